What follows belongs to an exercise in optimizing a design on an open flow for small area; a production flow would make more cautious choices. Function was checked by simulation only, so behaviour that the tests miss may differ from the original. Runs are listed by start time; runs that overlapped did not see each other's results, and the first one shown may already differ from the original design. Some runs may be left out. An edit can pass the tests and still lose a function that they never use. Power is estimated from default activity; no workload was simulated.

--- flow/design.v ---
module fifo 
#(
	parameter DATA_WIDTH = 32,
	parameter ADDR_WIDTH = 8
)(
clk      ,  
rst      ,  
data_in  ,  
rd_en    ,  
wr_en    ,  
data_out ,  
empty    ,  
full        
);    
parameter RAM_DEPTH = (1 << ADDR_WIDTH);
input clk ;
input rst ;
input rd_en ;
input wr_en ;
input [DATA_WIDTH-1:0] data_in ;
output full ;
output empty ;
output [DATA_WIDTH-1:0] data_out ;
reg [ADDR_WIDTH-1:0] wr_pointer;
reg [ADDR_WIDTH-1:0] rd_pointer;
reg [ADDR_WIDTH :0] status_cnt;
reg [DATA_WIDTH-1:0] data_out ;
reg [DATA_WIDTH-1:0] data_ram [RAM_DEPTH-1:0];
assign full = (status_cnt == (RAM_DEPTH-1));
assign empty = (status_cnt == 0);
wire write_data;
wire read_data;
assign write_data = wr_en && !full;
assign read_data = rd_en && !empty;
always @ (posedge clk or posedge rst)
begin : WRITE
  if (rst) begin
    wr_pointer <= 0;
  end else if (write_data) begin
    wr_pointer <= wr_pointer + 1;
  end
end
always @ (posedge clk)
begin : RAM_WRITE
  if (write_data) begin
    data_ram[wr_pointer] <= data_in;
  end
end
always @ (posedge clk or posedge rst)
begin : READ
  if (rst) begin
    rd_pointer <= 0;
    data_out <= 0;
  end else if (read_data) begin
    rd_pointer <= rd_pointer + 1;
    data_out <= data_ram[rd_pointer];
  end
end
always @ (posedge clk or posedge rst)
begin : STATUS_COUNTER
  if (rst) begin
    status_cnt <= 0;
  end else if (read_data && !write_data) begin
    status_cnt <= status_cnt - 1;
  end else if (write_data && !read_data) begin
    status_cnt <= status_cnt + 1;
  end
end 
endmodule
module comparator(
	input									clk,
	input									reset,	
	output reg [(4-1):0]      	comparator_task_id,
	output reg[1:0]							comparator_logical_core_id,
	input									comparator_nmr,
	input[10-1 : 0]		csr_task_maxcount,
	output 									comparator_status_write,
	output reg	 							comparator_mismatch_detected,
	input 									csr_status_ack,
	input [32 - 1: 0]				fprint_0,
	input [32 - 1: 0]				fprint_1,
	input [32 - 1: 0]				fprint_2,
	input [((1 << (4))-1):0]				fprint_checkin,
	output									fprint_reset_task,
	input									fprint_reset_task_ack,
	output									comparator_checkpoint,
	input									checkpoint_ack
);
wire[4:0]				task_check;
wire 								fprints_match;
wire								fprints_match_0_1;
wire								fprints_match_1_2;
wire								fprints_match_2_0;
reg[10-1 : 0]	task_count[(1 << (4))-1 : 0];
wire								task_count_inc;
wire								task_maxcount_reached;
wire								task_count_reset;
integer	i;
assign task_check = fprint_checkin[0]		?	0	: fprint_checkin[1]		? 1		: 
					fprint_checkin[2]		?	2	: fprint_checkin[3]		? 3		:
					fprint_checkin[4]		?	4	: fprint_checkin[5] 	? 5		:
					fprint_checkin[6]		?	6	: fprint_checkin[7]		? 7		:
					fprint_checkin[8]		?	8	: fprint_checkin[9]		? 9		:
					fprint_checkin[10]		?	10	: fprint_checkin[11]	? 11	:
					fprint_checkin[12]		?	12	: fprint_checkin[13]	? 13	:
					fprint_checkin[14]		?	14	: fprint_checkin[15]	? 15	:
					16;  
assign fprints_match_0_1 = (fprint_0 == fprint_1);
assign fprints_match_1_2 = (fprint_1 == fprint_2);
assign fprints_match_2_0 = (fprint_2 == fprint_0);
assign fprints_match = fprints_match_0_1 & ((fprints_match_1_2 & fprints_match_2_0) | ~comparator_nmr);
assign task_maxcount_reached = (task_count[comparator_task_id] == csr_task_maxcount);
reg[3:0] state;
parameter idle								= 0;
parameter st_set_task 						= 1;
parameter st_load_fprint   					= 2;
parameter st_compare_fprints				= 3;
parameter st_comparator_checkpoint			= 4;
parameter st_task_count_inc					= 5;
parameter st_comparator_mismatch_detected	= 6;
parameter st_fprint_reset_task				= 7;
parameter st_task_count_reset				= 8;
parameter st_comparator_status_write		= 9;
always @ (posedge clk or posedge reset)
begin
	if (reset) begin
		state <= idle;
	end else begin
		case (state)
			idle:
				if(~task_check[4])
					state <= st_set_task;
			st_set_task:
				state <= st_load_fprint;
			st_load_fprint:
				state <= st_compare_fprints;
			st_compare_fprints:
				if(fprints_match)
					state <= st_comparator_checkpoint;
				else 
					state <= st_comparator_mismatch_detected;
			st_comparator_checkpoint:
				if(checkpoint_ack)
					state <= st_task_count_inc;
			st_task_count_inc:
				state <= st_fprint_reset_task;
			st_comparator_mismatch_detected:
				state <= st_fprint_reset_task;
			st_fprint_reset_task:
				if(fprint_reset_task_ack)
					if(task_maxcount_reached | comparator_mismatch_detected)
						state <= st_task_count_reset;
					else
						state <= idle;
			st_task_count_reset:
				state <= st_comparator_status_write;
			st_comparator_status_write:
				if(csr_status_ack)
					state <= idle;
		endcase
	end
end
assign comparator_checkpoint		=	(state == st_comparator_checkpoint);
assign task_count_inc				=	(state == st_task_count_inc);
assign fprint_reset_task			=	(state == st_fprint_reset_task);
assign task_count_reset				=	(state == st_task_count_reset);
assign comparator_status_write		=	(state == st_comparator_status_write);
always @ (posedge clk or posedge reset)
begin
	if(reset)
		comparator_mismatch_detected <= 0;
	else begin
		if(state == st_comparator_mismatch_detected)
			comparator_mismatch_detected <= 1;
		else if(state == idle)
			comparator_mismatch_detected <= 0;
	end
end
always @ (posedge clk) begin
	if(state == st_comparator_mismatch_detected) begin
		comparator_logical_core_id <=	~comparator_nmr ? 3 :
										(~fprints_match_0_1 & ~fprints_match_2_0) ? 0 :
										(~fprints_match_1_2 & ~fprints_match_0_1) ? 1 :
										(~fprints_match_2_0 & ~fprints_match_1_2) ? 2 :
										3;
	end
end
always @ (posedge clk or posedge reset)
begin
	if(reset)
		comparator_task_id <= 4'h0;
	else begin
		if (state == st_set_task)
			comparator_task_id <= task_check[4-1:0];
	end
end
always @ (posedge clk or posedge reset)
begin
	if(reset) begin
		for(i=0 ; i<(1 << (4)) ; i=i+1) begin
			task_count[i] <= 0;
		end
	end else begin
	if(task_count_inc) begin
		task_count[comparator_task_id] <= task_count[comparator_task_id] + 1;
	end
	if(task_count_reset) begin
		task_count[comparator_task_id] <= 0;
	end
	end
end
endmodule
module csr_registers(
	input										clk,
	input										reset,	
	input [(10-1):0]				csr_address,
	input										csr_read,
	output reg [(32-1):0]			csr_readdata,
	input										csr_write,
	input [(32-1):0]				csr_writedata,
	output 										csr_waitrequest,
	input [(4-1):0]				comparator_task_id,
	input [1:0]									comparator_logical_core_id,
	output										comparator_nmr,
	output [10-1 : 0]		csr_task_maxcount,
	input 										comparator_status_write,
	input 		 								comparator_mismatch_detected,
	output 										csr_status_ack,
	input [(4-1):0]				fprint_task_id,
	input [(4-1):0]				fprint_physical_core_id,
	output [1:0]								fprint_logical_core_id,
	output [((1 << (4))-1):0]				fprint_nmr,
	input [1:0]									checkpoint_logical_core_id,
	output [(4-1):0]				checkpoint_physical_core_id,
	output 										irq
);
reg [(16-1):0] 	exception_reg;
reg [((1 << (4))-1):0] 						success_reg;
reg [1:0]				 						fail_reg[((1 << (4))-1):0];
reg [4-1:0]						cat_mem_0[(1 << (4))-1:0];
reg [4-1:0]						cat_mem_1[(1 << (4))-1:0];
reg [4-1:0]						cat_mem_2[(1 << (4))-1:0];
reg [10-1 : 0]				task_maxcount_mem	[((1 << (4))-1):0];
reg [((1 << (4))-1):0]						nmr_mem;
wire											csr_regs_write;
wire											csr_cat_write;
wire											csr_task_maxcount_write;
wire											csr_nmr_write;
wire											comparator_regs_write;
wire [10-1:0]				csr_task_maxcount_data;
wire											csr_nmr_data;
wire [(4-1):0]						csr_task_id;
wire [1:0]										csr_logical_core_id;
wire [(4-1):0]						csr_physical_core_id;
integer i,j;
wire 								exception_reg_sel;
wire 								success_reg_sel;
wire 								fail_reg_sel;
wire								cat_sel;
wire 								task_maxcount_reg_sel;
wire								nmr_sel;
wire [32-1:0]			fail_reg_out;
assign exception_reg_sel  			= (csr_address == 'h00);
assign success_reg_sel    			= (csr_address == 'h02);
assign fail_reg_sel       			= (csr_address == 'h03);
assign task_maxcount_reg_sel		= (csr_address == 'h06);
assign cat_sel			 			= (csr_address[5:0] == 'h04);
assign nmr_sel						= (csr_address == 'h05);
assign csr_task_id					= csr_writedata[19:16];
assign csr_logical_core_id			= csr_writedata[25:24];
assign csr_physical_core_id			= csr_writedata[3:0];
assign csr_task_maxcount_data		= csr_writedata[10-1:0];
assign csr_nmr_data					= csr_writedata[0];
assign irq 							= exception_reg[6];
assign fail_reg_out					=	{	fail_reg[15],
											fail_reg[14],
											fail_reg[13],
											fail_reg[12],
											fail_reg[11],
											fail_reg[10],
											fail_reg[9],
											fail_reg[8],
											fail_reg[7],
											fail_reg[6],
											fail_reg[5],
											fail_reg[4],
											fail_reg[3],
											fail_reg[2],
											fail_reg[1],
											fail_reg[0]
										};
reg[3:0] state;
parameter idle							= 0;
parameter st_csr_regs_write				= 1;
parameter st_csr_cat_write				= 2;
parameter st_csr_task_maxcount_write	= 3;
parameter st_csr_nmr_write				= 4;
parameter st_csr_read					= 5;
parameter st_waitrequest				= 6;
parameter st_comparator_regs_write		= 7;
parameter st_comparator_status_ack		= 8;
always @(posedge clk or posedge reset)
begin
	if(reset)
		state <= idle;
	else begin
		case(state)
			idle:
				if(csr_write) begin
					if(exception_reg_sel) begin
						state <= st_csr_regs_write;
					end else if (cat_sel) begin
						state <= st_csr_cat_write;
					end else if (task_maxcount_reg_sel) begin
						state <= st_csr_task_maxcount_write;
					end else if (nmr_sel) begin
						state <= st_csr_nmr_write;
					end
				end else if(csr_read) begin
					state <= st_csr_read;
				end else if(comparator_status_write & ~irq) begin
					state <= st_comparator_regs_write;
				end
			st_csr_regs_write:
				state <= st_waitrequest;
			st_csr_cat_write:
					state <= st_waitrequest;
			st_csr_task_maxcount_write:
					state <= st_waitrequest;
			st_csr_nmr_write:
				state <= st_waitrequest;
			st_csr_read:
				state <= st_waitrequest;
			st_waitrequest:
				state <= idle;
			st_comparator_regs_write:
				state <= st_comparator_status_ack;
			st_comparator_status_ack:
				state <= idle;
		endcase
	end
end
assign csr_regs_write			=	(state == st_csr_regs_write);
assign csr_cat_write			=	(state == st_csr_cat_write);
assign csr_task_maxcount_write	=	(state == st_csr_task_maxcount_write);
assign csr_nmr_write			=	(state == st_csr_nmr_write);
assign csr_waitrequest			=	~(state == st_waitrequest);
assign csr_status_ack			=	(state == st_comparator_status_ack);
assign comparator_regs_write	=	(state == st_comparator_regs_write);
always @(posedge clk or posedge reset)
begin
	if(reset)begin
		csr_readdata <= 0;
	end else begin
		if(state == st_csr_read)begin
			csr_readdata <= exception_reg_sel ? exception_reg : success_reg_sel ? success_reg :
									fail_reg_sel ? fail_reg_out : 0; 
		end 
	end
end
always @(posedge clk or posedge reset)
begin
	if(reset)begin
		exception_reg <= 0;
		success_reg <= 0;
		for(i=0 ; i<(1 << (4)) ; i=i+1) begin
			fail_reg[i] <= 3;
		end
	end else begin
		if(csr_regs_write)begin
			success_reg <= 0;
			for(i=0 ; i<(1 << (4)) ; i=i+1) begin
				fail_reg[i] <= 3;
			end
			exception_reg <= csr_writedata;
		end else if(comparator_regs_write)begin
			exception_reg[6] <= 1;
			exception_reg[(4)-1:0] <= comparator_task_id;
			exception_reg[5] <= comparator_mismatch_detected;
			success_reg[comparator_task_id] <= ~comparator_mismatch_detected;
			if(comparator_mismatch_detected) begin
				fail_reg[comparator_task_id] <= comparator_logical_core_id;
			end
		end
	end
end
always @ (posedge clk or posedge reset) begin
	if(reset) begin
		for(i=0 ; i<(1 << (4)) ; i=i+1) begin
			cat_mem_0[i] <= 0;
			cat_mem_1[i] <= 0;
			cat_mem_2[i] <= 0;
		end
	end else begin
	if(csr_cat_write & (csr_logical_core_id == 0)) begin
		cat_mem_0[csr_task_id] <= csr_physical_core_id;
	end
	if(csr_cat_write & (csr_logical_core_id == 1)) begin
		cat_mem_1[csr_task_id] <= csr_physical_core_id;
	end
	if(csr_cat_write & (csr_logical_core_id == 2)) begin
		cat_mem_2[csr_task_id] <= csr_physical_core_id;
	end
	end
end
assign fprint_logical_core_id	=	cat_mem_0[fprint_task_id] == fprint_physical_core_id ? 0 :
									cat_mem_1[fprint_task_id] == fprint_physical_core_id ? 1 :
									cat_mem_2[fprint_task_id] == fprint_physical_core_id ? 2 :
									3;
assign checkpoint_physical_core_id	=	checkpoint_logical_core_id == 0 ? cat_mem_0[comparator_task_id] :
										checkpoint_logical_core_id == 1 ? cat_mem_1[comparator_task_id] :
										checkpoint_logical_core_id == 2 ? cat_mem_2[comparator_task_id] :
										0;
always @ (posedge clk or posedge reset)
begin
	if(reset) begin
		for(i=0 ; i<(1 << (4)) ; i=i+1) begin
			task_maxcount_mem[i] <= 0;
		end
	end else if(csr_task_maxcount_write) begin
		task_maxcount_mem[csr_task_id] <= csr_task_maxcount_data;
	end
end
assign csr_task_maxcount = task_maxcount_mem[comparator_task_id];
always @ (posedge clk or posedge reset) begin
	if(reset)
		nmr_mem <= 0;
	else if(csr_nmr_write)
		nmr_mem[csr_task_id] <= csr_nmr_data;
end
assign comparator_nmr	=	nmr_mem[comparator_task_id];
assign fprint_nmr		=	nmr_mem;
endmodule
module fprint_registers(
	input								    	clk,
	input								    	reset,
	input 	[(10-1):0]	fprint_address,
	input										fprint_write,
	input 	[(32-1):0]			fprint_writedata,
	output										fprint_waitrequest,
	output [(4-1):0]				fprint_task_id,
	output [(4-1):0]				fprint_physical_core_id,
	input [1:0]									fprint_logical_core_id,
	input [((1 << (4))-1):0]					fprint_nmr,
	input [(4-1):0] 				comparator_task_id,
	output [32 - 1: 0] 					fprint_0,
	output [32 - 1: 0]             		fprint_1,
	output [32 - 1: 0]             		fprint_2,
	output [((1 << (4))-1):0]  				fprint_checkin,
	input 										fprint_reset_task,
	output 										fprint_reset_task_ack
);
reg  [((1 << (4))-1):0]                  checkout_reg[2:0];
reg  [((1 << (4))-1):0]                  checkin_reg[2:0];
reg  [32/2 - 1: 0] 					fprint_mem_0_0[(1 << (4)) -1 :0];
reg  [32/2 - 1: 0] 					fprint_mem_0_1[(1 << (4)) -1 :0];
reg  [32/2 - 1: 0] 					fprint_mem_1_0[(1 << (4)) -1 :0];
reg  [32/2 - 1: 0] 					fprint_mem_1_1[(1 << (4)) -1 :0];
reg  [32/2 - 1: 0] 					fprint_mem_2_0[(1 << (4)) -1 :0];
reg  [32/2 - 1: 0] 					fprint_mem_2_1[(1 << (4)) -1 :0];
reg [32/2 - 1: 0] 					fprint_0_0;
reg [32/2 - 1: 0] 					fprint_0_1;
reg [32/2 - 1: 0] 					fprint_1_0;
reg [32/2 - 1: 0] 					fprint_1_1;
reg [32/2 - 1: 0] 					fprint_2_0;
reg [32/2 - 1: 0] 					fprint_2_1;
wire [32/2 - 1: 0] 					fprint_mem_data_in;
wire 										fprint_regs_write;
wire										fprint_mem_write;
wire 										fprint_block;
wire										comparator_regs_write;
wire										fifo_rd_en;
wire										fifo_wr_en;
wire 										fifo_full;
wire										fifo_empty;
wire [29:0]									fifo_data_in;
wire [29:0]									fifo_data_out;
integer i,j;
wire checkout_sel;
wire checkin_sel;
wire fprint_sel;
assign fifo_data_in				=	{fprint_writedata[31:16],fprint_address[7:0],fprint_writedata[5:0]};
assign fprint_mem_data_in		=	fifo_data_out[29:14];
assign fprint_physical_core_id	=	fifo_data_out[13:10];
assign fprint_task_id			=	fifo_data_out[3:0];
assign checkout_sel				=	(fifo_data_out[9:6] == 0) & fifo_data_out[4];
assign checkin_sel				=	(fifo_data_out[9:6] == 0) & ~fifo_data_out[4];
assign fprint_sel				=	(fifo_data_out[9:6] == 1);
assign fprint_block				=	(fifo_data_out[5]);
assign fprint_0					=	{fprint_0_1,fprint_0_0};
assign fprint_1					=	{fprint_1_1,fprint_1_0};
assign fprint_2					=	{fprint_2_1,fprint_2_0};
reg[3:0] FIFO_state;
parameter idle 				= 0;
parameter st_fifo_wr_en		= 1;
parameter st_waitrequest    = 2;
always @(posedge clk or posedge reset)
begin
	if(reset)
		FIFO_state <= idle;
	else begin
		case(FIFO_state)
			idle:
				if(fprint_write & ~fifo_full)
					FIFO_state <= st_fifo_wr_en;
			st_fifo_wr_en:
				FIFO_state <= st_waitrequest;
			st_waitrequest:
				FIFO_state <= idle;	
		endcase
	end
end
assign fifo_wr_en           = (FIFO_state == st_fifo_wr_en);
assign fprint_waitrequest   = ~(FIFO_state == st_waitrequest);
fifo #(30, 4)
fifo_block (
clk,
reset,
fifo_data_in,
fifo_rd_en,
fifo_wr_en,
fifo_data_out,
fifo_empty,
fifo_full
);
reg[3:0] state;
parameter st_comparator_regs_write		= 1;
parameter st_fprint_reset_task_ack		= 2;
parameter st_fifo_rd_en					= 3;
parameter st_decode						= 4;
parameter st_fprint_regs_write			= 5;
parameter st_fprint_mem_write			= 6;
always @(posedge clk or posedge reset)
begin
	if(reset)
		state <= idle;
	else begin
		case(state)
			idle:
				if(fprint_reset_task)
					state <= st_comparator_regs_write;
				else if(~fifo_empty)
                    state <= st_fifo_rd_en;
			st_comparator_regs_write:
				state <= st_fprint_reset_task_ack;
			st_fprint_reset_task_ack:
				state <= idle;
			st_fifo_rd_en:
                state <= st_decode;
			st_decode:
                if(fprint_sel) begin
					if((fprint_logical_core_id != 3) && checkout_reg[fprint_logical_core_id][fprint_task_id])
						state <= st_fprint_mem_write;
					else 
						state <= idle;
				end else if(~fprint_sel)
                    state <= st_fprint_regs_write;
			st_fprint_regs_write:
				state <= idle;
			st_fprint_mem_write:
				state <= idle;
		endcase
	end
end
assign comparator_regs_write	= (state == st_comparator_regs_write);
assign fprint_reset_task_ack	= (state == st_fprint_reset_task_ack);
assign fifo_rd_en           	= (state == st_fifo_rd_en);
assign fprint_regs_write  		= (state == st_fprint_regs_write);
assign fprint_mem_write			= (state == st_fprint_mem_write);
always @ (posedge clk or posedge reset)
begin
	if(reset)begin
		for(i=0 ; i<3 ; i=i+1) begin
			checkout_reg[i] <= 0;
			checkin_reg[i] <= 0;
		end
	end else begin			
		if(comparator_regs_write)begin
			for(i=0 ; i<3 ; i=i+1) begin
				checkout_reg[i][comparator_task_id] <= 0;
				checkin_reg[i][comparator_task_id] <= 0;
			end
		end else if(fprint_regs_write)begin
			if(checkout_sel & ~(fprint_logical_core_id == 3))
				checkout_reg[fprint_logical_core_id][fprint_task_id] <= 1;
			if (checkin_sel & ~(fprint_logical_core_id == 3) && checkout_reg[fprint_logical_core_id][fprint_task_id])
				checkin_reg[fprint_logical_core_id][fprint_task_id] <= 1;
		end
	end
end
assign fprint_checkin = checkin_reg[0] & checkin_reg[1] & (checkin_reg[2] | ~fprint_nmr);
always @ (posedge clk)
begin
	fprint_0_0 <= fprint_mem_0_0[comparator_task_id];
	if(fprint_mem_write & (fprint_logical_core_id == 0) & ~fprint_block)begin
		fprint_mem_0_0[fprint_task_id] <= fprint_mem_data_in; 
	end
end
always @ (posedge clk)
begin
	fprint_0_1 <= fprint_mem_0_1[comparator_task_id];
	if(fprint_mem_write & (fprint_logical_core_id == 0) & fprint_block)begin
		fprint_mem_0_1[fprint_task_id] <= fprint_mem_data_in; 
	end
end
always @ (posedge clk)
begin
	fprint_1_0 <= fprint_mem_1_0[comparator_task_id];
	if(fprint_mem_write & (fprint_logical_core_id == 1) & ~fprint_block)begin
		fprint_mem_1_0[fprint_task_id] <= fprint_mem_data_in; 
	end
end
always @ (posedge clk)
begin
	fprint_1_1 <= fprint_mem_1_1[comparator_task_id];
	if(fprint_mem_write & (fprint_logical_core_id == 1) & fprint_block)begin
		fprint_mem_1_1[fprint_task_id] <= fprint_mem_data_in; 
	end
end
always @ (posedge clk)
begin
	fprint_2_0 <= fprint_mem_2_0[comparator_task_id];
	if(fprint_mem_write & (fprint_logical_core_id == 2) & ~fprint_block)begin
		fprint_mem_2_0[fprint_task_id] <= fprint_mem_data_in; 
	end
end
always @ (posedge clk)
begin
	fprint_2_1 <= fprint_mem_2_1[comparator_task_id];
	if(fprint_mem_write & (fprint_logical_core_id == 2) & fprint_block)begin
		fprint_mem_2_1[fprint_task_id] <= fprint_mem_data_in; 
	end
end
endmodule
module checkpoint(
	input											clk,
	input											reset,
	output											checkpoint_write,
	output [32-1 : 0]					checkpoint_writedata,
	output [27-1 : 0]				checkpoint_address,
	input											checkpoint_waitrequest,
	output reg [1:0]								checkpoint_logical_core_id,
	input											checkpoint_nmr,
	input [(4-1):0]					checkpoint_physical_core_id,	
	input[(4-1):0]						comparator_task_id,
	input											comparator_checkpoint,
	output											checkpoint_ack
);
wire											checkpoint_done;
wire											checkpoint_logical_core_count;
wire [4+4-1 : 0]		fifo_data_in;
wire											fifo_rd_en;
wire											fifo_wr_en;
wire [4+4-1 : 0]		fifo_data_out;
wire											fifo_empty;
wire											fifo_full;
reg[3:0] state;
parameter idle					= 0;
parameter st_checkpoint			= 1;
parameter st_checkpoint_ack		= 2;
always @(posedge clk or posedge reset)
begin
	if(reset)
		state <= idle;
	else begin
		case(state)
			idle:
				if(comparator_checkpoint)
					state <= st_checkpoint;
			st_checkpoint:
				if(checkpoint_done)
					state <= st_checkpoint_ack;
			st_checkpoint_ack:
				state <= idle;
		endcase
	end
end
assign checkpoint_logical_core_count	=	(state == st_checkpoint);
assign checkpoint_ack					=	(state == st_checkpoint_ack);
always @ (posedge clk) begin
	if (checkpoint_logical_core_count)
		checkpoint_logical_core_id <= checkpoint_logical_core_id + 1;
	else
		checkpoint_logical_core_id <= 0;
end
assign checkpoint_done = checkpoint_nmr ? checkpoint_logical_core_id == 2 : checkpoint_logical_core_id == 1;
assign fifo_wr_en				=	(state == st_checkpoint);								
assign fifo_data_in				=	{checkpoint_physical_core_id, comparator_task_id};
fifo #(4+4, 4)
overflow_fifo (
clk,
reset,
fifo_data_in,
fifo_rd_en,
fifo_wr_en,
fifo_data_out,
fifo_empty,
fifo_full
);
reg[3:0] fifo_state;
parameter st_fifo_rd_en		= 1;
parameter st_output_ready	= 2;
always @(posedge clk or posedge reset)
begin
	if(reset)
		fifo_state <= idle;
	else begin
		case(fifo_state)
			idle:
				if(~fifo_empty)
					fifo_state <= st_fifo_rd_en;
			st_fifo_rd_en:
				fifo_state <= st_output_ready;
			st_output_ready:
				if(~checkpoint_waitrequest)
					fifo_state <= idle;
		endcase
	end
end
assign fifo_rd_en				=	(fifo_state == st_fifo_rd_en);
assign checkpoint_write			=	(fifo_state == st_output_ready);
assign checkpoint_address		=	27'h6000000+{fifo_data_out[4+4-1 : 4],20'h0};
assign checkpoint_writedata		=	{9'h100}+fifo_data_out;
endmodule
module cfpu(
	input										clk,
	input										reset,
	input [(10-1):0]				csr_address,
	input										csr_read,
	output [(32-1):0]				csr_readdata,
	input										csr_write,
	input [(32-1):0]				csr_writedata,
	output										csr_waitrequest,
	input [(10-1):0]		fprint_address,
	input										fprint_write,
	input [(32-1):0]				fprint_writedata,
	output										fprint_waitrequest,
   	output										checkpoint_write,
	output [32-1 : 0]				checkpoint_writedata,
	output [27-1 : 0]			checkpoint_address,
	input										checkpoint_waitrequest,
	output										irq
);
	wire [(4-1):0]			comparator_task_id;
	wire [1:0]							comparator_logical_core_id;
	wire								comparator_nmr;
	wire[10-1 : 0]	csr_task_maxcount;
	wire 								comparator_status_write;
	wire 		 						comparator_mismatch_detected;
	wire 								csr_status_ack;
	wire [(4-1):0]			fprint_task_id;
	wire [(4-1):0]			fprint_physical_core_id;
	wire [1:0]							fprint_logical_core_id;
	wire [((1 << (4))-1):0]			fprint_nmr;
	wire [1:0]							checkpoint_logical_core_id;
	wire [(4-1):0]			checkpoint_physical_core_id;
	wire [32 - 1: 0]			fprint_0;
	wire [32 - 1: 0]			fprint_1;
	wire [32 - 1: 0]			fprint_2;
	wire [((1 << (4))-1):0]			fprint_checkin;
	wire								fprint_reset_task;
	wire								fprint_reset_task_ack;
	wire								comparator_checkpoint;
	wire								checkpoint_ack;
csr_registers csr_registers(
	clk,
	reset,	
	csr_address,
	csr_read,
	csr_readdata,
	csr_write,
	csr_writedata,
	csr_waitrequest,
	comparator_task_id,
	comparator_logical_core_id,
	comparator_nmr,
	csr_task_maxcount,
	comparator_status_write,
	comparator_mismatch_detected,
	csr_status_ack,
	fprint_task_id,
	fprint_physical_core_id,
	fprint_logical_core_id,
	fprint_nmr,
	checkpoint_logical_core_id,
	checkpoint_physical_core_id,
	irq
);
comparator comparator(
	clk,
	reset,	
	comparator_task_id,
	comparator_logical_core_id,
	comparator_nmr,
	csr_task_maxcount,
	comparator_status_write,
	comparator_mismatch_detected,
	csr_status_ack,
	fprint_0,
	fprint_1,
	fprint_2,
	fprint_checkin,
	fprint_reset_task,
	fprint_reset_task_ack,
	comparator_checkpoint,
	checkpoint_ack
);
fprint_registers fprint_registers(
	clk,
	reset,
	fprint_address,
	fprint_write,
	fprint_writedata,
	fprint_waitrequest,
	fprint_task_id,
	fprint_physical_core_id,
	fprint_logical_core_id,
	fprint_nmr,
	comparator_task_id,
	fprint_0,
	fprint_1,
	fprint_2,
	fprint_checkin,
	fprint_reset_task,
	fprint_reset_task_ack
);
checkpoint checkpoint(
	clk,
	reset,
	checkpoint_write,
	checkpoint_writedata,
	checkpoint_address,
	checkpoint_waitrequest,
	checkpoint_logical_core_id,
	comparator_nmr,
	checkpoint_physical_core_id,	
	comparator_task_id,
	comparator_checkpoint,
	checkpoint_ack
);
endmodule
--- flow/run.sh ---
#!/bin/bash
# synth_recipe.tcl (not shown) runs the flow's synth.tcl, then flattens the netlist and writes it again
# the make line also repeats each setting of config.mk as NAME=value (left out here)
make -C /OpenROAD-flow-scripts/flow DESIGN_CONFIG=/design/flow/config.mk WORK_HOME=/design/flow/orfs CLKGATE_MAP_FILE= SYNTH_SCRIPT=/design/flow/synth_recipe.tcl finish
--- flow/config.mk ---
export PLATFORM = sky130hd
export DESIGN_NAME = cfpu
export DESIGN_NICKNAME = cfpu
export VERILOG_FILES = /design/flow/design.v
export SDC_FILE = /design/flow/constraint.sdc
export NUM_CORES = 4
export LEC_CHECK = 0
export CAP_MARGIN = 20
export CORE_MARGIN = 2
export CORE_UTILIZATION = 40
export SLEW_MARGIN = 20
--- flow/constraint.sdc ---
create_clock -name core_clock -period 10.0 [get_ports {clk}]
set_input_delay 2.0000 -clock core_clock [delete_from_list [all_inputs] [get_ports {clk}]]
set_output_delay 2.0000 -clock core_clock [all_outputs]
set_load 0.01 [all_outputs]
==> results of run 1 <==
==> worst max-delay path: stages (launching register included) <==
cell and delay, ns:
dfrtp_1 0.67, ha_1 0.51, buf_4 0.44, nor3b_1 0.85, a22o_1 0.24, a221oi_1 0.05
a41oi_1 0.36, xnor2_1 0.17, nand4_1 0.29, o21ai_0 0.33, ha_1 0.75, a22oi_1 0.20
a211oi_1 0.34, o31ai_1 0.14, a221o_1 0.32, a21oi_1 0.22, nor3b_2 0.80, buf_4 0.43
a32o_1 0.23
==> power groups by stage <==
stage | clock network, uW | registers, uW | logic [uW]
2_1_floorplan | 0 | 16300 | 2680
5_1_grt | 12600 | 16300 | 5080
3_5_place_dp | 0 | 16700 | 4450
4_1_cts | 12100 | 16500 | 4460
6_report | 11900 | 16200 | 4750
3_3_place_gp | 0 | 16700 | 4330
==> worst paths after layout <==
kind | start | to | slack [ns]
setup / recovery | fprint_registers.fifo_block.data_out[1]$_DFFE_PP0P_ | fprint_registers.checkin_reg[1][4]$_DFFE_PP0P_ | 2.52
hold / removal | checkpoint.checkpoint_logical_core_id[0]$_SDFF_PN0_ | checkpoint.checkpoint_logical_core_id[0]$_SDFF_PN0_ | 0.46
setup reg to reg | fprint_registers.fifo_block.data_out[1]$_DFFE_PP0P_ | fprint_registers.checkin_reg[1][4]$_DFFE_PP0P_ | 2.52
hold reg to reg | checkpoint.checkpoint_logical_core_id[0]$_SDFF_PN0_ | checkpoint.checkpoint_logical_core_id[0]$_SDFF_PN0_ | 0.46
max in group asynchronous | reset | fprint_registers.fifo_block.data_out[17]$_DFFE_PP0P_ | 6.70
min in group asynchronous | reset | comparator.task_count[5][8]$_DFF_PP0_ | 1.68
==> cell families after synthesis <==
| logic type | share of synthesized area (%) |
|---|---|
| DFF | 69.8 |
| and+or+nand+nor | 4.62 |
| muxes | 16.8 |
| AOI/OAI and AO/OA | 5.16 |
| buffers and inverters | 1.94 |
| xor gates and xnor gates | 1.14 |
| adders and majority gates | 0.566 |
| other | 0.00605 |
==> metrics by stage <==
step	total power, uW	setup WS (ns)	std cells	utilization, %	hold WS (ns)
final	32900	2.52	11740	45.7	0.464
after global routing	34000	2.22	11734	45.7	0.477
after detailed placement	21200	2.78	11136	42.2	0.462
after CTS	33100	2.76	11725	45.7	0.468
after floorplan	18900	-3.04	7199	-	0.420
after global placement	21000	2.85	11136	42.2	0.436
==> placed cells by master (no fill, tap or decap), types with 29 or more instances in the layout <==
cell | Yosys | final
ha_1 | 53 | 49
dfstp_2 | 32 | 32
a222oi_1 | 31 | 31
nand2_1 | 370 | 370
a22oi_1 | 120 | 120
clkbuf_8 | 0 | 33
clkbuf_16 | 0 | 334
a22o_1 | 79 | 79
and2_1 | 29 | 29
a21oi_1 | 119 | 118
mux4_2 | 685 | 685
dfrtp_1 | 774 | 748
xor2_1 | 54 | 51
clkdlybuf4s50_1 | 0 | 111
inv_1 | 52 | 50
a31oi_1 | 33 | 32
clkinv_1 | 2 | 40
mux2_2 | 393 | 393
a32o_1 | 45 | 45
nand3_1 | 151 | 151
buf_4 | 68 | 191
a221oi_1 | 53 | 53
xnor2_1 | 100 | 100
nor2_2 | 1 | 55
conb_1 | 2 | 47
nor2b_1 | 31 | 29
a211oi_1 | 105 | 105
edfxtp_1 | 2146 | 2146
dfxtp_1 | 98 | 98
o21ai_0 | 149 | 149
clkbuf_1 | 319 | 79
clkinv_2 | 0 | 42
mux2i_1 | 100 | 100
nor2_1 | 478 | 410
nand4_1 | 48 | 48
==> layout make-up <==
cell class                 count  area share, %
antenna                        7         0.0124
clock buffer                 447           6.45
sequential                  3050           61.4
timing repair buffer         325           2.08
tap                         4120           3.65
multi-input combinational   3594           25.3
inverter                      55          0.154
clock inverter               142           1.00
==> metal layers <==
metal	up-vias	track usage (%)
li1	28657	-
met1	36197	28.9
met2	2665	33.3
met3	558	3.66
met4	6	5.54
met5	-	0
==> run notes, run 1 <==
* Sinks on Clock Net at 3050
* Synth area leader: edfxtp_1
* Dpl cell area at 0.130 mm2
* Met1 WL at 138 mm
* Die area at 0.315 mm2
* Initial core utilization at 40.2%
* Setup TNS Final at 0 ns
* # fillers at 26338
* F_max at 134 MHz
* First-pass GRT wire length at 483 mm
* Reg2Reg Depth at 18
* Synth Cell Area at 0.124 mm2
* Fin. max-slew vios at 0
* Core Region at 0.309 mm2
* Num CTS Buffers at 323
* PD cells at 233 mW/mm2
* Chip height at 561 um
* Count of different cell masters after synthesis at 88
* WL/cell at 28.2 um
* Multi-input logic area at 0.0357 mm2
* Clock slew at reported path FFs at 0.07 ns
* Routability Congestion at 0.882
* Max cap viols at 0
* Fin area at 0.141 mm2
* Post-DRT Antenna Nets at 0
* Vias per Instance at 5.80
* Number of global-route vias before repair at 68577
* Syn Area/Cell at 17.4 um2
* Main flop type after synthesis: edfxtp_1
* CP Capture Type: flop
* Pin count of the biggest net entering global routing at 179
* CP Data Required Time at 10.81 ns
* Min Clock Period, post-route at 7.48 ns
* Largest register FFs at 480
* Dpl hpwl at 200 mm
* Post-CTS Resized at 0
* Cell-internal power at 23800 uW
* Final Cycle Share at 74.8%
* Synth top cells by count: 2146 x edfxtp_1, 774 x dfrtp_1, 685 x mux4_2, 478 x nor2_1, 393 x mux2_2
* Yosys top cell area share at 51.9%
* Row cnt at 204
* Met3 routed wirelength at 24.2 mm
* Initial antenna violation count at 20
* Worst hold stages at 1
* FF+latch area at 0.0867 mm2
* TritonCTS clock tree: built
* GRT Total Usage at 20.7%
* Iteration-0 DRC Markers at 7535
* Max layer used: met5
* Post-CTS setup repair buffer count at 0
* Net switching power at 9050 uW
* First-pass detailed-route iteration total at 7
* Main area contributors after synthesis: edfxtp_1 52%, dfrtp_1 16%, mux4_2 12%, mux2_2 3.6%, dfxtp_1 1.6%
* DRC at 0
* Max VDD drop at 0.188 mV
* Most instantiated library cell after synthesis: edfxtp_1
* Most flop-heavy register: fprint_registers.fifo_block.data_ram
* Clock skew at 0.0659 ns
* Via count at 68083
* #FFs+latches synth at 3050
* Hold Buf Count CTS at 0
* Sequential power share at 49.3%
* # setup viols final at 0
* Clk pwr share at 36.2%
* CP Launch Type: flop
* Crit Path Class: reg2reg
* Routed wire length at 330 mm
* Width of the die at 561 um
* Sequential area share after synthesis at 69.8%
* Sw frac at 27.5%
* Asr flop ratio synth at 26.4%
* Metal2 WL at 159 mm
* Yosys warns at 14
* Root buffer cell: clkbuf_16
* Maximum fanout along the worst path at 27
* Slew Limit Headroom at 21.7%
* CP arrival at 8.29 ns
* Worst Tran Pin Value at 1.17 ns
* Comb pwr share at 14.4%
* Pleak at 0.0482 uW
* Area grow syn2layout at 13.8%
* Number of I/O pins at 185
* Worst min path class: reg2reg
* RSZ-0062 raised after global routing: no
* H-tree depth at 5
* Clock Path Buffers at 4
* Post-synth EDFFs at 2146
* Port Buffers at 115
* Status: timing/DRC/antenna clean
* Fin nets at 7494
* GRT overflow at 0
* Share of cells above drive strength 1 at 25.7%
* Syn Inst Count at 7154
* Hold Vio Cnt, Final at 0
* Clock latency (worst-skew pair) at 0.90 ns
==> inputs of run 2 (changes only) <==
==> flow/design.v (replaced) <==
module cfpu(
	input										clk,
	input										reset,
	input [(10-1):0]				csr_address,
	input										csr_read,
	output [(32-1):0]				csr_readdata,
	input										csr_write,
	input [(32-1):0]				csr_writedata,
	output										csr_waitrequest,
	input [(10-1):0]		fprint_address,
	input										fprint_write,
	input [(32-1):0]				fprint_writedata,
	output										fprint_waitrequest,
	output										checkpoint_write,
	output [32-1 : 0]				checkpoint_writedata,
	output [27-1 : 0]			checkpoint_address,
	input										checkpoint_waitrequest,
	output										irq
);
integer i;
localparam CS_IDLE = 3'd0, CS_ACC = 3'd1, CS_WAIT = 3'd2, CS_CMPW = 3'd3, CS_ACK = 3'd4;
reg [2:0] cs;
wire exception_sel	= (csr_address == 10'd0);
wire success_sel	= (csr_address == 10'd2);
wire fail_sel		= (csr_address == 10'd3);
wire cat_sel		= (csr_address[5:0] == 6'd4);
wire nmr_sel		= (csr_address == 10'd5);
wire maxcount_sel	= (csr_address == 10'd6);
wire wr_known		= exception_sel | cat_sel | nmr_sel | maxcount_sel;
reg [15:0]	exception_reg;
reg [15:0]	success_reg;
reg [31:0]	fail_reg;
assign irq = exception_reg[6];
wire cmp_status_write;
always @(posedge clk or posedge reset) begin
	if (reset)
		cs <= CS_IDLE;
	else case (cs)
		CS_IDLE:
			if (csr_write) begin
				if (wr_known) cs <= CS_ACC;
			end else if (csr_read)
				cs <= CS_ACC;
			else if (cmp_status_write & ~irq)
				cs <= CS_CMPW;
		CS_ACC:  cs <= CS_WAIT;
		CS_CMPW: cs <= CS_ACK;
		default: cs <= CS_IDLE;
	endcase
end
assign csr_waitrequest = ~(cs == CS_WAIT);
wire csr_status_ack  = (cs == CS_ACK);
wire csr_regs_write  = (cs == CS_ACC) & csr_write & exception_sel;
wire csr_cat_write   = (cs == CS_ACC) & csr_write & cat_sel;
wire csr_nmr_write   = (cs == CS_ACC) & csr_write & nmr_sel;
wire csr_max_write   = (cs == CS_ACC) & csr_write & maxcount_sel;
wire cmp_regs_write  = (cs == CS_CMPW);
assign csr_readdata = exception_sel ? {16'd0, exception_reg} :
					  success_sel   ? {16'd0, success_reg} :
					  fail_sel      ? fail_reg : 32'd0;
wire [3:0]	csr_task	= csr_writedata[19:16];
wire [1:0]	csr_lcore	= csr_writedata[25:24];
reg [3:0]	tid;			 
reg			mismatch;
reg [1:0]	lcid;			 
always @(posedge clk or posedge reset) begin
	if (reset) begin
		exception_reg <= 0;
		success_reg <= 0;
		fail_reg <= 32'hffffffff;
	end else if (csr_regs_write) begin
		exception_reg <= csr_writedata[15:0];
		success_reg <= 0;
		fail_reg <= 32'hffffffff;
	end else if (cmp_regs_write) begin
		exception_reg[6] <= 1'b1;
		exception_reg[3:0] <= tid;
		exception_reg[5] <= mismatch;
		for (i = 0; i < 16; i = i + 1)
			if (tid == i) begin
				success_reg[i] <= ~mismatch;
				if (mismatch) fail_reg[2*i +: 2] <= lcid;
			end
	end
end
reg [3:0]	cat0 [0:15];
reg [3:0]	cat1 [0:15];
reg [3:0]	cat2 [0:15];
reg [9:0]	maxc [0:15];
reg [15:0]	nmr;
always @(posedge clk or posedge reset) begin
	if (reset) begin
		for (i = 0; i < 16; i = i + 1) begin
			cat0[i] <= 0; cat1[i] <= 0; cat2[i] <= 0; maxc[i] <= 0;
		end
		nmr <= 0;
	end else begin
		for (i = 0; i < 16; i = i + 1) begin
			if (csr_cat_write && csr_task == i && csr_lcore == 2'd0) cat0[i] <= csr_writedata[3:0];
			if (csr_cat_write && csr_task == i && csr_lcore == 2'd1) cat1[i] <= csr_writedata[3:0];
			if (csr_cat_write && csr_task == i && csr_lcore == 2'd2) cat2[i] <= csr_writedata[3:0];
			if (csr_max_write && csr_task == i) maxc[i] <= csr_writedata[9:0];
			if (csr_nmr_write && csr_task == i) nmr[i] <= csr_writedata[0];
		end
	end
end
wire cmp_nmr = nmr[tid];
localparam FF_IDLE = 2'd0, FF_WR = 2'd1, FF_WQ = 2'd2;
reg [1:0] ff;
reg [4:0]	fi_cnt;
reg [3:0]	fi_wp;
reg [3:0]	fi_q;			 
reg [25:0]	fi_ram [0:15];
wire fi_full  = (fi_cnt == 5'd15);
wire fi_empty = (fi_cnt == 5'd0);
always @(posedge clk or posedge reset) begin
	if (reset)
		ff <= FF_IDLE;
	else case (ff)
		FF_IDLE: if (fprint_write & ~fi_full) ff <= FF_WR;
		FF_WR:   ff <= FF_WQ;
		default: ff <= FF_IDLE;
	endcase
end
assign fprint_waitrequest = ~(ff == FF_WQ);
wire fi_wr = (ff == FF_WR);
wire is_fp_in = (fprint_address[3:0] == 4'd1);
wire [25:0] fi_in = {is_fp_in ? fprint_writedata[5] : fprint_writedata[4], is_fp_in,
					 fprint_address[7:4], fprint_writedata[3:0],
					 fprint_writedata[31:17],
					 is_fp_in ? fprint_writedata[16] : (fprint_address[3:0] == 4'd0)};
always @(posedge clk)
	if (fi_wr) fi_ram[fi_wp] <= fi_in;
localparam FS_IDLE = 3'd0, FS_CRW = 3'd1, FS_ACK = 3'd2, FS_RD = 3'd3,
		   FS_DEC = 3'd4, FS_RW = 3'd5, FS_MW = 3'd6;
reg [2:0] fs;
wire fi_rd = (fs == FS_RD);
always @(posedge clk or posedge reset) begin
	if (reset) begin
		fi_cnt <= 0; fi_wp <= 0; fi_q <= 4'hf;
	end else begin
		if (fi_wr) fi_wp <= fi_wp + 1'b1;
		if (fi_rd) fi_q <= fi_q + 1'b1;
		if (fi_wr & ~fi_rd) fi_cnt <= fi_cnt + 1'b1;
		else if (fi_rd & ~fi_wr) fi_cnt <= fi_cnt - 1'b1;
	end
end
wire [25:0]	fe		= fi_ram[fi_q];
wire [15:0]	fe_data	= fe[15:0];
wire [3:0]	fe_task	= fe[19:16];
wire [3:0]	fe_core	= fe[23:20];
wire		fe_fp	= fe[24];
wire		fe_k	= fe[25];
wire		fe_cs	= ~fe_fp & fe[0];
wire [1:0]	fe_lid	= (cat0[fe_task] == fe_core) ? 2'd0 :
					  (cat1[fe_task] == fe_core) ? 2'd1 :
					  (cat2[fe_task] == fe_core) ? 2'd2 : 2'd3;
reg [15:0]	checkout0, checkout1, checkout2;
reg [15:0]	checkin0, checkin1, checkin2;
wire fe_out = (fe_lid == 2'd0) ? checkout0[fe_task] :
			  (fe_lid == 2'd1) ? checkout1[fe_task] :
			  (fe_lid == 2'd2) ? checkout2[fe_task] : 1'b0;
localparam C_IDLE = 4'd0, C_SET = 4'd1, C_LOAD = 4'd2, C_CMP = 4'd3, C_CKPT = 4'd4,
		   C_INC = 4'd5, C_MM = 4'd6, C_RST = 4'd7, C_TCR = 4'd8, C_STW = 4'd9;
reg [3:0] cst;
assign cmp_status_write = (cst == C_STW);
wire fprint_reset_task = (cst == C_RST);
wire fprint_reset_ack  = (fs == FS_ACK);
always @(posedge clk or posedge reset) begin
	if (reset)
		fs <= FS_IDLE;
	else case (fs)
		FS_IDLE:
			if (fprint_reset_task) fs <= FS_CRW;
			else if (~fi_empty) fs <= FS_RD;
		FS_CRW: fs <= FS_ACK;
		FS_RD:  fs <= FS_DEC;
		FS_DEC:
			if (fe_fp) fs <= fe_out ? FS_MW : FS_IDLE;
			else fs <= FS_RW;
		default: fs <= FS_IDLE;
	endcase
end
always @(posedge clk or posedge reset) begin
	if (reset) begin
		checkout0 <= 0; checkout1 <= 0; checkout2 <= 0;
		checkin0 <= 0; checkin1 <= 0; checkin2 <= 0;
	end else begin
		for (i = 0; i < 16; i = i + 1) begin
			if (fs == FS_CRW) begin
				if (tid == i) begin
					checkout0[i] <= 0; checkout1[i] <= 0; checkout2[i] <= 0;
					checkin0[i] <= 0; checkin1[i] <= 0; checkin2[i] <= 0;
				end
			end else if (fs == FS_RW && fe_cs && fe_task == i) begin
				if (fe_k) begin
					if (fe_lid == 2'd0) checkout0[i] <= 1'b1;
					if (fe_lid == 2'd1) checkout1[i] <= 1'b1;
					if (fe_lid == 2'd2) checkout2[i] <= 1'b1;
				end else if (fe_out) begin
					if (fe_lid == 2'd0) checkin0[i] <= 1'b1;
					if (fe_lid == 2'd1) checkin1[i] <= 1'b1;
					if (fe_lid == 2'd2) checkin2[i] <= 1'b1;
				end
			end
		end
	end
end
wire [15:0] fprint_checkin = checkin0 & checkin1 & (checkin2 | ~nmr);
reg [3:0] task_check;
always @(*) begin
	task_check = 4'd0;
	for (i = 15; i >= 0; i = i - 1)
		if (fprint_checkin[i]) task_check = i;
end
reg [15:0]	fm00 [0:15];
reg [15:0]	fm01 [0:15];
reg [15:0]	fm10 [0:15];
reg [15:0]	fm11 [0:15];
reg [15:0]	fm20 [0:15];
reg [15:0]	fm21 [0:15];
wire mw = (fs == FS_MW);
always @(posedge clk) begin
	if (mw && fe_lid == 2'd0 && !fe_k) fm00[fe_task] <= fe_data;
	if (mw && fe_lid == 2'd0 &&  fe_k) fm01[fe_task] <= fe_data;
	if (mw && fe_lid == 2'd1 && !fe_k) fm10[fe_task] <= fe_data;
	if (mw && fe_lid == 2'd1 &&  fe_k) fm11[fe_task] <= fe_data;
	if (mw && fe_lid == 2'd2 && !fe_k) fm20[fe_task] <= fe_data;
	if (mw && fe_lid == 2'd2 &&  fe_k) fm21[fe_task] <= fe_data;
end
wire [31:0] rf0 = {fm01[tid], fm00[tid]};
wire [31:0] rf1 = {fm11[tid], fm10[tid]};
wire [31:0] rf2 = {fm21[tid], fm20[tid]};
reg m01, m12, m20;
always @(posedge clk) begin
	m01 <= (rf0 == rf1);
	m12 <= (rf1 == rf2);
	m20 <= (rf2 == rf0);
end
wire fmatch = m01 & ((m12 & m20) | ~cmp_nmr);
reg [9:0]	tcount [0:15];
wire		ckpt_ack;
wire		max_reached = (tcount[tid] == maxc[tid]);
always @(posedge clk or posedge reset) begin
	if (reset)
		cst <= C_IDLE;
	else case (cst)
		C_IDLE: if (|fprint_checkin) cst <= C_SET;
		C_SET:  cst <= C_LOAD;
		C_LOAD: cst <= C_CMP;
		C_CMP:  cst <= fmatch ? C_CKPT : C_MM;
		C_CKPT: if (ckpt_ack) cst <= C_INC;
		C_INC:  cst <= C_RST;
		C_MM:   cst <= C_RST;
		C_RST:
			if (fprint_reset_ack)
				cst <= (max_reached | mismatch) ? C_TCR : C_IDLE;
		C_TCR:  cst <= C_STW;
		C_STW:  if (csr_status_ack) cst <= C_IDLE;
		default: cst <= cst;
	endcase
end
always @(posedge clk or posedge reset) begin
	if (reset)
		mismatch <= 0;
	else if (cst == C_MM)
		mismatch <= 1'b1;
	else if (cst == C_IDLE)
		mismatch <= 1'b0;
end
always @(posedge clk)
	if (cst == C_MM)
		lcid <= ~cmp_nmr ? 2'd3 :
				(~m01 & ~m20) ? 2'd0 :
				(~m12 & ~m01) ? 2'd1 :
				(~m20 & ~m12) ? 2'd2 : 2'd3;
always @(posedge clk or posedge reset) begin
	if (reset)
		tid <= 0;
	else if (cst == C_SET)
		tid <= task_check;
end
always @(posedge clk or posedge reset) begin
	if (reset) begin
		for (i = 0; i < 16; i = i + 1) tcount[i] <= 0;
	end else begin
		for (i = 0; i < 16; i = i + 1)
			if (tid == i) begin
				if (cst == C_TCR) tcount[i] <= 0;
				else if (cst == C_INC) tcount[i] <= tcount[i] + 1'b1;
			end
	end
end
localparam P_IDLE = 2'd0, P_CK = 2'd1, P_ACK = 2'd2;
reg [1:0] ps;
reg [1:0] cp_lid;
wire cp_done = cmp_nmr ? (cp_lid == 2'd2) : (cp_lid == 2'd1);
assign ckpt_ack = (ps == P_ACK);
always @(posedge clk or posedge reset) begin
	if (reset)
		ps <= P_IDLE;
	else case (ps)
		P_IDLE: if (cst == C_CKPT) ps <= P_CK;
		P_CK:   if (cp_done) ps <= P_ACK;
		default: ps <= P_IDLE;
	endcase
end
always @(posedge clk)
	cp_lid <= (ps == P_CK) ? cp_lid + 1'b1 : 2'd0;
wire [3:0] cp_phys = (cp_lid == 2'd0) ? cat0[tid] :
					 (cp_lid == 2'd1) ? cat1[tid] :
					 (cp_lid == 2'd2) ? cat2[tid] : 4'd0;
reg [4:0]	co_cnt;
reg [3:0]	co_wp;
reg [3:0]	co_q;
reg [7:0]	co_ram [0:15];
wire co_full  = (co_cnt == 5'd15);
wire co_empty = (co_cnt == 5'd0);
wire co_wr = (ps == P_CK) & ~co_full;
localparam O_IDLE = 2'd0, O_RD = 2'd1, O_OUT = 2'd2;
reg [1:0] os;
wire co_rd = (os == O_RD);
always @(posedge clk)
	if (co_wr) co_ram[co_wp] <= {cp_phys, tid};
always @(posedge clk or posedge reset) begin
	if (reset) begin
		co_cnt <= 0; co_wp <= 0; co_q <= 4'hf;
	end else begin
		if (co_wr) co_wp <= co_wp + 1'b1;
		if (co_rd) co_q <= co_q + 1'b1;
		if (co_wr & ~co_rd) co_cnt <= co_cnt + 1'b1;
		else if (co_rd & ~co_wr) co_cnt <= co_cnt - 1'b1;
	end
end
always @(posedge clk or posedge reset) begin
	if (reset)
		os <= O_IDLE;
	else case (os)
		O_IDLE: if (~co_empty) os <= O_RD;
		O_RD:   os <= O_OUT;
		O_OUT:  if (~checkpoint_waitrequest) os <= O_IDLE;
		default: os <= O_IDLE;
	endcase
end
wire [7:0] co_out = co_ram[co_q];
assign checkpoint_write     = (os == O_OUT);
assign checkpoint_address   = {3'b110, co_out[7:4], 20'h0};
assign checkpoint_writedata = {23'd0, 1'b1, co_out};
endmodule
==> run 2 against run 1 <==
Against the previous run: synthesized cell count down 0.45%; synthesized area down 4.5%; critical endpoint is now fm10[14][15]$_DFFE_PP_; core utilization up 0.17 points; cell count down 2.0%; clock power down 7%; still clean; via count about the same; register-to-register slack worse by 0.31 ns; highest routed layer unchanged; total power down 0.79%; critical path depth down 6.
==> run notes, run 2 <==
* Number of I/O pins at 185 (unchanged)
* Pleak at 0.0460 uW (was 0.0482 uW)
* Maximum fanout along the worst path at 35 (was 27)
* Pin count of the biggest net entering global routing at 181 (was 179)
* Most instantiated library cell after synthesis: edfxtp_1 (unchanged)
* Most flop-heavy register: fi_ram (was fprint_registers.fifo_block.data_ram)
* Synth top cells by count: 2082 x edfxtp_1, 695 x dfrtp_1, 641 x mux4_2, 442 x nand2_1 (was 2146 x edfxtp_1, 774 x dfrtp_1, 685 x mux4_2, 478 x nor2_1, 393 x mux2_2)
* Post-CTS Resized at 0 (unchanged)
* Slew Limit Headroom at 22.9% (was 21.7%)
* Cell-internal power at 22700 uW (was 23800 uW)
* Crit-path cells: mux2i_1 -> a22oi_1 -> nand3_1 -> nand2_1 -> nor2_1 -> a22o_1 -> a31o_1 -> and3_1 -> nor3_2 -> and3_1 -> nand2_1 -> nor2_2 (was ha_1 -> buf_4 -> nor3b_1 -> a22o_1 -> a221oi_1 -> a41oi_1 -> xnor2_1 -> nand4_1 -> o21ai_0 -> ha_1 -> a22oi_1 -> a211oi_1 -> o31ai_1 -> a221o_1 -> a21oi_1 -> nor3b_2 -> buf_4 -> a32o_1)
* CP startpoint: fi_q[2]$_DFFE_PP1N_ (was fprint_registers.fifo_block.data_out[1]$_DFFE_PP0P_)
* Total power at 32600 uW (was 32900 uW)
* Via count at 68124 (was 68083)
* Worst Tran Pin Value at 1.16 ns (was 1.17 ns)
* Sequential area share after synthesis at 68.4% (was 69.8%)
* Synth area leader: edfxtp_1 (unchanged)
* Hold Buf Count CTS at 0 (unchanged)
* Clock Path Buffers at 4 (unchanged)
* Iteration-0 DRC Markers at 8210 (was 7535)
* Post-synth EDFFs at 2082 (was 2146)
* Hold Vio Cnt, Final at 0 (unchanged)
* CP arrival at 8.26 ns (was 8.29 ns)
* Row cnt at 199 (was 204)
* First-pass detailed-route iteration total at 8 (was 7)
* Main area contributors after synthesis: edfxtp_1 53%, dfrtp_1 15%, mux4_2 12%, mux2_2 3.6%, nand2_1 1.4% (was edfxtp_1 52%, dfrtp_1 16%, mux4_2 12%, mux2_2 3.6%, dfxtp_1 1.6%)
* Area grow syn2layout at 14.0% (was 13.8%)
* Port Buffers at 115 (unchanged)
* Place WS at 2.46 ns (was 2.78 ns)
* # fillers at 25061 (was 26338)
* Most common cell after layout, fill and taps aside: edfxtp_1 (unchanged)
* CP Launch Type: flop (unchanged)
* Main flop type after synthesis: edfxtp_1 (unchanged)
* Sequential power share at 45.6% (was 49.3%)
* H-tree depth at 5 (unchanged)
* F_max at 128 MHz (was 134 MHz)
* GRT overflow at 0 (unchanged)
* Yosys top cell area share at 52.8% (was 51.9%)
* Vias per Instance at 5.92 (was 5.80)
* Chip height at 548 um (was 561 um)
* Crit Path Class: reg2reg (unchanged)
* Clock skew at 0.0524 ns (was 0.0659 ns)
* R2R setup slack at 2.21 ns (was 2.52 ns)
* FF-to-FF Start: fi_q[2]$_DFFE_PP1N_ (was fprint_registers.fifo_block.data_out[1]$_DFFE_PP0P_)
* Post-DRT Antenna Nets at 0 (unchanged)
* CP Data Required Time at 10.47 ns (was 10.81 ns)
* Min Clock Period, post-route at 7.79 ns (was 7.48 ns)
* Routed wire length at 320 mm (was 330 mm)
* Width of the die at 548 um (was 561 um)
* Final Cycle Share at 77.9% (was 74.8%)
* RSZ-0062 raised after global routing: no (unchanged)
* Syn Inst Count at 7122 (was 7154)
* Yosys warns at 6 (was 14)
* Syn Area/Cell at 16.6 um2 (was 17.4 um2)
* Worst-path cell with the longest stage delay: dfstp_4 (was nor3b_1)
* GRT Total Usage at 21.0% (was 20.7%)
* Routability Congestion at 0.917 (was 0.882)
* Initial core utilization at 40.3% (was 40.2%)
* Fin. max-slew vios at 0 (unchanged)
* # setup viols final at 0 (unchanged)
* Comb pwr share at 20.4% (was 14.4%)
* Largest register FFs at 416 (was 480)
* Hold Path Origin: ps[1]$_DFFE_PP0P_ (was checkpoint.checkpoint_logical_core_id[0]$_SDFF_PN0_)
* #FFs+latches synth at 2822 (was 3050)
* CP Capture Type: flop (unchanged)
* DRC at 0 (unchanged)
* Clk pwr share at 34.0% (was 36.2%)
* Root buffer cell: clkbuf_16 (unchanged)
* Max stage delay on crit path at 1.02 ns (was 0.85 ns)
* Most frequent cells in the layout: 2082 x edfxtp_1, 691 x dfrtp_1, 625 x mux4_2 (was 2146 x edfxtp_1, 748 x dfrtp_1, 685 x mux4_2)
* Num CTS Buffers at 303 (was 323)
* Share of cells above drive strength 1 at 25.1% (was 25.7%)
* Core Region at 0.294 mm2 (was 0.309 mm2)
* Post-CTS setup repair buffer count at 0 (unchanged)
* Final WS setup at 2.21 ns (was 2.52 ns)
* Clock latency (worst-skew pair) at 0.86 ns (was 0.90 ns)
* PD cells at 241 mW/mm2 (was 233 mW/mm2)
* Max cap viols at 0 (unchanged)
* Fin nets at 7483 (was 7494)
* Worst min path class: reg2reg (unchanged)
* Synth Cell Area at 0.118 mm2 (was 0.124 mm2)
* Sw frac at 30.4% (was 27.5%)
* Count of different cell masters after synthesis at 101 (was 88)
* Number of global-route vias before repair at 67525 (was 68577)
* Sinks on Clock Net at 2822 (was 3050)
* Dpl hpwl at 196 mm (was 200 mm)
* WL/cell at 27.8 um (was 28.2 um)
* Net switching power at 9900 uW (was 9050 uW)
* Clock slew at reported path FFs at 0.06 ns (was 0.07 ns)
* Status: timing/DRC/antenna clean (unchanged)
* Die area at 0.301 mm2 (was 0.315 mm2)
* Max VDD drop at 0.293 mV (was 0.188 mV)
* Initial antenna violation count at 12 (was 20)
* First-pass GRT wire length at 469 mm (was 483 mm)
* TritonCTS clock tree: built (unchanged)
* Asr flop ratio synth at 26.0% (was 26.4%)
## run 2: cell count changes after synthesis, sizes merged, moves of 71 or more
cell    change
nand2      +73
or3        +71
dfrtp      -79
nor2       -97
xor2      +112
dfxtp      -93
a211oi     -98
xnor2      -82
a22oi      +85
o21ai     +150
## run 2: logic make-up after synthesis
family	after synthesis	synth area share (%)
other cells	2	0.00634
buf+inv	516	1.91
compound gates	1029	5.84
flops	2822	68.4
fa+ha+maj	39	0.425
mux	1057	16.1
simple gates	1469	5.87
xor+xnor	188	1.39
## run 2: critical path, delay by kind of cell (launching register included)
kind | cells | cell delay (ns)
AND/OR/NAND/NOR | 8 | 5.05
AO/OA/AOI/OAI | 3 | 1.00
flip-flops | 1 | 1.02
multiplexers | 1 | 0.25
## run 2: final cells by class
cell class	count	area, um2	share of cell area [%]
flip-flops and latches	2822	81100	60.0
multi-input cells	3829	35900	26.6
clock buffers	399	8310	6.15
well taps	3919	4900	3.63
repair buffers	338	3130	2.32
clock inverters	133	1470	1.09
inverters	60	229	0.169
diodes	2	5.00	0.00370
## run 2: power groups by stage
stage          Clock [uW]  Combinational, uW  Sequential (uW)
5_1_grt             11700               7030            14900
6_report            11100               6660            14900
4_1_cts             11300               6340            14900
2_1_floorplan           0               3600            15000
3_5_place_dp            0               6340            15200
3_3_place_gp            0               6080            15200
## run 2: worst paths after layout
| kind | endpoint | depth (start not counted) |
|---|---|---|
| hold reg to reg | ps[0]$_DFFE_PP0P_ | 1 |
| setup reg to reg | fm10[14][15]$_DFFE_PP_ | 12 |
| min in group asynchronous | ff[1]$_DFFE_PP0P_ | 2 |
| hold / removal | ps[0]$_DFFE_PP0P_ | 1 |
| max in group asynchronous | maxc[6][6]$_DFFE_PP0P_ | 4 |
| setup / recovery | fm10[14][15]$_DFFE_PP_ | 12 |
## run 2: per-layer routing
layer	vias up	global-route usage [%]	wire length (um)	part of all wire [%]
met5	-	0	57	0.018
met1	35977	30.3	137000	43
met3	633	3.36	23000	7.2
met4	8	6.25	10200	3.2
met2	2827	32.9	150000	47
li1	28679	-	-	-
## run 2: per-stage QoR
| stage | TNS, ns | hold slack, ns | std cells | util (%) | area, um2 |
|---|---|---|---|---|---|
| after floorplan | -1417.03 | 0.409 | 7167 | - | 119000 |
| after global placement | 0 | 0.423 | 10955 | 42.5 | 125000 |
| after detailed placement | 0 | 0.426 | 10955 | 42.5 | 125000 |
| after CTS | 0 | 0.435 | 11487 | 45.8 | 135000 |
| after global routing | 0 | 0.467 | 11501 | 45.9 | 135000 |
| final | 0 | 0.438 | 11502 | 45.9 | 135000 |
==> inputs of run 3 (changes only) <==
--- a/flow/design.v
+++ b/flow/design.v
@@ -110,7 +110,9 @@
 reg [4:0]	fi_cnt;
 reg [3:0]	fi_wp;
 reg [3:0]	fi_q;			 
-reg [25:0]	fi_ram [0:15];
+reg [25:0]	fr0 [0:7];
+reg [25:0]	fr1 [0:7];
+reg			fph;
 wire fi_full  = (fi_cnt == 5'd15);
 wire fi_empty = (fi_cnt == 5'd0);
 always @(posedge clk or posedge reset) begin
@@ -129,23 +131,29 @@
 					 fprint_address[7:4], fprint_writedata[3:0],
 					 fprint_writedata[31:17],
 					 is_fp_in ? fprint_writedata[16] : (fprint_address[3:0] == 4'd0)};
-always @(posedge clk)
-	if (fi_wr) fi_ram[fi_wp] <= fi_in;
+wire fi_commit = ((ff == FF_WR) | ((ff == FF_IDLE) & fprint_write & ~fi_full)) & (fi_wp[0] ^ fph);
+always @(posedge clk) begin
+	for (i = 0; i < 8; i = i + 1) begin
+		fr1[i] <= fr0[i];
+		fr0[i] <= (fi_commit && fi_wp[3:1] == i) ? fi_in : fr1[i];
+	end
+end
 localparam FS_IDLE = 3'd0, FS_CRW = 3'd1, FS_ACK = 3'd2, FS_RD = 3'd3,
 		   FS_DEC = 3'd4, FS_RW = 3'd5, FS_MW = 3'd6;
 reg [2:0] fs;
 wire fi_rd = (fs == FS_RD);
 always @(posedge clk or posedge reset) begin
 	if (reset) begin
-		fi_cnt <= 0; fi_wp <= 0; fi_q <= 4'hf;
+		fi_cnt <= 0; fi_wp <= 0; fi_q <= 4'hf; fph <= 0;
 	end else begin
+		fph <= ~fph;
 		if (fi_wr) fi_wp <= fi_wp + 1'b1;
 		if (fi_rd) fi_q <= fi_q + 1'b1;
 		if (fi_wr & ~fi_rd) fi_cnt <= fi_cnt + 1'b1;
 		else if (fi_rd & ~fi_wr) fi_cnt <= fi_cnt - 1'b1;
 	end
 end
-wire [25:0]	fe		= fi_ram[fi_q];
+wire [25:0]	fe		= (fi_q[0] ^ fph) ? fr1[fi_q[3:1]] : fr0[fi_q[3:1]];
 wire [15:0]	fe_data	= fe[15:0];
 wire [3:0]	fe_task	= fe[19:16];
 wire [3:0]	fe_core	= fe[23:20];
@@ -213,24 +221,43 @@
 	for (i = 15; i >= 0; i = i - 1)
 		if (fprint_checkin[i]) task_check = i;
 end
-reg [15:0]	fm00 [0:15];
-reg [15:0]	fm01 [0:15];
-reg [15:0]	fm10 [0:15];
-reg [15:0]	fm11 [0:15];
-reg [15:0]	fm20 [0:15];
-reg [15:0]	fm21 [0:15];
+reg [15:0]	fm [0:95];		 
+reg [1:0]	mph;
+reg			pvalid;
+reg [15:0]	pv;
+reg [3:0]	pt;
+reg [2:0]	pch;
 wire mw = (fs == FS_MW);
+wire paligned = ((pt[1:0] + mph) == 2'd3);
+always @(posedge clk) begin
+	mph <= mph + 1'b1;
+	if (mw) begin
+		pvalid <= (fe_lid != 2'd3);
+		pv <= fe_data;
+		pt <= fe_task;
+		pch <= {fe_lid, fe_k};
+	end else if (paligned)
+		pvalid <= 1'b0;
+end
 always @(posedge clk) begin
-	if (mw && fe_lid == 2'd0 && !fe_k) fm00[fe_task] <= fe_data;
-	if (mw && fe_lid == 2'd0 &&  fe_k) fm01[fe_task] <= fe_data;
-	if (mw && fe_lid == 2'd1 && !fe_k) fm10[fe_task] <= fe_data;
-	if (mw && fe_lid == 2'd1 &&  fe_k) fm11[fe_task] <= fe_data;
-	if (mw && fe_lid == 2'd2 && !fe_k) fm20[fe_task] <= fe_data;
-	if (mw && fe_lid == 2'd2 &&  fe_k) fm21[fe_task] <= fe_data;
-end
-wire [31:0] rf0 = {fm01[tid], fm00[tid]};
-wire [31:0] rf1 = {fm11[tid], fm10[tid]};
-wire [31:0] rf2 = {fm21[tid], fm20[tid]};
+	for (i = 0; i < 24; i = i + 1) begin
+		fm[i*4+1] <= fm[i*4+0];
+		fm[i*4+2] <= fm[i*4+1];
+		fm[i*4+3] <= fm[i*4+2];
+		fm[i*4+0] <= (pvalid && paligned && {pch, pt[3:2]} == i) ? pv : fm[i*4+3];
+	end
+end
+wire [1:0] rpos = tid[1:0] + mph;
+wire [3:0] ridx = {tid[3:2], rpos};
+wire [15:0] fr00 = (pvalid && pt == tid && pch == 3'd0) ? pv : fm[0*16 + ridx];
+wire [15:0] fr01 = (pvalid && pt == tid && pch == 3'd1) ? pv : fm[1*16 + ridx];
+wire [15:0] fr10 = (pvalid && pt == tid && pch == 3'd2) ? pv : fm[2*16 + ridx];
+wire [15:0] fr11 = (pvalid && pt == tid && pch == 3'd3) ? pv : fm[3*16 + ridx];
+wire [15:0] fr20 = (pvalid && pt == tid && pch == 3'd4) ? pv : fm[4*16 + ridx];
+wire [15:0] fr21 = (pvalid && pt == tid && pch == 3'd5) ? pv : fm[5*16 + ridx];
+wire [31:0] rf0 = {fr01, fr00};
+wire [31:0] rf1 = {fr11, fr10};
+wire [31:0] rf2 = {fr21, fr20};
 reg m01, m12, m20;
 always @(posedge clk) begin
 	m01 <= (rf0 == rf1);
@@ -238,9 +265,12 @@
 	m20 <= (rf2 == rf0);
 end
 wire fmatch = m01 & ((m12 & m20) | ~cmp_nmr);
-reg [9:0]	tcount [0:15];
+reg [9:0]	tc0 [0:7];
+reg [9:0]	tc1 [0:7];
+reg			tc_late;
+wire [9:0]	tc_rd = (tid[0] ^ fph) ? tc1[tid[3:1]] : tc0[tid[3:1]];
 wire		ckpt_ack;
-wire		max_reached = (tcount[tid] == maxc[tid]);
+wire		max_reached = (tc_rd == maxc[tid]);
 always @(posedge clk or posedge reset) begin
 	if (reset)
 		cst <= C_IDLE;
@@ -280,15 +310,21 @@
 	else if (cst == C_SET)
 		tid <= task_check;
 end
+wire tc_wr = (cst == C_INC) | (cst == C_TCR);
+wire tc_commit = (tc_wr & (tid[0] ^ fph)) | tc_late;
+wire [9:0] tc_data = ((cst == C_INC) | (cst == C_RST)) ? tc_rd + 1'b1 : 10'd0;
 always @(posedge clk or posedge reset) begin
 	if (reset) begin
-		for (i = 0; i < 16; i = i + 1) tcount[i] <= 0;
+		tc_late <= 0;
+		for (i = 0; i < 8; i = i + 1) begin
+			tc0[i] <= 0; tc1[i] <= 0;
+		end
 	end else begin
-		for (i = 0; i < 16; i = i + 1)
-			if (tid == i) begin
-				if (cst == C_TCR) tcount[i] <= 0;
-				else if (cst == C_INC) tcount[i] <= tcount[i] + 1'b1;
-			end
+		tc_late <= tc_wr & ~(tid[0] ^ fph);
+		for (i = 0; i < 8; i = i + 1) begin
+			tc1[i] <= tc0[i];
+			tc0[i] <= (tc_commit && tid[3:1] == i) ? tc_data : tc1[i];
+		end
 	end
 end
 localparam P_IDLE = 2'd0, P_CK = 2'd1, P_ACK = 2'd2;
==> run 3 against run 2 <==
Against the previous run: total power down 4.0%; critical path type is now in2out; via count up 7.0%; sequential power down 9%; design area down 13%; fmax up 3.0%; count of clock-buffer cells in the layout up 41.
==> run notes, run 3 <==
* CP Launch Type: primary input (was flop)
* Main flop type after synthesis: dfxtp_1 (was edfxtp_1)
* Place WS at 2.26 ns (was 2.46 ns)
* Pin count of the biggest net entering global routing at 167 (was 181)
* Clock latency (worst-skew pair) at 0.94 ns (was 0.86 ns)
* Yosys top cell area share at 38.2% (was 52.8%)
* Crit Path Class: in2out (was reg2reg)
* Most flop-heavy register: fm (was fi_ram)
* Worst-path cell with the longest stage delay: nor4_2 (was dfstp_4)
* Synth area leader: dfxtp_1 (was edfxtp_1)
* H-tree depth at 5 (unchanged)
* RSZ-0062 raised after global routing: no (unchanged)
* Iteration-0 DRC Markers at 7639 (was 8210)
* Asr flop ratio synth at 25.9% (was 26.0%)
* Fin. max-slew vios at 0 (unchanged)
* First-pass GRT wire length at 485 mm (was 469 mm)
* First-pass detailed-route iteration total at 8 (unchanged)
* Row cnt at 185 (was 199)
* Port Buffers at 115 (unchanged)
* Sinks on Clock Net at 2850 (was 2822)
* CP Data Required Time at 8.00 ns (was 10.47 ns)
* Share of cells above drive strength 1 at 20.2% (was 25.1%)
* Synth Cell Area at 0.103 mm2 (was 0.118 mm2)
* Synth top cells by count: 1959 x dfxtp_1, 907 x mux2_2, 901 x nand2_1, 697 x dfrtp_1, 498 x nor2_1 (was 2082 x edfxtp_1, 695 x dfrtp_1, 641 x mux4_2, 442 x nand2_1)
* Most instantiated library cell after synthesis: dfxtp_1 (was edfxtp_1)
* Max VDD drop at 0.230 mV (was 0.293 mV)
* Yosys warns at 10 (was 6)
* Initial core utilization at 40.3% (about the same)
* Dpl cells at 11830 (was 10955)
* Syn Area/Cell at 11.7 um2 (was 16.6 um2)
* Post-synth EDFFs at 154 (was 2082)
* CP arrival at 5.57 ns (was 8.26 ns)
* Final WS setup at 2.43 ns (was 2.21 ns)
* #FFs+latches synth at 2850 (was 2822)
* Max stage delay on crit path at 0.96 ns (was 1.02 ns)
* Sequential area share after synthesis at 60.8% (was 68.4%)
* Maximum fanout along the worst path at 19 (was 35)
* Num CTS Buffers at 309 (was 303)
* # setup viols final at 0 (unchanged)
* Count of different cell masters after synthesis at 104 (was 101)
* Vias per Instance at 5.89 (was 5.92)
* Number of global-route vias before repair at 73869 (was 67525)
* Clock skew at 0.0545 ns (was 0.0524 ns)
* Hold Vio Cnt, Final at 0 (unchanged)
* Post-DRT Antenna Nets at 0 (unchanged)
* Min Hold Slack at 0.307 ns (was 0.438 ns)
* Max cap viols at 0 (unchanged)
* Most frequent cells in the layout: 1959 x dfxtp_1, 907 x mux2_2, 898 x nand2_1 (was 2082 x edfxtp_1, 691 x dfrtp_1, 625 x mux4_2)
* Dpl hpwl at 197 mm (was 196 mm)
* Die area at 0.260 mm2 (was 0.301 mm2)
* Width of the die at 510 um (was 548 um)
* Syn Inst Count at 8753 (was 7122)
* Clock Path Buffers at 4 (unchanged)
* Number of I/O pins at 185 (unchanged)
* Worst min path class: reg2reg (unchanged)
* Root buffer cell: clkbuf_16 (unchanged)
* Worst Tran Pin Value at 1.34 ns (was 1.16 ns)
* Simple-Gate Fraction of Synth Area at 8.39% (was 5.87%)
* TritonCTS clock tree: built (unchanged)
* CP Capture Type: output pin (was flop)
* Min Clock Period, post-route at 7.57 ns (was 7.79 ns)
* Routed wire length at 328 mm (was 320 mm)
* Pleak at 0.0477 uW (was 0.0460 uW)
* Area fraction in compound gates after synthesis at 13.5% (was 5.84%)
* Largest register FFs at 1536 (was 416)
* Main area contributors after synthesis: dfxtp_1 38%, dfrtp_1 17%, mux2_2 10%, edfxtp_1 4.5%, a22oi_1 3.4% (was edfxtp_1 53%, dfrtp_1 15%, mux4_2 12%, mux2_2 3.6%, nand2_1 1.4%)
* Slew Limit Headroom at 10.6% (was 22.9%)
* Total power at 31300 uW (was 32600 uW)
* GRT overflow at 0 (unchanged)
* Core Region at 0.255 mm2 (was 0.294 mm2)
* Via count at 72903 (was 68124)
* Final Cycle Share at 75.7% (was 77.9%)
* Post-CTS setup repair buffer count at 0 (unchanged)
* F_max at 132 MHz (was 128 MHz)
* Status: timing/DRC/antenna clean (unchanged)
* Clock slew at reported path FFs at 0.06 ns (about the same)
* Cell mode on critical path: clkdlybuf4s50_1
* Initial antenna violation count at 23 (was 12)
* PD cells at 267 mW/mm2 (was 241 mW/mm2)
* Chip height at 510 um (was 548 um)
* Post-Synth Adder-Cell Area at 0.295% (was 0.425%)
* Post-CTS Resized at 0 (unchanged)
* Area grow syn2layout at 14.5% (was 14.0%)
* Post-synthesis mux area share at 12.7% (was 16.1%)
* Most common cell after layout, fill and taps aside: dfxtp_1 (was edfxtp_1)
* Routability Congestion at 0.928 (was 0.917)
* XOR/XNOR Fraction of Synth Area at 1.32% (was 1.39%)
* Hold Buf Count CTS at 0 (unchanged)
* WL/cell at 26.5 um (was 27.8 um)
* Fin nets at 8889 (was 7483)
* Largest family of logic cells by synthesized area: compound AO/OA/AOI/OAI gates (was multiplexers)
* GRT Total Usage at 24.6% (was 21.0%)
* Top flop regs: fm x1536, fr0 x208, fr1 x208
* Non-filler cells, final at 12376 (was 11502)
* Crit-path cells: clkdlybuf4s50_1 -> nor4_2 -> or3b_2 -> nor2_1 -> and2_1 -> clkdlybuf4s50_1 (was mux2i_1 -> a22oi_1 -> nand3_1 -> nand2_1 -> nor2_1 -> a22o_1 -> a31o_1 -> and3_1 -> nor3_2 -> and3_1 -> nand2_1 -> nor2_2)
* DRC at 0 (unchanged)
## run 3: path summary, 6_finish.rpt
check	start	to	slack [ns]	cells after the start
worst max-delay path	csr_address[7]	csr_readdata[16]	2.43	6
worst min-delay path	fr0[2][6]$_DFF_P_	fr1[2][6]$_DFF_P_	0.31	0
worst max register to register	fi_q[2]$_DFFE_PP1P_	checkin2[10]$_DFFE_PP0P_	2.88	15
worst min register to register	fr0[2][6]$_DFF_P_	fr1[2][6]$_DFF_P_	0.31	0
max in group asynchronous	reset	tc0[0][2]$_DFF_PP0_	6.43	4
min in group asynchronous	reset	success_reg[11]$_DFFE_PP0P_	1.39	2
## run 3: area by class of cell
cell class / instances / area, um2
clock inverters: 96 / 867
fillers: 23025 / 137000
diodes: 9 / 22.5
repair buffers: 322 / 2910
inverters: 73 / 280
well taps: 3366 / 4210
clock buffers: 440 / 9150
multi-input cells: 5220 / 37600
flip-flops and latches: 2850 / 62400
## run 3: critical path, delay by kind of cell
kind,cells,cell delay [ns]
buf+inv,2,1.04
simple gates,4,2.50
## run 3: report_power, final
part           switching, uW  internal [uW]
combinational           4470           2010
sequential               784          12800
clock                   4630           6670
total                   9890          21400
## run 3: cell families after synthesis
kind of cell               after synthesis
and+or+nand+nor                       1971
AOI/OAI and AO/OA                     1916
muxes                                 1112
DFF                                   2850
other                                    2
adders and majority gates               23
xor gates and xnor gates               151
buffers and inverters                  728
## run 3: through the flow
stage / utilization, % / TNS [ns] / area (um2)
after floorplan: - / -1440.61 / 103000
after global placement: 42.2 / 0 / 107000
after detailed placement: 42.2 / 0 / 107000
after CTS: 46.1 / 0 / 117000
after global routing: 46.1 / 0 / 117000
final: 46.1 / 0 / 117000
## run 3: routing by layer
layer	vias up	global-route usage, %	part of all wire, %
met5	-	0	0.022
met4	10	9.47	4.2
met3	824	4.46	8.1
met2	3420	38.7	45
met1	36759	33.8	43
li1	31890	-	-
==> inputs of run 4 (changes only) <==
--- a/flow/config.mk
+++ b/flow/config.mk
@@ -7,5 +7,8 @@
 export LEC_CHECK = 0
 export CAP_MARGIN = 20
 export CORE_MARGIN = 2
-export CORE_UTILIZATION = 40
+export CORE_UTILIZATION = 50
+export CTS_BUF_LIST = sky130_fd_sc_hd__clkbuf_8
+export CTS_CLUSTER_DIAMETER = 50
+export CTS_CLUSTER_SIZE = 12
 export SLEW_MARGIN = 20
==> run 4 against run 3 <==
Against the previous run: sequential power barely moved; critical path depth rose by 10; combinational power shrank 3%; design area shrank 4.6%; clock skew increased by 0.032 ns; via count fell by 1.1%; sequential share of layout area increased by 2.5 points; global-route usage up 5.9 points; wire length shrank 0.67%; largest power group unchanged.
==> run notes, run 4 <==
* Sinks on Clock Net at 2850 (unchanged)
* WL/cell at 28.1 um (was 26.5 um)
* Post-DRT Antenna Nets at 0 (unchanged)
* Iteration-0 DRC Markers at 7035 (was 7639)
* Most common cell after layout, fill and taps aside: dfxtp_1 (unchanged)
* Dpl hpwl at 194 mm (was 197 mm)
* Via count at 72128 (was 72903)
* Count of different cell masters after synthesis at 104 (unchanged)
* CP Data Required Time at 10.95 ns (was 8.00 ns)
* Max VDD drop at 0.347 mV (was 0.230 mV)
* Area grow syn2layout at 9.28% (was 14.5%)
* Synth top cells by count: 1959 x dfxtp_1, 907 x mux2_2, 901 x nand2_1, 697 x dfrtp_1, 498 x nor2_1 (unchanged)
* Hold Buf Count CTS at 0 (unchanged)
* R2R setup slack at 2.75 ns (was 2.88 ns)
* Share of cells above drive strength 1 at 19.5% (was 20.2%)
* Root buffer cell: clkbuf_8 (was clkbuf_16)
* Synth area leader: dfxtp_1 (unchanged)
* Hold Path Origin: fm[48][3]$_DFF_P_ (was fr0[2][6]$_DFF_P_)
* Max stage delay on crit path at 1.05 ns (was 0.96 ns)
* Largest register FFs at 1536 (unchanged)
* Crit path buf inv count at 3 (was 2)
* Fin. max-slew vios at 0 (unchanged)
* Worst hold endpoint: fm[49][3]$_DFF_P_ (was fr1[2][6]$_DFF_P_)
* Row cnt at 166 (was 185)
* Worst hold stages at 0 (unchanged)
* Min Hold Slack at 0.302 ns (was 0.307 ns)
* Main area contributors after synthesis: dfxtp_1 38%, dfrtp_1 17%, mux2_2 10%, edfxtp_1 4.5%, a22oi_1 3.4% (unchanged)
* #FFs+latches synth at 2850 (unchanged)
* Worst min path class: reg2reg (unchanged)
* H-tree depth at 5 (unchanged)
* Core Region at 0.204 mm2 (was 0.255 mm2)
* R2R Path End: checkin2[1]$_DFFE_PP0P_ (was checkin2[10]$_DFFE_PP0P_)
* Clock slew at reported path FFs at 0.08 ns (was 0.06 ns)
* Setup TNS Final at 0 ns (unchanged)
* Width of the die at 457 um (was 510 um)
* Final WS setup at 2.75 ns (was 2.43 ns)
* F_max at 138 MHz (was 132 MHz)
* Fin area at 0.112 mm2 (was 0.117 mm2)
* Most frequent cells in the layout: 1959 x dfxtp_1, 907 x mux2_2, 899 x nand2_1 (was 1959 x dfxtp_1, 907 x mux2_2, 898 x nand2_1)
* Number of I/O pins at 185 (unchanged)
* Clock skew at 0.0860 ns (was 0.0545 ns)
* Syn Inst Count at 8753 (unchanged)
* Syn Area/Cell at 11.7 um2 (unchanged)
* Die area at 0.209 mm2 (was 0.260 mm2)
* Hold Vio Cnt, Final at 0 (unchanged)
* RSZ-0062 raised after global routing: no (unchanged)
* Fin nets at 8894 (was 8889)
* DRC at 0 (unchanged)
* Clock latency (worst-skew pair) at 1.11 ns (was 0.94 ns)
* Status: timing/DRC/antenna clean (unchanged)
* Slew Limit Headroom at 19.9% (was 10.6%)
* Initial core utilization at 50.2% (was 40.3%)
* Top flop regs: fm x1536, fr0 x208, fr1 x208 (unchanged)
* Pin count of the biggest net entering global routing at 167 (unchanged)
* Routability Congestion at 0.919 (was 0.928)
* Yosys top cell area share at 38.2% (unchanged)
* Place WS at 2.92 ns (was 2.26 ns)
* CP Capture Type: flop (was output pin)
* Worst Tran Pin Value at 1.19 ns (was 1.34 ns)
* Most flop-heavy register: fm (unchanged)
* Vias per Instance at 6.22 (was 5.89)
* Yosys warns at 10 (unchanged)
* Clock Path Buffers at 4 (unchanged)
* Asr flop ratio synth at 25.9% (unchanged)
* First-pass detailed-route iteration total at 8 (unchanged)
* Port Buffers at 115 (unchanged)
* PD cells at 244 mW/mm2 (was 267 mW/mm2)
* GRT overflow at 0 (unchanged)
* Synth Cell Area at 0.103 mm2 (unchanged)
* Sequential area share after synthesis at 60.8% (unchanged)
* Final Util at 54.9% (was 46.1%)
* Post-CTS Resized at 0 (unchanged)
* First-pass GRT wire length at 482 mm (was 485 mm)
* Routed wire length at 326 mm (was 328 mm)
* Worst-path cell with the longest stage delay: dfstp_4 (was nor4_2)
* Final Cycle Share at 72.5% (was 75.7%)
* FF-to-FF Start: fi_q[2]$_DFFE_PP1P_ (unchanged)
* Number of global-route vias before repair at 72430 (was 73869)
* Dpl cell area at 0.106 mm2 (was 0.107 mm2)
* Post-CTS setup repair buffer count at 0 (unchanged)
* # setup viols final at 0 (unchanged)
* CP Launch Type: flop (was primary input)
* Initial antenna violation count at 10 (was 23)
* Num CTS Buffers at 311 (was 309)
* Crit Path Class: reg2reg (was in2out)
* GRT Total Usage at 30.6% (was 24.6%)
* CP arrival at 8.20 ns (was 5.57 ns)
* TritonCTS clock tree: built (unchanged)
* Crit-path cells: buf_4 -> nand2_1 -> o2bb2ai_1 -> a211o_1 -> o211ai_4 -> buf_4 -> inv_2 -> nor2_1 -> a32o_1 -> a2111oi_0 -> and4b_1 -> nor3_1 -> and3_1 -> nor3_4 -> nand2_1 -> o21ai_0 (was clkdlybuf4s50_1 -> nor4_2 -> or3b_2 -> nor2_1 -> and2_1 -> clkdlybuf4s50_1)
* Maximum fanout along the worst path at 48 (was 19)
* Max cap viols at 0 (unchanged)
* Post-synth EDFFs at 154 (unchanged)
* Most instantiated library cell after synthesis: dfxtp_1 (unchanged)
* Chip height at 457 um (was 510 um)
* Min Clock Period, post-route at 7.25 ns (was 7.57 ns)
* Pleak at 0.0457 uW (was 0.0477 uW)
* Crit-path leading delay family: simple AND/OR/NAND/NOR gates (unchanged)
* Main flop type after synthesis: dfxtp_1 (unchanged)
* Reg2Reg Depth at 16 (was 15)
## run 4: cell counts after synthesis
Identical to the previous run, type by type.
## run 4: final cells by class
type	instances	area, um2
well taps	2688	3360
clock buffers	333	4580
flip-flops and latches	2850	62400
inverters	73	280
clock inverters	104	953
multi-input cells	5220	37600
repair buffers	325	2910
fillers	17376	92100
diodes	5	12.5
## run 4: kinds of logic (layout without fill, tap and decap cells)
family / count (synthesis) / after routing / synth area share, %
flip-flops: 2850 / 2850 / 60.8
AND/OR/NAND/NOR: 1971 / 1971 / 8.39
AO/OA/AOI/OAI: 1916 / 1916 / 13.5
multiplexers: 1112 / 1112 / 12.7
buffers and inverters: 728 / 835 / 3.03
XOR/XNOR: 151 / 151 / 1.32
adder cells (fa/ha/maj): 23 / 23 / 0.295
other: 2 / 52 / 0.00732
## run 4: report_power, final
| part | switching [uW] | internal, uW |
|---|---|---|
| clock network | 4080 | 3470 |
| registers | 800 | 12700 |
| logic | 4300 | 1990 |
## run 4: worst max path at each step
stage                   startpoint                 endpoint  cells after the start
2_1_floorplan                reset   cat0[0][0]$_DFFE_PP0P_                      1
3_3_place_gp        csr_address[7]         csr_readdata[18]                      7
3_5_place_dp        csr_address[7]         csr_readdata[22]                      7
4_1_cts             csr_address[7]         csr_readdata[22]                      7
5_1_grt        fi_q[2]$_DFFE_PP1P_  checkin2[4]$_DFFE_PP0P_                     16
6_report       fi_q[2]$_DFFE_PP1P_  checkin2[1]$_DFFE_PP0P_                     16
## run 4: stage by stage
stage	power, uW	instances
after CTS	27400	11590
after global routing	28400	11597
after detailed placement	19900	11153
after global placement	19800	11153
final	27400	11598
after floorplan	17600	8798
## run 4: worst reg2reg max path: cells and delay by family (launching register included)
kind                   cells  cell delay, ns
AND/OR/NAND/NOR            7            2.54
buffers and inverters      3            1.62
flip-flops                 1            1.05
AO/OA/AOI/OAI              6            1.91
## run 4: per-layer routing
metal  up-vias  share of wire [%]  global-route usage, %
li1      31716                  -                      -
met1     36397                 43                   42.6
met2      3259                 45                   47.7
met3       756                8.3                   5.81
met4         0                3.5                   10.5
met5         -                  0                      0
==> inputs of run 5 (changes only) <==
--- a/flow/config.mk
+++ b/flow/config.mk
@@ -5,10 +5,11 @@
 export SDC_FILE = /design/flow/constraint.sdc
 export NUM_CORES = 4
 export LEC_CHECK = 0
+export ABC_AREA = 1
 export CAP_MARGIN = 20
 export CORE_MARGIN = 2
 export CORE_UTILIZATION = 50
 export CTS_BUF_LIST = sky130_fd_sc_hd__clkbuf_8
 export CTS_CLUSTER_DIAMETER = 50
-export CTS_CLUSTER_SIZE = 12
+export CTS_CLUSTER_SIZE = 16
 export SLEW_MARGIN = 20
==> run 5 against run 4 <==
Against the previous run: total power is 5.2% higher; core utilization fell by 0.17 points; synthesized cell count rose by 24%; clock skew fell by 0.016 ns; register-to-register slack better by 0.64 ns; cell count rose by 17%; count of clock-buffer cells in the layout down 77; critical path type is now in2out; largest cell class unchanged; highest routed layer unchanged.
==> run notes, run 5 <==
* CP Capture Type: output pin (was flop)
* Hold Path Origin: fm[61][0]$_DFF_P_ (was fm[48][3]$_DFF_P_)
* Main area contributors after synthesis: dfxtp_1 39%, dfrtp_1 17%, nand2_1 11%, o21ai_0 6.4%, edfxtp_1 4.6% (was dfxtp_1 38%, dfrtp_1 17%, mux2_2 10%, edfxtp_1 4.5%, a22oi_1 3.4%)
* Most flop-heavy register: fm (unchanged)
* Vias per Instance at 5.77 (was 6.22)
* CP Launch Type: primary input (was flop)
* CP arrival at 5.02 ns (was 8.20 ns)
* Pin count of the biggest net entering global routing at 148 (was 167)
* Number of I/O pins at 185 (unchanged)
* Worst Tran Pin Value at 1.23 ns (was 1.19 ns)
* RSZ-0062 raised after global routing: no (unchanged)
* Synth area leader: dfxtp_1 (unchanged)
* #FFs+latches synth at 2850 (unchanged)
* Initial antenna violation count at 12 (was 10)
* Crit Path Class: in2out (was reg2reg)
* Final Cycle Share at 70.2% (was 72.5%)
* # fillers at 18163 (was 17376)
* Main flop type after synthesis: dfxtp_1 (unchanged)
* Yosys warns at 10 (unchanged)
* F_max at 143 MHz (was 138 MHz)
* Routability Congestion at 0.937 (was 0.919)
* Syn Area/Cell at 9.33 um2 (was 11.7 um2)
* Clock skew at 0.0698 ns (was 0.0860 ns)
* Clock slew at reported path FFs at 0.10 ns (was 0.08 ns)
* Clock Path Buffers at 3 (was 4)
* Iteration-0 DRC Markers at 8083 (was 7035)
* Initial core utilization at 50.4% (was 50.2%)
* Num CTS Buffers at 240 (was 311)
* Area grow syn2layout at 8.51% (was 9.28%)
* Sequential area share after synthesis at 61.7% (was 60.8%)
* Root buffer cell: clkbuf_8 (unchanged)
* First-pass GRT wire length at 473 mm (was 482 mm)
* Hold Buf Count CTS at 0 (unchanged)
* Post-CTS Resized at 0 (unchanged)
* Core Region at 0.200 mm2 (was 0.204 mm2)
* Min Hold Slack at 0.297 ns (was 0.302 ns)
* CP startpoint: csr_address[9] (was fi_q[2]$_DFFE_PP1P_)
* Row cnt at 164 (was 166)
* Final WS setup at 2.98 ns (was 2.75 ns)
* FF-to-FF Start: fi_q[3]$_DFFE_PP1P_ (was fi_q[2]$_DFFE_PP1P_)
* Max cap viols at 0 (unchanged)
* Width of the die at 453 um (was 457 um)
* Worst min path class: reg2reg (unchanged)
* Max VDD drop at 0.410 mV (was 0.347 mV)
* Non-filler cells, final at 13611 (was 11598)
* Chip height at 453 um (was 457 um)
* WL/cell at 22.8 um (was 28.1 um)
* Yosys top cell area share at 38.8% (was 38.2%)
* Hold Vio Cnt, Final at 0 (unchanged)
* Clock latency (worst-skew pair) at 1.12 ns (was 1.11 ns)
* H-tree depth at 4 (was 5)
* PD cells at 263 mW/mm2 (was 244 mW/mm2)
* Synth top cells by count: 2909 x nand2_1, 1959 x dfxtp_1, 1297 x o21ai_0, 697 x dfrtp_1, 511 x inv_1 (was 1959 x dfxtp_1, 907 x mux2_2, 901 x nand2_1, 697 x dfrtp_1, 498 x nor2_1)
* # setup viols final at 0 (unchanged)
* Post-synth EDFFs at 154 (unchanged)
* Pleak at 0.0452 uW (was 0.0457 uW)
* GRT Total Usage at 29.9% (was 30.6%)
* Slew Limit Headroom at 17.4% (was 19.9%)
* Synth Cell Area at 0.101 mm2 (was 0.103 mm2)
* Most common cell after layout, fill and taps aside: nand2_1 (was dfxtp_1)
* Routed wire length at 311 mm (was 326 mm)
* Most instantiated library cell after synthesis: nand2_1 (was dfxtp_1)
* CP Data Required Time at 8.00 ns (was 10.95 ns)
* Status: timing/DRC/antenna clean (unchanged)
* Fin. max-slew vios at 0 (unchanged)
* Most frequent cells in the layout: 2908 x nand2_1, 1959 x dfxtp_1, 1294 x o21ai_0 (was 1959 x dfxtp_1, 907 x mux2_2, 899 x nand2_1)
* Largest register FFs at 1536 (unchanged)
* DRC at 0 (unchanged)
* Syn Inst Count at 10829 (was 8753)
* Number of global-route vias before repair at 75916 (was 72430)
* Post-DRT Antenna Nets at 0 (unchanged)
* Maximum fanout along the worst path at 22 (was 48)
* Share of cells above drive strength 1 at 6.74% (was 19.5%)
* Post-CTS setup repair buffer count at 0 (unchanged)
* Min Clock Period, post-route at 7.02 ns (was 7.25 ns)
* Sinks on Clock Net at 2850 (unchanged)
* TritonCTS clock tree: built (unchanged)
* GRT overflow at 0 (unchanged)
* Via count at 78538 (was 72128)
* Top flop regs: fm x1536, fr0 x208, fr1 x208 (unchanged)
* Dpl cells at 13193 (was 11153)
* Dpl hpwl at 192 mm (was 194 mm)
* Count of different cell masters after synthesis at 68 (was 104)
* Asr flop ratio synth at 25.9% (unchanged)
* Final Util at 54.7% (was 54.9%)
* Die area at 0.206 mm2 (was 0.209 mm2)
* Place WS at 3.01 ns (was 2.92 ns)
* Setup TNS Final at 0 ns (unchanged)
* Fin nets at 10895 (was 8894)
* Port Buffers at 115 (unchanged)
* First-pass detailed-route iteration total at 8 (unchanged)
==> run 5: cell types whose count changed after synthesis, sizes merged, moves of 41 or more <==
cell / previous run / this run
nand2: 902 / 2931
o21ai: 323 / 1306
o211ai: 38 / 87
a22o: 197 / 98
mux2i: 141 / 32
nand3: 199 / 397
a21oi: 245 / 290
mux2: 911 / 0
mux4: 60 / 0
and3: 44 / 3
a22oi: 466 / 229
inv: 71 / 528
nand4: 80 / 321
a31oi: 66 / 19
==> run 5: worst paths after layout <==
path,to,slack (ns),depth (start not counted)
worst max-delay path,csr_readdata[4],2.98,11
worst min-delay path,fm[62][0]$_DFF_P_,0.30,0
worst max register to register,checkin0[11]$_DFFE_PP0P_,3.39,21
worst min register to register,fm[62][0]$_DFF_P_,0.30,0
max in group asynchronous,success_reg[12]$_DFFE_PP0P_,6.94,4
min in group asynchronous,cat0[4][0]$_DFFE_PP0P_,1.45,3
==> run 5: area by class of cell <==
type                            instances  area (um2)  area share [%]
Inverter                              546        2090            1.91
Clock buffer                          256        3520            3.22
Sequential cell                      2850       62300            56.9
Tap cell                             2656        3320            3.03
Timing Repair Buffer                  303        2720            2.48
Antenna cell                            9        22.5          0.0206
Clock inverter                        150        1440            1.31
Multi-Input combinational cell       6841       34100            31.2
==> run 5: critical path, cell delays in order <==
cell and delay, ns:
clkdlybuf4s50_1 0.41, nor2_1 0.26, inv_1 0.07, nor2_1 0.17, nand3_1 0.58, inv_1 0.51, nand2_1 0.13, o211ai_1 0.11
o21ai_0 0.11, inv_1 0.08, clkdlybuf4s50_1 0.57
==> run 5: per-layer routing <==
metal | vias up | track usage [%] | share of wire [%]
li1 | 36370 | - | -
met1 | 38365 | 42.9 | 44
met2 | 3224 | 46.1 | 44
met3 | 579 | 5.29 | 8.6
met4 | 0 | 9.06 | 2.9
met5 | - | 0 | 0
==> run 5: power by group <==
part / internal, uW / switching (uW) / total (uW)
logic: 2070 / 6120 / 8200
clock network: 2760 / 4150 / 6910
registers: 12900 / 852 / 13700
==> run 5: cell families (layout without fill, tap and decap cells) <==
family                     after synthesis  in the layout  share of synthesized area [%]
muxes                                   32             32                          0.317
DFF                                   2850           2850                           61.7
xor gates and xnor gates               122            122                           1.06
adders and majority gates               23             23                          0.300
and+or+nand+nor                       4208           4208                           17.4
other                                    2             56                        0.00744
AOI/OAI and AO/OA                     2409           2409                           14.4
buffers and inverters                 1183           1255                           4.80
==> run 5: stage by stage <==
step	total power, uW	area, um2
floorplan	18900	101000
global placement	21800	105000
detailed placement	22000	105000
CTS	28800	110000
global route	30200	110000
finish	28800	110000
==> inputs of run 6 (changes only) <==
--- a/flow/config.mk
+++ b/flow/config.mk
@@ -9,7 +9,7 @@
 export CAP_MARGIN = 20
 export CORE_MARGIN = 2
 export CORE_UTILIZATION = 50
-export CTS_BUF_LIST = sky130_fd_sc_hd__clkbuf_8
-export CTS_CLUSTER_DIAMETER = 50
-export CTS_CLUSTER_SIZE = 16
+export CTS_BUF_LIST = sky130_fd_sc_hd__clkbuf_16
+export CTS_CLUSTER_DIAMETER = 60
+export CTS_CLUSTER_SIZE = 24
 export SLEW_MARGIN = 20
==> run 6 against run 5 <==
Against the previous run: largest power group unchanged; critical endpoint unchanged; sequential power is essentially flat; design area grew 0.82%; global-route usage shrank 0.11 points; die area is the same.
==> run notes, run 6 <==
* Initial core utilization at 50.4% (unchanged)
* Core Region at 0.200 mm2 (unchanged)
* Die area at 0.206 mm2 (unchanged)
* CP Data Required Time at 8.00 ns (about the same)
* Post-CTS setup repair buffer count at 0 (unchanged)
* First-pass detailed-route iteration total at 6 (was 8)
* Worst hold stages at 0 (unchanged)
* GR Layer Usage met1 at 42.9% (about the same)
* Via count at 78260 (was 78538)
* Yosys top cell area share at 38.8% (unchanged)
* Clock slew at reported path FFs at 0.09 ns (was 0.10 ns)
* Yosys warns at 10 (unchanged)
* Fin. max-slew vios at 0 (unchanged)
* Post-CTS Resized at 0 (unchanged)
* Most frequent cells in the layout: 2908 x nand2_1, 1959 x dfxtp_1, 1294 x o21ai_0 (unchanged)
* Most instantiated library cell after synthesis: nand2_1 (unchanged)
* RSZ-0062 raised after global routing: no (unchanged)
* DRC at 0 (unchanged)
* Fin nets at 10827 (was 10895)
* Share of cells above drive strength 1 at 5.99% (was 6.74%)
* Syn Area/Cell at 9.33 um2 (unchanged)
* Main flop type after synthesis: dfxtp_1 (unchanged)
* GRT Total Usage at 29.8% (was 29.9%)
* Pin count of the biggest net entering global routing at 148 (unchanged)
* Area grow syn2layout at 9.40% (was 8.51%)
* Row cnt at 164 (unchanged)
* Largest register FFs at 1536 (unchanged)
* Min Hold Slack at 0.327 ns (was 0.297 ns)
* Hold Vio Cnt, Final at 0 (unchanged)
* Max VDD drop at 0.394 mV (was 0.410 mV)
* Count of different cell masters after synthesis at 68 (unchanged)
* Number of global-route vias before repair at 75297 (was 75916)
* Worst Tran Pin Value at 1.24 ns (was 1.23 ns)
* # setup viols final at 0 (unchanged)
* H-tree depth at 4 (unchanged)
* Crit Path Class: in2out (unchanged)
* Max cap viols at 0 (unchanged)
* Routed wire length at 310 mm (was 311 mm)
* Met3 GRT Util at 4.83% (was 5.29%)
* FF-to-FF Start: fi_q[3]$_DFFE_PP1P_ (unchanged)
* Initial antenna violation count at 12 (unchanged)
* Maximum fanout along the worst path at 22 (unchanged)
* Chip height at 453 um (unchanged)
* Synth area leader: dfxtp_1 (unchanged)
* Hold Path Origin: fm[12][15]$_DFF_P_ (was fm[61][0]$_DFF_P_)
* TritonCTS clock tree: built (unchanged)
* Iteration-0 DRC Markers at 8644 (was 8083)
* Clock latency (worst-skew pair) at 0.87 ns (was 1.12 ns)
* Worst min path class: reg2reg (unchanged)
* CP startpoint: csr_address[9] (unchanged)
* Min Clock Period, post-route at 7.01 ns (was 7.02 ns)
* PD cells at 270 mW/mm2 (was 263 mW/mm2)
* Synth Cell Area at 0.101 mm2 (unchanged)
* Routability Congestion at 0.937 (unchanged)
* Dpl cell area at 0.105 mm2 (unchanged)
* Dpl hpwl at 192 mm (unchanged)
* WL/cell at 23.0 um (was 22.8 um)
* Final Cycle Share at 70.1% (was 70.2%)
* CP Capture Type: output pin (unchanged)
* Synth top cells by count: 2909 x nand2_1, 1959 x dfxtp_1, 1297 x o21ai_0, 697 x dfrtp_1, 511 x inv_1 (unchanged)
* Clock Path Buffers at 3 (unchanged)
* Number of I/O pins at 185 (unchanged)
* Syn Inst Count at 10829 (unchanged)
* Sinks on Clock Net at 2850 (unchanged)
* First-pass GRT wire length at 471 mm (was 473 mm)
* Status: timing/DRC/antenna clean (unchanged)
* Root buffer cell: clkbuf_16 (was clkbuf_8)
* Slew Limit Headroom at 16.5% (was 17.4%)
* Pleak at 0.0454 uW (was 0.0452 uW)
* Width of the die at 453 um (unchanged)
* GRT Max-Usage Layer: met2 (unchanged)
* R2R setup slack at 3.39 ns (about the same)
* Clock skew at 0.0360 ns (was 0.0698 ns)
* Reg2Reg Depth at 21 (unchanged)
* Top flop regs: fm x1536, fr0 x208, fr1 x208 (unchanged)
* F_max at 143 MHz (about the same)
* #FFs+latches synth at 2850 (unchanged)
* Post-synth EDFFs at 154 (unchanged)
* Most flop-heavy register: fm (unchanged)
* Vias per Instance at 5.79 (was 5.77)
* Main area contributors after synthesis: dfxtp_1 39%, dfrtp_1 17%, nand2_1 11%, o21ai_0 6.4%, edfxtp_1 4.6% (unchanged)
* Met2 Usage GRT at 46.4% (was 46.1%)
* Worst hold endpoint: fm[13][15]$_DFF_P_ (was fm[62][0]$_DFF_P_)
* CP arrival at 5.01 ns (was 5.02 ns)
* CP Launch Type: primary input (unchanged)
* R2R Path End: checkin0[11]$_DFFE_PP0P_ (unchanged)
* Asr flop ratio synth at 25.9% (unchanged)
* Num CTS Buffers at 172 (was 240)
* Port Buffers at 115 (unchanged)
* GRT overflow at 0 (unchanged)
* Fin area at 0.110 mm2 (about the same)
* Sequential area share after synthesis at 61.7% (unchanged)
* Setup TNS Final at 0 ns (unchanged)
* Hold Buf Count CTS at 0 (unchanged)
* Most common cell after layout, fill and taps aside: nand2_1 (unchanged)
* Post-DRT Antenna Nets at 0 (unchanged)
==> run 6: area by class of cell <==
class,instances,area [um2]
multi-input cells,6841,34100
clock buffers,176,4400
clock inverters,135,1460
diodes,7,17.5
repair buffers,303,2720
well taps,2656,3320
flip-flops and latches,2850,62300
inverters,546,2090
fillers,17949,89800
==> run 6: how the worst max path moves through the flow <==
stage / cells after the start / slack [ns] / end
2_1_floorplan: 1 / -2.07 / cat0[0][0]$_DFFE_PP0P_
3_3_place_gp: 11 / 2.98 / csr_readdata[4]
3_5_place_dp: 11 / 3.01 / csr_readdata[4]
4_1_cts: 11 / 3.00 / csr_readdata[4]
5_1_grt: 11 / 2.73 / csr_readdata[4]
6_report: 11 / 2.99 / csr_readdata[4]
==> run 6: cell families (layout without fill, tap and decap cells) <==
logic type	after synthesis	after routing	synth area share [%]
muxes	32	32	0.317
buffers and inverters	1183	1160	4.80
xor gates and xnor gates	122	122	1.06
and+or+nand+nor	4208	4208	17.4
other	2	54	0.00744
AOI/OAI and AO/OA	2409	2409	14.4
adders and majority gates	23	23	0.300
DFF	2850	2850	61.7
==> run 6: per-stage QoR <==
step	std cells	util (%)	total power (uW)	worst slack [ns]
final	13514	55.2	29800	2.99
after global routing	13509	55.2	31100	2.73
after CTS	13504	55.1	29700	3.00
after detailed placement	13193	52.2	22000	3.01
after global placement	13193	52.2	21800	2.98
after floorplan	10874	-	18900	-2.07
==> run 6: layer usage <==
layer | share of wire [%] | vias to the layer above
met5 | 0 | -
met4 | 2.8 | 0
met3 | 8.5 | 543
met2 | 45 | 3239
met1 | 44 | 38181
li1 | - | 36297
==> run 6: power by group <==
group	leakage [uW]	switching, uW	internal (uW)
combinational	0.0153	6140	2070
clock	0.00288	4210	3640
sequential	0.0273	852	12900
total	0.0454	11200	18600
==> run 6: worst max-delay path, cell delays in order <==
cell             delay (ns)
clkdlybuf4s50_1        0.40
nor2_1                 0.27
inv_1                  0.07
nor2_1                 0.17
nand3_1                0.58
inv_1                  0.51
nand2_1                0.13
o211ai_1               0.11
o21ai_0                0.11
inv_1                  0.08
clkdlybuf4s50_1        0.57
==> inputs of run 7 (changes only) <==
--- a/flow/design.v
+++ b/flow/design.v
@@ -83,27 +83,63 @@
 			end
 	end
 end
-reg [3:0]	cat0 [0:15];
-reg [3:0]	cat1 [0:15];
-reg [3:0]	cat2 [0:15];
-reg [9:0]	maxc [0:15];
+reg			fph;
+reg [3:0]	ca0 [0:23];		 
+reg [3:0]	ca1 [0:23];
+reg [9:0]	mx0 [0:7];
+reg [9:0]	mx1 [0:7];
 reg [15:0]	nmr;
+reg [9:0]	p_val;
+reg [3:0]	p_task;
+reg [1:0]	p_lcore;
+reg			cat_late, max_late;		 
+wire p_al = p_task[0] ^ fph;
+always @(posedge clk)
+	if (cs == CS_ACC) begin
+		p_val <= csr_writedata[9:0];
+		p_task <= csr_task;
+		p_lcore <= csr_lcore;
+	end
 always @(posedge clk or posedge reset) begin
 	if (reset) begin
-		for (i = 0; i < 16; i = i + 1) begin
-			cat0[i] <= 0; cat1[i] <= 0; cat2[i] <= 0; maxc[i] <= 0;
+		for (i = 0; i < 24; i = i + 1) begin
+			ca0[i] <= 0; ca1[i] <= 0;
+		end
+		for (i = 0; i < 8; i = i + 1) begin
+			mx0[i] <= 0; mx1[i] <= 0;
 		end
 		nmr <= 0;
+		cat_late <= 0;
+		max_late <= 0;
 	end else begin
-		for (i = 0; i < 16; i = i + 1) begin
-			if (csr_cat_write && csr_task == i && csr_lcore == 2'd0) cat0[i] <= csr_writedata[3:0];
-			if (csr_cat_write && csr_task == i && csr_lcore == 2'd1) cat1[i] <= csr_writedata[3:0];
-			if (csr_cat_write && csr_task == i && csr_lcore == 2'd2) cat2[i] <= csr_writedata[3:0];
-			if (csr_max_write && csr_task == i) maxc[i] <= csr_writedata[9:0];
-			if (csr_nmr_write && csr_task == i) nmr[i] <= csr_writedata[0];
+		if (csr_cat_write) cat_late <= (csr_lcore != 2'd3);
+		else if (p_al) cat_late <= 1'b0;
+		if (csr_max_write) max_late <= 1'b1;
+		else if (p_al) max_late <= 1'b0;
+		for (i = 0; i < 24; i = i + 1) begin
+			ca1[i] <= ca0[i];
+			ca0[i] <= (cat_late && p_al && {p_lcore, p_task[3:1]} == i) ? p_val[3:0] : ca1[i];
+		end
+		for (i = 0; i < 8; i = i + 1) begin
+			mx1[i] <= mx0[i];
+			mx0[i] <= (max_late && p_al && p_task[3:1] == i) ? p_val : mx1[i];
 		end
+		for (i = 0; i < 16; i = i + 1)
+			if (csr_nmr_write && csr_task == i) nmr[i] <= csr_writedata[0];
 	end
 end
+function [3:0] cat_rd(input [1:0] c, input [3:0] t);
+	begin
+		if (cat_late && p_lcore == c && p_task == t)
+			cat_rd = p_val[3:0];
+		else if (t[0] ^ fph)
+			cat_rd = ca1[{c, t[3:1]}];
+		else
+			cat_rd = ca0[{c, t[3:1]}];
+	end
+endfunction
+wire [9:0] maxc_tid = (max_late && p_task == tid) ? p_val :
+					  (tid[0] ^ fph) ? mx1[tid[3:1]] : mx0[tid[3:1]];
 wire cmp_nmr = nmr[tid];
 localparam FF_IDLE = 2'd0, FF_WR = 2'd1, FF_WQ = 2'd2;
 reg [1:0] ff;
@@ -112,7 +148,6 @@
 reg [3:0]	fi_q;			 
 reg [25:0]	fr0 [0:7];
 reg [25:0]	fr1 [0:7];
-reg			fph;
 wire fi_full  = (fi_cnt == 5'd15);
 wire fi_empty = (fi_cnt == 5'd0);
 always @(posedge clk or posedge reset) begin
@@ -160,9 +195,9 @@
 wire		fe_fp	= fe[24];
 wire		fe_k	= fe[25];
 wire		fe_cs	= ~fe_fp & fe[0];
-wire [1:0]	fe_lid	= (cat0[fe_task] == fe_core) ? 2'd0 :
-					  (cat1[fe_task] == fe_core) ? 2'd1 :
-					  (cat2[fe_task] == fe_core) ? 2'd2 : 2'd3;
+wire [1:0]	fe_lid	= (cat_rd(2'd0, fe_task) == fe_core) ? 2'd0 :
+					  (cat_rd(2'd1, fe_task) == fe_core) ? 2'd1 :
+					  (cat_rd(2'd2, fe_task) == fe_core) ? 2'd2 : 2'd3;
 reg [15:0]	checkout0, checkout1, checkout2;
 reg [15:0]	checkin0, checkin1, checkin2;
 wire fe_out = (fe_lid == 2'd0) ? checkout0[fe_task] :
@@ -270,7 +305,7 @@
 reg			tc_late;
 wire [9:0]	tc_rd = (tid[0] ^ fph) ? tc1[tid[3:1]] : tc0[tid[3:1]];
 wire		ckpt_ack;
-wire		max_reached = (tc_rd == maxc[tid]);
+wire		max_reached = (tc_rd == maxc_tid);
 always @(posedge clk or posedge reset) begin
 	if (reset)
 		cst <= C_IDLE;
@@ -343,9 +378,7 @@
 end
 always @(posedge clk)
 	cp_lid <= (ps == P_CK) ? cp_lid + 1'b1 : 2'd0;
-wire [3:0] cp_phys = (cp_lid == 2'd0) ? cat0[tid] :
-					 (cp_lid == 2'd1) ? cat1[tid] :
-					 (cp_lid == 2'd2) ? cat2[tid] : 4'd0;
+wire [3:0] cp_phys = (cp_lid == 2'd3) ? 4'd0 : cat_rd(cp_lid, tid);
 reg [4:0]	co_cnt;
 reg [3:0]	co_wp;
 reg [3:0]	co_q;
--- a/flow/config.mk
+++ b/flow/config.mk
@@ -9,7 +9,7 @@
 export CAP_MARGIN = 20
 export CORE_MARGIN = 2
 export CORE_UTILIZATION = 50
-export CTS_BUF_LIST = sky130_fd_sc_hd__clkbuf_16
-export CTS_CLUSTER_DIAMETER = 60
-export CTS_CLUSTER_SIZE = 24
+export CTS_BUF_LIST = sky130_fd_sc_hd__clkbuf_8
+export CTS_CLUSTER_DIAMETER = 50
+export CTS_CLUSTER_SIZE = 16
 export SLEW_MARGIN = 20
==> run 7 against run 6 <==
Against the previous run: via count fell by 2.8%; hold slack worse by 0.016 ns; cell count is 2.8% lower; clock power is 5.3% lower; combinational power increased by 3.0%; global-route usage is 0.22 points lower; clock skew increased by 0.025 ns; count of clock-buffer cells in the layout rose by 123; fmax decreased by 4.2%; register-to-register slack better by 0.12 ns; critical path type unchanged; largest power group unchanged.
==> run notes, run 7 <==
* Place WS at 2.74 ns (was 3.01 ns)
* Initial antenna violation count at 14 (was 12)
* WL/cell at 23.3 um (was 23.0 um)
* DRC at 0 (unchanged)
* Width of the die at 451 um (was 453 um)
* FF+latch area at 0.0629 mm2 (was 0.0623 mm2)
* Final Cycle Share at 73.2% (was 70.1%)
* Status: timing/DRC/antenna clean (unchanged)
* # setup viols final at 0 (unchanged)
* CP Capture Type: output pin (unchanged)
* Cell-internal power at 18500 uW (was 18600 uW)
* Synth Cell Area at 0.0998 mm2 (was 0.101 mm2)
* Synth area leader: dfxtp_1 (unchanged)
* Total power at 29800 uW (about the same)
* Row cnt at 164 (unchanged)
* Most common cell after layout, fill and taps aside: nand2_1 (unchanged)
* PD cells at 274 mW/mm2 (was 270 mW/mm2)
* Sinks on Clock Net at 2868 (was 2850)
* Syn Area/Cell at 9.66 um2 (was 9.33 um2)
* Fin nets at 10431 (was 10827)
* Routability Congestion at 0.947 (was 0.937)
* Worst min path class: reg2reg (unchanged)
* First-pass GRT wire length at 463 mm (was 471 mm)
* Die area at 0.203 mm2 (was 0.206 mm2)
* #FFs+latches synth at 2868 (was 2850)
* Simple-Gate Fraction of Synth Area at 15.4% (was 17.4%)
* Yosys warns at 10 (unchanged)
* # fillers at 17742 (was 17949)
* GRT Total Usage at 29.6% (was 29.8%)
* Clock skew at 0.0607 ns (was 0.0360 ns)
* Main area contributors after synthesis: dfxtp_1 39%, dfrtp_1 18%, nand2_1 9.5%, o21ai_0 5.7%, edfxtp_1 5.1% (was dfxtp_1 39%, dfrtp_1 17%, nand2_1 11%, o21ai_0 6.4%, edfxtp_1 4.6%)
* XOR/XNOR Fraction of Synth Area at 1.01% (was 1.06%)
* Sequential power share at 46.7% (was 46.1%)
* CP arrival at 5.32 ns (was 5.01 ns)
* Non-filler cells, final at 13131 (was 13514)
* Largest register FFs at 1536 (unchanged)
* Clk pwr share at 24.9% (was 26.4%)
* Most instantiated library cell after synthesis: nand2_1 (unchanged)
* Core Region at 0.199 mm2 (was 0.200 mm2)
* Hold Vio Cnt, Final at 0 (unchanged)
* Post-synthesis mux area share at 0.321% (was 0.317%)
* Post-synth EDFFs at 170 (was 154)
* Net switching power at 11300 uW (was 11200 uW)
* Post-CTS Resized at 0 (unchanged)
* Num CTS Buffers at 274 (was 172)
* Port Buffers at 115 (unchanged)
* RSZ-0062 raised after global routing: no (unchanged)
* Asr flop ratio synth at 25.8% (was 25.9%)
* Final WS setup at 2.68 ns (was 2.99 ns)
* Post-CTS setup repair buffer count at 0 (unchanged)
* Final Util at 54.7% (was 55.2%)
* Area grow syn2layout at 8.98% (was 9.40%)
* Max VDD drop at 0.254 mV (was 0.394 mV)
* Sw frac at 38.0% (was 37.6%)
* Comb pwr share at 28.4% (was 27.6%)
* Count of different cell masters after synthesis at 69 (was 68)
* Min Clock Period, post-route at 7.32 ns (was 7.01 ns)
* Number of global-route vias before repair at 74043 (was 75297)
* Slew Limit Headroom at 19.9% (was 16.5%)
* GRT overflow at 0 (unchanged)
* Iteration-0 DRC Markers at 7613 (was 8644)
* Pin count of the biggest net entering global routing at 179 (was 148)
* Sequential area share after synthesis at 63.0% (was 61.7%)
* Maximum fanout along the worst path at 24 (was 22)
* Share of cells above drive strength 1 at 6.55% (was 5.99%)
* TritonCTS clock tree: built (unchanged)
* Post-Synth Adder-Cell Area at 0.278% (was 0.300%)
* Fin area at 0.109 mm2 (was 0.110 mm2)
* Root buffer cell: clkbuf_8 (was clkbuf_16)
* Via count at 76074 (was 78260)
* CP Launch Type: primary input (unchanged)
* Dpl hpwl at 186 mm (was 192 mm)
* Initial core utilization at 50.2% (was 50.4%)
* Area fraction in compound gates after synthesis at 15.1% (was 14.4%)
* Most flop-heavy register: fm (unchanged)
* Clock Path Buffers at 4 (was 3)
* First-pass detailed-route iteration total at 6 (unchanged)
* Largest family of logic cells by synthesized area: simple AND/OR/NAND/NOR gates (unchanged)
* Dpl cell area at 0.103 mm2 (was 0.105 mm2)
* Fin. max-slew vios at 0 (unchanged)
* Top flop regs: fm x1536, fr0 x208, fr1 x208 (unchanged)
* CP Data Required Time at 8.00 ns (about the same)
* R2R setup slack at 3.51 ns (was 3.39 ns)
* Syn Inst Count at 10330 (was 10829)
* Synth top cells by count: 2518 x nand2_1, 1959 x dfxtp_1, 1143 x o21ai_0, 699 x dfrtp_1, 545 x inv_1 (was 2909 x nand2_1, 1959 x dfxtp_1, 1297 x o21ai_0, 697 x dfrtp_1, 511 x inv_1)
* Routed wire length at 307 mm (was 310 mm)
* Most frequent cells in the layout: 2516 x nand2_1, 1959 x dfxtp_1, 1140 x o21ai_0 (was 2908 x nand2_1, 1959 x dfxtp_1, 1294 x o21ai_0)
* Post-DRT Antenna Nets at 0 (unchanged)
* Main flop type after synthesis: dfxtp_1 (unchanged)
* Worst Tran Pin Value at 1.20 ns (was 1.24 ns)
* Chip height at 451 um (was 453 um)
* Multi-input logic area at 0.0325 mm2 (was 0.0341 mm2)
* Pleak at 0.0448 uW (was 0.0454 uW)
* Clock slew at reported path FFs at 0.09 ns (about the same)
* Crit Path Class: in2out (unchanged)
* H-tree depth at 5 (was 4)
* F_max at 137 MHz (was 143 MHz)
* Vias per Instance at 5.79 (about the same)
* Clock latency (worst-skew pair) at 1.06 ns (was 0.87 ns)
* Yosys top cell area share at 39.3% (was 38.8%)
* Max cap viols at 0 (unchanged)
* Hold Buf Count CTS at 0 (unchanged)
* Dpl cells at 12700 (was 13193)
* Number of I/O pins at 185 (unchanged)
-- run 7: logic make-up after synthesis --
group,Yosys count
and+or+nand+nor,3701
DFF,2868
AOI/OAI and AO/OA,2411
buffers and inverters,1181
xor gates and xnor gates,114
muxes,32
adders and majority gates,21
other,2
-- run 7: routing by layer --
layer	part of all wire [%]	GRT usage (%)	vias up
li1	-	-	35116
met4	3.5	10.3	2
met5	0.0039	0	-
met1	44	41.7	37365
met3	7.5	4.66	634
met2	45	46.3	2957
-- run 7: final timing paths --
path                       cells after the start                   end                from
min                                            0     fm[70][7]$_DFF_P_   fm[69][7]$_DFF_P_
min reg2reg                                    0     fm[70][7]$_DFF_P_   fm[69][7]$_DFF_P_
max reg2reg                                   15           m12$_DFF_P_  tid[3]$_DFFE_PP0P_
max in group asynchronous                      4   tc1[3][0]$_DFF_PP0_               reset
max                                           11       csr_readdata[8]      csr_address[5]
min in group asynchronous                      3  ca0[23][3]$_DFF_PP0_               reset
-- run 7: layout make-up --
type / instances / share of cell area, %
antenna: 4 / 0.00920
clock buffer: 299 / 3.78
clock inverter: 128 / 1.19
inverter: 582 / 2.03
multi-input combinational: 6326 / 29.9
sequential: 2868 / 57.8
tap: 2656 / 3.05
timing repair buffer: 268 / 2.28
-- run 7: critical path: stages --
cell and delay (ns):
clkdlybuf4s50_1 0.39, nor2_1 0.10, inv_1 0.06, nor3_1 0.32
inv_1 0.11, nor4_1 0.37, nand3_1 0.74, o221ai_1 0.45
o21ai_0 0.15, inv_1 0.09, clkdlybuf4s50_1 0.53
-- run 7: power by group through the flow --
stage | sequential [uW] | combinational [uW] | clock, uW
after detailed placement | 14200 | 8300 | 0
after global routing | 14100 | 9150 | 8000
after CTS | 13900 | 8320 | 7580
final | 13900 | 8460 | 7440
after global placement | 14100 | 8230 | 0
after floorplan | 13800 | 5580 | 0
-- run 7: per-stage QoR --
stage | TNS, ns | hold slack, ns
detailed placement | 0 | 0.332
finish | 0 | 0.311
global placement | 0 | 0.329
CTS | 0 | 0.320
global route | 0 | 0.311
floorplan | -1464.29 | 0.324
==> inputs of run 8 (changes only) <==
--- a/flow/config.mk
+++ b/flow/config.mk
@@ -8,8 +8,8 @@
 export ABC_AREA = 1
 export CAP_MARGIN = 20
 export CORE_MARGIN = 2
-export CORE_UTILIZATION = 50
+export CORE_UTILIZATION = 60
 export CTS_BUF_LIST = sky130_fd_sc_hd__clkbuf_8
-export CTS_CLUSTER_DIAMETER = 50
-export CTS_CLUSTER_SIZE = 16
+export CTS_CLUSTER_DIAMETER = 45
+export CTS_CLUSTER_SIZE = 20
 export SLEW_MARGIN = 20
==> run 8 against run 7 <==
Against the previous run: hold slack worse by 0.0030 ns; critical path depth stayed put; design area hardly changed; wire length is 2.5% lower.
==> run notes, run 8 <==
* Status: timing/DRC/antenna clean (unchanged)
* Cell-internal power at 18800 uW (was 18500 uW)
* Yosys top cell area share at 39.3% (unchanged)
* Dpl cell area at 0.103 mm2 (about the same)
* TritonCTS clock tree: built (unchanged)
* Post-synth EDFFs at 170 (unchanged)
* Most common cell after layout, fill and taps aside: nand2_1 (unchanged)
* Chip height at 412 um (was 451 um)
* Hold Vio Cnt, Final at 0 (unchanged)
* CP Launch Type: primary input (unchanged)
* Most instantiated library cell after synthesis: nand2_1 (unchanged)
* Worst Tran Pin Value at 1.20 ns (about the same)
* Worst-path cell with the longest stage delay: nand3_1 (unchanged)
* Post-CTS Resized at 0 (unchanged)
* Main flop type after synthesis: dfxtp_1 (unchanged)
* Max cap viols at 0 (unchanged)
* GRT overflow at 0 (unchanged)
* Area grow syn2layout at 9.04% (was 8.98%)
* Port Buffers at 115 (unchanged)
* PD cells at 279 mW/mm2 (was 274 mW/mm2)
* Sequential area share after synthesis at 63.0% (unchanged)
* Dpl hpwl at 179 mm (was 186 mm)
* Clk pwr share at 26.1% (was 24.9%)
* Post-CTS setup repair buffer count at 0 (unchanged)
* Metal2 WL at 133 mm (was 138 mm)
* Main area contributors after synthesis: dfxtp_1 39%, dfrtp_1 18%, nand2_1 9.5%, o21ai_0 5.7%, edfxtp_1 5.1% (unchanged)
* First-pass detailed-route iteration total at 8 (was 6)
* Largest register FFs at 1536 (unchanged)
* Comb pwr share at 28.0% (was 28.4%)
* Syn Inst Count at 10330 (unchanged)
* Clock latency (worst-skew pair) at 1.08 ns (was 1.06 ns)
* # fillers at 13490 (was 17742)
* CP arrival at 5.32 ns (about the same)
* Most flop-heavy register: fm (unchanged)
* Yosys warns at 10 (unchanged)
* Routability Congestion at 0.937 (was 0.947)
* RSZ-0062 raised after global routing: no (unchanged)
* Crit-path cells: clkdlybuf4s50_1 -> nor2_1 -> inv_1 -> nor3_1 -> inv_1 -> nor4_1 -> nand3_1 -> o221ai_1 -> o21ai_0 -> inv_1 -> clkdlybuf4s50_1 (unchanged)
* Row cnt at 149 (was 164)
* Number of global-route vias before repair at 74504 (was 74043)
* Clock skew at 0.0582 ns (was 0.0607 ns)
* Max VDD drop at 0.328 mV (was 0.254 mV)
* Crit Path Class: in2out (unchanged)
* # setup viols final at 0 (unchanged)
* First-pass GRT wire length at 454 mm (was 463 mm)
* Pin count of the biggest net entering global routing at 207 (was 179)
* GRT Total Usage at 34.9% (was 29.6%)
* Worst min path class: reg2reg (unchanged)
* Die area at 0.170 mm2 (was 0.203 mm2)
* Syn Area/Cell at 9.66 um2 (unchanged)
* F_max at 137 MHz (about the same)
* Fin area at 0.109 mm2 (about the same)
* Cell mode on critical path: inv_1 (unchanged)
* Slew Limit Headroom at 19.1% (was 19.9%)
* Initial antenna violation count at 9 (was 14)
* CP Data Required Time at 8.00 ns (about the same)
* Crit-path leading delay family: simple AND/OR/NAND/NOR gates (unchanged)
* Most frequent cells in the layout: 2515 x nand2_1, 1959 x dfxtp_1, 1141 x o21ai_0 (was 2516 x nand2_1, 1959 x dfxtp_1, 1140 x o21ai_0)
* Root buffer cell: clkbuf_8 (unchanged)
* Number of I/O pins at 185 (unchanged)
* Hold Buf Count CTS at 0 (unchanged)
* Crit path buf inv count at 5 (unchanged)
* Routed wire length at 299 mm (was 307 mm)
* Max layer used: met5 (unchanged)
* Post-DRT Antenna Nets at 0 (unchanged)
* Count of different cell masters after synthesis at 69 (unchanged)
* Top flop regs: fm x1536, fr0 x208, fr1 x208 (unchanged)
* H-tree depth at 5 (unchanged)
* Synth Cell Area at 0.0998 mm2 (unchanged)
* Sequential power share at 45.9% (was 46.7%)
* Share of cells above drive strength 1 at 6.94% (was 6.55%)
* Core Region at 0.165 mm2 (was 0.199 mm2)
* Min Clock Period, post-route at 7.32 ns (about the same)
* Sinks on Clock Net at 2868 (unchanged)
* Initial core utilization at 60.4% (was 50.2%)
* Max stage delay on crit path at 0.71 ns (was 0.74 ns)
* CP Capture Type: output pin (unchanged)
* Clock Path Buffers at 4 (unchanged)
* Net switching power at 11500 uW (was 11300 uW)
* Setup TNS Final at 0 ns (unchanged)
* Synth area leader: dfxtp_1 (unchanged)
* Met1 WL at 126 mm (was 134 mm)
* Vias per Instance at 6.06 (was 5.79)
* WL/cell at 23.5 um (was 23.3 um)
* Clock slew at reported path FFs at 0.11 ns (was 0.09 ns)
* DRC at 0 (unchanged)
* Synth top cells by count: 2518 x nand2_1, 1959 x dfxtp_1, 1143 x o21ai_0, 699 x dfrtp_1, 545 x inv_1 (unchanged)
* Fin. max-slew vios at 0 (unchanged)
* Num CTS Buffers at 277 (was 274)
* Fin nets at 10419 (was 10431)
* #FFs+latches synth at 2868 (unchanged)
* Final Cycle Share at 73.2% (about the same)
* Maximum fanout along the worst path at 24 (unchanged)
* Via count at 76932 (was 76074)
* Iteration-0 DRC Markers at 8108 (was 7613)
* Met3 routed wirelength at 26.5 mm (was 22.9 mm)
* Width of the die at 412 um (was 451 um)
* Pleak at 0.0450 uW (was 0.0448 uW)
* Asr flop ratio synth at 25.8% (unchanged)
* Sw frac at 38.0% (about the same)
[run 8: cells by family (layout without fill, tap and decap cells)]
| kind of cell | count (synthesis) | in the layout | synth area share, % |
|---|---|---|---|
| AND/OR/NAND/NOR | 3701 | 3701 | 15.4 |
| XOR/XNOR | 114 | 114 | 1.01 |
| other | 2 | 54 | 0.00752 |
| AO/OA/AOI/OAI | 2411 | 2411 | 15.1 |
| flip-flops | 2868 | 2868 | 63.0 |
| buffers and inverters | 1181 | 1311 | 4.85 |
| multiplexers | 32 | 32 | 0.321 |
| adder cells (fa/ha/maj) | 21 | 21 | 0.278 |
[run 8: layer usage]
| metal | GRT usage [%] | up-vias |
|---|---|---|
| met1 | 48.5 | 37429 |
| met2 | 54.1 | 3544 |
| met5 | 0 | - |
| met3 | 6.32 | 786 |
| met4 | 14.5 | 2 |
| li1 | - | 35171 |
[run 8: final timing paths]
path / from / endpoint / slack, ns / cells past startpoint
setup / recovery: csr_address[5] / csr_readdata[8] / 2.68 / 11
hold / removal: fm[48][5]$_DFF_P_ / fm[49][5]$_DFF_P_ / 0.31 / 0
setup reg to reg: fph$_DFF_PP0_ / checkout2[10]$_DFFE_PP0P_ / 3.46 / 22
hold reg to reg: fm[48][5]$_DFF_P_ / fm[49][5]$_DFF_P_ / 0.31 / 0
max in group asynchronous: reset / tc0[7][0]$_DFF_PP0_ / 6.32 / 5
min in group asynchronous: reset / mx1[2][5]$_DFF_PP0_ / 1.47 / 2
[run 8: per-stage QoR]
stage,setup slack (ns),instances,total power [uW],utilization [%],hold WS (ns)
6_report,2.68,12701,30300,65.9,0.308
5_1_grt,2.15,12696,31700,65.9,0.315
2_1_floorplan,-2.09,10375,19400,-,0.324
3_3_place_gp,2.77,12216,22300,62.2,0.329
4_1_cts,2.75,12692,30200,65.9,0.312
3_5_place_dp,2.75,12216,22400,62.2,0.334
[run 8: power groups by stage]
| stage | combinational, uW | sequential [uW] | clock [uW] |
|---|---|---|---|
| after detailed placement | 8240 | 14200 | 0 |
| after floorplan | 5580 | 13800 | 0 |
| final | 8490 | 13900 | 7920 |
| after CTS | 8270 | 13900 | 8000 |
| after global routing | 9170 | 14100 | 8450 |
| after global placement | 8170 | 14100 | 0 |
[run 8: final cells by class]
class | count | area (um2) | area share [%]
clock buffers | 307 | 4230 | 3.88
inverters | 582 | 2210 | 2.03
multi-input cells | 6326 | 32500 | 29.8
diodes | 7 | 17.5 | 0.0161
well taps | 2189 | 2740 | 2.52
clock inverters | 169 | 1890 | 1.74
flip-flops and latches | 2868 | 62900 | 57.8
repair buffers | 253 | 2430 | 2.23
[run 8: worst reg2reg max path, delay by kind of cell, from the launching register on]
kind	cells	cell delay (ns)
AO/OA/AOI/OAI	4	1.65
XOR/XNOR	1	0.16
buffers and inverters	4	0.96
flip-flops	1	0.65
AND/OR/NAND/NOR	13	3.04
==> inputs of run 9 (changes only) <==
--- a/flow/design.v
+++ b/flow/design.v
@@ -100,14 +100,27 @@
 		p_task <= csr_task;
 		p_lcore <= csr_lcore;
 	end
+reg [1:0]	clr;
+always @(posedge clk or posedge reset) begin
+	if (reset)
+		clr <= 2'b11;
+	else
+		clr <= {clr[0], 1'b0};
+end
+always @(posedge clk) begin
+	for (i = 0; i < 24; i = i + 1) begin
+		ca1[i] <= ca0[i];
+		ca0[i] <= clr[1] ? 4'd0 :
+				  (cat_late && p_al && {p_lcore, p_task[3:1]} == i) ? p_val[3:0] : ca1[i];
+	end
+	for (i = 0; i < 8; i = i + 1) begin
+		mx1[i] <= mx0[i];
+		mx0[i] <= clr[1] ? 10'd0 :
+				  (max_late && p_al && p_task[3:1] == i) ? p_val : mx1[i];
+	end
+end
 always @(posedge clk or posedge reset) begin
 	if (reset) begin
-		for (i = 0; i < 24; i = i + 1) begin
-			ca0[i] <= 0; ca1[i] <= 0;
-		end
-		for (i = 0; i < 8; i = i + 1) begin
-			mx0[i] <= 0; mx1[i] <= 0;
-		end
 		nmr <= 0;
 		cat_late <= 0;
 		max_late <= 0;
@@ -116,14 +129,6 @@
 		else if (p_al) cat_late <= 1'b0;
 		if (csr_max_write) max_late <= 1'b1;
 		else if (p_al) max_late <= 1'b0;
-		for (i = 0; i < 24; i = i + 1) begin
-			ca1[i] <= ca0[i];
-			ca0[i] <= (cat_late && p_al && {p_lcore, p_task[3:1]} == i) ? p_val[3:0] : ca1[i];
-		end
-		for (i = 0; i < 8; i = i + 1) begin
-			mx1[i] <= mx0[i];
-			mx0[i] <= (max_late && p_al && p_task[3:1] == i) ? p_val : mx1[i];
-		end
 		for (i = 0; i < 16; i = i + 1)
 			if (csr_nmr_write && csr_task == i) nmr[i] <= csr_writedata[0];
 	end
@@ -349,17 +354,15 @@
 wire tc_commit = (tc_wr & (tid[0] ^ fph)) | tc_late;
 wire [9:0] tc_data = ((cst == C_INC) | (cst == C_RST)) ? tc_rd + 1'b1 : 10'd0;
 always @(posedge clk or posedge reset) begin
-	if (reset) begin
+	if (reset)
 		tc_late <= 0;
-		for (i = 0; i < 8; i = i + 1) begin
-			tc0[i] <= 0; tc1[i] <= 0;
-		end
-	end else begin
+	else
 		tc_late <= tc_wr & ~(tid[0] ^ fph);
-		for (i = 0; i < 8; i = i + 1) begin
-			tc1[i] <= tc0[i];
-			tc0[i] <= (tc_commit && tid[3:1] == i) ? tc_data : tc1[i];
-		end
+end
+always @(posedge clk) begin
+	for (i = 0; i < 8; i = i + 1) begin
+		tc1[i] <= tc0[i];
+		tc0[i] <= clr[1] ? 10'd0 : (tc_commit && tid[3:1] == i) ? tc_data : tc1[i];
 	end
 end
 localparam P_IDLE = 2'd0, P_CK = 2'd1, P_ACK = 2'd2;
--- a/flow/config.mk
+++ b/flow/config.mk
@@ -8,8 +8,8 @@
 export ABC_AREA = 1
 export CAP_MARGIN = 20
 export CORE_MARGIN = 2
-export CORE_UTILIZATION = 60
+export CORE_UTILIZATION = 50
 export CTS_BUF_LIST = sky130_fd_sc_hd__clkbuf_8
-export CTS_CLUSTER_DIAMETER = 45
-export CTS_CLUSTER_SIZE = 20
+export CTS_CLUSTER_DIAMETER = 50
+export CTS_CLUSTER_SIZE = 16
 export SLEW_MARGIN = 20
==> run 9 against run 8 <==
Against the previous run: via count down 0.11%; total power down 9.5%; combinational power down about 20%; wire length up 3.1%; synthesized area down 1.7%; hold slack better by 0.0038 ns; synthesized cell count up 2.1%.
==> run notes, run 9 <==
* H-tree depth at 4 (was 5)
* Main flop type after synthesis: dfxtp_1 (unchanged)
* Synth area leader: dfxtp_1 (unchanged)
* Cell-internal power at 17500 uW (was 18800 uW)
* Total power at 27500 uW (was 30300 uW)
* Post-CTS setup repair buffer count at 0 (unchanged)
* Clock Path Buffers at 3 (was 4)
* Clock slew at reported path FFs at 0.10 ns (was 0.11 ns)
* Share of cells above drive strength 1 at 6.49% (was 6.94%)
* Slew Limit Headroom at 21.7% (was 19.1%)
* Row cnt at 162 (was 149)
* Number of global-route vias before repair at 73893 (was 74504)
* Area grow syn2layout at 8.60% (was 9.04%)
* Root buffer cell: clkbuf_8 (unchanged)
* First-pass detailed-route iteration total at 7 (was 8)
* GR Layer Usage met1 at 42.6% (was 48.5%)
* RSZ-0062 raised after global routing: no (unchanged)
* Pleak at 0.0422 uW (was 0.0450 uW)
* CP Capture Type: output pin (unchanged)
* Hold Buf Count CTS at 0 (unchanged)
* Clk pwr share at 25.4% (was 26.1%)
* Main area contributors after synthesis: dfxtp_1 50%, nand2_1 9.1%, o21ai_0 5.8%, edfxtp_1 5.2%, dfrtp_1 4.8% (was dfxtp_1 39%, dfrtp_1 18%, nand2_1 9.5%, o21ai_0 5.7%, edfxtp_1 5.1%)
* Final Util at 54.7% (was 65.9%)
* Yosys warns at 10 (unchanged)
* Top flop regs: fm x1536, fr0 x208, fr1 x208 (unchanged)
* Chip height at 447 um (was 412 um)
* # fillers at 17722 (was 13490)
* Sw frac at 36.2% (was 38.0%)
* Num CTS Buffers at 236 (was 277)
* Post-DRT Antenna Nets at 0 (unchanged)
* Dpl hpwl at 191 mm (was 179 mm)
* FF-to-FF Start: tid[3]$_DFFE_PP0P_ (was fph$_DFF_PP0_)
* GRT overflow at 0 (unchanged)
* Status: timing/DRC/antenna clean (unchanged)
* Routability Congestion at 0.943 (was 0.937)
* Largest register FFs at 1536 (unchanged)
* Vias per Instance at 5.79 (was 6.06)
* Most flop-heavy register: fm (unchanged)
* Core Region at 0.195 mm2 (was 0.165 mm2)
* Count of different cell masters after synthesis at 69 (unchanged)
* Setup TNS Final at 0 ns (unchanged)
* Worst min path class: reg2reg (unchanged)
* Post-CTS Resized at 0 (unchanged)
* Post-synth EDFFs at 170 (unchanged)
* Routed wire length at 308 mm (was 299 mm)
* CP Launch Type: primary input (unchanged)
* Min Clock Period, post-route at 7.20 ns (was 7.32 ns)
* Sinks on Clock Net at 2870 (was 2868)
* Comb pwr share at 24.7% (was 28.0%)
* CP Data Required Time at 8.00 ns (about the same)
* Syn Inst Count at 10550 (was 10330)
* Asr flop ratio synth at 7.98% (was 25.8%)
* Die area at 0.200 mm2 (was 0.170 mm2)
* PD cells at 258 mW/mm2 (was 279 mW/mm2)
* #FFs+latches synth at 2870 (was 2868)
* Most frequent cells in the layout: 2471 x dfxtp_1, 2382 x nand2_1, 1146 x o21ai_0 (was 2515 x nand2_1, 1959 x dfxtp_1, 1141 x o21ai_0)
* Net switching power at 9940 uW (was 11500 uW)
* Syn Area/Cell at 9.30 um2 (was 9.66 um2)
* Width of the die at 447 um (was 412 um)
* First-pass GRT wire length at 463 mm (was 454 mm)
* GRT Total Usage at 30.2% (was 34.9%)
* Clock skew at 0.0576 ns (was 0.0582 ns)
* CP startpoint: csr_address[5] (unchanged)
* Max cap viols at 0 (unchanged)
* Port Buffers at 115 (unchanged)
* Sequential area share after synthesis at 61.5% (was 63.0%)
* CP arrival at 5.20 ns (was 5.32 ns)
* Clock latency (worst-skew pair) at 1.06 ns (was 1.08 ns)
* TritonCTS clock tree: built (unchanged)
* Hold Vio Cnt, Final at 0 (unchanged)
* Most common cell after layout, fill and taps aside: dfxtp_1 (was nand2_1)
* Initial core utilization at 50.3% (was 60.4%)
* Fin nets at 10599 (was 10419)
* Most instantiated library cell after synthesis: dfxtp_1 (was nand2_1)
* Worst Tran Pin Value at 1.16 ns (was 1.20 ns)
* Max VDD drop at 0.567 mV (was 0.328 mV)
* Met3 GRT Util at 4.68% (was 6.32%)
* Initial antenna violation count at 20 (was 9)
* Number of I/O pins at 185 (unchanged)
* Sequential power share at 49.9% (was 45.9%)
* Final Cycle Share at 72.0% (was 73.2%)
* Crit Path Class: in2out (unchanged)
* Iteration-0 DRC Markers at 7339 (was 8108)
* Hold Path Origin: fm[36][2]$_DFF_P_ (was fm[48][5]$_DFF_P_)
* Pin count of the biggest net entering global routing at 117 (was 207)
* Maximum fanout along the worst path at 25 (was 24)
* WL/cell at 23.2 um (was 23.5 um)
* F_max at 139 MHz (was 137 MHz)
* Synth Cell Area at 0.0982 mm2 (was 0.0998 mm2)
* Fin. max-slew vios at 0 (unchanged)
* Met2 Usage GRT at 47.8% (was 54.1%)
* DRC at 0 (unchanged)
* GRT Max-Usage Layer: met2 (unchanged)
* Synth top cells by count: 2471 x dfxtp_1, 2385 x nand2_1, 1146 x o21ai_0, 569 x nor2_1, 536 x inv_1 (was 2518 x nand2_1, 1959 x dfxtp_1, 1143 x o21ai_0, 699 x dfrtp_1, 545 x inv_1)
* Yosys top cell area share at 50.4% (was 39.3%)
* # setup viols final at 0 (unchanged)
* Via count at 76845 (was 76932)
==> run 9: final cells by class <==
class	instances	area [um2]	share of cell area, %
Multi-Input combinational cell	6524	33200	31.2
Antenna cell	9	22.5	0.0211
Clock inverter	127	1330	1.25
Tap cell	2624	3280	3.08
Inverter	574	2180	2.05
Timing Repair Buffer	282	2530	2.38
Sequential cell	2870	60400	56.6
Clock buffer	265	3650	3.42
==> run 9: final timing paths <==
| check | endpoint | slack (ns) | cells past startpoint |
|---|---|---|---|
| max | csr_readdata[14] | 2.80 | 13 |
| min | fm[37][2]$_DFF_P_ | 0.31 | 0 |
| max reg2reg | co_ram[14][6]$_DFFE_PP_ | 3.41 | 14 |
| min reg2reg | fm[37][2]$_DFF_P_ | 0.31 | 0 |
| max in group asynchronous | success_reg[14]$_DFFE_PP0P_ | 7.02 | 3 |
| min in group asynchronous | success_reg[10]$_DFFE_PP0P_ | 1.52 | 2 |
==> run 9: kinds of logic (layout without fill, tap and decap cells) <==
group | count (synthesis) | count (layout) | share of synthesized area [%]
xor gates and xnor gates | 108 | 108 | 0.971
AOI/OAI and AO/OA | 2557 | 2557 | 15.9
other | 2 | 57 | 0.00765
and+or+nand+nor | 3758 | 3758 | 16.0
buffers and inverters | 1202 | 1248 | 5.02
muxes | 32 | 32 | 0.326
DFF | 2870 | 2870 | 61.5
adders and majority gates | 21 | 21 | 0.283
==> run 9: through the flow <==
stage	hold slack [ns]	worst slack, ns	instance area [um2]	std cells
after global placement	0.329	2.85	102000	12872
after global routing	0.306	2.44	107000	13274
after detailed placement	0.331	2.83	102000	12874
after floorplan	0.324	1.79	98300	10596
final	0.312	2.80	107000	13275
after CTS	0.290	2.82	107000	13266
==> run 9: metal layers <==
layer / part of all wire, % / up-vias
met2: 45 / 3101
met5: 0.011 / -
met4: 3.0 / 6
met1: 45 / 37396
met3: 7.6 / 511
li1: - / 35831
==> run 9: critical path, cell delays in order <==
cell,delay [ns]
clkdlybuf4s50_1,0.40
nor2_1,0.10
inv_1,0.06
nor3_1,0.33
nand3_1,0.17
inv_1,0.11
nand3_1,0.61
inv_1,0.48
nand2_1,0.10
o211ai_1,0.10
o21ai_0,0.11
inv_1,0.08
clkdlybuf4s50_1,0.53
==> run 9: power groups by stage <==
stage                     Combinational, uW  Sequential [uW]  Clock, uW
after floorplan                        4780            13500          0
after global placement                 6600            13900          0
after detailed placement               6650            13900          0
after CTS                              6670            13700       7070
after global routing                   7380            13800       7540
final                                  6790            13700       6970
==> inputs of run 10 (changes only) <==
--- a/flow/config.mk
+++ b/flow/config.mk
@@ -9,7 +9,7 @@
 export CAP_MARGIN = 20
 export CORE_MARGIN = 2
 export CORE_UTILIZATION = 50
-export CTS_BUF_LIST = sky130_fd_sc_hd__clkbuf_8
-export CTS_CLUSTER_DIAMETER = 50
-export CTS_CLUSTER_SIZE = 16
+export CTS_BUF_LIST = sky130_fd_sc_hd__clkbuf_4
+export CTS_CLUSTER_DIAMETER = 35
+export CTS_CLUSTER_SIZE = 8
 export SLEW_MARGIN = 20
==> run 10 against run 9 <==
Against the previous run: cell count up 2.9%; critical path depth is the same; count of clock-buffer cells in the layout is 317 higher; critical path type unchanged; sequential share of layout area is 0.56 points lower; non-clock buffer count unchanged; die area stayed put; still clean on timing, DRC and antenna; total power rose by 3.1%; largest power group unchanged; largest cell class unchanged; design area is 1.0% higher; fmax is 0.27% higher.
==> run notes, run 10 <==
* Min Hold Slack at 0.278 ns (was 0.312 ns)
* H-tree depth at 5 (was 4)
* GR Layer Usage met1 at 42.5% (was 42.6%)
* Slew Limit Headroom at 20.1% (was 21.7%)
* Status: timing/DRC/antenna clean (unchanged)
* Most instantiated library cell after synthesis: dfxtp_1 (unchanged)
* Vias per Instance at 5.77 (was 5.79)
* Clock slew at reported path FFs at 0.08 ns (was 0.10 ns)
* Worst Tran Pin Value at 1.19 ns (was 1.16 ns)
* Crit Path Class: in2out (unchanged)
* Die area at 0.200 mm2 (unchanged)
* Initial core utilization at 50.3% (unchanged)
* # setup viols final at 0 (unchanged)
* Clock Path Buffers at 4 (was 3)
* Sequential area share after synthesis at 61.5% (unchanged)
* Dpl hpwl at 191 mm (unchanged)
* Sequential power share at 48.4% (was 49.9%)
* Row cnt at 162 (unchanged)
* Post-DRT Antenna Nets at 0 (unchanged)
* First-pass GRT wire length at 471 mm (was 463 mm)
* Width of the die at 447 um (unchanged)
* CP Data Required Time at 8.00 ns (about the same)
* Iteration-0 DRC Markers at 7083 (was 7339)
* Synth area leader: dfxtp_1 (unchanged)
* RSZ-0062 raised after global routing: no (unchanged)
* GRT Total Usage at 30.7% (was 30.2%)
* CP Capture Type: output pin (unchanged)
* Fin. max-slew vios at 0 (unchanged)
* WL/cell at 22.9 um (was 23.2 um)
* Max cap viols at 0 (unchanged)
* Total power at 28300 uW (was 27500 uW)
* Clock skew at 0.104 ns (was 0.0576 ns)
* Min Clock Period, post-route at 7.18 ns (was 7.20 ns)
* Max VDD drop at 0.565 mV (was 0.567 mV)
* Worst min path class: reg2reg (unchanged)
* GRT Max-Usage Layer: met2 (unchanged)
* Num CTS Buffers at 486 (was 236)
* TritonCTS clock tree: built (unchanged)
* Chip height at 447 um (unchanged)
* GRT overflow at 0 (unchanged)
* Most flop-heavy register: fm (unchanged)
* Main area contributors after synthesis: dfxtp_1 50%, nand2_1 9.1%, o21ai_0 5.8%, edfxtp_1 5.2%, dfrtp_1 4.8% (unchanged)
* CP arrival at 5.18 ns (was 5.20 ns)
* Met2 Usage GRT at 48.4% (was 47.8%)
* PD cells at 263 mW/mm2 (was 258 mW/mm2)
* Comb pwr share at 24.0% (was 24.7%)
* Most frequent cells in the layout: 2471 x dfxtp_1, 2382 x nand2_1, 1146 x o21ai_0 (unchanged)
* Fin nets at 10849 (was 10599)
* Sw frac at 35.8% (was 36.2%)
* Post-synth EDFFs at 170 (unchanged)
* Pin count of the biggest net entering global routing at 117 (unchanged)
* Largest register FFs at 1536 (unchanged)
* Initial antenna violation count at 19 (was 20)
* Clk pwr share at 27.6% (was 25.4%)
* Synth Cell Area at 0.0982 mm2 (unchanged)
* Post-CTS Resized at 0 (unchanged)
* #FFs+latches synth at 2870 (unchanged)
* Sinks on Clock Net at 2870 (unchanged)
* Routability Congestion at 0.943 (unchanged)
* Area grow syn2layout at 9.70% (was 8.60%)
* First-pass detailed-route iteration total at 6 (was 7)
* Port Buffers at 115 (unchanged)
* Setup TNS Final at 0 ns (unchanged)
* Number of I/O pins at 185 (unchanged)
* Share of cells above drive strength 1 at 9.19% (was 6.49%)
* Syn Inst Count at 10550 (unchanged)
* Met3 GRT Util at 5.22% (was 4.68%)
* Cell-internal power at 18200 uW (was 17500 uW)
* Net switching power at 10100 uW (was 9940 uW)
* Pleak at 0.0431 uW (was 0.0422 uW)
* Count of different cell masters after synthesis at 69 (unchanged)
* Top flop regs: fm x1536, fr0 x208, fr1 x208 (unchanged)
* Syn Area/Cell at 9.30 um2 (unchanged)
* Asr flop ratio synth at 7.98% (unchanged)
* Root buffer cell: clkbuf_4 (was clkbuf_8)
* Main flop type after synthesis: dfxtp_1 (unchanged)
* Yosys top cell area share at 50.4% (unchanged)
* Final Cycle Share at 71.8% (was 72.0%)
* F_max at 139 MHz (about the same)
* Post-CTS setup repair buffer count at 0 (unchanged)
* Via count at 78772 (was 76845)
* Routed wire length at 312 mm (was 308 mm)
* Number of global-route vias before repair at 76407 (was 73893)
* DRC at 0 (unchanged)
* Yosys warns at 10 (unchanged)
* Most common cell after layout, fill and taps aside: dfxtp_1 (unchanged)
* Hold Buf Count CTS at 0 (unchanged)
* Core Region at 0.195 mm2 (unchanged)
* CP Launch Type: primary input (unchanged)
* Hold Vio Cnt, Final at 0 (unchanged)
* Clock latency (worst-skew pair) at 1.50 ns (was 1.06 ns)
* Maximum fanout along the worst path at 25 (unchanged)
* Synth top cells by count: 2471 x dfxtp_1, 2385 x nand2_1, 1146 x o21ai_0, 569 x nor2_1, 536 x inv_1 (unchanged)
-- run 10: metal layers --
metal	wire [um]	part of all wire, %	up-vias
met5	23	0.0074	-
met4	9760	3.1	4
met3	24400	7.8	642
met2	141000	45	3250
met1	137000	44	38245
li1	-	-	36631
-- run 10: final timing paths --
path | start | to | slack (ns) | depth (start not counted)
max in group asynchronous | reset | checkin2[1]$_DFFE_PP0P_ | 7.47 | 3
max reg2reg | tid[3]$_DFFE_PP0P_ | co_ram[2][6]$_DFFE_PP_ | 3.43 | 14
min | tc0[6][5]$_SDFF_PP0_ | tc1[6][5]$_DFF_P_ | 0.28 | 0
min in group asynchronous | reset | success_reg[8]$_DFFE_PP0P_ | 1.07 | 2
min reg2reg | tc0[6][5]$_SDFF_PP0_ | tc1[6][5]$_DFF_P_ | 0.28 | 0
max | csr_address[5] | csr_readdata[14] | 2.82 | 13
-- run 10: power groups by stage --
stage,Combinational (uW),Clock [uW],Sequential (uW)
final,6780,7810,13700
after global routing,7390,8480,13800
after CTS,6670,7940,13700
after detailed placement,6650,0,13900
after global placement,6600,0,13900
after floorplan,4780,0,13500
-- run 10: final cells by class --
class / count / area (um2)
tap: 2624 / 3280
sequential: 2870 / 60400
inverter: 574 / 2180
multi-input combinational: 6524 / 33200
clock buffer: 582 / 4370
timing repair buffer: 282 / 2530
fill: 17801 / 87300
antenna: 14 / 35.0
clock inverter: 185 / 1670
-- run 10: worst max-delay path, stage by stage --
cell             delay [ns]
clkdlybuf4s50_1        0.40
nor2_1                 0.10
inv_1                  0.06
nor3_1                 0.33
nand3_1                0.17
inv_1                  0.10
nand3_1                0.60
inv_1                  0.48
nand2_1                0.10
o211ai_1               0.10
o21ai_0                0.11
inv_1                  0.09
clkdlybuf4s50_1        0.53
-- run 10: cell families after synthesis --
logic type / synth area share, %
and+or+nand+nor: 16.0
DFF: 61.5
AOI/OAI and AO/OA: 15.9
buffers and inverters: 5.02
xor gates and xnor gates: 0.971
muxes: 0.326
adders and majority gates: 0.283
other: 0.00765
-- run 10: per-stage QoR --
| step | setup WS [ns] | instance area (um2) | cells | util, % |
|---|---|---|---|---|
| floorplan | 1.79 | 98300 | 10596 | - |
| global placement | 2.85 | 102000 | 12872 | 52.1 |
| detailed placement | 2.83 | 102000 | 12874 | 52.1 |
| CTS | 2.82 | 108000 | 13641 | 55.2 |
| global route | 2.44 | 108000 | 13650 | 55.2 |
| finish | 2.82 | 108000 | 13655 | 55.2 |
==> inputs of run 11 (changes only) <==
==> flow/config.mk (replaced) <==
export PLATFORM = sky130hd
export DESIGN_NAME = cfpu
export DESIGN_NICKNAME = cfpu
export VERILOG_FILES = /design/flow/design.v
export SDC_FILE = /design/flow/constraint.sdc
export NUM_CORES = 4
export LEC_CHECK = 0
export ABC_AREA = 1
export CAP_MARGIN = 5
export CORE_MARGIN = 2
export CORE_UTILIZATION = 50
export CTS_BUF_LIST = sky130_fd_sc_hd__clkbuf_8
export CTS_CLUSTER_DIAMETER = 50
export CTS_CLUSTER_SIZE = 16
export GPL_TIMING_DRIVEN = 0
export SLEW_MARGIN = 5
==> run 11 against run 10 <==
Against the previous run: now fails the layout checks on max-capacitance violations, max-slew violations; largest cell class unchanged; critical path depth increased by 3; non-clock buffer count increased by 484; critical endpoint is now co_ram[8][5]$_DFFE_PP_; fmax decreased by 20%; synthesized area unchanged; flip-flop and latch count unchanged; clock power decreased by 3.1%; hold slack got worse by 0.026 ns; register-to-register slack got worse by 2.4 ns; sequential share of layout area decreased by 0.66 points; die area unchanged; global-route usage increased by 13 points; via count increased by 11%; largest power group unchanged.
==> run notes, run 11 <==
* Vias per Instance at 6.31 (was 5.77)
* Initial antenna violation count at 74 (was 19)
* Met3 GRT Util at 14.5% (was 5.22%)
* TritonCTS clock tree: built (unchanged)
* Final WS setup at 1.05 ns (was 2.82 ns)
* Main flop type after synthesis: dfxtp_1 (unchanged)
* GRT Total Usage at 43.6% (was 30.7%)
* First-pass detailed-route iteration total at 7 (was 6)
* RSZ-0062 raised after global routing: no (unchanged)
* Maximum fanout along the worst path at 22 (was 25)
* Synth top cells by count: 2471 x dfxtp_1, 2385 x nand2_1, 1146 x o21ai_0, 569 x nor2_1, 536 x inv_1 (unchanged)
* Dpl cells at 13357 (was 12874)
* Sequential area share after synthesis at 61.5% (unchanged)
* GRT Max-Usage Layer: met2 (unchanged)
* Asr flop ratio synth at 7.98% (unchanged)
* Clock Path Buffers at 4 (unchanged)
* Status: finished with violations (was timing/DRC/antenna clean)
* First-pass GRT wire length at 611 mm (was 471 mm)
* Syn Area/Cell at 9.30 um2 (unchanged)
* Place WS at 1.49 ns (was 2.83 ns)
* Syn Inst Count at 10550 (unchanged)
* Crit-path cells: inv_1 -> nor2_2 -> inv_1 -> nor2_1 -> buf_2 -> buf_2 -> inv_1 -> nor2_1 -> a22oi_1 -> nand4_1 -> nor4_1 -> nand2_1 -> o21ai_0 -> o221ai_1 -> o211ai_1 -> inv_1 (was clkdlybuf4s50_1 -> nor2_1 -> inv_1 -> nor3_1 -> nand3_1 -> inv_1 -> nand3_1 -> inv_1 -> nand2_1 -> o211ai_1 -> o21ai_0 -> inv_1 -> clkdlybuf4s50_1)
* Worst Tran Pin Value at 1.65 ns (was 1.19 ns)
* GRT overflow at 0 (unchanged)
* Number of I/O pins at 185 (unchanged)
* Post-synth EDFFs at 170 (unchanged)
* Root buffer cell: clkbuf_8 (was clkbuf_4)
* Die area at 0.200 mm2 (unchanged)
* Width of the die at 447 um (unchanged)
* Main area contributors after synthesis: dfxtp_1 50%, nand2_1 9.1%, o21ai_0 5.8%, edfxtp_1 5.2%, dfrtp_1 4.8% (unchanged)
* Count of different cell masters after synthesis at 69 (unchanged)
* Area fraction in compound gates after synthesis at 15.9% (unchanged)
* Post-Synth Adder-Cell Area at 0.283% (unchanged)
* Max stage delay on crit path at 1.25 ns (was 0.60 ns)
* Worst min path class: reg2reg (unchanged)
* Clock slew at reported path FFs at 0.10 ns (was 0.08 ns)
* Clock latency (worst-skew pair) at 1.12 ns (was 1.50 ns)
* Min Hold Slack at 0.252 ns (was 0.278 ns)
* Row cnt at 162 (unchanged)
* Post-CTS Resized at 0 (unchanged)
* Largest family of logic cells by synthesized area: simple AND/OR/NAND/NOR gates (unchanged)
* Iteration-0 DRC Markers at 14030 (was 7083)
* CP Data Required Time at 10.76 ns (was 8.00 ns)
* Sinks on Clock Net at 2870 (unchanged)
* Crit Path Class: reg2reg (was in2out)
* Routed wire length at 449 mm (was 312 mm)
* Synth Cell Area at 0.0982 mm2 (unchanged)
* CP Launch Type: flop (was primary input)
* Worst-path cell with the longest stage delay: dfrtp_1 (was nand3_1)
* Min Clock Period, post-route at 8.95 ns (was 7.18 ns)
* H-tree depth at 5 (unchanged)
* Dpl hpwl at 310 mm (was 191 mm)
* Hold Vio Cnt, Final at 0 (unchanged)
* Via count at 87503 (was 78772)
* Final Cycle Share at 89.5% (was 71.8%)
* F_max at 112 MHz (was 139 MHz)
* Pleak at 0.0435 uW (was 0.0431 uW)
* XOR/XNOR Fraction of Synth Area at 0.971% (unchanged)
* Clock skew at 0.109 ns (was 0.104 ns)
* PD cells at 269 mW/mm2 (was 263 mW/mm2)
* Most common cell after layout, fill and taps aside: dfxtp_1 (unchanged)
* DRC at 0 (unchanged)
* Post-CTS setup repair buffer count at 0 (unchanged)
* Routability Congestion at 1.06 (was 0.943)
* Most frequent cells in the layout: 2471 x dfxtp_1, 2384 x nand2_1, 1145 x o21ai_0 (was 2471 x dfxtp_1, 2382 x nand2_1, 1146 x o21ai_0)
* Synth area leader: dfxtp_1 (unchanged)
* Area grow syn2layout at 11.0% (was 9.70%)
* Initial core utilization at 50.3% (unchanged)
* # setup viols final at 0 (unchanged)
* Cell mode on critical path: inv_1 (unchanged)
* Top flop regs: fm x1536, fr0 x208, fr1 x208 (unchanged)
* Most flop-heavy register: fm (unchanged)
* Max VDD drop at 0.252 mV (was 0.565 mV)
* Met2 Usage GRT at 60.9% (was 48.4%)
* Chip height at 447 um (unchanged)
* Share of cells above drive strength 1 at 7.19% (was 9.19%)
* CP Capture Type: flop (was output pin)
* Slew Limit Headroom at -10.3% (was 20.1%)
* Pin count of the biggest net entering global routing at 103 (was 117)
* Num CTS Buffers at 275 (was 486)
* Fin nets at 11122 (was 10849)
* SO Faults: max-capacitance violations, max-slew violations
* Number of global-route vias before repair at 79636 (was 76407)
* Post-synthesis mux area share at 0.326% (unchanged)
* GR Layer Usage met1 at 58.4% (was 42.5%)
* Hold Buf Count CTS at 0 (unchanged)
* #FFs+latches synth at 2870 (unchanged)
* Simple-Gate Fraction of Synth Area at 16.0% (unchanged)
* Fin. max-slew vios at 141 (was 0)
* Max cap viols at 17 (was 0)
* Yosys top cell area share at 50.4% (unchanged)
* WL/cell at 32.4 um (was 22.9 um)
* Core Region at 0.195 mm2 (unchanged)
* Port Buffers at 115 (unchanged)
* Post-DRT Antenna Nets at 0 (unchanged)
* Most instantiated library cell after synthesis: dfxtp_1 (unchanged)
* Largest register FFs at 1536 (unchanged)
* Yosys warns at 10 (unchanged)
* CP arrival at 9.71 ns (was 5.18 ns)
* Non-filler cells, final at 13871 (was 13655)
-- run 11: cell counts after synthesis --
No cell type changed its count.
-- run 11: metal layers --
layer  up-vias  share of wire [%]  wire (um)
met1     42360                 39     175000
met4        22                6.8      30500
met2      6701                 40     182000
met5         -              0.033        147
met3      1412                 14      61400
li1      37008                  -          -
-- run 11: final timing paths --
| check | start | to | slack [ns] | cells past startpoint |
|---|---|---|---|---|
| worst max-delay path | tid[3]$_DFFE_PP0P_ | co_ram[8][5]$_DFFE_PP_ | 1.05 | 16 |
| min in group asynchronous | reset | co_wp[2]$_DFFE_PP0P_ | 1.30 | 2 |
| worst min register to register | fm[49][1]$_DFF_P_ | fm[50][1]$_DFF_P_ | 0.25 | 0 |
| worst max register to register | tid[3]$_DFFE_PP0P_ | co_ram[8][5]$_DFFE_PP_ | 1.05 | 16 |
| worst min-delay path | fm[49][1]$_DFF_P_ | fm[50][1]$_DFF_P_ | 0.25 | 0 |
| max in group asynchronous | reset | fi_q[1]$_DFFE_PP1P_ | 7.31 | 4 |
-- run 11: where the power goes --
part           internal (uW)  switching, uW  leakage [uW]  total (uW)
Sequential             12800            755        0.0246       13600
Clock                   3230           4340       0.00289        7570
Combinational           2150           6030        0.0160        8180
Total                  18200          11100        0.0435       29400
-- run 11: per-stage QoR --
step	TNS [ns]	instance area (um2)	total power, uW	util (%)
6_report	0	109000	29400	55.9
5_1_grt	0	109000	30300	55.8
4_1_cts	0	109000	29000	55.8
3_5_place_dp	0	103000	21700	53.0
3_3_place_gp	-334.21	103000	21600	52.7
2_1_floorplan	0	98300	18300	-
-- run 11: kinds of logic (layout without fill, tap and decap cells) --
group | count (synthesis) | count (layout)
AND/OR/NAND/NOR | 3758 | 3758
flip-flops | 2870 | 2870
AO/OA/AOI/OAI | 2557 | 2557
buffers and inverters | 1202 | 1782
XOR/XNOR | 108 | 108
multiplexers | 32 | 32
adder cells (fa/ha/maj) | 21 | 21
other | 2 | 119
-- run 11: layout make-up --
type	instances	area [um2]
Antenna cell	71	178
Buffer	628	2910
Clock buffer	303	4170
Clock inverter	139	1270
Fill cell	17754	86000
Inverter	574	2160
Multi-Input combinational cell	6524	33100
Sequential cell	2870	60400
Tap cell	2624	3280
Timing Repair Buffer	138	1510
-- run 11: worst max-delay path: cells and delay by family, from the launching register on --
kind | cells | cell delay (ns)
flops | 1 | 1.25
simple gates | 6 | 2.98
buf+inv | 6 | 3.19
compound gates | 4 | 1.16
==> inputs of run 12 (changes only) <==
==> flow/flow/run.sh (new file) <==
#!/bin/bash
export BUFFER_PORTS_ARGS="-buffer_cell sky130_fd_sc_hd__buf_1"
bash standard.sh > standard.log 2>&1
==> flow/standard.sh (new file) <==
#!/bin/bash
# synth_recipe.tcl (not shown) runs the flow's synth.tcl, then flattens the netlist and writes it again
# the make line also repeats each setting of config.mk as NAME=value (left out here)
make -C /OpenROAD-flow-scripts/flow DESIGN_CONFIG=/design/flow/config.mk WORK_HOME=/design/flow/orfs CLKGATE_MAP_FILE= SYNTH_SCRIPT=/design/flow/synth_recipe.tcl "${@:-finish}"
--- a/flow/config.mk
+++ b/flow/config.mk
@@ -6,11 +6,10 @@
 export NUM_CORES = 4
 export LEC_CHECK = 0
 export ABC_AREA = 1
-export CAP_MARGIN = 5
+export CAP_MARGIN = 20
 export CORE_MARGIN = 2
 export CORE_UTILIZATION = 50
 export CTS_BUF_LIST = sky130_fd_sc_hd__clkbuf_8
 export CTS_CLUSTER_DIAMETER = 50
 export CTS_CLUSTER_SIZE = 16
-export GPL_TIMING_DRIVEN = 0
-export SLEW_MARGIN = 5
+export SLEW_MARGIN = 20
removed: flow/run.sh
==> run 12 against run 11 <==
Against the previous run: now clean on timing, DRC and antenna; die area did not move; clock skew fell by 0.043 ns; flip-flop and latch count is the same; critical endpoint is now co_ram[5][6]$_DFFE_PP_.
==> run notes, run 12 <==
* Number of global-route vias before repair at 73895 (was 79636)
* Chip height at 447 um (unchanged)
* Die area at 0.200 mm2 (unchanged)
* Syn Inst Count at 10550 (unchanged)
* CP Data Required Time at 10.61 ns (was 10.76 ns)
* Crit-path cells: nor2_1 -> buf_4 -> inv_1 -> nor2_2 -> inv_2 -> buf_4 -> nor2_1 -> nand2_1 -> nand4_1 -> or4_1 -> a2111oi_0 -> buf_4 -> o21ai_0 -> o221ai_1 -> inv_1 (was inv_1 -> nor2_2 -> inv_1 -> nor2_1 -> buf_2 -> buf_2 -> inv_1 -> nor2_1 -> a22oi_1 -> nand4_1 -> nor4_1 -> nand2_1 -> o21ai_0 -> o221ai_1 -> o211ai_1 -> inv_1)
* Share of cells above drive strength 1 at 6.46% (was 7.19%)
* Root buffer cell: clkbuf_8 (unchanged)
* Crit path buf inv count at 6 (unchanged)
* GRT Total Usage at 30.4% (was 43.6%)
* Num CTS Buffers at 236 (was 275)
* Multi-input logic area at 0.0333 mm2 (was 0.0331 mm2)
* WL/cell at 23.4 um (was 32.4 um)
* Pleak at 0.0420 uW (was 0.0435 uW)
* Synth top cells by count: 2471 x dfxtp_1, 2385 x nand2_1, 1146 x o21ai_0, 569 x nor2_1, 536 x inv_1 (unchanged)
* Iteration-0 DRC Markers at 7839 (was 14030)
* Dpl cells at 12866 (was 13357)
* FF-to-FF Start: tid[3]$_DFFE_PP0P_ (unchanged)
* Most flop-heavy register: fm (unchanged)
* Hold Buf Count CTS at 0 (unchanged)
* Post-DRT Antenna Nets at 0 (unchanged)
* Worst hold stages at 0 (unchanged)
* Asr flop ratio synth at 7.98% (unchanged)
* First-pass detailed-route iteration total at 7 (unchanged)
* Dpl hpwl at 191 mm (was 310 mm)
* TritonCTS clock tree: built (unchanged)
* Crit Path Class: reg2reg (unchanged)
* Clock skew at 0.0668 ns (was 0.109 ns)
* Synth Cell Area at 0.0982 mm2 (unchanged)
* H-tree depth at 4 (was 5)
* Initial core utilization at 50.3% (unchanged)
* Non-filler cells, final at 13283 (was 13871)
* # fillers at 17669 (was 17754)
* Number of I/O pins at 185 (unchanged)
* Maximum fanout along the worst path at 57 (was 22)
* Count of different cell masters after synthesis at 69 (unchanged)
* Main flop type after synthesis: dfxtp_1 (unchanged)
* Yosys warns at 10 (unchanged)
* Min Clock Period, post-route at 6.57 ns (was 8.95 ns)
* Max VDD drop at 0.314 mV (was 0.252 mV)
* Post-CTS setup repair buffer count at 0 (unchanged)
* DRC at 0 (unchanged)
* XOR/XNOR Fraction of Synth Area at 0.971% (unchanged)
* Simple-Gate Fraction of Synth Area at 16.0% (unchanged)
* Largest family of logic cells by synthesized area: simple AND/OR/NAND/NOR gates (unchanged)
* Largest register FFs at 1536 (unchanged)
* Max stage delay on crit path at 1.09 ns (was 1.25 ns)
* First-pass GRT wire length at 465 mm (was 611 mm)
* Most instantiated library cell after synthesis: dfxtp_1 (unchanged)
* # setup viols final at 0 (unchanged)
* #FFs+latches synth at 2870 (unchanged)
* Post-synthesis mux area share at 0.326% (unchanged)
* Reg2Reg Depth at 15 (was 16)
* Crit-path leading delay family: buffers and inverters (unchanged)
* R2R setup slack at 3.43 ns (was 1.05 ns)
* Clock slew at reported path FFs at 0.10 ns (about the same)
* Clock latency (worst-skew pair) at 1.05 ns (was 1.12 ns)
* Synth area leader: dfxtp_1 (unchanged)
* RSZ-0062 raised after global routing: no (unchanged)
* Slew Limit Headroom at 20.0% (was -10.3%)
* Max cap viols at 0 (was 17)
* Width of the die at 447 um (unchanged)
* Most frequent cells in the layout: 2471 x dfxtp_1, 2384 x nand2_1, 1146 x o21ai_0 (was 2471 x dfxtp_1, 2384 x nand2_1, 1145 x o21ai_0)
* Final Cycle Share at 65.7% (was 89.5%)
* Worst hold endpoint: fm[1][2]$_DFF_P_ (was fm[50][1]$_DFF_P_)
* Fin. max-slew vios at 0 (was 141)
* Final WS setup at 3.43 ns (was 1.05 ns)
* Sequential area share after synthesis at 61.5% (unchanged)
* PD cells at 260 mW/mm2 (was 269 mW/mm2)
* Hold Vio Cnt, Final at 0 (unchanged)
* Sinks on Clock Net at 2870 (unchanged)
* Place WS at 3.29 ns (was 1.49 ns)
* CP Launch Type: flop (unchanged)
* Worst min path class: reg2reg (unchanged)
* Worst-path cell with the longest stage delay: dfrtp_1 (unchanged)
* Setup TNS Final at 0 ns (unchanged)
* Pin count of the biggest net entering global routing at 141 (was 103)
* Area fraction in compound gates after synthesis at 15.9% (unchanged)
* Initial antenna violation count at 16 (was 74)
* Syn Area/Cell at 9.30 um2 (unchanged)
* Main area contributors after synthesis: dfxtp_1 50%, nand2_1 9.1%, o21ai_0 5.8%, edfxtp_1 5.2%, dfrtp_1 4.8% (unchanged)
* Row cnt at 162 (unchanged)
* Cell mode on critical path: buf_4 (was inv_1)
* Most common cell after layout, fill and taps aside: dfxtp_1 (unchanged)
* Status: timing/DRC/antenna clean (was finished with violations)
* Worst Tran Pin Value at 1.20 ns (was 1.65 ns)
* R2R Path End: co_ram[5][6]$_DFFE_PP_ (was co_ram[8][5]$_DFFE_PP_)
* Vias per Instance at 5.81 (was 6.31)
* CP arrival at 7.18 ns (was 9.71 ns)
* Via count at 77215 (was 87503)
* F_max at 152 MHz (was 112 MHz)
* Clock Path Buffers at 3 (was 4)
* Area grow syn2layout at 7.92% (was 11.0%)
* Core Region at 0.195 mm2 (unchanged)
* Hold Path Origin: fm[0][2]$_DFF_P_ (was fm[49][1]$_DFF_P_)
* Routability Congestion at 0.945 (was 1.06)
* GRT overflow at 0 (unchanged)
* Post-Synth Adder-Cell Area at 0.283% (unchanged)
* Top flop regs: fm x1536, fr0 x208, fr1 x208 (unchanged)
* Yosys top cell area share at 50.4% (unchanged)
* CP Capture Type: flop (unchanged)
* Routed wire length at 311 mm (was 449 mm)
* Fin nets at 10594 (was 11122)
* Port Buffers at 115 (unchanged)
* Post-synth EDFFs at 170 (unchanged)
* Min Hold Slack at 0.322 ns (was 0.252 ns)
* FF+latch area at 0.0604 mm2 (about the same)
* Post-CTS Resized at 0 (unchanged)
## run 12: power by group
| group | internal, uW | switching (uW) |
|---|---|---|
| registers | 12800 | 855 |
| logic | 1680 | 5030 |
| clock network | 3030 | 4040 |
## run 12: final cells by class
class / count / area share [%]
Clock inverter: 133 / 1.34
Clock buffer: 265 / 3.44
Timing Repair Buffer: 277 / 1.62
Multi-Input combinational cell: 6524 / 31.4
Inverter: 574 / 2.06
Sequential cell: 2870 / 57.0
Tap cell: 2624 / 3.10
Antenna cell: 16 / 0.0378
## run 12: cells by family after synthesis
family | Yosys count
multiplexers | 32
buffers and inverters | 1202
XOR/XNOR | 108
flip-flops | 2870
adder cells (fa/ha/maj) | 21
other | 2
AO/OA/AOI/OAI | 2557
AND/OR/NAND/NOR | 3758
## run 12: worst max path at each step
stage,from,to,cells after the start
after detailed placement,fi_q[1]$_DFFE_PP1P_,checkin0[11]$_DFFE_PP0P_,24
final,tid[3]$_DFFE_PP0P_,co_ram[5][6]$_DFFE_PP_,15
after floorplan,reset,cat_late$_DFFE_PP0P_,1
after CTS,fi_q[1]$_DFFE_PP1P_,checkin0[11]$_DFFE_PP0P_,24
after global routing,csr_address[5],csr_readdata[14],13
after global placement,fi_q[1]$_DFFE_PP1P_,checkin0[11]$_DFFE_PP0P_,24
## run 12: per-stage QoR
| stage | instance area [um2] | utilization (%) | power (uW) |
|---|---|---|---|
| after floorplan | 98300 | - | 18300 |
| after global placement | 101000 | 51.7 | 20400 |
| after detailed placement | 101000 | 51.7 | 20500 |
| after CTS | 106000 | 54.3 | 27400 |
| after global routing | 106000 | 54.3 | 28800 |
| final | 106000 | 54.3 | 27500 |
## run 12: per-layer routing
metal | vias to the layer above | wire length, um | track usage (%)
met3 | 583 | 23500 | 4.90
li1 | 35869 | - | -
met4 | 2 | 10000 | 10.2
met5 | - | 11 | 0
met1 | 37620 | 137000 | 42.3
met2 | 3141 | 140000 | 48.2
==> inputs of run 13 (changes only) <==
--- a/flow/design.v
+++ b/flow/design.v
@@ -55,15 +55,22 @@
 wire csr_nmr_write   = (cs == CS_ACC) & csr_write & nmr_sel;
 wire csr_max_write   = (cs == CS_ACC) & csr_write & maxcount_sel;
 wire cmp_regs_write  = (cs == CS_CMPW);
-assign csr_readdata = exception_sel ? {16'd0, exception_reg} :
-					  success_sel   ? {16'd0, success_reg} :
-					  fail_sel      ? fail_reg : 32'd0;
+reg [31:0] readdata_r;
+assign csr_readdata = readdata_r;
 wire [3:0]	csr_task	= csr_writedata[19:16];
 wire [1:0]	csr_lcore	= csr_writedata[25:24];
 reg [3:0]	tid;			 
 reg			mismatch;
 reg [1:0]	lcid;			 
 always @(posedge clk or posedge reset) begin
+	if (reset)
+		readdata_r <= 0;
+	else if ((cs == CS_ACC) & ~csr_write)
+		readdata_r <= exception_sel ? {16'd0, exception_reg} :
+					  success_sel   ? {16'd0, success_reg} :
+					  fail_sel      ? fail_reg : 32'd0;
+end
+always @(posedge clk or posedge reset) begin
 	if (reset) begin
 		exception_reg <= 0;
 		success_reg <= 0;
==> flow/run.sh (new file) <==
#!/bin/bash
# synth_recipe.tcl (not shown) runs the flow's synth.tcl, then flattens the netlist and writes it again
# the make line also repeats each setting of config.mk as NAME=value (left out here)
make -C /OpenROAD-flow-scripts/flow DESIGN_CONFIG=/design/flow/config.mk WORK_HOME=/design/flow/orfs CLKGATE_MAP_FILE= SYNTH_SCRIPT=/design/flow/synth_recipe.tcl finish
removed: flow/flow/run.sh
removed: flow/standard.sh
==> run 13 against run 12 <==
Against the previous run: global-route usage decreased by 0.15 points; core utilization rose by 0.60 points; non-clock buffer count increased by 4; hold slack better by 0.0060 ns; design area grew 2.6%; sequential share of layout area shrank 0.69 points; sequential power up 4%; worst setup slack got worse by 0.25 ns; register-to-register slack worse by 0.25 ns; first-iteration DRC count up 2.9%; critical path type unchanged; largest cell class unchanged.
==> run notes, run 13 <==
* Status: timing/DRC/antenna clean (unchanged)
* CP Data Required Time at 10.93 ns (was 10.61 ns)
* Setup TNS Final at 0 ns (unchanged)
* Vias per Instance at 5.82 (was 5.81)
* Via count at 78548 (was 77215)
* Fin nets at 10804 (was 10594)
* Fin. max-slew vios at 0 (unchanged)
* Share of cells above drive strength 1 at 6.77% (was 6.46%)
* Post-CTS Resized at 0 (unchanged)
* Num CTS Buffers at 276 (was 236)
* Min Hold Slack at 0.328 ns (was 0.322 ns)
* F_max at 147 MHz (was 152 MHz)
* Sinks on Clock Net at 2902 (was 2870)
* Chip height at 451 um (was 447 um)
* Port Buffers at 115 (unchanged)
* Initial core utilization at 50.4% (was 50.3%)
* Clock skew at 0.0530 ns (was 0.0668 ns)
* Area grow syn2layout at 8.91% (was 7.92%)
* H-tree depth at 5 (was 4)
* Hold Vio Cnt, Final at 0 (unchanged)
* Dpl hpwl at 193 mm (was 191 mm)
* DRC at 0 (unchanged)
* Synth Cell Area at 0.0998 mm2 (was 0.0982 mm2)
* # fillers at 18025 (was 17669)
* First-pass GRT wire length at 474 mm (was 465 mm)
* Synth area leader: dfxtp_1 (unchanged)
* Sequential area share after synthesis at 61.3% (was 61.5%)
* Crit path buf inv count at 4 (was 6)
* Worst-path cell with the longest stage delay: dfstp_2 (was dfrtp_1)
* Pin count of the biggest net entering global routing at 156 (was 141)
* Iteration-0 DRC Markers at 8068 (was 7839)
* Post-CTS setup repair buffer count at 0 (unchanged)
* #FFs+latches synth at 2902 (was 2870)
* Most instantiated library cell after synthesis: nand2_1 (was dfxtp_1)
* GRT Total Usage at 30.3% (was 30.4%)
* Dpl cell area at 0.103 mm2 (was 0.101 mm2)
* Slew Limit Headroom at 14.8% (was 20.0%)
* Routability Congestion at 0.946 (was 0.945)
* Max cap viols at 0 (unchanged)
* Most flop-heavy register: fm (unchanged)
* Root buffer cell: clkbuf_8 (unchanged)
* CP arrival at 7.75 ns (was 7.18 ns)
* Worst min path class: reg2reg (unchanged)
* PD cells at 290 mW/mm2 (was 260 mW/mm2)
* Max VDD drop at 0.488 mV (was 0.314 mV)
* WL/cell at 23.4 um (about the same)
* Main area contributors after synthesis: dfxtp_1 50%, nand2_1 9.4%, o21ai_0 5.8%, dfrtp_1 5.5%, edfxtp_1 5.1% (was dfxtp_1 50%, nand2_1 9.1%, o21ai_0 5.8%, edfxtp_1 5.2%, dfrtp_1 4.8%)
* Most frequent cells in the layout: 2511 x nand2_1, 2471 x dfxtp_1, 1155 x o21ai_0 (was 2471 x dfxtp_1, 2384 x nand2_1, 1146 x o21ai_0)
* Main flop type after synthesis: dfxtp_1 (unchanged)
* CP Launch Type: flop (unchanged)
* Routed wire length at 315 mm (was 311 mm)
* CP Capture Type: flop (unchanged)
* Syn Area/Cell at 9.29 um2 (was 9.30 um2)
* Width of the die at 451 um (was 447 um)
* Synth top cells by count: 2511 x nand2_1, 2471 x dfxtp_1, 1156 x o21ai_0, 549 x nor2_1, 517 x a21oi_1 (was 2471 x dfxtp_1, 2385 x nand2_1, 1146 x o21ai_0, 569 x nor2_1, 536 x inv_1)
* First-pass detailed-route iteration total at 7 (unchanged)
* Max stage delay on crit path at 0.84 ns (was 1.09 ns)
* Number of global-route vias before repair at 75671 (was 73895)
* Total power at 31500 uW (was 27500 uW)
* Maximum fanout along the worst path at 48 (was 57)
* Clock slew at reported path FFs at 0.10 ns (about the same)
* Initial antenna violation count at 10 (was 16)
* TritonCTS clock tree: built (unchanged)
* Min Clock Period, post-route at 6.82 ns (was 6.57 ns)
* Yosys top cell area share at 49.6% (was 50.4%)
* Yosys warns at 10 (unchanged)
* Top flop regs: fm x1536, fr0 x208, fr1 x208 (unchanged)
* Syn Inst Count at 10741 (was 10550)
* Final Cycle Share at 68.2% (was 65.7%)
* Crit-path leading delay family: simple AND/OR/NAND/NOR gates (was buffers and inverters)
* Count of different cell masters after synthesis at 69 (unchanged)
* Core Region at 0.198 mm2 (was 0.195 mm2)
* Crit Path Class: reg2reg (unchanged)
* RSZ-0062 raised after global routing: no (unchanged)
* Pleak at 0.0431 uW (was 0.0420 uW)
* Largest register FFs at 1536 (unchanged)
* # setup viols final at 0 (unchanged)
* Die area at 0.203 mm2 (was 0.200 mm2)
* Number of I/O pins at 185 (unchanged)
* Fin area at 0.109 mm2 (was 0.106 mm2)
* Cell mode on critical path: nand2_1 (was buf_4)
* Row cnt at 163 (was 162)
* Worst Tran Pin Value at 1.26 ns (was 1.20 ns)
* Clock latency (worst-skew pair) at 1.07 ns (was 1.05 ns)
* Clock Path Buffers at 4 (was 3)
* Post-synth EDFFs at 170 (unchanged)
* Hold Buf Count CTS at 0 (unchanged)
* Asr flop ratio synth at 8.99% (was 7.98%)
* Post-DRT Antenna Nets at 0 (unchanged)
* GRT overflow at 0 (unchanged)
* Most common cell after layout, fill and taps aside: nand2_1 (was dfxtp_1)
[run 13: cell types whose count changed in the layout (fill, tap and decap cells not counted), sizes merged, moves of 32 or more]
cell	before	now
clkbuf	265	306
clkdlybuf4s50	0	115
buf	276	166
nand2	2404	2526
dfrtp	187	219
nand4	348	302
inv	624	591
a22oi	213	246
a21oi	469	517
[run 13: routing by layer]
metal	GRT usage (%)	part of all wire (%)
met1	42.8	44
met2	46.9	44
met3	4.86	7.9
met4	10.7	3.6
met5	0	0.018
[run 13: cell type report]
cell class / instances / area, um2 / share of cell area [%]
antenna: 8 / 20.0 / 0.0184
clock buffer: 306 / 4210 / 3.88
clock inverter: 125 / 1310 / 1.20
inverter: 555 / 2120 / 1.95
multi-input combinational: 6677 / 34000 / 31.3
sequential: 2902 / 61200 / 56.3
tap: 2640 / 3300 / 3.04
timing repair buffer: 281 / 2560 / 2.36
[run 13: worst register-to-register path, delay by kind of cell (launching register included)]
kind | cells | cell delay (ns)
simple gates | 26 | 4.02
flops | 1 | 0.84
buf+inv | 4 | 1.85
[run 13: power by group]
group	internal, uW	total [uW]	leakage (uW)	switching [uW]
sequential	13200	14200	0.0249	915
clock	3350	7520	0.00292	4170
combinational	2520	9860	0.0152	7340
total	19100	31500	0.0431	12400
[run 13: metrics by stage]
stage	setup WS, ns	util (%)	std cells
final	3.18	54.9	13494
after global routing	2.75	54.9	13490
after CTS	2.91	54.9	13486
after detailed placement	2.92	52.1	13055
after global placement	3.04	52.1	13053
after floorplan	0.886	-	10787
[run 13: worst paths after layout]
path	depth (start not counted)	to	slack, ns	from
max	30	checkin2[6]$_DFFE_PP0P_	3.18	fi_q[2]$_DFFE_PP1P_
min	0	fm[66][1]$_DFF_P_	0.33	fm[65][1]$_DFF_P_
max reg2reg	30	checkin2[6]$_DFFE_PP0P_	3.18	fi_q[2]$_DFFE_PP1P_
min reg2reg	0	fm[66][1]$_DFF_P_	0.33	fm[65][1]$_DFF_P_
max in group asynchronous	3	checkin2[6]$_DFFE_PP0P_	6.99	reset
min in group asynchronous	2	os[1]$_DFFE_PP0P_	1.46	reset
[run 13: cell families (layout without fill, tap and decap cells)]
kind of cell / count (synthesis) / after routing / share of synthesized area [%]
XOR/XNOR: 118 / 118 / 1.04
flip-flops: 2902 / 2902 / 61.3
AND/OR/NAND/NOR: 3828 / 3828 / 16.0
adder cells (fa/ha/maj): 21 / 21 / 0.278
multiplexers: 49 / 49 / 0.512
AO/OA/AOI/OAI: 2613 / 2613 / 15.9
buffers and inverters: 1208 / 1267 / 4.98
other: 2 / 56 / 0.00753

re-timing with driven ports:
The results above use ideal ports. As a check the final layouts listed here were re-extracted and re-timed, cells and wires unchanged.
Step 1, drivers: a clkbuf_16 drives clk and a buf_2 each remaining input, both assumed.
Step 2 adds t to the input delays and takes it off the output delays; t is the mean of the earliest and latest rising clock arrival at the registers after step 1. Input paths then give back, and output paths get back, about the clock's delay inside the block.
Three values: ideal, step 1, step 2; two values: the first two.
run	shift t [ns]	slack for setup (ns)	worst data-port slew with drivers (ns)	cell pins on the clock port's net
run 1	0.965	2.522 / 2.522 / 2.522	0.16	1
run 2	0.941	2.208 / 2.208 / 2.208	0.17	1
run 3	1.022	2.433 / 2.349 / 2.349	0.15	1
run 4	1.144	2.753 / 2.753 / 2.753	0.14	1
run 5	1.147	2.984 / 2.957 / 2.957	0.09	1
run 6	0.943	2.993 / 2.967 / 2.967	0.09	1
run 7	1.131	2.684 / 2.658 / 2.658	0.12	1
run 8	1.137	2.677 / 2.654 / 2.654	0.15	1
run 9	1.118	2.798 / 2.773 / 2.773	0.11	1
run 10	1.534	2.817 / 2.792 / 2.792	0.11	1
run 11	1.147	1.055 / 1.055 / 1.055	0.11	1
run 12	1.103	3.432 / 3.432 / 3.432	0.15	1
run 13	1.129	3.181 / 3.181 / 3.181	0.21	1
The setup slack of run 3, which loses most, moves by -0.084 ns with the drivers and by -0.084 ns with both steps.
